Source: an optimization exercise on an open RTL-to-GDS flow (aim: small area and a short achievable clock period). Production flows keep margins and buffers that such runs may drop. The RTL was checked by simulation tests, not by an equivalence proof against the original design. Order is by start time. A run may have started before the one above it ended, and the first run may already hold edits. Some runs may be left out. An edit can pass the tests and still lose a function that they never use.

<file path="design/flow/config.mk">
export PLATFORM = sky130hd
export DESIGN_NAME = mult_div_pipe
export DESIGN_NICKNAME = mult_div_pipe
export VERILOG_FILES = /design/flow/design.v
export SDC_FILE = /design/flow/constraint.sdc
export NUM_CORES = 4
export LEC_CHECK = 0
export CAP_MARGIN = 20
export CORE_MARGIN = 2
export CORE_UTILIZATION = 40
export SLEW_MARGIN = 20
</file>
<file path="design/flow/constraint.sdc">
create_clock -name core_clock -period 115.0 [get_ports {clk}]
set_input_delay 23.0000 -clock core_clock [delete_from_list [all_inputs] [get_ports {clk}]]
set_output_delay 23.0000 -clock core_clock [all_outputs]
set_load 0.01 [all_outputs]
</file>
<file path="design/flow/design.v">
package PARAMS_pkg;
    parameter INSTR_SIZE = 32;
    parameter ADDR_SIZE = 32;
    parameter WD_SIZE = 32;
    parameter INSTR_REG_SIZE = 5;
    parameter OPCODE_SIZE = 7;
    parameter FUNCT3_SIZE = 3;
    parameter FUNCT7_SIZE = 7;
    parameter IMM_I_SIZE = 12;
    parameter OPCODE_OP = 7'b0110011;  
    parameter OPCODE_IM = 7'b0010011;
    parameter OPCODE_LD = 7'b0000011;
    parameter OPCODE_ST = 7'b0100011;
    parameter OPCODE_BR = 7'b1100011;
    parameter OPCODE_JM = 7'b1101111;
    parameter F7_ADD = 7'b0;
    parameter F7_SUB = 7'b0100000;
    parameter F7_MULDIV = 7'b0000001;
    parameter F3_ADD = 3'b0;
    parameter F3_SUB = 3'b0;
    parameter F3_MUL = 3'b0;
    parameter F3_MULH = 3'b001;
    parameter F3_MULHSU = 3'b010;
    parameter F3_MULHU = 3'b011;
    parameter F3_DIV = 3'b100;
    parameter F3_DIVU = 3'b101;
    parameter F3_REM = 3'b110;
    parameter F3_REMU = 3'b111;
    parameter F3_LDB = 3'b0;
    parameter F3_LDW = 3'b010;
    parameter F3_STB = 3'b0;
    parameter F3_STW = 3'b010;
    parameter F3_BEQ = 3'b0;
    parameter F3_BNE = 3'b001;
    parameter F3_BLT = 3'b100;
    parameter F3_BGE = 3'b101;
    parameter F3_BLTU = 3'b110;
    parameter F3_BGEU = 3'b111;
    parameter MEM_ACCESS_BYTE = 3'b000;
    parameter MEM_ACCESS_HALF = 3'b001;
    parameter MEM_ACCESS_WORD = 3'b010;
    parameter RD = 1'b0;
    parameter WR = 1'b1;
    parameter BOOT_ADDR = 32'h00001000;
    parameter EXCEP_ADDR = 32'h00002000;
    parameter NOP_INSTR = { {{WD_SIZE-7}{1'b0}}, OPCODE_IM};  
    parameter CACHE_LINE_SIZE = 64;  
    parameter CACHE_NUM_LINES = 4;
endpackage
`timescale 1ns/1ps
import PARAMS_pkg::*;
module mult_div #(
    parameter bit FINAL_STAGE = 0
) (
    input clk,
    input reset_n,
    input logic op_i,
    output logic op_o,
    input logic [FUNCT7_SIZE-1:0] funct7_i,
    output logic [FUNCT7_SIZE-1:0] funct7_o,
    input logic [FUNCT3_SIZE-1:0] funct3_i,
    output logic [FUNCT3_SIZE-1:0] funct3_o,
    input logic [WD_SIZE-1:0] op1_data_i,
    output logic [WD_SIZE-1:0] op1_data_o,
    input logic [WD_SIZE-1:0] op2_data_i, 
    output logic [WD_SIZE-1:0] op2_data_o,
    input logic ctrl_reg_write_i,
    output logic ctrl_reg_write_o,
    input logic [INSTR_REG_SIZE-1:0] rd_i,
    output logic [INSTR_REG_SIZE-1:0] rd_o,
    output logic [WD_SIZE-1:0] bypass_ml_data_o,
    output logic bypass_ctrl_reg_write_ml_o,
    output logic valid_result_o,
    output logic [WD_SIZE-1:0] result_o
);
localparam integer DW_SIZE = 2*WD_SIZE;
logic ctrl_reg_write_q, op_q;
logic [FUNCT7_SIZE-1:0] funct7_q;
logic [FUNCT3_SIZE-1:0] funct3_q;
logic [WD_SIZE-1:0] op1_data_q, op2_data_q;
logic [INSTR_REG_SIZE-1:0] rd_q;
assign op_o = op_q;
assign ctrl_reg_write_o = ctrl_reg_write_q;
assign funct7_o = funct7_q;
assign funct3_o = funct3_q;
assign op1_data_o = op1_data_q;
assign op2_data_o = op2_data_q;
assign rd_o = rd_q;
always_ff@(posedge clk) begin
    if (!reset_n) begin
        ctrl_reg_write_q <= 1'b0;
        rd_q <= 5'b0;
    end
    else begin
        op_q <= op_i;
        funct7_q <= funct7_i;
        funct3_q <= funct3_i;
        op1_data_q <= op1_data_i;
        op2_data_q <= op2_data_i;
        rd_q <= ctrl_reg_write_i ? rd_i : 5'b0;
        ctrl_reg_write_q <= ctrl_reg_write_i;
    end
end
logic [DW_SIZE-1:0] mult_result_s, mult_result_su, mult_result_u;
logic signed [WD_SIZE-1:0] op1_s, op2_s;
logic unsigned [WD_SIZE-1:0] op1_u, op2_u;
generate 
logic valid_result_d;
logic [WD_SIZE-1:0] result_d;
    if (FINAL_STAGE == 1) begin
        assign op1_s = signed'(op1_data_i);
        assign op2_s = signed'(op2_data_i);
        assign op1_u = unsigned'(op1_data_i);
        assign op2_u = unsigned'(op2_data_i);
        assign mult_result_s = op1_s * op2_s;
        assign mult_result_u = op1_u * op2_u;
        assign mult_result_su = { {WD_SIZE{op1_data_i[WD_SIZE-1]}}, op1_data_i } * { {WD_SIZE{1'b0}}, op2_data_i };
        logic div_zero, div_ovf;
        assign div_zero = (op2_data_i == {WD_SIZE{1'b0}});
        assign div_ovf = (op1_data_i == {1'b1, {WD_SIZE-1{1'b0}}}) && (op2_data_i == {WD_SIZE{1'b1}});
        logic signed [WD_SIZE-1:0] div_s, rem_s;
        logic [WD_SIZE-1:0] div_u, rem_u;
        assign div_s = op1_s / op2_s;
        assign rem_s = op1_s % op2_s;
        assign div_u = op1_u / op2_u;
        assign rem_u = op1_u % op2_u;
        always_comb begin
            case (funct3_i) 
                F3_MUL: 
                    result_d = mult_result_s[WD_SIZE-1:0];
                F3_MULH: 
                    result_d = mult_result_s[DW_SIZE-1:WD_SIZE];
                F3_MULHSU:
                    result_d = mult_result_su[DW_SIZE-1:WD_SIZE];
                F3_MULHU:
                    result_d = mult_result_u[DW_SIZE-1:WD_SIZE];
                F3_DIV:
                    result_d = div_zero ? {WD_SIZE{1'b1}} : div_ovf ? op1_data_i : div_s;
                F3_DIVU:
                    result_d = div_zero ? {WD_SIZE{1'b1}} : div_u;
                F3_REM:
                    result_d = div_zero ? op1_data_i : div_ovf ? {WD_SIZE{1'b0}} : rem_s;
                default:  
                    result_d = div_zero ? op1_data_i : rem_u;
            endcase
        end
        assign valid_result_d = (op_i) && (funct7_i == F7_MULDIV) && (ctrl_reg_write_i);  
        assign bypass_ml_data_o = result_d;
        assign bypass_ctrl_reg_write_ml_o = ctrl_reg_write_i;
        always_ff@(posedge clk) begin
            if (!reset_n) begin
                valid_result_o <= 1'b0;
            end
            else begin
                valid_result_o <= valid_result_d;
                result_o <= result_d;
            end
        end
    end
endgenerate
endmodule
`timescale 1ns/1ps
import PARAMS_pkg::*;
module mult_div_pipe (
    input clk,
    input reset_n,
    input logic op_i,
    input logic [FUNCT7_SIZE-1:0] funct7_i,
    input logic [FUNCT3_SIZE-1:0] funct3_i,
    input logic [WD_SIZE-1:0] op1_data_i,
    input logic [WD_SIZE-1:0] op2_data_i,
    input logic [INSTR_REG_SIZE-1:0] rd_i,
    input logic ctrl_reg_write_i,
    output logic [INSTR_REG_SIZE-1:0] rd_m0_o,
    output logic [INSTR_REG_SIZE-1:0] rd_m1_o,
    output logic [INSTR_REG_SIZE-1:0] rd_m2_o,
    output logic [INSTR_REG_SIZE-1:0] rd_m3_o,
    output logic [WD_SIZE-1:0] bypass_ml_data_o,
    output logic bypass_ctrl_reg_write_ml_o,
    output logic [INSTR_REG_SIZE-1:0] rd_o,
    output logic ctrl_reg_write_o,
    output logic valid_result_o,
    output logic [WD_SIZE-1:0] result_o
);
wire op_m0_m1, op_m1_m2, op_m2_m3, op_m3_m4;
wire [FUNCT7_SIZE-1:0] funct7_m0_m1, funct7_m1_m2, funct7_m2_m3, funct7_m3_m4;
wire [FUNCT3_SIZE-1:0] funct3_m0_m1, funct3_m1_m2, funct3_m2_m3, funct3_m3_m4;
wire [WD_SIZE-1:0] op1_data_m0_m1, op1_data_m1_m2, op1_data_m2_m3, op1_data_m3_m4;
wire [WD_SIZE-1:0] op2_data_m0_m1, op2_data_m1_m2, op2_data_m2_m3, op2_data_m3_m4;
wire ctrl_reg_write_m0_m1, ctrl_reg_write_m1_m2, ctrl_reg_write_m2_m3, ctrl_reg_write_m3_m4;
wire [INSTR_REG_SIZE-1:0] rd_m0_m1, rd_m1_m2, rd_m2_m3, rd_m3_m4;
assign rd_m0_o = rd_m0_m1;
assign rd_m1_o = rd_m1_m2;
assign rd_m2_o = rd_m2_m3;
assign rd_m3_o = rd_m3_m4;
mult_div #() m0_inst (
    .clk (clk),
    .reset_n (reset_n),
    .op_i (op_i),
    .op_o (op_m0_m1),
    .funct7_i (funct7_i),
    .funct7_o (funct7_m0_m1),
    .funct3_i (funct3_i),
    .funct3_o (funct3_m0_m1),
    .op1_data_i (op1_data_i),
    .op1_data_o (op1_data_m0_m1),
    .op2_data_i (op2_data_i),
    .op2_data_o (op2_data_m0_m1),
    .rd_i (rd_i),
    .rd_o (rd_m0_m1),
    .ctrl_reg_write_i (ctrl_reg_write_i),
    .ctrl_reg_write_o (ctrl_reg_write_m0_m1),
    .bypass_ml_data_o (),
    .bypass_ctrl_reg_write_ml_o (),
    .valid_result_o (),
    .result_o ()
);
mult_div #() m1_inst (
    .clk (clk),
    .reset_n (reset_n),
    .op_i (op_m0_m1),
    .op_o (op_m1_m2),
    .funct7_i (funct7_m0_m1),
    .funct7_o (funct7_m1_m2),
    .funct3_i (funct3_m0_m1),
    .funct3_o (funct3_m1_m2),
    .op1_data_i (op1_data_m0_m1),
    .op1_data_o (op1_data_m1_m2),
    .op2_data_i (op2_data_m0_m1),
    .op2_data_o (op2_data_m1_m2),
    .rd_i (rd_m0_m1),
    .rd_o (rd_m1_m2),
    .ctrl_reg_write_i (ctrl_reg_write_m0_m1),
    .ctrl_reg_write_o (ctrl_reg_write_m1_m2),
    .bypass_ml_data_o (),
    .bypass_ctrl_reg_write_ml_o (),
    .valid_result_o (),
    .result_o ()
);
mult_div #() m2_inst (
    .clk (clk),
    .reset_n (reset_n),
    .op_i (op_m1_m2),
    .op_o (op_m2_m3),
    .funct7_i (funct7_m1_m2),
    .funct7_o (funct7_m2_m3),
    .funct3_i (funct3_m1_m2),
    .funct3_o (funct3_m2_m3),
    .op1_data_i (op1_data_m1_m2),
    .op1_data_o (op1_data_m2_m3),
    .op2_data_i (op2_data_m1_m2),
    .op2_data_o (op2_data_m2_m3),
    .rd_i (rd_m1_m2),
    .rd_o (rd_m2_m3),
    .ctrl_reg_write_i (ctrl_reg_write_m1_m2),
    .ctrl_reg_write_o (ctrl_reg_write_m2_m3),
    .bypass_ml_data_o (),
    .bypass_ctrl_reg_write_ml_o (),
    .valid_result_o (),
    .result_o ()
);
mult_div #() m3_inst (
    .clk (clk),
    .reset_n (reset_n),
    .op_i (op_m2_m3),
    .op_o (op_m3_m4),
    .funct7_i (funct7_m2_m3),
    .funct7_o (funct7_m3_m4),
    .funct3_i (funct3_m2_m3),
    .funct3_o (funct3_m3_m4),
    .op1_data_i (op1_data_m2_m3),
    .op1_data_o (op1_data_m3_m4),
    .op2_data_i (op2_data_m2_m3),
    .op2_data_o (op2_data_m3_m4),
    .rd_i (rd_m2_m3),
    .rd_o (rd_m3_m4),
    .ctrl_reg_write_i (ctrl_reg_write_m2_m3),
    .ctrl_reg_write_o (ctrl_reg_write_m3_m4),
    .bypass_ml_data_o (),
    .bypass_ctrl_reg_write_ml_o (),
    .valid_result_o (),
    .result_o ()
);
mult_div #(
    .FINAL_STAGE (1)
    ) m4_inst (
    .clk (clk),
    .reset_n (reset_n),
    .op_i (op_m3_m4),
    .op_o (),
    .funct7_i (funct7_m3_m4),
    .funct7_o (),
    .funct3_i (funct3_m3_m4),
    .funct3_o (),
    .op1_data_i (op1_data_m3_m4),
    .op1_data_o (),
    .op2_data_i (op2_data_m3_m4),
    .op2_data_o (),
    .rd_i (rd_m3_m4),
    .rd_o (rd_o),
    .ctrl_reg_write_i (ctrl_reg_write_m3_m4),
    .ctrl_reg_write_o (ctrl_reg_write_o),
    .bypass_ml_data_o (bypass_ml_data_o),
    .bypass_ctrl_reg_write_ml_o (bypass_ctrl_reg_write_ml_o),
    .valid_result_o (valid_result_o),
    .result_o (result_o)
);
endmodule
</file>
<file path="design/flow/run.sh">
#!/bin/bash
# synth_recipe.tcl (not shown) runs the flow's synth.tcl, then flattens the netlist and writes it again
# the make line also repeats each setting of config.mk as NAME=value (left out here)
make -C /OpenROAD-flow-scripts/flow DESIGN_CONFIG=/design/flow/config.mk WORK_HOME=/design/flow/orfs CLKGATE_MAP_FILE= SYNTH_SCRIPT=/design/flow/synth_recipe.tcl finish
</file>
==> summary.txt, run 1 <==
status timing/DRC/antenna clean; Hold Buf Count CTS 0; Core Box Area 369000 µm²; wire per inst 28.6 µm; post-DP HPWL 580 mm; crit path launch type flip-flop; vias in the first global route 140k; hold slack 350 ps; fraction of layout cells with a size suffix above 1 0.141; Slew Limit Fails 0; Num CTS Buffers 37; clock buffer depth 3; Worst EP required 92000 ps; Pre-antenna DRT Iters 9; Synth async-reset ratio 0; initial antenna violation count 76; Least-Margin Pin Slew 1350 ps; Data arrival, critical path 87710 ps; PortBufs 174; # DRC 0; most frequent cells in the layout inv_1, fa_1, buf_4; final net count 23.4k; most used cell, CP buf_4; synthesized area 148000 µm²; Die ar. 376000 µm²; final hold vios 0; # H-tree levels 2; global route hottest layer met2; Final Non-Filler Cells 24.4k; synth unique cells 121; routed vias/inst 5.83; final core utilization 0.468; grt met2 use 0.551; FP Rows 223; largest net degree at the start of global routing 115; clock skew 104 ps; worst min-delay path category flip-flop to flip-flop; Detailed Route Iter0 Violations 15.2k; synthesized flop and latch total 363; Cells after Synth 17.6k; Post-synth top flop edfxtp_1; CP endpoint kind output pin; grt ovf 0; final setup violation count 0; M3 GR Usage 0.0842; drt total wl 698 mm; multi-input logic area 126000 µm²; Max Fclk 9.03 MHz; register area 10600 µm²; I/O pin count 175; CP max-delay cell or4_1; CTS tree yes; Layout area overhead 16.5%; Post-synth EDFFs 332; Worst slew margin 0.0918; clock transition at the registers of the reported paths 60 ps; Starting Density 0.402; DR vias 142k; All-Layer GR Usage 0.367; Setup Crit Path Kind flip-flop to output pin; clock latency on the worst-skew pair 730 ps; placer congestion estimate 1.08; Die Wd 613 µm; first-pass GRT wire length 994 mm; Num Clock Sinks 363; commonest non-fill, non-tap cell in the layout inv_1; dpl cells 24.2k; CP max FO 20; met1 GRT Util 0.475; Root Driver clkbuf_16; yosys warns 2; Max Cap Viol 0; min cycle time layout 110710 ps; chip height 613 µm; sequential element share of the synthesized area 0.0714; Max stage delay on crit path 760 ps; crit share post-route 0.963; synthesized net count 21.6k; syn_area_per_cell 8.45 µm²; FILL cells 36.3k; antenna-violating nets left 0
[metrics by stage]
| stage | instance area (µm²) | setup WS, ps | setup TNS [ps] |
|---|---|---|---|
| after floorplan | 148000 | 8530 | 0 |
| after global placement | 171000 | 2280 | 0 |
| after global routing | 173000 | -78.8 | -78.8 |
| after detailed placement | 171000 | 2360 | 0 |
| after CTS | 172000 | 1180 | 0 |
| final | 173000 | 4290 | 0 |
[per-layer routing]
metal | share of wire | up-vias
li1 | - | 62900
met1 | 0.40 | 69900
met2 | 0.42 | 7549
met3 | 0.10 | 1648
met4 | 0.078 | 44
met5 | 0.00044 | -
[timing repair]
action	in CTS	in global routing
setup endpoints to repair	0	32
buffers inserted	0	15
endpoints found under the hold margin	0	0
gates resized for setup	0	78
[layout make-up]
cell class                 count  area share
multi-input combinational  13900       0.731
timing repair buffer        2375       0.107
sequential                   363      0.0613
inverter                    2629      0.0572
tap                         4950      0.0358
clock buffer                  47     0.00581
clock inverter                20     0.00102
antenna                       52    0.000753
[final timing paths]
kind	end	cells after the start	from	slack [ps]
worst max register to register	m4_inst.result_o[28]$_DFFE_PP_	353	m3_inst.op2_data_q[26]$_DFFE_PP_	27950
worst min-delay path	m1_inst.op2_data_q[20]$_DFFE_PP_	0	m0_inst.op2_data_q[20]$_DFFE_PP_	350
worst min register to register	m1_inst.op2_data_q[20]$_DFFE_PP_	0	m0_inst.op2_data_q[20]$_DFFE_PP_	350
worst max-delay path	bypass_ml_data_o[30]	354	m3_inst.op2_data_q[26]$_DFFE_PP_	4290
[registers in the layout (all words and copies together) (netlist names), 32 cells and up]
| register | cells |
|---|---|
| m2_inst.op1_data_q | 32 |
| m2_inst.op2_data_q | 32 |
| m3_inst.op2_data_q | 32 |
| m1_inst.op1_data_q | 32 |
| m4_inst.result_o | 32 |
| m3_inst.op1_data_q | 32 |
| m1_inst.op2_data_q | 32 |
| m0_inst.op1_data_q | 32 |
| m0_inst.op2_data_q | 32 |
[critical path: cells and delay by family, from the launching register on]
| kind | cells | cell delay [ps] |
|---|---|---|
| flip-flops | 1 | 710 |
| AND/OR/NAND/NOR | 114 | 26900 |
| multiplexers | 6 | 2280 |
| buffers and inverters | 51 | 9240 |
| adder cells (fa/ha/maj) | 32 | 9340 |
| AO/OA/AOI/OAI | 150 | 38140 |
| XOR/XNOR | 1 | 200 |
[cell families (layout without fill, tap and decap cells)]
logic type,after synthesis,in the layout,synth area share
simple gates,5154,5154,0.163
fa+ha+maj,3998,3998,0.453
compound gates,3665,3665,0.162
buf+inv,3256,5071,0.0831
xor+xnor,982,982,0.0580
flops,363,363,0.0714
mux,140,140,0.0101
other cells,0,52,0
[cell usage after synthesis, types with 118 or more instances]
cell      number  area [µm²]
a31oi_1      172        1080
a21oi_1     1030        5150
xnor2_1      633        5540
o21ai_0      662        3310
nor2_1      1550        5820
nand4_1      138         863
clkbuf_1     466        1750
buf_1        118         443
fa_1        2279       45600
inv_1       2612        9800
nand3_1      321        1610
nor2b_1      137         857
xor2_1       349        3060
a211oi_1     120         901
nor3_1       345        1730
or3_1        131         820
ha_1        1719       21500
nand2_1     1578        5920
and2_1       302        1890
o21a_1       248        1860
nand2b_1     137         857
edfxtp_1     332        9970
and3_1       127         795
a21o_1       353        2650
Power of run 1 is left out: the tool's default activity adds up to more than one toggle a clock period on the data nets, which glitch-free logic cannot reach.
==> run 2, diff against run 1 <==
==> design/flow/design.v (replaced) <==
package PARAMS_pkg;
    parameter INSTR_SIZE = 32;
    parameter ADDR_SIZE = 32;
    parameter WD_SIZE = 32;
    parameter INSTR_REG_SIZE = 5;
    parameter OPCODE_SIZE = 7;
    parameter FUNCT3_SIZE = 3;
    parameter FUNCT7_SIZE = 7;
    parameter IMM_I_SIZE = 12;
    parameter OPCODE_OP = 7'b0110011;  
    parameter OPCODE_IM = 7'b0010011;
    parameter OPCODE_LD = 7'b0000011;
    parameter OPCODE_ST = 7'b0100011;
    parameter OPCODE_BR = 7'b1100011;
    parameter OPCODE_JM = 7'b1101111;
    parameter F7_ADD = 7'b0;
    parameter F7_SUB = 7'b0100000;
    parameter F7_MULDIV = 7'b0000001;
    parameter F3_ADD = 3'b0;
    parameter F3_SUB = 3'b0;
    parameter F3_MUL = 3'b0;
    parameter F3_MULH = 3'b001;
    parameter F3_MULHSU = 3'b010;
    parameter F3_MULHU = 3'b011;
    parameter F3_DIV = 3'b100;
    parameter F3_DIVU = 3'b101;
    parameter F3_REM = 3'b110;
    parameter F3_REMU = 3'b111;
    parameter F3_LDB = 3'b0;
    parameter F3_LDW = 3'b010;
    parameter F3_STB = 3'b0;
    parameter F3_STW = 3'b010;
    parameter F3_BEQ = 3'b0;
    parameter F3_BNE = 3'b001;
    parameter F3_BLT = 3'b100;
    parameter F3_BGE = 3'b101;
    parameter F3_BLTU = 3'b110;
    parameter F3_BGEU = 3'b111;
    parameter MEM_ACCESS_BYTE = 3'b000;
    parameter MEM_ACCESS_HALF = 3'b001;
    parameter MEM_ACCESS_WORD = 3'b010;
    parameter RD = 1'b0;
    parameter WR = 1'b1;
    parameter BOOT_ADDR = 32'h00001000;
    parameter EXCEP_ADDR = 32'h00002000;
    parameter NOP_INSTR = { {{WD_SIZE-7}{1'b0}}, OPCODE_IM};  
    parameter CACHE_LINE_SIZE = 64;  
    parameter CACHE_NUM_LINES = 4;
endpackage
`timescale 1ns/1ps
module div_chain #(
    parameter integer K0 = 0,
    parameter integer K1 = 8
) (
    input  logic [(K0 > 0 ? K0 : 1)-1:0] r_i,
    input  logic [31:0] n_i,             
    input  logic [31:0] d_i,             
    output logic [K1-1:0] r_o,           
    output logic [K1-K0-1:0] q_o         
);
    logic [K1:K0][31:0] rr;
    if (K0 > 0) begin : g_rin
        assign rr[K0] = {{(32-K0){1'b0}}, r_i[K0-1:0]};
    end else begin : g_rzero
        assign rr[K0] = 32'b0;
    end
    for (genvar k = K0; k < K1; k++) begin : st
        localparam integer W = k + 1;
        logic [W-1:0] x;
        logic [W:0] diff;
        logic hnz, q;
        if (k == 0) begin : g_x0
            assign x = n_i[31];
        end else begin : g_xn
            assign x = {rr[k][k-1:0], n_i[31-k]};
        end
        assign diff = {1'b0, x} - {1'b0, d_i[W-1:0]};
        if (W < 32) begin : g_hi
            assign hnz = |d_i[31:W];
            assign rr[k+1][31:W] = '0;
        end else begin : g_nohi
            assign hnz = 1'b0;
        end
        assign q = ~diff[W] & ~hnz;
        assign rr[k+1][W-1:0] = q ? diff[W-1:0] : x;
        assign q_o[K1-1-k] = q;
    end
    assign r_o = rr[K1][K1-1:0];
endmodule
module booth_mul (
    input  logic [32:0] x,    
    input  logic [32:0] y,    
    output logic [63:0] p
);
    localparam integer NR = 17;
    logic [33:0] ys;
    assign ys = {y[32], y};
    logic [33:0] xs;             
    assign xs = {x[32], x};
    localparam logic [63:0] C = 64'h5555555600000000;
    logic [NR-1:0][63:0] row;
    for (genvar i = 0; i < NR; i++) begin : g_row
        logic y0, y1, y2, one, two, neg;
        assign y0 = (i == 0) ? 1'b0 : ys[2*i-1];
        assign y1 = ys[2*i];
        assign y2 = ys[2*i+1];
        assign one = y1 ^ y0;
        assign two = (y2 & ~y1 & ~y0) | (~y2 & y1 & y0);
        assign neg = y2;
        logic [33:0] sel;
        assign sel = ({34{one}} & xs) | ({34{two}} & {xs[32:0], 1'b0});
        logic [33:0] pv;
        assign pv = sel ^ {34{neg}};
        logic [63:0] r;
        assign r = ({30'b0, ~pv[33], pv[32:0]} << (2*i));
        assign row[i] = r;
    end
    logic [63:0] negs;
    for (genvar i = 0; i < 64; i++) begin : g_neg
        if (i % 2 == 0 && i / 2 < NR) begin : g_n
            assign negs[i] = g_row[i/2].neg;
        end else begin : g_z
            assign negs[i] = 1'b0;
        end
    end
    always_comb begin
        p = C + negs;
        for (int i = 0; i < NR; i++) p = p + row[i];
    end
endmodule
`timescale 1ns/1ps
import PARAMS_pkg::*;
module mult_div_pipe (
    input clk,
    input reset_n,
    input logic op_i,
    input logic [FUNCT7_SIZE-1:0] funct7_i,
    input logic [FUNCT3_SIZE-1:0] funct3_i,
    input logic [WD_SIZE-1:0] op1_data_i,
    input logic [WD_SIZE-1:0] op2_data_i,
    input logic [INSTR_REG_SIZE-1:0] rd_i,
    input logic ctrl_reg_write_i,
    output logic [INSTR_REG_SIZE-1:0] rd_m0_o,
    output logic [INSTR_REG_SIZE-1:0] rd_m1_o,
    output logic [INSTR_REG_SIZE-1:0] rd_m2_o,
    output logic [INSTR_REG_SIZE-1:0] rd_m3_o,
    output logic [WD_SIZE-1:0] bypass_ml_data_o,
    output logic bypass_ctrl_reg_write_ml_o,
    output logic [INSTR_REG_SIZE-1:0] rd_o,
    output logic ctrl_reg_write_o,
    output logic valid_result_o,
    output logic [WD_SIZE-1:0] result_o
);
localparam integer K1 = 13;    
localparam integer K2 = 22;    
logic v0, w0;
logic [4:0] rd0;
logic [2:0] f0;
logic [31:0] a0, b0;
always_ff @(posedge clk) begin
    a0 <= op1_data_i;
    b0 <= op2_data_i;
    f0 <= funct3_i;
    if (!reset_n) begin
        v0 <= 1'b0;
        w0 <= 1'b0;
        rd0 <= 5'b0;
    end else begin
        v0 <= op_i && (funct7_i == F7_MULDIV) && ctrl_reg_write_i;
        w0 <= ctrl_reg_write_i;
        rd0 <= ctrl_reg_write_i ? rd_i : 5'b0;
    end
end
logic as1, bs1;
assign as1 = a0[31] & (f0[1:0] != 2'b11);
assign bs1 = b0[31] & (f0[1:0] == 2'b01);
logic [63:0] prod;
booth_mul bm (.x ({as1, a0}), .y ({bs1, b0}), .p (prod));
logic [31:0] mulres;
assign mulres = (f0[1:0] == 2'b00) ? prod[31:0] : prod[63:32];
logic na, nb, bz;
assign na = ~f0[0] & a0[31];
assign nb = ~f0[0] & b0[31];
assign bz = (b0 == 32'b0);
logic [31:0] ua, ub;
assign ua = (a0 ^ {32{na}}) + {31'b0, na};
assign ub = (b0 ^ {32{nb}}) + {31'b0, nb};
logic [K1-1:0] r1_d, q1_d;
div_chain #(.K0(0), .K1(K1)) dc1 (
    .r_i (1'b0), .n_i (ua), .d_i (ub), .r_o (r1_d), .q_o (q1_d)
);
logic v1, w1, neg1, rem1, mul1;
logic [4:0] rd1;
logic [K1-1:0] r1, q1;
logic [31-K1:0] n1;
logic [31:0] d1;
always_ff @(posedge clk) begin
    r1 <= r1_d;
    q1 <= q1_d;
    n1 <= ua[31-K1:0];
    d1 <= f0[2] ? ub : mulres;
    neg1 <= f0[1] ? na : (na ^ nb) & ~bz;
    rem1 <= f0[1];
    mul1 <= ~f0[2];
    if (!reset_n) begin
        v1 <= 1'b0;
        w1 <= 1'b0;
        rd1 <= 5'b0;
    end else begin
        v1 <= v0;
        w1 <= w0;
        rd1 <= rd0;
    end
end
logic [K2-1:0] r2_d;
logic [K2-K1-1:0] q2_d;
div_chain #(.K0(K1), .K1(K2)) dc2 (
    .r_i (r1), .n_i ({q1, n1}), .d_i (d1), .r_o (r2_d), .q_o (q2_d)
);
logic v2, w2, neg2, rem2, mul2;
logic [4:0] rd2;
logic [K2-1:0] r2, q2;
logic [31-K2:0] n2;
logic [31:0] d2;
always_ff @(posedge clk) begin
    r2 <= r2_d;
    q2 <= {q1, q2_d};
    n2 <= n1[31-K2:0];
    d2 <= d1;
    neg2 <= neg1;
    rem2 <= rem1;
    mul2 <= mul1;
    if (!reset_n) begin
        v2 <= 1'b0;
        w2 <= 1'b0;
        rd2 <= 5'b0;
    end else begin
        v2 <= v1;
        w2 <= w1;
        rd2 <= rd1;
    end
end
logic [31:0] r3_d;
logic [31-K2:0] q3_d;
div_chain #(.K0(K2), .K1(32)) dc3 (
    .r_i (r2), .n_i ({q2, n2}), .d_i (d2), .r_o (r3_d), .q_o (q3_d)
);
logic [31:0] dres, sres, res3_d;
assign dres = rem2 ? r3_d : {q2, q3_d};
assign sres = (dres ^ {32{neg2}}) + {31'b0, neg2};
assign res3_d = mul2 ? d2 : sres;
logic v3, w3, v4, w4;
logic [4:0] rd3, rd4;
logic [31:0] res3, res4;
always_ff @(posedge clk) begin
    res3 <= res3_d;
    res4 <= res3;
    if (!reset_n) begin
        v3 <= 1'b0;
        w3 <= 1'b0;
        rd3 <= 5'b0;
        v4 <= 1'b0;
        w4 <= 1'b0;
        rd4 <= 5'b0;
    end else begin
        v3 <= v2;
        w3 <= w2;
        rd3 <= rd2;
        v4 <= v3;
        w4 <= w3;
        rd4 <= rd3;
    end
end
assign rd_m0_o = rd0;
assign rd_m1_o = rd1;
assign rd_m2_o = rd2;
assign rd_m3_o = rd3;
assign bypass_ml_data_o = res3;
assign bypass_ctrl_reg_write_ml_o = w3;
assign rd_o = rd4;
assign ctrl_reg_write_o = w4;
assign valid_result_o = v4;
assign result_o = res4;
endmodule
--- a/design/flow/config.mk
+++ b/design/flow/config.mk
@@ -5,6 +5,7 @@
 export SDC_FILE = /design/flow/constraint.sdc
 export NUM_CORES = 4
 export LEC_CHECK = 0
+export ABC_AREA = 1
 export CAP_MARGIN = 20
 export CORE_MARGIN = 2
 export CORE_UTILIZATION = 40
==> summary.txt, run 2 <==
Num Clock Sinks 335 (-7.7%); CP max FO 32 (+60%); synthesized flop and latch total 335 (-7.7%); post-synthesis adder-cell area fraction 0.275 (-0.178); fraction of layout cells with a size suffix above 1 0.0439 (-0.0967); post-DP HPWL 209 mm (-64%); Post-CTS Setup Bufs 0 (unchanged); register-to-register setup slack 85270 ps (+57320 ps); area leader, netlist fa_1; synthesized area 69100 µm² (-53%); Core Box Area 172000 µm² (-53%); synth top area cells fa_1, ha_1, nand2_1; Critical Path Start a0[31]$_DFF_P_; sequential element share of the synthesized area 0.0970 (+0.0256); CP endpoint kind flip-flop; Worst slew margin 0.256 (+0.164); Compound-Gate Fraction of Synth Area 0.163 (+0.000589); Detailed Route Iter0 Violations 5579 (-63%); Max Cap Viol 0 (unchanged); Data arrival, critical path 30210 ps (-57500 ps); Worst R2R Start a0[31]$_DFF_P_; Hold Buf Count CTS 0 (unchanged); first-pass GRT wire length 405 mm (-59%); min cycle time layout 29730 ps (-80980 ps); Post-Synth Simple-Gate Area 0.231 (+0.0689); clock latency on the worst-skew pair 630 ps (-100 ps); post-synth top area share 0.139 (-0.168); Post-synth top flop dfxtp_1; post_cts resized 0 (unchanged); vias in the first global route 68.3k (-51%); routed vias/inst 5.58 (-4.2%); Slew Limit Fails 0 (unchanged); I/O pin count 175 (unchanged); wire per inst 21.5 µm (-25%); antenna-violating nets left 0 (unchanged); synth cell count leaders nand2_1, inv_1, xor2_1, ha_1, a21oi_1; clock transition at the registers of the reported paths 70 ps (about the same); Post-synth EDFFs 0 (-100%); # H-tree levels 2 (unchanged); clock skew 38.3 ps (-65.2 ps); drt total wl 268 mm (-62%); crit share post-route 0.259 (-0.704); syn_area_per_cell 6.82 µm² (-19%); dpl cell area 73400 µm² (-57%); final setup violation count 0 (unchanged); most frequent cells in the layout nand2_1, inv_1, xor2_1; crit path launch type flip-flop; worst min-delay path category flip-flop to flip-flop; All-Layer GR Usage 0.297 (-0.0698); status timing/DRC/antenna clean; design area 74800 µm² (-57%); CP max-delay cell dfxtp_1; final setup TNS 0 ps (unchanged); Least-Margin Pin Slew 1120 ps (-235 ps); commonest non-fill, non-tap cell in the layout nand2_1; FF-to-FF End r1[8]$_DFF_P_; # DRC 0 (unchanged); Worst EP required 115480 ps (+23480 ps); largest family of logic cells by synthesized area adder cells; Root Driver clkbuf_16; FP Rows 152 (-32%); Cells after Synth 10.1k (-42%); Layout area overhead 8.23%; clock buffer depth 3 (unchanged); chip height 420 µm (-32%); Die ar. 176000 µm² (-53%); most used cell, CP nand2_1; grt ovf 0 (unchanged); DR vias 69.5k (-51%); RSZ-0062 raised after global routing no; xor/xnor share of the synthesized area 0.135 (+0.0770); largest net degree at the start of global routing 66 (-43%); Setup Crit Path Kind flip-flop to flip-flop; PortBufs 174 (unchanged); crit path capture r1[8]$_DFF_P_; final hold vios 0 (unchanged); Num CTS Buffers 41 (+11%); CTS tree yes; Max stage delay on crit path 580 ps (-180 ps); reg2reg path depth 170 (-52%); most numerous cell in the Yosys netlist nand2_1; synth unique cells 74 (-39%); final net count 11.4k (-51%); Die Wd 420 µm (-32%); yosys warns 2 (unchanged); Pre-antenna DRT Iters 8 (-1); initial antenna violation count 10 (-87%); Starting Density 0.403 (+0.000691); synthesized net count 11.5k (-47%); multiplexer area fraction after synthesis 0.000145 (-0.00993); Max Fclk 33.6 MHz (+270%); hold slack 326 ps (-24.3 ps); placer congestion estimate 1.00 (-6.9%); FILL cells 17.9k (-51%); Synth async-reset ratio 0 (unchanged)
[run 2: layout make-up]
type,count,area (µm²),area share
Tap cell,2310,2890,0.0386
Antenna cell,6,15.0,0.000201
Clock inverter,20,295,0.00395
Inverter,1398,5250,0.0702
Multi-Input combinational cell,8017,55700,0.745
Timing Repair Buffer,310,2770,0.0370
Clock buffer,54,1150,0.0153
Sequential cell,335,6720,0.0898
[run 2: how the worst min path moves through the flow]
stage | slack (ps) | depth (start not counted) | end | startpoint
3_5_place_dp | 310 | 0 | rem2$_DFF_P_ | rem1$_DFF_P_
6_report | 330 | 0 | q2[13]$_DFF_P_ | q1[4]$_DFF_P_
2_1_floorplan | 310 | 0 | mul2$_DFF_P_ | mul1$_DFF_P_
5_1_grt | 330 | 0 | n2[4]$_DFF_P_ | n1[4]$_DFF_P_
3_3_place_gp | 310 | 0 | n2[9]$_DFF_P_ | n1[9]$_DFF_P_
4_1_cts | 320 | 0 | neg2$_DFF_P_ | neg1$_DFF_P_
[run 2: metal layers]
| metal | global-route usage | vias up | share of wire |
|---|---|---|---|
| li1 | - | 33100 | - |
| met1 | 0.354 | 32500 | 0.39 |
| met2 | 0.499 | 3037 | 0.46 |
| met3 | 0.0449 | 835 | 0.073 |
| met4 | 0.189 | 2 | 0.074 |
| met5 | 0 | - | 0.000048 |
[run 2: kinds of logic after synthesis]
| family | Yosys count |
|---|---|
| AOI/OAI and AO/OA | 1946 |
| xor gates and xnor gates | 1052 |
| adders and majority gates | 1230 |
| buffers and inverters | 1788 |
| DFF | 335 |
| muxes | 1 |
| and+or+nand+nor | 3788 |
[run 2: worst max-delay path, delay by kind of cell (launching register included)]
family,cells,cell delay [ps]
xor+xnor,1,390
compound gates,50,8170
flops,1,580
fa+ha+maj,15,4990
simple gates,85,12480
buf+inv,19,2890
[run 2: metrics by stage]
step           cells   util  setup slack, ps
3_5_place_dp   12400  0.427            85570
4_1_cts        12400  0.436            85450
5_1_grt        12400  0.436            82350
6_report       12500  0.436            85270
3_3_place_gp   12400  0.427            85490
2_1_floorplan  10100      -            91300
Power of run 2 is left out for the same reason.
==> run 3, diff against run 2 <==
==> design/flow/flow/run.sh (new file) <==
#!/bin/bash
# The standard layout, with repair_timing asked to leave a setup margin so
# that it shortens the register-to-register paths below the clock period.
# The clock period, the I/O delays and every other constraint are unchanged.
set -euo pipefail
export SETUP_SLACK_MARGIN=90
bash standard.sh > standard_flow.log 2>&1
==> design/flow/standard.sh (new file) <==
#!/bin/bash
# synth_recipe.tcl (not shown) runs the flow's synth.tcl, then flattens the netlist and writes it again
# the make line also repeats each setting of config.mk as NAME=value (left out here)
make -C /OpenROAD-flow-scripts/flow DESIGN_CONFIG=/design/flow/config.mk WORK_HOME=/design/flow/orfs CLKGATE_MAP_FILE= SYNTH_SCRIPT=/design/flow/synth_recipe.tcl "${@:-finish}"
--- a/design/flow/config.mk
+++ b/design/flow/config.mk
@@ -8,5 +8,5 @@
 export ABC_AREA = 1
 export CAP_MARGIN = 20
 export CORE_MARGIN = 2
-export CORE_UTILIZATION = 40
+export CORE_UTILIZATION = 55
 export SLEW_MARGIN = 20
removed: design/flow/run.sh
==> summary.txt, run 3 <==
final setup TNS 0 ps (unchanged); Hold Path Depth 0 (unchanged); placer congestion estimate 1.00 (about the same); Crit path depth 1 (-99%); Root Driver clkbuf_16; synthesized net count 11.5k (unchanged); Starting Density 0.552 (+0.149); # H-tree levels 2 (unchanged); Num Clock Sinks 335 (unchanged); crit share post-route 0.215 (-0.0438); chip height 359 µm (-15%); register-to-register setup slack 91680 ps (+6410 ps); Max stage delay on crit path 590 ps (about the same); post-synth top area share 0.139 (unchanged); FP Rows 130 (-14%); RSZ-0062 raised after global routing no; most frequent cells in the layout nand2_1, inv_1, xor2_1; Post-synth EDFFs 0 (unchanged); fraction of layout cells with a size suffix above 1 0.0644 (+0.0205); sequential element share of the synthesized area 0.0970 (unchanged); Slew Limit Fails 0 (unchanged); most numerous cell in the Yosys netlist nand2_1; # DRC 0 (unchanged); worst min-delay path category flip-flop to flip-flop; grt ovf 0 (unchanged); syn_area_per_cell 6.82 µm² (unchanged); clock buffer depth 3 (unchanged); commonest non-fill, non-tap cell in the layout nand2_1; Die Wd 359 µm (-15%); multi-input logic area 56500 µm² (+1.3%); I/O pin count 175 (unchanged); PortBufs 174 (unchanged); register area 6740 µm² (+0.30%); Synth async-reset ratio 0 (unchanged); CTS tree yes; Worst slew margin 0.251 (-0.00495); Hold Buf Count CTS 0 (unchanged); CP max FO 2 (-94%); Setup Crit Path Kind flip-flop to output pin; final hold vios 0 (unchanged); reg2reg path depth 166 (-2.4%); final net count 11.5k (+0.65%); delay-heaviest family, CP buffers and inverters; Least-Margin Pin Slew 1120 ps (+7.42 ps); Post-synth top flop dfxtp_1; Num CTS Buffers 43 (+4.9%); drt total wl 270 mm (+0.81%); wire per inst 22.8 µm (+5.8%); yosys warns 2 (unchanged); area leader, netlist fa_1; first-pass GRT wire length 403 mm (-0.39%); largest net degree at the start of global routing 66 (unchanged); Core Box Area 125000 µm² (-27%); synthesized area 69100 µm² (unchanged); Die ar. 129000 µm² (-27%); post-DP HPWL 206 mm (-1.3%); Cells after Synth 10.1k (unchanged); vias in the first global route 68.8k (+0.67%); synth top area cells fa_1, ha_1, nand2_1; clock latency on the worst-skew pair 650 ps (+20 ps); critical path cell sequence clkdlybuf4s50_1; synthesized flop and latch total 335 (unchanged); crit path launch type flip-flop; Worst EP required 92000 ps (-23480 ps); final setup violation count 0 (unchanged); All-Layer GR Usage 0.408 (+0.111); worst path bufs/invs 1 (-18); synth cell count leaders nand2_1, inv_1, xor2_1, ha_1, a21oi_1; Max Fclk 40.5 MHz (+20%); CP endpoint kind output pin; clock transition at the registers of the reported paths 60 ps (about the same); synth unique cells 74 (unchanged); FILL cells 11.9k (-34%); Detailed Route Iter0 Violations 7242 (+30%); clock skew 37.1 ps (-1.22 ps); Max Cap Viol 0 (unchanged); Layout area overhead 9.45%; initial antenna violation count 9 (-1); min cycle time layout 24690 ps (-5040 ps); Pre-antenna DRT Iters 7 (-1); DR vias 71.2k (+2.4%); antenna-violating nets left 0 (unchanged); Data arrival, critical path 1690 ps (-28520 ps); CP max-delay cell clkdlybuf4s50_1; status timing/DRC/antenna clean; routed vias/inst 6.00 (+7.5%)
-- run 3: per-layer routing --
layer,global-route usage,vias to the layer above,wire [µm]
met2,0.645,3707,118000
met1,0.497,33100,105000
li1,-,33300,-
met4,0.282,2,22500
met5,0,-,9
met3,0.0866,1099,25200
-- run 3: what timing repair did --
action	CTS	global route
endpoints found under the setup margin	68	70
endpoints found under the hold margin	0	0
gates cloned	2	8
setup buffers	14	60
pin swaps	2	28
gates resized for setup	61	220
-- run 3: layout make-up --
type / count / share of cell area
clock buffers: 52 / 0.0149
flip-flops and latches: 335 / 0.0891
clock inverters: 28 / 0.00546
multi-input cells: 8024 / 0.746
repair buffers: 372 / 0.0453
well taps: 1650 / 0.0273
repair inverters: 3 / 0.000265
inverters: 1398 / 0.0711
diodes: 4 / 0.000132
-- run 3: logic make-up after synthesis --
logic type | count (synthesis) | share of synthesized area
AOI/OAI and AO/OA | 1946 | 0.163
muxes | 1 | 0.000145
xor gates and xnor gates | 1052 | 0.135
DFF | 335 | 0.0970
and+or+nand+nor | 3788 | 0.231
buffers and inverters | 1788 | 0.0986
adders and majority gates | 1230 | 0.275
-- run 3: path summary, 6_finish.rpt --
| kind | start | to |
|---|---|---|
| min | rem1$_DFF_P_ | rem2$_DFF_P_ |
| max | res3[0]$_DFF_P_ | bypass_ml_data_o[0] |
| min reg2reg | rem1$_DFF_P_ | rem2$_DFF_P_ |
| max reg2reg | b0[31]$_DFF_P_ | r1[11]$_DFF_P_ |
-- run 3: through the flow --
| step | util | instances | area (µm²) | hold slack, ps | setup WS [ps] |
|---|---|---|---|---|---|
| final | 0.604 | 11900 | 75700 | 319 | 90310 |
| after global routing | 0.604 | 11900 | 75700 | 325 | 89610 |
| after CTS | 0.593 | 11800 | 74300 | 314 | 90010 |
| after detailed placement | 0.578 | 11700 | 72400 | 312 | 87040 |
| after global placement | 0.578 | 11700 | 72400 | 310 | 87440 |
| after floorplan | - | 10100 | 69100 | 310 | 91300 |
Power of run 3 is left out for the same reason.
==> run 4, diff against run 3 <==
--- a/design/flow/design.v
+++ b/design/flow/design.v
@@ -87,46 +87,795 @@
     end
     assign r_o = rr[K1][K1-1:0];
 endmodule
+module cond_neg (
+    input  logic [31:0] x,
+    input  logic n,
+    input  logic c,
+    output logic [31:0] y
+);
+    logic [6*32-1:0] a;        
+    assign a[31:0] = {~x[30:0], 1'b1};
+    for (genvar l = 0; l < 5; l++) begin : lv
+        for (genvar j = 0; j < 32; j++) begin : b
+            if (j >= (1 << l)) begin : c2
+                assign a[(l+1)*32+j] = a[l*32+j] & a[l*32+j-(1<<l)];
+            end else begin : c1
+                assign a[(l+1)*32+j] = a[l*32+j];
+            end
+        end
+    end
+    assign y = n ? (~x ^ ({32{c}} & a[5*32 +: 32])) : x;
+endmodule
 module booth_mul (
-    input  logic [32:0] x,    
-    input  logic [32:0] y,    
+    input  logic [32:0] x,
+    input  logic [32:0] y,
     output logic [63:0] p
 );
-    localparam integer NR = 17;
     logic [33:0] ys;
     assign ys = {y[32], y};
-    logic [33:0] xs;             
+    logic [33:0] xs, x2;
     assign xs = {x[32], x};
-    localparam logic [63:0] C = 64'h5555555600000000;
-    logic [NR-1:0][63:0] row;
-    for (genvar i = 0; i < NR; i++) begin : g_row
-        logic y0, y1, y2, one, two, neg;
-        assign y0 = (i == 0) ? 1'b0 : ys[2*i-1];
-        assign y1 = ys[2*i];
-        assign y2 = ys[2*i+1];
-        assign one = y1 ^ y0;
-        assign two = (y2 & ~y1 & ~y0) | (~y2 & y1 & y0);
-        assign neg = y2;
-        logic [33:0] sel;
-        assign sel = ({34{one}} & xs) | ({34{two}} & {xs[32:0], 1'b0});
-        logic [33:0] pv;
-        assign pv = sel ^ {34{neg}};
-        logic [63:0] r;
-        assign r = ({30'b0, ~pv[33], pv[32:0]} << (2*i));
-        assign row[i] = r;
-    end
-    logic [63:0] negs;
-    for (genvar i = 0; i < 64; i++) begin : g_neg
-        if (i % 2 == 0 && i / 2 < NR) begin : g_n
-            assign negs[i] = g_row[i/2].neg;
-        end else begin : g_z
-            assign negs[i] = 1'b0;
-        end
-    end
-    always_comb begin
-        p = C + negs;
-        for (int i = 0; i < NR; i++) p = p + row[i];
-    end
+    assign x2 = {x, 1'b0};
+    logic one0, two0, neg0;
+    assign one0 = ys[0] ^ 1'b0;
+    assign two0 = (ys[1] & ~ys[0] & ~1'b0) | (~ys[1] & ys[0] & 1'b0);
+    assign neg0 = ys[1];
+    logic [33:0] pp0;
+    assign pp0 = (({34{one0}} & xs) | ({34{two0}} & x2)) ^ {34{neg0}};
+    logic one1, two1, neg1;
+    assign one1 = ys[2] ^ ys[1];
+    assign two1 = (ys[3] & ~ys[2] & ~ys[1]) | (~ys[3] & ys[2] & ys[1]);
+    assign neg1 = ys[3];
+    logic [33:0] pp1;
+    assign pp1 = (({34{one1}} & xs) | ({34{two1}} & x2)) ^ {34{neg1}};
+    logic one2, two2, neg2;
+    assign one2 = ys[4] ^ ys[3];
+    assign two2 = (ys[5] & ~ys[4] & ~ys[3]) | (~ys[5] & ys[4] & ys[3]);
+    assign neg2 = ys[5];
+    logic [33:0] pp2;
+    assign pp2 = (({34{one2}} & xs) | ({34{two2}} & x2)) ^ {34{neg2}};
+    logic one3, two3, neg3;
+    assign one3 = ys[6] ^ ys[5];
+    assign two3 = (ys[7] & ~ys[6] & ~ys[5]) | (~ys[7] & ys[6] & ys[5]);
+    assign neg3 = ys[7];
+    logic [33:0] pp3;
+    assign pp3 = (({34{one3}} & xs) | ({34{two3}} & x2)) ^ {34{neg3}};
+    logic one4, two4, neg4;
+    assign one4 = ys[8] ^ ys[7];
+    assign two4 = (ys[9] & ~ys[8] & ~ys[7]) | (~ys[9] & ys[8] & ys[7]);
+    assign neg4 = ys[9];
+    logic [33:0] pp4;
+    assign pp4 = (({34{one4}} & xs) | ({34{two4}} & x2)) ^ {34{neg4}};
+    logic one5, two5, neg5;
+    assign one5 = ys[10] ^ ys[9];
+    assign two5 = (ys[11] & ~ys[10] & ~ys[9]) | (~ys[11] & ys[10] & ys[9]);
+    assign neg5 = ys[11];
+    logic [33:0] pp5;
+    assign pp5 = (({34{one5}} & xs) | ({34{two5}} & x2)) ^ {34{neg5}};
+    logic one6, two6, neg6;
+    assign one6 = ys[12] ^ ys[11];
+    assign two6 = (ys[13] & ~ys[12] & ~ys[11]) | (~ys[13] & ys[12] & ys[11]);
+    assign neg6 = ys[13];
+    logic [33:0] pp6;
+    assign pp6 = (({34{one6}} & xs) | ({34{two6}} & x2)) ^ {34{neg6}};
+    logic one7, two7, neg7;
+    assign one7 = ys[14] ^ ys[13];
+    assign two7 = (ys[15] & ~ys[14] & ~ys[13]) | (~ys[15] & ys[14] & ys[13]);
+    assign neg7 = ys[15];
+    logic [33:0] pp7;
+    assign pp7 = (({34{one7}} & xs) | ({34{two7}} & x2)) ^ {34{neg7}};
+    logic one8, two8, neg8;
+    assign one8 = ys[16] ^ ys[15];
+    assign two8 = (ys[17] & ~ys[16] & ~ys[15]) | (~ys[17] & ys[16] & ys[15]);
+    assign neg8 = ys[17];
+    logic [33:0] pp8;
+    assign pp8 = (({34{one8}} & xs) | ({34{two8}} & x2)) ^ {34{neg8}};
+    logic one9, two9, neg9;
+    assign one9 = ys[18] ^ ys[17];
+    assign two9 = (ys[19] & ~ys[18] & ~ys[17]) | (~ys[19] & ys[18] & ys[17]);
+    assign neg9 = ys[19];
+    logic [33:0] pp9;
+    assign pp9 = (({34{one9}} & xs) | ({34{two9}} & x2)) ^ {34{neg9}};
+    logic one10, two10, neg10;
+    assign one10 = ys[20] ^ ys[19];
+    assign two10 = (ys[21] & ~ys[20] & ~ys[19]) | (~ys[21] & ys[20] & ys[19]);
+    assign neg10 = ys[21];
+    logic [33:0] pp10;
+    assign pp10 = (({34{one10}} & xs) | ({34{two10}} & x2)) ^ {34{neg10}};
+    logic one11, two11, neg11;
+    assign one11 = ys[22] ^ ys[21];
+    assign two11 = (ys[23] & ~ys[22] & ~ys[21]) | (~ys[23] & ys[22] & ys[21]);
+    assign neg11 = ys[23];
+    logic [33:0] pp11;
+    assign pp11 = (({34{one11}} & xs) | ({34{two11}} & x2)) ^ {34{neg11}};
+    logic one12, two12, neg12;
+    assign one12 = ys[24] ^ ys[23];
+    assign two12 = (ys[25] & ~ys[24] & ~ys[23]) | (~ys[25] & ys[24] & ys[23]);
+    assign neg12 = ys[25];
+    logic [33:0] pp12;
+    assign pp12 = (({34{one12}} & xs) | ({34{two12}} & x2)) ^ {34{neg12}};
+    logic one13, two13, neg13;
+    assign one13 = ys[26] ^ ys[25];
+    assign two13 = (ys[27] & ~ys[26] & ~ys[25]) | (~ys[27] & ys[26] & ys[25]);
+    assign neg13 = ys[27];
+    logic [33:0] pp13;
+    assign pp13 = (({34{one13}} & xs) | ({34{two13}} & x2)) ^ {34{neg13}};
+    logic one14, two14, neg14;
+    assign one14 = ys[28] ^ ys[27];
+    assign two14 = (ys[29] & ~ys[28] & ~ys[27]) | (~ys[29] & ys[28] & ys[27]);
+    assign neg14 = ys[29];
+    logic [33:0] pp14;
+    assign pp14 = (({34{one14}} & xs) | ({34{two14}} & x2)) ^ {34{neg14}};
+    logic one15, two15, neg15;
+    assign one15 = ys[30] ^ ys[29];
+    assign two15 = (ys[31] & ~ys[30] & ~ys[29]) | (~ys[31] & ys[30] & ys[29]);
+    assign neg15 = ys[31];
+    logic [33:0] pp15;
+    assign pp15 = (({34{one15}} & xs) | ({34{two15}} & x2)) ^ {34{neg15}};
+    logic one16, two16, neg16;
+    assign one16 = ys[32] ^ ys[31];
+    assign two16 = (ys[33] & ~ys[32] & ~ys[31]) | (~ys[33] & ys[32] & ys[31]);
+    assign neg16 = ys[33];
+    logic [33:0] pp16;
+    assign pp16 = (({34{one16}} & xs) | ({34{two16}} & x2)) ^ {34{neg16}};
+    logic t1, t2, t3, t4, t5, t6, t7, t8, t9, t10, t11, t12, t13, t14, t15, t16, t17, t18, t19, t20, t21, t22, t23, t24, t25, t26, t27, t28, t29, t30, t31, t32, t33, t34, t35, t36, t37, t38, t39, t40, t41, t42, t43, t44, t45, t46, t47, t48, t49, t50, t51, t52, t53, t54, t55, t56, t57, t58, t59, t60, t61, t62, t63, t64, t65, t66, t67, t68, t69, t70, t71, t72, t73, t74, t75, t76, t77, t78, t79, t80, t81, t82, t83, t84, t85, t86, t87, t88, t89, t90, t91, t92, t93, t94, t95, t96, t97, t98, t99, t100, t101, t102, t103, t104, t105, t106, t107, t108, t109, t110, t111, t112, t113, t114, t115, t116, t117, t118, t119, t120, t121, t122, t123, t124, t125, t126, t127, t128, t129, t130, t131, t132, t133, t134, t135, t136, t137, t138, t139, t140, t141, t142, t143, t144, t145, t146, t147, t148, t149, t150, t151, t152, t153, t154, t155, t156, t157, t158, t159, t160, t161, t162, t163, t164, t165, t166, t167, t168, t169, t170, t171, t172, t173, t174, t175, t176, t177, t178, t179, t180, t181, t182, t183, t184, t185, t186, t187, t188, t189, t190, t191, t192, t193, t194, t195, t196, t197, t198, t199, t200, t201, t202, t203, t204, t205, t206, t207, t208, t209, t210, t211, t212, t213, t214, t215, t216, t217, t218, t219, t220, t221, t222, t223, t224, t225, t226, t227, t228, t229, t230, t231, t232, t233, t234, t235, t236, t237, t238, t239, t240, t241, t242, t243, t244, t245, t246, t247, t248, t249, t250, t251, t252, t253, t254, t255, t256, t257, t258, t259, t260, t261, t262, t263, t264, t265, t266, t267, t268, t269, t270, t271, t272, t273, t274, t275, t276, t277, t278, t279, t280, t281, t282, t283, t284, t285, t286, t287, t288, t289, t290, t291, t292, t293, t294, t295, t296, t297, t298, t299, t300, t301, t302, t303, t304, t305, t306, t307, t308, t309, t310, t311, t312, t313, t314, t315, t316, t317, t318, t319, t320, t321, t322, t323, t324, t325, t326, t327, t328, t329, t330, t331, t332, t333, t334, t335, t336, t337, t338, t339, t340, t341, t342, t343, t344, t345, t346, t347, t348, t349, t350, t351, t352, t353, t354, t355, t356, t357, t358, t359, t360, t361, t362, t363, t364, t365, t366, t367, t368, t369, t370, t371, t372, t373, t374, t375, t376, t377, t378, t379, t380, t381, t382, t383, t384, t385, t386, t387, t388, t389, t390, t391, t392, t393, t394, t395, t396, t397, t398, t399, t400, t401, t402, t403, t404, t405, t406, t407, t408, t409, t410, t411, t412, t413, t414, t415, t416, t417, t418, t419, t420, t421, t422, t423, t424, t425, t426, t427, t428, t429, t430, t431, t432, t433, t434, t435, t436, t437, t438, t439, t440, t441, t442, t443, t444, t445, t446, t447, t448, t449, t450, t451, t452, t453, t454, t455, t456, t457, t458, t459, t460, t461, t462, t463, t464, t465, t466, t467, t468, t469, t470, t471, t472, t473, t474, t475, t476, t477, t478, t479, t480, t481, t482, t483, t484, t485, t486, t487, t488, t489, t490, t491, t492, t493, t494, t495, t496, t497, t498, t499, t500, t501, t502, t503, t504, t505, t506, t507, t508, t509, t510, t511, t512, t513, t514, t515, t516, t517, t518, t519, t520, t521, t522, t523, t524, t525, t526, t527, t528, t529, t530, t531, t532, t533, t534, t535, t536, t537, t538, t539, t540, t541, t542, t543, t544, t545, t546, t547, t548, t549, t550, t551, t552, t553, t554, t555, t556, t557, t558, t559, t560, t561, t562, t563, t564, t565, t566, t567, t568, t569, t570, t571, t572, t573, t574, t575, t576, t577, t578, t579, t580, t581, t582, t583, t584, t585, t586, t587, t588, t589, t590, t591, t592, t593, t594, t595, t596, t597, t598, t599, t600, t601, t602, t603, t604, t605, t606, t607, t608, t609, t610, t611, t612, t613, t614, t615, t616, t617, t618, t619, t620, t621, t622, t623, t624, t625, t626, t627, t628, t629, t630, t631, t632, t633, t634, t635, t636, t637, t638, t639, t640, t641, t642, t643, t644, t645, t646, t647, t648, t649, t650, t651, t652, t653, t654, t655, t656, t657, t658, t659, t660, t661, t662, t663, t664, t665, t666, t667, t668, t669, t670, t671, t672, t673, t674, t675, t676, t677, t678, t679, t680, t681, t682, t683, t684, t685, t686, t687, t688, t689, t690, t691, t692, t693, t694, t695, t696, t697, t698, t699, t700, t701, t702, t703, t704, t705, t706, t707, t708, t709, t710, t711, t712, t713, t714, t715, t716, t717, t718, t719, t720, t721, t722, t723, t724, t725, t726, t727, t728, t729, t730, t731, t732, t733, t734, t735, t736, t737, t738, t739, t740, t741, t742, t743, t744, t745, t746, t747, t748, t749, t750, t751, t752, t753, t754, t755, t756, t757, t758, t759, t760, t761, t762, t763, t764, t765, t766, t767, t768, t769, t770, t771, t772, t773, t774, t775, t776, t777, t778, t779, t780, t781, t782, t783, t784, t785, t786, t787, t788, t789, t790, t791, t792, t793, t794, t795, t796, t797, t798, t799, t800, t801, t802, t803, t804, t805, t806, t807, t808, t809, t810, t811, t812, t813, t814, t815, t816, t817, t818, t819, t820, t821, t822, t823, t824, t825, t826, t827, t828, t829, t830, t831, t832, t833, t834, t835, t836, t837, t838, t839, t840, t841, t842, t843, t844, t845, t846, t847, t848, t849, t850, t851, t852, t853, t854, t855, t856, t857, t858, t859, t860, t861, t862, t863, t864, t865, t866, t867, t868, t869, t870, t871, t872, t873, t874, t875, t876, t877, t878, t879, t880, t881, t882, t883, t884, t885, t886, t887, t888, t889, t890, t891, t892, t893, t894, t895, t896, t897, t898, t899, t900, t901, t902, t903, t904, t905, t906, t907, t908, t909, t910, t911, t912, t913, t914, t915, t916, t917, t918, t919, t920, t921, t922, t923, t924, t925, t926, t927, t928, t929, t930, t931, t932, t933, t934, t935, t936, t937, t938, t939, t940, t941, t942, t943, t944, t945, t946, t947, t948, t949, t950, t951, t952, t953, t954, t955, t956, t957, t958, t959, t960, t961, t962, t963, t964, t965, t966, t967, t968, t969, t970, t971, t972, t973, t974, t975, t976, t977, t978, t979, t980, t981, t982, t983, t984, t985, t986, t987, t988, t989, t990, t991, t992, t993, t994, t995, t996, t997, t998, t999, t1000, t1001, t1002, t1003, t1004, t1005, t1006, t1007, t1008, t1009, t1010, t1011, t1012, t1013, t1014, t1015, t1016, t1017, t1018, t1019, t1020, t1021, t1022, t1023, t1024, t1025, t1026, t1027, t1028, t1029, t1030, t1031, t1032, t1033, t1034, t1035, t1036, t1037, t1038, t1039, t1040, t1041, t1042, t1043, t1044, t1045, t1046, t1047, t1048, t1049, t1050, t1051, t1052, t1053, t1054;
+    assign {t2, t1} = {1'b0, pp0[24]} + {1'b0, pp1[22]};
+    assign {t4, t3} = {1'b0, pp0[25]} + {1'b0, pp1[23]};
+    assign {t6, t5} = {1'b0, pp0[26]} + {1'b0, pp1[24]} + {1'b0, pp2[22]};
+    assign {t8, t7} = {1'b0, pp3[20]} + {1'b0, pp4[18]};
+    assign {t10, t9} = {1'b0, pp0[27]} + {1'b0, pp1[25]} + {1'b0, pp2[23]};
+    assign {t12, t11} = {1'b0, pp3[21]} + {1'b0, pp4[19]};
+    assign {t14, t13} = {1'b0, pp0[28]} + {1'b0, pp1[26]} + {1'b0, pp2[24]};
+    assign {t16, t15} = {1'b0, pp3[22]} + {1'b0, pp4[20]} + {1'b0, pp5[18]};
+    assign {t18, t17} = {1'b0, pp6[16]} + {1'b0, pp7[14]};
+    assign {t20, t19} = {1'b0, pp0[29]} + {1'b0, pp1[27]} + {1'b0, pp2[25]};
+    assign {t22, t21} = {1'b0, pp3[23]} + {1'b0, pp4[21]} + {1'b0, pp5[19]};
+    assign {t24, t23} = {1'b0, pp6[17]} + {1'b0, pp7[15]};
+    assign {t26, t25} = {1'b0, pp0[30]} + {1'b0, pp1[28]} + {1'b0, pp2[26]};
+    assign {t28, t27} = {1'b0, pp3[24]} + {1'b0, pp4[22]} + {1'b0, pp5[20]};
+    assign {t30, t29} = {1'b0, pp6[18]} + {1'b0, pp7[16]} + {1'b0, pp8[14]};
+    assign {t32, t31} = {1'b0, pp9[12]} + {1'b0, pp10[10]};
+    assign {t34, t33} = {1'b0, pp0[31]} + {1'b0, pp1[29]} + {1'b0, pp2[27]};
+    assign {t36, t35} = {1'b0, pp3[25]} + {1'b0, pp4[23]} + {1'b0, pp5[21]};
+    assign {t38, t37} = {1'b0, pp6[19]} + {1'b0, pp7[17]} + {1'b0, pp8[15]};
+    assign {t40, t39} = {1'b0, pp9[13]} + {1'b0, pp10[11]};
+    assign {t42, t41} = {1'b0, pp0[32]} + {1'b0, pp1[30]} + {1'b0, pp2[28]};
+    assign {t44, t43} = {1'b0, pp3[26]} + {1'b0, pp4[24]} + {1'b0, pp5[22]};
+    assign {t46, t45} = {1'b0, pp6[20]} + {1'b0, pp7[18]} + {1'b0, pp8[16]};
+    assign {t48, t47} = {1'b0, pp9[14]} + {1'b0, pp10[12]} + {1'b0, pp11[10]};
+    assign {t50, t49} = {1'b0, pp12[8]} + {1'b0, pp13[6]};
+    assign {t52, t51} = {1'b0, ~pp0[33]} + {1'b0, pp1[31]} + {1'b0, pp2[29]};
+    assign {t54, t53} = {1'b0, pp3[27]} + {1'b0, pp4[25]} + {1'b0, pp5[23]};
+    assign {t56, t55} = {1'b0, pp6[21]} + {1'b0, pp7[19]} + {1'b0, pp8[17]};
+    assign {t58, t57} = {1'b0, pp9[15]} + {1'b0, pp10[13]} + {1'b0, pp11[11]};
+    assign {t60, t59} = {1'b0, pp12[9]} + {1'b0, pp13[7]} + {1'b0, pp14[5]};
+    assign {t62, t61} = {1'b0, pp1[32]} + {1'b0, pp2[30]} + {1'b0, pp3[28]};
+    assign {t64, t63} = {1'b0, pp4[26]} + {1'b0, pp5[24]} + {1'b0, pp6[22]};
+    assign {t66, t65} = {1'b0, pp7[20]} + {1'b0, pp8[18]} + {1'b0, pp9[16]};
+    assign {t68, t67} = {1'b0, pp10[14]} + {1'b0, pp11[12]} + {1'b0, pp12[10]};
+    assign {t70, t69} = {1'b0, pp13[8]} + {1'b0, pp14[6]};
+    assign {t72, t71} = {1'b0, ~pp1[33]} + {1'b0, pp2[31]} + {1'b0, pp3[29]};
+    assign {t74, t73} = {1'b0, pp4[27]} + {1'b0, pp5[25]} + {1'b0, pp6[23]};
+    assign {t76, t75} = {1'b0, pp7[21]} + {1'b0, pp8[19]} + {1'b0, pp9[17]};
+    assign {t78, t77} = {1'b0, pp10[15]} + {1'b0, pp11[13]} + {1'b0, pp12[11]};
+    assign {t80, t79} = {1'b0, pp2[32]} + {1'b0, pp3[30]} + {1'b0, pp4[28]};
+    assign {t82, t81} = {1'b0, pp5[26]} + {1'b0, pp6[24]} + {1'b0, pp7[22]};
+    assign {t84, t83} = {1'b0, pp8[20]} + {1'b0, pp9[18]} + {1'b0, pp10[16]};
+    assign {t86, t85} = {1'b0, pp11[14]} + {1'b0, pp12[12]};
+    assign {t88, t87} = {1'b0, ~pp2[33]} + {1'b0, pp3[31]} + {1'b0, pp4[29]};
+    assign {t90, t89} = {1'b0, pp5[27]} + {1'b0, pp6[25]} + {1'b0, pp7[23]};
+    assign {t92, t91} = {1'b0, pp8[21]} + {1'b0, pp9[19]} + {1'b0, pp10[17]};
+    assign {t94, t93} = {1'b0, pp3[32]} + {1'b0, pp4[30]} + {1'b0, pp5[28]};
+    assign {t96, t95} = {1'b0, pp6[26]} + {1'b0, pp7[24]} + {1'b0, pp8[22]};
+    assign {t98, t97} = {1'b0, pp9[20]} + {1'b0, pp10[18]};
+    assign {t100, t99} = {1'b0, ~pp3[33]} + {1'b0, pp4[31]} + {1'b0, pp5[29]};
+    assign {t102, t101} = {1'b0, pp6[27]} + {1'b0, pp7[25]} + {1'b0, pp8[23]};
+    assign {t104, t103} = {1'b0, pp4[32]} + {1'b0, pp5[30]} + {1'b0, pp6[28]};
+    assign {t106, t105} = {1'b0, pp7[26]} + {1'b0, pp8[24]};
+    assign {t108, t107} = {1'b0, ~pp4[33]} + {1'b0, pp5[31]} + {1'b0, pp6[29]};
+    assign {t110, t109} = {1'b0, pp5[32]} + {1'b0, pp6[30]};
+    assign {t112, t111} = {1'b0, pp0[16]} + {1'b0, pp1[14]};
+    assign {t114, t113} = {1'b0, pp0[17]} + {1'b0, pp1[15]};
+    assign {t116, t115} = {1'b0, pp0[18]} + {1'b0, pp1[16]} + {1'b0, pp2[14]};
+    assign {t118, t117} = {1'b0, pp3[12]} + {1'b0, pp4[10]};
+    assign {t120, t119} = {1'b0, pp0[19]} + {1'b0, pp1[17]} + {1'b0, pp2[15]};
+    assign {t122, t121} = {1'b0, pp3[13]} + {1'b0, pp4[11]};
+    assign {t124, t123} = {1'b0, pp0[20]} + {1'b0, pp1[18]} + {1'b0, pp2[16]};
+    assign {t126, t125} = {1'b0, pp3[14]} + {1'b0, pp4[12]} + {1'b0, pp5[10]};
+    assign {t128, t127} = {1'b0, pp6[8]} + {1'b0, pp7[6]};
+    assign {t130, t129} = {1'b0, pp0[21]} + {1'b0, pp1[19]} + {1'b0, pp2[17]};
+    assign {t132, t131} = {1'b0, pp3[15]} + {1'b0, pp4[13]} + {1'b0, pp5[11]};
+    assign {t134, t133} = {1'b0, pp6[9]} + {1'b0, pp7[7]};
+    assign {t136, t135} = {1'b0, pp0[22]} + {1'b0, pp1[20]} + {1'b0, pp2[18]};
+    assign {t138, t137} = {1'b0, pp3[16]} + {1'b0, pp4[14]} + {1'b0, pp5[12]};
+    assign {t140, t139} = {1'b0, pp6[10]} + {1'b0, pp7[8]} + {1'b0, pp8[6]};
+    assign {t142, t141} = {1'b0, pp9[4]} + {1'b0, pp10[2]};
+    assign {t144, t143} = {1'b0, pp0[23]} + {1'b0, pp1[21]} + {1'b0, pp2[19]};
+    assign {t146, t145} = {1'b0, pp3[17]} + {1'b0, pp4[15]} + {1'b0, pp5[13]};
+    assign {t148, t147} = {1'b0, pp6[11]} + {1'b0, pp7[9]} + {1'b0, pp8[7]};
+    assign {t150, t149} = {1'b0, pp9[5]} + {1'b0, pp10[3]};
+    assign {t152, t151} = {1'b0, t1} + {1'b0, pp2[20]} + {1'b0, pp3[18]};
+    assign {t154, t153} = {1'b0, pp4[16]} + {1'b0, pp5[14]} + {1'b0, pp6[12]};
+    assign {t156, t155} = {1'b0, pp7[10]} + {1'b0, pp8[8]} + {1'b0, pp9[6]};
+    assign {t158, t157} = {1'b0, pp10[4]} + {1'b0, pp11[2]} + {1'b0, pp12[0]};
+    assign {t160, t159} = {1'b0, t3} + {1'b0, pp2[21]} + {1'b0, pp3[19]};
+    assign {t162, t161} = {1'b0, pp4[17]} + {1'b0, pp5[15]} + {1'b0, pp6[13]};
+    assign {t164, t163} = {1'b0, pp7[11]} + {1'b0, pp8[9]} + {1'b0, pp9[7]};
+    assign {t166, t165} = {1'b0, pp10[5]} + {1'b0, pp11[3]} + {1'b0, pp12[1]};
+    assign {t168, t167} = {1'b0, t5} + {1'b0, t7} + {1'b0, pp5[16]};
+    assign {t170, t169} = {1'b0, pp6[14]} + {1'b0, pp7[12]} + {1'b0, pp8[10]};
+    assign {t172, t171} = {1'b0, pp9[8]} + {1'b0, pp10[6]} + {1'b0, pp11[4]};
+    assign {t174, t173} = {1'b0, pp12[2]} + {1'b0, pp13[0]} + {1'b0, neg13};
+    assign {t176, t175} = {1'b0, t9} + {1'b0, t11} + {1'b0, pp5[17]};
+    assign {t178, t177} = {1'b0, pp6[15]} + {1'b0, pp7[13]} + {1'b0, pp8[11]};
+    assign {t180, t179} = {1'b0, pp9[9]} + {1'b0, pp10[7]} + {1'b0, pp11[5]};
+    assign {t182, t181} = {1'b0, pp12[3]} + {1'b0, pp13[1]} + {1'b0, t6};
+    assign {t184, t183} = {1'b0, t13} + {1'b0, t15} + {1'b0, t17};
+    assign {t186, t185} = {1'b0, pp8[12]} + {1'b0, pp9[10]} + {1'b0, pp10[8]};
+    assign {t188, t187} = {1'b0, pp11[6]} + {1'b0, pp12[4]} + {1'b0, pp13[2]};
+    assign {t190, t189} = {1'b0, pp14[0]} + {1'b0, neg14} + {1'b0, t10};
+    assign {t192, t191} = {1'b0, t19} + {1'b0, t21} + {1'b0, t23};
+    assign {t194, t193} = {1'b0, pp8[13]} + {1'b0, pp9[11]} + {1'b0, pp10[9]};
+    assign {t196, t195} = {1'b0, pp11[7]} + {1'b0, pp12[5]} + {1'b0, pp13[3]};
+    assign {t198, t197} = {1'b0, pp14[1]} + {1'b0, t14} + {1'b0, t16};
+    assign {t200, t199} = {1'b0, t25} + {1'b0, t27} + {1'b0, t29};
+    assign {t202, t201} = {1'b0, t31} + {1'b0, pp11[8]} + {1'b0, pp12[6]};
+    assign {t204, t203} = {1'b0, pp13[4]} + {1'b0, pp14[2]} + {1'b0, pp15[0]};
+    assign {t206, t205} = {1'b0, neg15} + {1'b0, t20} + {1'b0, t22};
+    assign {t208, t207} = {1'b0, t33} + {1'b0, t35} + {1'b0, t37};
+    assign {t210, t209} = {1'b0, t39} + {1'b0, pp11[9]} + {1'b0, pp12[7]};
+    assign {t212, t211} = {1'b0, pp13[5]} + {1'b0, pp14[3]} + {1'b0, pp15[1]};
+    assign {t214, t213} = {1'b0, t26} + {1'b0, t28} + {1'b0, t30};
+    assign {t216, t215} = {1'b0, t41} + {1'b0, t43} + {1'b0, t45};
+    assign {t218, t217} = {1'b0, t47} + {1'b0, t49} + {1'b0, pp14[4]};
+    assign {t220, t219} = {1'b0, pp15[2]} + {1'b0, pp16[0]} + {1'b0, neg16};
+    assign {t222, t221} = {1'b0, t34} + {1'b0, t36} + {1'b0, t38};
+    assign {t224, t223} = {1'b0, t51} + {1'b0, t53} + {1'b0, t55};
+    assign {t226, t225} = {1'b0, t57} + {1'b0, t59} + {1'b0, pp15[3]};
+    assign {t228, t227} = {1'b0, pp16[1]} + {1'b0, 1'b1} + {1'b0, t42};
+    assign {t230, t229} = {1'b0, t44} + {1'b0, t46} + {1'b0, t48};
+    assign {t232, t231} = {1'b0, t61} + {1'b0, t63} + {1'b0, t65};
+    assign {t234, t233} = {1'b0, t67} + {1'b0, t69} + {1'b0, pp15[4]};
+    assign {t236, t235} = {1'b0, pp16[2]} + {1'b0, 1'b1} + {1'b0, t52};
+    assign {t238, t237} = {1'b0, t54} + {1'b0, t56} + {1'b0, t58};
+    assign {t240, t239} = {1'b0, t71} + {1'b0, t73} + {1'b0, t75};
+    assign {t242, t241} = {1'b0, t77} + {1'b0, pp13[9]} + {1'b0, pp14[7]};
+    assign {t244, t243} = {1'b0, pp15[5]} + {1'b0, pp16[3]} + {1'b0, t62};
+    assign {t246, t245} = {1'b0, t64} + {1'b0, t66} + {1'b0, t68};
+    assign {t248, t247} = {1'b0, t79} + {1'b0, t81} + {1'b0, t83};
+    assign {t250, t249} = {1'b0, t85} + {1'b0, pp13[10]} + {1'b0, pp14[8]};
+    assign {t252, t251} = {1'b0, pp15[6]} + {1'b0, pp16[4]} + {1'b0, 1'b1};
+    assign {t254, t253} = {1'b0, t72} + {1'b0, t74} + {1'b0, t76};
+    assign {t256, t255} = {1'b0, t87} + {1'b0, t89} + {1'b0, t91};
+    assign {t258, t257} = {1'b0, pp11[15]} + {1'b0, pp12[13]} + {1'b0, pp13[11]};
+    assign {t260, t259} = {1'b0, pp14[9]} + {1'b0, pp15[7]} + {1'b0, pp16[5]};
+    assign {t262, t261} = {1'b0, t80} + {1'b0, t82} + {1'b0, t84};
+    assign {t264, t263} = {1'b0, t93} + {1'b0, t95} + {1'b0, t97};
+    assign {t266, t265} = {1'b0, pp11[16]} + {1'b0, pp12[14]} + {1'b0, pp13[12]};
+    assign {t268, t267} = {1'b0, pp14[10]} + {1'b0, pp15[8]} + {1'b0, pp16[6]};
+    assign {t270, t269} = {1'b0, 1'b1} + {1'b0, t88} + {1'b0, t90};
+    assign {t272, t271} = {1'b0, t99} + {1'b0, t101} + {1'b0, pp9[21]};
+    assign {t274, t273} = {1'b0, pp10[19]} + {1'b0, pp11[17]} + {1'b0, pp12[15]};
+    assign {t276, t275} = {1'b0, pp13[13]} + {1'b0, pp14[11]} + {1'b0, pp15[9]};
+    assign {t278, t277} = {1'b0, pp16[7]} + {1'b0, t94} + {1'b0, t96};
+    assign {t280, t279} = {1'b0, t103} + {1'b0, t105} + {1'b0, pp9[22]};
+    assign {t282, t281} = {1'b0, pp10[20]} + {1'b0, pp11[18]} + {1'b0, pp12[16]};
+    assign {t284, t283} = {1'b0, pp13[14]} + {1'b0, pp14[12]} + {1'b0, pp15[10]};
+    assign {t286, t285} = {1'b0, pp16[8]} + {1'b0, 1'b1} + {1'b0, t100};
+    assign {t288, t287} = {1'b0, t107} + {1'b0, pp7[27]} + {1'b0, pp8[25]};
+    assign {t290, t289} = {1'b0, pp9[23]} + {1'b0, pp10[21]} + {1'b0, pp11[19]};
+    assign {t292, t291} = {1'b0, pp12[17]} + {1'b0, pp13[15]} + {1'b0, pp14[13]};
+    assign {t294, t293} = {1'b0, pp15[11]} + {1'b0, pp16[9]} + {1'b0, t104};
+    assign {t296, t295} = {1'b0, t109} + {1'b0, pp7[28]} + {1'b0, pp8[26]};
+    assign {t298, t297} = {1'b0, pp9[24]} + {1'b0, pp10[22]} + {1'b0, pp11[20]};
+    assign {t300, t299} = {1'b0, pp12[18]} + {1'b0, pp13[16]} + {1'b0, pp14[14]};
+    assign {t302, t301} = {1'b0, pp15[12]} + {1'b0, pp16[10]} + {1'b0, 1'b1};
+    assign {t304, t303} = {1'b0, ~pp5[33]} + {1'b0, pp6[31]} + {1'b0, pp7[29]};
+    assign {t306, t305} = {1'b0, pp8[27]} + {1'b0, pp9[25]} + {1'b0, pp10[23]};
+    assign {t308, t307} = {1'b0, pp11[21]} + {1'b0, pp12[19]} + {1'b0, pp13[17]};
+    assign {t310, t309} = {1'b0, pp14[15]} + {1'b0, pp15[13]} + {1'b0, pp16[11]};
+    assign {t312, t311} = {1'b0, pp6[32]} + {1'b0, pp7[30]} + {1'b0, pp8[28]};
+    assign {t314, t313} = {1'b0, pp9[26]} + {1'b0, pp10[24]} + {1'b0, pp11[22]};
+    assign {t316, t315} = {1'b0, pp12[20]} + {1'b0, pp13[18]} + {1'b0, pp14[16]};
+    assign {t318, t317} = {1'b0, pp15[14]} + {1'b0, pp16[12]};
+    assign {t320, t319} = {1'b0, ~pp6[33]} + {1'b0, pp7[31]} + {1'b0, pp8[29]};
+    assign {t322, t321} = {1'b0, pp9[27]} + {1'b0, pp10[25]} + {1'b0, pp11[23]};
+    assign {t324, t323} = {1'b0, pp12[21]} + {1'b0, pp13[19]} + {1'b0, pp14[17]};
+    assign {t326, t325} = {1'b0, pp7[32]} + {1'b0, pp8[30]} + {1'b0, pp9[28]};
+    assign {t328, t327} = {1'b0, pp10[26]} + {1'b0, pp11[24]} + {1'b0, pp12[22]};
+    assign {t330, t329} = {1'b0, pp13[20]} + {1'b0, pp14[18]};
+    assign {t332, t331} = {1'b0, ~pp7[33]} + {1'b0, pp8[31]} + {1'b0, pp9[29]};
+    assign {t334, t333} = {1'b0, pp10[27]} + {1'b0, pp11[25]} + {1'b0, pp12[23]};
+    assign {t336, t335} = {1'b0, pp8[32]} + {1'b0, pp9[30]} + {1'b0, pp10[28]};
+    assign {t338, t337} = {1'b0, pp11[26]} + {1'b0, pp12[24]};
+    assign {t340, t339} = {1'b0, ~pp8[33]} + {1'b0, pp9[31]} + {1'b0, pp10[29]};
+    assign {t342, t341} = {1'b0, pp9[32]} + {1'b0, pp10[30]};
+    assign {t344, t343} = {1'b0, pp0[10]} + {1'b0, pp1[8]};
+    assign {t346, t345} = {1'b0, pp0[11]} + {1'b0, pp1[9]};
+    assign {t348, t347} = {1'b0, pp0[12]} + {1'b0, pp1[10]} + {1'b0, pp2[8]};
+    assign {t350, t349} = {1'b0, pp3[6]} + {1'b0, pp4[4]};
+    assign {t352, t351} = {1'b0, pp0[13]} + {1'b0, pp1[11]} + {1'b0, pp2[9]};
+    assign {t354, t353} = {1'b0, pp3[7]} + {1'b0, pp4[5]};
+    assign {t356, t355} = {1'b0, pp0[14]} + {1'b0, pp1[12]} + {1'b0, pp2[10]};
+    assign {t358, t357} = {1'b0, pp3[8]} + {1'b0, pp4[6]} + {1'b0, pp5[4]};
+    assign {t360, t359} = {1'b0, pp6[2]} + {1'b0, pp7[0]};
+    assign {t362, t361} = {1'b0, pp0[15]} + {1'b0, pp1[13]} + {1'b0, pp2[11]};
+    assign {t364, t363} = {1'b0, pp3[9]} + {1'b0, pp4[7]} + {1'b0, pp5[5]};
+    assign {t366, t365} = {1'b0, pp6[3]} + {1'b0, pp7[1]};
+    assign {t368, t367} = {1'b0, t111} + {1'b0, pp2[12]} + {1'b0, pp3[10]};
+    assign {t370, t369} = {1'b0, pp4[8]} + {1'b0, pp5[6]} + {1'b0, pp6[4]};
+    assign {t372, t371} = {1'b0, pp7[2]} + {1'b0, pp8[0]} + {1'b0, neg8};
+    assign {t374, t373} = {1'b0, t113} + {1'b0, pp2[13]} + {1'b0, pp3[11]};
+    assign {t376, t375} = {1'b0, pp4[9]} + {1'b0, pp5[7]} + {1'b0, pp6[5]};
+    assign {t378, t377} = {1'b0, pp7[3]} + {1'b0, pp8[1]} + {1'b0, t112};
+    assign {t380, t379} = {1'b0, t115} + {1'b0, t117} + {1'b0, pp5[8]};
+    assign {t382, t381} = {1'b0, pp6[6]} + {1'b0, pp7[4]} + {1'b0, pp8[2]};
+    assign {t384, t383} = {1'b0, pp9[0]} + {1'b0, neg9} + {1'b0, t114};
+    assign {t386, t385} = {1'b0, t119} + {1'b0, t121} + {1'b0, pp5[9]};
+    assign {t388, t387} = {1'b0, pp6[7]} + {1'b0, pp7[5]} + {1'b0, pp8[3]};
+    assign {t390, t389} = {1'b0, pp9[1]} + {1'b0, t116} + {1'b0, t118};
+    assign {t392, t391} = {1'b0, t123} + {1'b0, t125} + {1'b0, t127};
+    assign {t394, t393} = {1'b0, pp8[4]} + {1'b0, pp9[2]} + {1'b0, pp10[0]};
+    assign {t396, t395} = {1'b0, neg10} + {1'b0, t120} + {1'b0, t122};
+    assign {t398, t397} = {1'b0, t129} + {1'b0, t131} + {1'b0, t133};
+    assign {t400, t399} = {1'b0, pp8[5]} + {1'b0, pp9[3]} + {1'b0, pp10[1]};
+    assign {t402, t401} = {1'b0, t124} + {1'b0, t126} + {1'b0, t128};
+    assign {t404, t403} = {1'b0, t135} + {1'b0, t137} + {1'b0, t139};
+    assign {t406, t405} = {1'b0, t141} + {1'b0, pp11[0]} + {1'b0, neg11};
+    assign {t408, t407} = {1'b0, t130} + {1'b0, t132} + {1'b0, t134};
+    assign {t410, t409} = {1'b0, t143} + {1'b0, t145} + {1'b0, t147};
+    assign {t412, t411} = {1'b0, t149} + {1'b0, pp11[1]} + {1'b0, t136};
+    assign {t414, t413} = {1'b0, t138} + {1'b0, t140} + {1'b0, t142};
+    assign {t416, t415} = {1'b0, t151} + {1'b0, t153} + {1'b0, t155};
+    assign {t418, t417} = {1'b0, t157} + {1'b0, neg12} + {1'b0, t144};
+    assign {t420, t419} = {1'b0, t146} + {1'b0, t148} + {1'b0, t150};
+    assign {t422, t421} = {1'b0, t159} + {1'b0, t161} + {1'b0, t163};
+    assign {t424, t423} = {1'b0, t165} + {1'b0, t2} + {1'b0, t152};
+    assign {t426, t425} = {1'b0, t154} + {1'b0, t156} + {1'b0, t158};
+    assign {t428, t427} = {1'b0, t167} + {1'b0, t169} + {1'b0, t171};
+    assign {t430, t429} = {1'b0, t173} + {1'b0, t4} + {1'b0, t160};
+    assign {t432, t431} = {1'b0, t162} + {1'b0, t164} + {1'b0, t166};
+    assign {t434, t433} = {1'b0, t175} + {1'b0, t177} + {1'b0, t179};
+    assign {t436, t435} = {1'b0, t181} + {1'b0, t8} + {1'b0, t168};
+    assign {t438, t437} = {1'b0, t170} + {1'b0, t172} + {1'b0, t174};
+    assign {t440, t439} = {1'b0, t183} + {1'b0, t185} + {1'b0, t187};
+    assign {t442, t441} = {1'b0, t189} + {1'b0, t12} + {1'b0, t176};
+    assign {t444, t443} = {1'b0, t178} + {1'b0, t180} + {1'b0, t182};
+    assign {t446, t445} = {1'b0, t191} + {1'b0, t193} + {1'b0, t195};
+    assign {t448, t447} = {1'b0, t197} + {1'b0, t18} + {1'b0, t184};
+    assign {t450, t449} = {1'b0, t186} + {1'b0, t188} + {1'b0, t190};
+    assign {t452, t451} = {1'b0, t199} + {1'b0, t201} + {1'b0, t203};
+    assign {t454, t453} = {1'b0, t205} + {1'b0, t24} + {1'b0, t192};
+    assign {t456, t455} = {1'b0, t194} + {1'b0, t196} + {1'b0, t198};
+    assign {t458, t457} = {1'b0, t207} + {1'b0, t209} + {1'b0, t211};
+    assign {t460, t459} = {1'b0, t213} + {1'b0, t32} + {1'b0, t200};
+    assign {t462, t461} = {1'b0, t202} + {1'b0, t204} + {1'b0, t206};
+    assign {t464, t463} = {1'b0, t215} + {1'b0, t217} + {1'b0, t219};
+    assign {t466, t465} = {1'b0, t221} + {1'b0, t40} + {1'b0, t208};
+    assign {t468, t467} = {1'b0, t210} + {1'b0, t212} + {1'b0, t214};
+    assign {t470, t469} = {1'b0, t223} + {1'b0, t225} + {1'b0, t227};
+    assign {t472, t471} = {1'b0, t229} + {1'b0, t50} + {1'b0, t216};
+    assign {t474, t473} = {1'b0, t218} + {1'b0, t220} + {1'b0, t222};
+    assign {t476, t475} = {1'b0, t231} + {1'b0, t233} + {1'b0, t235};
+    assign {t478, t477} = {1'b0, t237} + {1'b0, t60} + {1'b0, t224};
+    assign {t480, t479} = {1'b0, t226} + {1'b0, t228} + {1'b0, t230};
+    assign {t482, t481} = {1'b0, t239} + {1'b0, t241} + {1'b0, t243};
+    assign {t484, t483} = {1'b0, t245} + {1'b0, t70} + {1'b0, t232};
+    assign {t486, t485} = {1'b0, t234} + {1'b0, t236} + {1'b0, t238};
+    assign {t488, t487} = {1'b0, t247} + {1'b0, t249} + {1'b0, t251};
+    assign {t490, t489} = {1'b0, t253} + {1'b0, t78} + {1'b0, t240};
+    assign {t492, t491} = {1'b0, t242} + {1'b0, t244} + {1'b0, t246};
+    assign {t494, t493} = {1'b0, t255} + {1'b0, t257} + {1'b0, t259};
+    assign {t496, t495} = {1'b0, t261} + {1'b0, t86} + {1'b0, t248};
+    assign {t498, t497} = {1'b0, t250} + {1'b0, t252} + {1'b0, t254};
+    assign {t500, t499} = {1'b0, t263} + {1'b0, t265} + {1'b0, t267};
+    assign {t502, t501} = {1'b0, t269} + {1'b0, t92} + {1'b0, t256};
+    assign {t504, t503} = {1'b0, t258} + {1'b0, t260} + {1'b0, t262};
+    assign {t506, t505} = {1'b0, t271} + {1'b0, t273} + {1'b0, t275};
+    assign {t508, t507} = {1'b0, t277} + {1'b0, t98} + {1'b0, t264};
+    assign {t510, t509} = {1'b0, t266} + {1'b0, t268} + {1'b0, t270};
+    assign {t512, t511} = {1'b0, t279} + {1'b0, t281} + {1'b0, t283};
+    assign {t514, t513} = {1'b0, t285} + {1'b0, t102} + {1'b0, t272};
+    assign {t516, t515} = {1'b0, t274} + {1'b0, t276} + {1'b0, t278};
+    assign {t518, t517} = {1'b0, t287} + {1'b0, t289} + {1'b0, t291};
+    assign {t520, t519} = {1'b0, t293} + {1'b0, t106} + {1'b0, t280};
+    assign {t522, t521} = {1'b0, t282} + {1'b0, t284} + {1'b0, t286};
+    assign {t524, t523} = {1'b0, t295} + {1'b0, t297} + {1'b0, t299};
+    assign {t526, t525} = {1'b0, t301} + {1'b0, t108} + {1'b0, t288};
+    assign {t528, t527} = {1'b0, t290} + {1'b0, t292} + {1'b0, t294};
+    assign {t530, t529} = {1'b0, t303} + {1'b0, t305} + {1'b0, t307};
+    assign {t532, t531} = {1'b0, t309} + {1'b0, t110} + {1'b0, t296};
+    assign {t534, t533} = {1'b0, t298} + {1'b0, t300} + {1'b0, t302};
+    assign {t536, t535} = {1'b0, t311} + {1'b0, t313} + {1'b0, t315};
+    assign {t538, t537} = {1'b0, t317} + {1'b0, 1'b1} + {1'b0, t304};
+    assign {t540, t539} = {1'b0, t306} + {1'b0, t308} + {1'b0, t310};
+    assign {t542, t541} = {1'b0, t319} + {1'b0, t321} + {1'b0, t323};
+    assign {t544, t543} = {1'b0, pp15[15]} + {1'b0, pp16[13]} + {1'b0, t312};
+    assign {t546, t545} = {1'b0, t314} + {1'b0, t316} + {1'b0, t318};
+    assign {t548, t547} = {1'b0, t325} + {1'b0, t327} + {1'b0, t329};
+    assign {t550, t549} = {1'b0, pp15[16]} + {1'b0, pp16[14]} + {1'b0, 1'b1};
+    assign {t552, t551} = {1'b0, t320} + {1'b0, t322} + {1'b0, t324};
+    assign {t554, t553} = {1'b0, t331} + {1'b0, t333} + {1'b0, pp13[21]};
+    assign {t556, t555} = {1'b0, pp14[19]} + {1'b0, pp15[17]} + {1'b0, pp16[15]};
+    assign {t558, t557} = {1'b0, t326} + {1'b0, t328} + {1'b0, t330};
+    assign {t560, t559} = {1'b0, t335} + {1'b0, t337} + {1'b0, pp13[22]};
+    assign {t562, t561} = {1'b0, pp14[20]} + {1'b0, pp15[18]} + {1'b0, pp16[16]};
+    assign {t564, t563} = {1'b0, 1'b1} + {1'b0, t332} + {1'b0, t334};
+    assign {t566, t565} = {1'b0, t339} + {1'b0, pp11[27]} + {1'b0, pp12[25]};
+    assign {t568, t567} = {1'b0, pp13[23]} + {1'b0, pp14[21]} + {1'b0, pp15[19]};
+    assign {t570, t569} = {1'b0, pp16[17]} + {1'b0, t336} + {1'b0, t338};
+    assign {t572, t571} = {1'b0, t341} + {1'b0, pp11[28]} + {1'b0, pp12[26]};
+    assign {t574, t573} = {1'b0, pp13[24]} + {1'b0, pp14[22]} + {1'b0, pp15[20]};
+    assign {t576, t575} = {1'b0, pp16[18]} + {1'b0, 1'b1} + {1'b0, t340};
+    assign {t578, t577} = {1'b0, ~pp9[33]} + {1'b0, pp10[31]} + {1'b0, pp11[29]};
+    assign {t580, t579} = {1'b0, pp12[27]} + {1'b0, pp13[25]} + {1'b0, pp14[23]};
+    assign {t582, t581} = {1'b0, pp15[21]} + {1'b0, pp16[19]} + {1'b0, t342};
+    assign {t584, t583} = {1'b0, pp10[32]} + {1'b0, pp11[30]} + {1'b0, pp12[28]};
+    assign {t586, t585} = {1'b0, pp13[26]} + {1'b0, pp14[24]} + {1'b0, pp15[22]};
+    assign {t588, t587} = {1'b0, pp16[20]} + {1'b0, 1'b1};
+    assign {t590, t589} = {1'b0, ~pp10[33]} + {1'b0, pp11[31]} + {1'b0, pp12[29]};
+    assign {t592, t591} = {1'b0, pp13[27]} + {1'b0, pp14[25]} + {1'b0, pp15[23]};
+    assign {t594, t593} = {1'b0, pp11[32]} + {1'b0, pp12[30]} + {1'b0, pp13[28]};
+    assign {t596, t595} = {1'b0, pp14[26]} + {1'b0, pp15[24]};
+    assign {t598, t597} = {1'b0, ~pp11[33]} + {1'b0, pp12[31]} + {1'b0, pp13[29]};
+    assign {t600, t599} = {1'b0, pp12[32]} + {1'b0, pp13[30]};
+    assign {t602, t601} = {1'b0, pp0[6]} + {1'b0, pp1[4]};
+    assign {t604, t603} = {1'b0, pp0[7]} + {1'b0, pp1[5]};
+    assign {t606, t605} = {1'b0, pp0[8]} + {1'b0, pp1[6]} + {1'b0, pp2[4]};
+    assign {t608, t607} = {1'b0, pp3[2]} + {1'b0, pp4[0]};
+    assign {t610, t609} = {1'b0, pp0[9]} + {1'b0, pp1[7]} + {1'b0, pp2[5]};
+    assign {t612, t611} = {1'b0, pp3[3]} + {1'b0, pp4[1]};
+    assign {t614, t613} = {1'b0, t343} + {1'b0, pp2[6]} + {1'b0, pp3[4]};
+    assign {t616, t615} = {1'b0, pp4[2]} + {1'b0, pp5[0]} + {1'b0, neg5};
+    assign {t618, t617} = {1'b0, t345} + {1'b0, pp2[7]} + {1'b0, pp3[5]};
+    assign {t620, t619} = {1'b0, pp4[3]} + {1'b0, pp5[1]} + {1'b0, t344};
+    assign {t622, t621} = {1'b0, t347} + {1'b0, t349} + {1'b0, pp5[2]};
+    assign {t624, t623} = {1'b0, pp6[0]} + {1'b0, neg6} + {1'b0, t346};
+    assign {t626, t625} = {1'b0, t351} + {1'b0, t353} + {1'b0, pp5[3]};
+    assign {t628, t627} = {1'b0, pp6[1]} + {1'b0, t348} + {1'b0, t350};
+    assign {t630, t629} = {1'b0, t355} + {1'b0, t357} + {1'b0, t359};
+    assign {t632, t631} = {1'b0, neg7} + {1'b0, t352} + {1'b0, t354};
+    assign {t634, t633} = {1'b0, t361} + {1'b0, t363} + {1'b0, t365};
+    assign {t636, t635} = {1'b0, t356} + {1'b0, t358} + {1'b0, t360};
+    assign {t638, t637} = {1'b0, t367} + {1'b0, t369} + {1'b0, t371};
+    assign {t640, t639} = {1'b0, t362} + {1'b0, t364} + {1'b0, t366};
+    assign {t642, t641} = {1'b0, t373} + {1'b0, t375} + {1'b0, t377};
+    assign {t644, t643} = {1'b0, t368} + {1'b0, t370} + {1'b0, t372};
+    assign {t646, t645} = {1'b0, t379} + {1'b0, t381} + {1'b0, t383};
+    assign {t648, t647} = {1'b0, t374} + {1'b0, t376} + {1'b0, t378};
+    assign {t650, t649} = {1'b0, t385} + {1'b0, t387} + {1'b0, t389};
+    assign {t652, t651} = {1'b0, t380} + {1'b0, t382} + {1'b0, t384};
+    assign {t654, t653} = {1'b0, t391} + {1'b0, t393} + {1'b0, t395};
+    assign {t656, t655} = {1'b0, t386} + {1'b0, t388} + {1'b0, t390};
+    assign {t658, t657} = {1'b0, t397} + {1'b0, t399} + {1'b0, t401};
+    assign {t660, t659} = {1'b0, t392} + {1'b0, t394} + {1'b0, t396};
+    assign {t662, t661} = {1'b0, t403} + {1'b0, t405} + {1'b0, t407};
+    assign {t664, t663} = {1'b0, t398} + {1'b0, t400} + {1'b0, t402};
+    assign {t666, t665} = {1'b0, t409} + {1'b0, t411} + {1'b0, t413};
+    assign {t668, t667} = {1'b0, t404} + {1'b0, t406} + {1'b0, t408};
+    assign {t670, t669} = {1'b0, t415} + {1'b0, t417} + {1'b0, t419};
+    assign {t672, t671} = {1'b0, t410} + {1'b0, t412} + {1'b0, t414};
+    assign {t674, t673} = {1'b0, t421} + {1'b0, t423} + {1'b0, t425};
+    assign {t676, t675} = {1'b0, t416} + {1'b0, t418} + {1'b0, t420};
+    assign {t678, t677} = {1'b0, t427} + {1'b0, t429} + {1'b0, t431};
+    assign {t680, t679} = {1'b0, t422} + {1'b0, t424} + {1'b0, t426};
+    assign {t682, t681} = {1'b0, t433} + {1'b0, t435} + {1'b0, t437};
+    assign {t684, t683} = {1'b0, t428} + {1'b0, t430} + {1'b0, t432};
+    assign {t686, t685} = {1'b0, t439} + {1'b0, t441} + {1'b0, t443};
+    assign {t688, t687} = {1'b0, t434} + {1'b0, t436} + {1'b0, t438};
+    assign {t690, t689} = {1'b0, t445} + {1'b0, t447} + {1'b0, t449};
+    assign {t692, t691} = {1'b0, t440} + {1'b0, t442} + {1'b0, t444};
+    assign {t694, t693} = {1'b0, t451} + {1'b0, t453} + {1'b0, t455};
+    assign {t696, t695} = {1'b0, t446} + {1'b0, t448} + {1'b0, t450};
+    assign {t698, t697} = {1'b0, t457} + {1'b0, t459} + {1'b0, t461};
+    assign {t700, t699} = {1'b0, t452} + {1'b0, t454} + {1'b0, t456};
+    assign {t702, t701} = {1'b0, t463} + {1'b0, t465} + {1'b0, t467};
+    assign {t704, t703} = {1'b0, t458} + {1'b0, t460} + {1'b0, t462};
+    assign {t706, t705} = {1'b0, t469} + {1'b0, t471} + {1'b0, t473};
+    assign {t708, t707} = {1'b0, t464} + {1'b0, t466} + {1'b0, t468};
+    assign {t710, t709} = {1'b0, t475} + {1'b0, t477} + {1'b0, t479};
+    assign {t712, t711} = {1'b0, t470} + {1'b0, t472} + {1'b0, t474};
+    assign {t714, t713} = {1'b0, t481} + {1'b0, t483} + {1'b0, t485};
+    assign {t716, t715} = {1'b0, t476} + {1'b0, t478} + {1'b0, t480};
+    assign {t718, t717} = {1'b0, t487} + {1'b0, t489} + {1'b0, t491};
+    assign {t720, t719} = {1'b0, t482} + {1'b0, t484} + {1'b0, t486};
+    assign {t722, t721} = {1'b0, t493} + {1'b0, t495} + {1'b0, t497};
+    assign {t724, t723} = {1'b0, t488} + {1'b0, t490} + {1'b0, t492};
+    assign {t726, t725} = {1'b0, t499} + {1'b0, t501} + {1'b0, t503};
+    assign {t728, t727} = {1'b0, t494} + {1'b0, t496} + {1'b0, t498};
+    assign {t730, t729} = {1'b0, t505} + {1'b0, t507} + {1'b0, t509};
+    assign {t732, t731} = {1'b0, t500} + {1'b0, t502} + {1'b0, t504};
+    assign {t734, t733} = {1'b0, t511} + {1'b0, t513} + {1'b0, t515};
+    assign {t736, t735} = {1'b0, t506} + {1'b0, t508} + {1'b0, t510};
+    assign {t738, t737} = {1'b0, t517} + {1'b0, t519} + {1'b0, t521};
+    assign {t740, t739} = {1'b0, t512} + {1'b0, t514} + {1'b0, t516};
+    assign {t742, t741} = {1'b0, t523} + {1'b0, t525} + {1'b0, t527};
+    assign {t744, t743} = {1'b0, t518} + {1'b0, t520} + {1'b0, t522};
+    assign {t746, t745} = {1'b0, t529} + {1'b0, t531} + {1'b0, t533};
+    assign {t748, t747} = {1'b0, t524} + {1'b0, t526} + {1'b0, t528};
+    assign {t750, t749} = {1'b0, t535} + {1'b0, t537} + {1'b0, t539};
+    assign {t752, t751} = {1'b0, t530} + {1'b0, t532} + {1'b0, t534};
+    assign {t754, t753} = {1'b0, t541} + {1'b0, t543} + {1'b0, t545};
+    assign {t756, t755} = {1'b0, t536} + {1'b0, t538} + {1'b0, t540};
+    assign {t758, t757} = {1'b0, t547} + {1'b0, t549} + {1'b0, t551};
+    assign {t760, t759} = {1'b0, t542} + {1'b0, t544} + {1'b0, t546};
+    assign {t762, t761} = {1'b0, t553} + {1'b0, t555} + {1'b0, t557};
+    assign {t764, t763} = {1'b0, t548} + {1'b0, t550} + {1'b0, t552};
+    assign {t766, t765} = {1'b0, t559} + {1'b0, t561} + {1'b0, t563};
+    assign {t768, t767} = {1'b0, t554} + {1'b0, t556} + {1'b0, t558};
+    assign {t770, t769} = {1'b0, t565} + {1'b0, t567} + {1'b0, t569};
+    assign {t772, t771} = {1'b0, t560} + {1'b0, t562} + {1'b0, t564};
+    assign {t774, t773} = {1'b0, t571} + {1'b0, t573} + {1'b0, t575};
+    assign {t776, t775} = {1'b0, t566} + {1'b0, t568} + {1'b0, t570};
+    assign {t778, t777} = {1'b0, t577} + {1'b0, t579} + {1'b0, t581};
+    assign {t780, t779} = {1'b0, t572} + {1'b0, t574} + {1'b0, t576};
+    assign {t782, t781} = {1'b0, t583} + {1'b0, t585} + {1'b0, t587};
+    assign {t784, t783} = {1'b0, t578} + {1'b0, t580} + {1'b0, t582};
+    assign {t786, t785} = {1'b0, t589} + {1'b0, t591} + {1'b0, pp16[21]};
+    assign {t788, t787} = {1'b0, t584} + {1'b0, t586} + {1'b0, t588};
+    assign {t790, t789} = {1'b0, t593} + {1'b0, t595} + {1'b0, pp16[22]};
+    assign {t792, t791} = {1'b0, 1'b1} + {1'b0, t590} + {1'b0, t592};
+    assign {t794, t793} = {1'b0, t597} + {1'b0, pp14[27]} + {1'b0, pp15[25]};
+    assign {t796, t795} = {1'b0, pp16[23]} + {1'b0, t594} + {1'b0, t596};
+    assign {t798, t797} = {1'b0, t599} + {1'b0, pp14[28]} + {1'b0, pp15[26]};
+    assign {t800, t799} = {1'b0, pp16[24]} + {1'b0, 1'b1} + {1'b0, t598};
+    assign {t802, t801} = {1'b0, ~pp12[33]} + {1'b0, pp13[31]} + {1'b0, pp14[29]};
+    assign {t804, t803} = {1'b0, pp15[27]} + {1'b0, pp16[25]} + {1'b0, t600};
+    assign {t806, t805} = {1'b0, pp13[32]} + {1'b0, pp14[30]} + {1'b0, pp15[28]};
+    assign {t808, t807} = {1'b0, pp16[26]} + {1'b0, 1'b1};
+    assign {t810, t809} = {1'b0, ~pp13[33]} + {1'b0, pp14[31]} + {1'b0, pp15[29]};
+    assign {t812, t811} = {1'b0, pp14[32]} + {1'b0, pp15[30]};
+    assign {t814, t813} = {1'b0, pp0[4]} + {1'b0, pp1[2]};
+    assign {t816, t815} = {1'b0, pp0[5]} + {1'b0, pp1[3]};
+    assign {t818, t817} = {1'b0, t601} + {1'b0, pp2[2]} + {1'b0, pp3[0]};
+    assign {t820, t819} = {1'b0, t603} + {1'b0, pp2[3]} + {1'b0, pp3[1]};
+    assign {t822, t821} = {1'b0, t605} + {1'b0, t607} + {1'b0, neg4};
+    assign {t824, t823} = {1'b0, t609} + {1'b0, t611} + {1'b0, t606};
+    assign {t826, t825} = {1'b0, t613} + {1'b0, t615} + {1'b0, t610};
+    assign {t828, t827} = {1'b0, t617} + {1'b0, t619} + {1'b0, t614};
+    assign {t830, t829} = {1'b0, t621} + {1'b0, t623} + {1'b0, t618};
+    assign {t832, t831} = {1'b0, t625} + {1'b0, t627} + {1'b0, t622};
+    assign {t834, t833} = {1'b0, t629} + {1'b0, t631} + {1'b0, t626};
+    assign {t836, t835} = {1'b0, t633} + {1'b0, t635} + {1'b0, t630};
+    assign {t838, t837} = {1'b0, t637} + {1'b0, t639} + {1'b0, t634};
+    assign {t840, t839} = {1'b0, t641} + {1'b0, t643} + {1'b0, t638};
+    assign {t842, t841} = {1'b0, t645} + {1'b0, t647} + {1'b0, t642};
+    assign {t844, t843} = {1'b0, t649} + {1'b0, t651} + {1'b0, t646};
+    assign {t846, t845} = {1'b0, t653} + {1'b0, t655} + {1'b0, t650};
+    assign {t848, t847} = {1'b0, t657} + {1'b0, t659} + {1'b0, t654};
+    assign {t850, t849} = {1'b0, t661} + {1'b0, t663} + {1'b0, t658};
+    assign {t852, t851} = {1'b0, t665} + {1'b0, t667} + {1'b0, t662};
+    assign {t854, t853} = {1'b0, t669} + {1'b0, t671} + {1'b0, t666};
+    assign {t856, t855} = {1'b0, t673} + {1'b0, t675} + {1'b0, t670};
+    assign {t858, t857} = {1'b0, t677} + {1'b0, t679} + {1'b0, t674};
+    assign {t860, t859} = {1'b0, t681} + {1'b0, t683} + {1'b0, t678};
+    assign {t862, t861} = {1'b0, t685} + {1'b0, t687} + {1'b0, t682};
+    assign {t864, t863} = {1'b0, t689} + {1'b0, t691} + {1'b0, t686};
+    assign {t866, t865} = {1'b0, t693} + {1'b0, t695} + {1'b0, t690};
+    assign {t868, t867} = {1'b0, t697} + {1'b0, t699} + {1'b0, t694};
+    assign {t870, t869} = {1'b0, t701} + {1'b0, t703} + {1'b0, t698};
+    assign {t872, t871} = {1'b0, t705} + {1'b0, t707} + {1'b0, t702};
+    assign {t874, t873} = {1'b0, t709} + {1'b0, t711} + {1'b0, t706};
+    assign {t876, t875} = {1'b0, t713} + {1'b0, t715} + {1'b0, t710};
+    assign {t878, t877} = {1'b0, t717} + {1'b0, t719} + {1'b0, t714};
+    assign {t880, t879} = {1'b0, t721} + {1'b0, t723} + {1'b0, t718};
+    assign {t882, t881} = {1'b0, t725} + {1'b0, t727} + {1'b0, t722};
+    assign {t884, t883} = {1'b0, t729} + {1'b0, t731} + {1'b0, t726};
+    assign {t886, t885} = {1'b0, t733} + {1'b0, t735} + {1'b0, t730};
+    assign {t888, t887} = {1'b0, t737} + {1'b0, t739} + {1'b0, t734};
+    assign {t890, t889} = {1'b0, t741} + {1'b0, t743} + {1'b0, t738};
+    assign {t892, t891} = {1'b0, t745} + {1'b0, t747} + {1'b0, t742};
+    assign {t894, t893} = {1'b0, t749} + {1'b0, t751} + {1'b0, t746};
+    assign {t896, t895} = {1'b0, t753} + {1'b0, t755} + {1'b0, t750};
+    assign {t898, t897} = {1'b0, t757} + {1'b0, t759} + {1'b0, t754};
+    assign {t900, t899} = {1'b0, t761} + {1'b0, t763} + {1'b0, t758};
+    assign {t902, t901} = {1'b0, t765} + {1'b0, t767} + {1'b0, t762};
+    assign {t904, t903} = {1'b0, t769} + {1'b0, t771} + {1'b0, t766};
+    assign {t906, t905} = {1'b0, t773} + {1'b0, t775} + {1'b0, t770};
+    assign {t908, t907} = {1'b0, t777} + {1'b0, t779} + {1'b0, t774};
+    assign {t910, t909} = {1'b0, t781} + {1'b0, t783} + {1'b0, t778};
+    assign {t912, t911} = {1'b0, t785} + {1'b0, t787} + {1'b0, t782};
+    assign {t914, t913} = {1'b0, t789} + {1'b0, t791} + {1'b0, t786};
+    assign {t916, t915} = {1'b0, t793} + {1'b0, t795} + {1'b0, t790};
+    assign {t918, t917} = {1'b0, t797} + {1'b0, t799} + {1'b0, t794};
+    assign {t920, t919} = {1'b0, t801} + {1'b0, t803} + {1'b0, t798};
+    assign {t922, t921} = {1'b0, t805} + {1'b0, t807} + {1'b0, t802};
+    assign {t924, t923} = {1'b0, t809} + {1'b0, pp16[27]} + {1'b0, t806};
+    assign {t926, t925} = {1'b0, t811} + {1'b0, pp16[28]} + {1'b0, 1'b1};
+    assign {t928, t927} = {1'b0, ~pp14[33]} + {1'b0, pp15[31]} + {1'b0, pp16[29]};
+    assign {t930, t929} = {1'b0, pp15[32]} + {1'b0, pp16[30]};
+    assign {t932, t931} = {1'b0, pp0[2]} + {1'b0, pp1[0]};
+    assign {t934, t933} = {1'b0, pp0[3]} + {1'b0, pp1[1]};
+    assign {t936, t935} = {1'b0, t813} + {1'b0, pp2[0]} + {1'b0, neg2};
+    assign {t938, t937} = {1'b0, t815} + {1'b0, pp2[1]} + {1'b0, t814};
+    assign {t940, t939} = {1'b0, t817} + {1'b0, neg3} + {1'b0, t816};
+    assign {t942, t941} = {1'b0, t819} + {1'b0, t602} + {1'b0, t818};
+    assign {t944, t943} = {1'b0, t821} + {1'b0, t604} + {1'b0, t820};
+    assign {t946, t945} = {1'b0, t823} + {1'b0, t608} + {1'b0, t822};
+    assign {t948, t947} = {1'b0, t825} + {1'b0, t612} + {1'b0, t824};
+    assign {t950, t949} = {1'b0, t827} + {1'b0, t616} + {1'b0, t826};
+    assign {t952, t951} = {1'b0, t829} + {1'b0, t620} + {1'b0, t828};
+    assign {t954, t953} = {1'b0, t831} + {1'b0, t624} + {1'b0, t830};
+    assign {t956, t955} = {1'b0, t833} + {1'b0, t628} + {1'b0, t832};
+    assign {t958, t957} = {1'b0, t835} + {1'b0, t632} + {1'b0, t834};
+    assign {t960, t959} = {1'b0, t837} + {1'b0, t636} + {1'b0, t836};
+    assign {t962, t961} = {1'b0, t839} + {1'b0, t640} + {1'b0, t838};
+    assign {t964, t963} = {1'b0, t841} + {1'b0, t644} + {1'b0, t840};
+    assign {t966, t965} = {1'b0, t843} + {1'b0, t648} + {1'b0, t842};
+    assign {t968, t967} = {1'b0, t845} + {1'b0, t652} + {1'b0, t844};
+    assign {t970, t969} = {1'b0, t847} + {1'b0, t656} + {1'b0, t846};
+    assign {t972, t971} = {1'b0, t849} + {1'b0, t660} + {1'b0, t848};
+    assign {t974, t973} = {1'b0, t851} + {1'b0, t664} + {1'b0, t850};
+    assign {t976, t975} = {1'b0, t853} + {1'b0, t668} + {1'b0, t852};
+    assign {t978, t977} = {1'b0, t855} + {1'b0, t672} + {1'b0, t854};
+    assign {t980, t979} = {1'b0, t857} + {1'b0, t676} + {1'b0, t856};
+    assign {t982, t981} = {1'b0, t859} + {1'b0, t680} + {1'b0, t858};
+    assign {t984, t983} = {1'b0, t861} + {1'b0, t684} + {1'b0, t860};
+    assign {t986, t985} = {1'b0, t863} + {1'b0, t688} + {1'b0, t862};
+    assign {t988, t987} = {1'b0, t865} + {1'b0, t692} + {1'b0, t864};
+    assign {t990, t989} = {1'b0, t867} + {1'b0, t696} + {1'b0, t866};
+    assign {t992, t991} = {1'b0, t869} + {1'b0, t700} + {1'b0, t868};
+    assign {t994, t993} = {1'b0, t871} + {1'b0, t704} + {1'b0, t870};
+    assign {t996, t995} = {1'b0, t873} + {1'b0, t708} + {1'b0, t872};
+    assign {t998, t997} = {1'b0, t875} + {1'b0, t712} + {1'b0, t874};
+    assign {t1000, t999} = {1'b0, t877} + {1'b0, t716} + {1'b0, t876};
+    assign {t1002, t1001} = {1'b0, t879} + {1'b0, t720} + {1'b0, t878};
+    assign {t1004, t1003} = {1'b0, t881} + {1'b0, t724} + {1'b0, t880};
+    assign {t1006, t1005} = {1'b0, t883} + {1'b0, t728} + {1'b0, t882};
+    assign {t1008, t1007} = {1'b0, t885} + {1'b0, t732} + {1'b0, t884};
+    assign {t1010, t1009} = {1'b0, t887} + {1'b0, t736} + {1'b0, t886};
+    assign {t1012, t1011} = {1'b0, t889} + {1'b0, t740} + {1'b0, t888};
+    assign {t1014, t1013} = {1'b0, t891} + {1'b0, t744} + {1'b0, t890};
+    assign {t1016, t1015} = {1'b0, t893} + {1'b0, t748} + {1'b0, t892};
+    assign {t1018, t1017} = {1'b0, t895} + {1'b0, t752} + {1'b0, t894};
+    assign {t1020, t1019} = {1'b0, t897} + {1'b0, t756} + {1'b0, t896};
+    assign {t1022, t1021} = {1'b0, t899} + {1'b0, t760} + {1'b0, t898};
+    assign {t1024, t1023} = {1'b0, t901} + {1'b0, t764} + {1'b0, t900};
+    assign {t1026, t1025} = {1'b0, t903} + {1'b0, t768} + {1'b0, t902};
+    assign {t1028, t1027} = {1'b0, t905} + {1'b0, t772} + {1'b0, t904};
+    assign {t1030, t1029} = {1'b0, t907} + {1'b0, t776} + {1'b0, t906};
+    assign {t1032, t1031} = {1'b0, t909} + {1'b0, t780} + {1'b0, t908};
+    assign {t1034, t1033} = {1'b0, t911} + {1'b0, t784} + {1'b0, t910};
+    assign {t1036, t1035} = {1'b0, t913} + {1'b0, t788} + {1'b0, t912};
+    assign {t1038, t1037} = {1'b0, t915} + {1'b0, t792} + {1'b0, t914};
+    assign {t1040, t1039} = {1'b0, t917} + {1'b0, t796} + {1'b0, t916};
+    assign {t1042, t1041} = {1'b0, t919} + {1'b0, t800} + {1'b0, t918};
+    assign {t1044, t1043} = {1'b0, t921} + {1'b0, t804} + {1'b0, t920};
+    assign {t1046, t1045} = {1'b0, t923} + {1'b0, t808} + {1'b0, t922};
+    assign {t1048, t1047} = {1'b0, t925} + {1'b0, t810} + {1'b0, t924};
+    assign {t1050, t1049} = {1'b0, t927} + {1'b0, t812} + {1'b0, t926};
+    assign {t1052, t1051} = {1'b0, t929} + {1'b0, 1'b1} + {1'b0, t928};
+    assign {t1054, t1053} = {1'b0, ~pp15[33]} + {1'b0, pp16[31]} + {1'b0, t930};
+    logic [63:0] sa, sb;
+    assign sa[0] = pp0[0];
+    assign sb[0] = neg0;
+    assign sa[1] = pp0[1];
+    assign sb[1] = 1'b0;
+    assign sa[2] = t931;
+    assign sb[2] = neg1;
+    assign sa[3] = t933;
+    assign sb[3] = t932;
+    assign sa[4] = t935;
+    assign sb[4] = t934;
+    assign sa[5] = t937;
+    assign sb[5] = t936;
+    assign sa[6] = t939;
+    assign sb[6] = t938;
+    assign sa[7] = t941;
+    assign sb[7] = t940;
+    assign sa[8] = t943;
+    assign sb[8] = t942;
+    assign sa[9] = t945;
+    assign sb[9] = t944;
+    assign sa[10] = t947;
+    assign sb[10] = t946;
+    assign sa[11] = t949;
+    assign sb[11] = t948;
+    assign sa[12] = t951;
+    assign sb[12] = t950;
+    assign sa[13] = t953;
+    assign sb[13] = t952;
+    assign sa[14] = t955;
+    assign sb[14] = t954;
+    assign sa[15] = t957;
+    assign sb[15] = t956;
+    assign sa[16] = t959;
+    assign sb[16] = t958;
+    assign sa[17] = t961;
+    assign sb[17] = t960;
+    assign sa[18] = t963;
+    assign sb[18] = t962;
+    assign sa[19] = t965;
+    assign sb[19] = t964;
+    assign sa[20] = t967;
+    assign sb[20] = t966;
+    assign sa[21] = t969;
+    assign sb[21] = t968;
+    assign sa[22] = t971;
+    assign sb[22] = t970;
+    assign sa[23] = t973;
+    assign sb[23] = t972;
+    assign sa[24] = t975;
+    assign sb[24] = t974;
+    assign sa[25] = t977;
+    assign sb[25] = t976;
+    assign sa[26] = t979;
+    assign sb[26] = t978;
+    assign sa[27] = t981;
+    assign sb[27] = t980;
+    assign sa[28] = t983;
+    assign sb[28] = t982;
+    assign sa[29] = t985;
+    assign sb[29] = t984;
+    assign sa[30] = t987;
+    assign sb[30] = t986;
+    assign sa[31] = t989;
+    assign sb[31] = t988;
+    assign sa[32] = t991;
+    assign sb[32] = t990;
+    assign sa[33] = t993;
+    assign sb[33] = t992;
+    assign sa[34] = t995;
+    assign sb[34] = t994;
+    assign sa[35] = t997;
+    assign sb[35] = t996;
+    assign sa[36] = t999;
+    assign sb[36] = t998;
+    assign sa[37] = t1001;
+    assign sb[37] = t1000;
+    assign sa[38] = t1003;
+    assign sb[38] = t1002;
+    assign sa[39] = t1005;
+    assign sb[39] = t1004;
+    assign sa[40] = t1007;
+    assign sb[40] = t1006;
+    assign sa[41] = t1009;
+    assign sb[41] = t1008;
+    assign sa[42] = t1011;
+    assign sb[42] = t1010;
+    assign sa[43] = t1013;
+    assign sb[43] = t1012;
+    assign sa[44] = t1015;
+    assign sb[44] = t1014;
+    assign sa[45] = t1017;
+    assign sb[45] = t1016;
+    assign sa[46] = t1019;
+    assign sb[46] = t1018;
+    assign sa[47] = t1021;
+    assign sb[47] = t1020;
+    assign sa[48] = t1023;
+    assign sb[48] = t1022;
+    assign sa[49] = t1025;
+    assign sb[49] = t1024;
+    assign sa[50] = t1027;
+    assign sb[50] = t1026;
+    assign sa[51] = t1029;
+    assign sb[51] = t1028;
+    assign sa[52] = t1031;
+    assign sb[52] = t1030;
+    assign sa[53] = t1033;
+    assign sb[53] = t1032;
+    assign sa[54] = t1035;
+    assign sb[54] = t1034;
+    assign sa[55] = t1037;
+    assign sb[55] = t1036;
+    assign sa[56] = t1039;
+    assign sb[56] = t1038;
+    assign sa[57] = t1041;
+    assign sb[57] = t1040;
+    assign sa[58] = t1043;
+    assign sb[58] = t1042;
+    assign sa[59] = t1045;
+    assign sb[59] = t1044;
+    assign sa[60] = t1047;
+    assign sb[60] = t1046;
+    assign sa[61] = t1049;
+    assign sb[61] = t1048;
+    assign sa[62] = t1051;
+    assign sb[62] = t1050;
+    assign sa[63] = t1053;
+    assign sb[63] = t1052;
+    assign p = sa + sb;
 endmodule
 `timescale 1ns/1ps
 import PARAMS_pkg::*;
@@ -151,7 +900,7 @@
     output logic valid_result_o,
     output logic [WD_SIZE-1:0] result_o
 );
-localparam integer K1 = 13;    
+localparam integer K1 = 12;    
 localparam integer K2 = 22;    
 logic v0, w0;
 logic [4:0] rd0;
@@ -171,25 +920,27 @@
         rd0 <= ctrl_reg_write_i ? rd_i : 5'b0;
     end
 end
-logic as1, bs1;
-assign as1 = a0[31] & (f0[1:0] != 2'b11);
-assign bs1 = b0[31] & (f0[1:0] == 2'b01);
+logic sa0, sb0, na0, nb0;
+assign sa0 = f0[2] ? ~f0[0] : (f0[1] ^ f0[0]);
+assign sb0 = f0[2] ? ~f0[0] : (f0[1:0] == 2'b01);
+assign na0 = sa0 & a0[31];
+assign nb0 = sb0 & b0[31];
+logic [31:0] ua0, ub0;
+cond_neg nga (.x (a0), .n (na0), .c (1'b1), .y (ua0));
+cond_neg ngb (.x (b0), .n (nb0), .c (1'b1), .y (ub0));
 logic [63:0] prod;
-booth_mul bm (.x ({as1, a0}), .y ({bs1, b0}), .p (prod));
+booth_mul bm (.x ({1'b0, ua0}), .y ({1'b0, ub0}), .p (prod));
 logic [31:0] mulres;
 assign mulres = (f0[1:0] == 2'b00) ? prod[31:0] : prod[63:32];
-logic na, nb, bz;
-assign na = ~f0[0] & a0[31];
-assign nb = ~f0[0] & b0[31];
-assign bz = (b0 == 32'b0);
-logic [31:0] ua, ub;
-assign ua = (a0 ^ {32{na}}) + {31'b0, na};
-assign ub = (b0 ^ {32{nb}}) + {31'b0, nb};
+logic bz, neg, cin;
+assign bz = (ub0 == 32'b0);
+assign neg = ~f0[2] ? (na0 ^ nb0) : f0[1] ? na0 : (na0 ^ nb0) & ~bz;
+assign cin = neg & (f0[2] | (f0[1:0] == 2'b00) | (prod[31:0] == 32'b0));
 logic [K1-1:0] r1_d, q1_d;
 div_chain #(.K0(0), .K1(K1)) dc1 (
-    .r_i (1'b0), .n_i (ua), .d_i (ub), .r_o (r1_d), .q_o (q1_d)
+    .r_i (1'b0), .n_i (ua0), .d_i (ub0), .r_o (r1_d), .q_o (q1_d)
 );
-logic v1, w1, neg1, rem1, mul1;
+logic v1, w1, neg1, cin1, rem1, mul1;
 logic [4:0] rd1;
 logic [K1-1:0] r1, q1;
 logic [31-K1:0] n1;
@@ -197,9 +948,10 @@
 always_ff @(posedge clk) begin
     r1 <= r1_d;
     q1 <= q1_d;
-    n1 <= ua[31-K1:0];
-    d1 <= f0[2] ? ub : mulres;
-    neg1 <= f0[1] ? na : (na ^ nb) & ~bz;
+    n1 <= ua0[31-K1:0];
+    d1 <= f0[2] ? ub0 : mulres;
+    neg1 <= neg;
+    cin1 <= cin;
     rem1 <= f0[1];
     mul1 <= ~f0[2];
     if (!reset_n) begin
@@ -217,7 +969,7 @@
 div_chain #(.K0(K1), .K1(K2)) dc2 (
     .r_i (r1), .n_i ({q1, n1}), .d_i (d1), .r_o (r2_d), .q_o (q2_d)
 );
-logic v2, w2, neg2, rem2, mul2;
+logic v2, w2, neg2, cin2, rem2, mul2;
 logic [4:0] rd2;
 logic [K2-1:0] r2, q2;
 logic [31-K2:0] n2;
@@ -228,6 +980,7 @@
     n2 <= n1[31-K2:0];
     d2 <= d1;
     neg2 <= neg1;
+    cin2 <= cin1;
     rem2 <= rem1;
     mul2 <= mul1;
     if (!reset_n) begin
@@ -245,10 +998,9 @@
 div_chain #(.K0(K2), .K1(32)) dc3 (
     .r_i (r2), .n_i ({q2, n2}), .d_i (d2), .r_o (r3_d), .q_o (q3_d)
 );
-logic [31:0] dres, sres, res3_d;
-assign dres = rem2 ? r3_d : {q2, q3_d};
-assign sres = (dres ^ {32{neg2}}) + {31'b0, neg2};
-assign res3_d = mul2 ? d2 : sres;
+logic [31:0] ures, res3_d;
+assign ures = mul2 ? d2 : rem2 ? r3_d : {q2, q3_d};
+cond_neg ngr (.x (ures), .n (neg2), .c (cin2), .y (res3_d));
 logic v3, w3, v4, w4;
 logic [4:0] rd3, rd4;
 logic [31:0] res3, res4;
==> summary.txt, run 4 <==
RSZ-0062 raised after global routing no; final hold vios 0 (unchanged); Cells after Synth 9898 (-2.4%); worst path bufs/invs 1 (unchanged); Setup Crit Path Kind flip-flop to output pin; post-DP HPWL 196 mm (-5.1%); clock latency on the worst-skew pair 610 ps (-40 ps); first-pass GRT wire length 400 mm (-0.75%); Post-synth EDFFs 0 (unchanged); CP endpoint kind output pin; Hold Path Depth 0 (unchanged); most numerous cell in the Yosys netlist nand2_1; Starting Density 0.553 (+0.00143); min cycle time layout 24530 ps (-165 ps); clock buffer depth 3 (unchanged); placer congestion estimate 1.02 (+1.2%); CP max FO 2 (unchanged); yosys warns 1 (-1); drt total wl 268 mm (-0.95%); Least-Margin Pin Slew 1240 ps (+117 ps); Worst EP required 92000 ps (about the same); vias in the first global route 68.3k (-0.61%); Num Clock Sinks 336 (+0.30%); Core Box Area 122000 µm² (-2.9%); reg2reg path depth 169 (+1.8%); routed vias/inst 6.03 (+0.50%); most frequent cells in the layout nand2_1, inv_1, xor2_1; clock transition at the registers of the reported paths 60 ps (about the same); clock skew 35.0 ps (-2.12 ps); Pre-antenna DRT Iters 9 (+2); commonest non-fill, non-tap cell in the layout nand2_1; antenna-violating nets left 0 (unchanged); Max Cap Viol 0 (unchanged); Num CTS Buffers 39 (-9.3%); PortBufs 174 (unchanged); register-to-register setup slack 91400 ps (-280 ps); synth unique cells 64 (-14%); Slew Limit Fails 0 (unchanged); sequential element share of the synthesized area 0.100 (+0.00298); worst min-delay path category flip-flop to flip-flop; synth cell count leaders nand2_1, inv_1, xor2_1, ha_1, a21oi_1; area leader, netlist fa_1; DR vias 70.4k (-1.1%); Worst slew margin 0.171 (-0.0801); crit path launch type flip-flop; CTS tree yes; # DRC 0 (unchanged); Post-synth top flop dfxtp_1; I/O pin count 175 (unchanged); Crit path depth 1 (unchanged); # H-tree levels 2 (unchanged); syn_area_per_cell 6.80 µm² (-0.31%); chip height 354 µm (-1.3%); post-synth top area share 0.145 (+0.00594); delay-heaviest family, CP buffers and inverters; initial antenna violation count 11 (+2); synthesized net count 11.2k (-2.6%); final setup violation count 0 (unchanged); Hold Buf Count CTS 0 (unchanged); Max Fclk 40.8 MHz (+0.67%); final core utilization 0.613 (+0.00837); synthesized area 67300 µm² (-2.7%); critical path cell sequence clkdlybuf4s50_1; CP max-delay cell clkdlybuf4s50_1; largest net degree at the start of global routing 48 (-27%); status timing/DRC/antenna clean; Synth async-reset ratio 0 (unchanged); Die ar. 125000 µm² (-2.7%); crit share post-route 0.213 (-0.00143); Data arrival, critical path 1530 ps (-160 ps); Max stage delay on crit path 570 ps (-20 ps); fraction of layout cells with a size suffix above 1 0.0714 (+0.00695); synthesized flop and latch total 336 (+0.30%); Root Driver clkbuf_16; grt ovf 0 (unchanged); FP Rows 128 (-1.5%); Die Wd 354 µm (-1.3%); wire per inst 22.9 µm (+0.68%); final setup TNS 0 ps (unchanged); final net count 11.3k (-1.9%); synth top area cells fa_1, ha_1, nand2_1; Layout area overhead 10.7%; All-Layer GR Usage 0.412 (+0.00417); FILL cells 11.7k (-2.1%); Detailed Route Iter0 Violations 6902 (-4.7%)
run 4: cell families after synthesis:
| family | after synthesis | share of synthesized area |
|---|---|---|
| fa+ha+maj | 1169 | 0.272 |
| buf+inv | 1766 | 0.0995 |
| compound gates | 1889 | 0.161 |
| flops | 336 | 0.100 |
| simple gates | 3713 | 0.233 |
| xor+xnor | 1022 | 0.134 |
| mux | 3 | 0.000502 |
run 4: routing by layer:
| metal | up-vias | share of wire | global-route usage |
|---|---|---|---|
| li1 | 32600 | - | - |
| met1 | 32700 | 0.38 | 0.496 |
| met2 | 3856 | 0.43 | 0.642 |
| met3 | 1207 | 0.11 | 0.108 |
| met4 | 12 | 0.085 | 0.286 |
| met5 | - | 0.00027 | 0 |
run 4: path summary, 6_finish.rpt:
| check | startpoint | endpoint |
|---|---|---|
| worst max-delay path | res3[11]$_DFF_P_ | bypass_ml_data_o[11] |
| worst max register to register | d1[3]$_DFF_P_ | r2[20]$_DFF_P_ |
| worst min-delay path | q1[4]$_DFF_P_ | q2[14]$_DFF_P_ |
| worst min register to register | q1[4]$_DFF_P_ | q2[14]$_DFF_P_ |
run 4: what timing repair did:
item                       in CTS  in global routing
resized for setup             117                219
gates cloned                    9                 16
pin swaps                      16                 54
setup endpoints to repair      68                 68
setup buffers                  44                 69
run 4: area by class of cell:
cell class | instances | area (µm²) | share of cell area
repair inverters | 5 | 32.5 | 0.000437
clock inverters | 24 | 309 | 0.00415
clock buffers | 46 | 1030 | 0.0139
well taps | 1625 | 2030 | 0.0273
repair buffers | 423 | 3870 | 0.0520
flip-flops and latches | 336 | 6730 | 0.0904
diodes | 4 | 10.0 | 0.000134
multi-input cells | 7810 | 55000 | 0.739
inverters | 1400 | 5420 | 0.0728
run 4: through the flow:
stage	area (µm²)	hold slack, ps	worst slack (ps)	cells
floorplan	67300	310	91300	9898
CTS	72800	318	90000	11600
detailed placement	70700	312	83710	11500
global placement	70700	310	84500	11500
global route	74500	327	89790	11700
finish	74500	311	90470	11700
Power of run 4 is left out for the same reason.
==> run 5, diff against run 4 <==
--- a/design/flow/design.v
+++ b/design/flow/design.v
@@ -902,13 +902,23 @@
 );
 localparam integer K1 = 12;    
 localparam integer K2 = 22;    
-logic v0, w0;
+logic sa_i, sb_i, na_i, nb_i;
+assign sa_i = funct3_i[2] ? ~funct3_i[0] : (funct3_i[1] ^ funct3_i[0]);
+assign sb_i = funct3_i[2] ? ~funct3_i[0] : (funct3_i[1:0] == 2'b01);
+assign na_i = sa_i & op1_data_i[31];
+assign nb_i = sb_i & op2_data_i[31];
+logic v0, w0, na0, nb0;
 logic [4:0] rd0;
 logic [2:0] f0;
-logic [31:0] a0, b0;
+logic [31:0] ua0, ub0;
+logic [31:0] ua_i, ub_i;
+cond_neg nga (.x (op1_data_i), .n (na_i), .c (1'b1), .y (ua_i));
+cond_neg ngb (.x (op2_data_i), .n (nb_i), .c (1'b1), .y (ub_i));
 always_ff @(posedge clk) begin
-    a0 <= op1_data_i;
-    b0 <= op2_data_i;
+    ua0 <= ua_i;
+    ub0 <= ub_i;
+    na0 <= na_i;
+    nb0 <= nb_i;
     f0 <= funct3_i;
     if (!reset_n) begin
         v0 <= 1'b0;
@@ -920,14 +930,6 @@
         rd0 <= ctrl_reg_write_i ? rd_i : 5'b0;
     end
 end
-logic sa0, sb0, na0, nb0;
-assign sa0 = f0[2] ? ~f0[0] : (f0[1] ^ f0[0]);
-assign sb0 = f0[2] ? ~f0[0] : (f0[1:0] == 2'b01);
-assign na0 = sa0 & a0[31];
-assign nb0 = sb0 & b0[31];
-logic [31:0] ua0, ub0;
-cond_neg nga (.x (a0), .n (na0), .c (1'b1), .y (ua0));
-cond_neg ngb (.x (b0), .n (nb0), .c (1'b1), .y (ub0));
 logic [63:0] prod;
 booth_mul bm (.x ({1'b0, ua0}), .y ({1'b0, ub0}), .p (prod));
 logic [31:0] mulres;
@@ -998,15 +1000,17 @@
 div_chain #(.K0(K2), .K1(32)) dc3 (
     .r_i (r2), .n_i ({q2, n2}), .d_i (d2), .r_o (r3_d), .q_o (q3_d)
 );
-logic [31:0] ures, res3_d;
-assign ures = mul2 ? d2 : rem2 ? r3_d : {q2, q3_d};
-cond_neg ngr (.x (ures), .n (neg2), .c (cin2), .y (res3_d));
-logic v3, w3, v4, w4;
+logic [31:0] res3_d;
+assign res3_d = mul2 ? d2 : rem2 ? r3_d : {q2, q3_d};
+logic v3, w3, v4, w4, neg3, cin3;
 logic [4:0] rd3, rd4;
-logic [31:0] res3, res4;
+logic [31:0] res3, res4, sres;
+cond_neg ngr (.x (res3), .n (neg3), .c (cin3), .y (sres));
 always_ff @(posedge clk) begin
     res3 <= res3_d;
-    res4 <= res3;
+    neg3 <= neg2;
+    cin3 <= cin2;
+    res4 <= sres;
     if (!reset_n) begin
         v3 <= 1'b0;
         w3 <= 1'b0;
@@ -1027,7 +1031,7 @@
 assign rd_m1_o = rd1;
 assign rd_m2_o = rd2;
 assign rd_m3_o = rd3;
-assign bypass_ml_data_o = res3;
+assign bypass_ml_data_o = sres;
 assign bypass_ctrl_reg_write_ml_o = w3;
 assign rd_o = rd4;
 assign ctrl_reg_write_o = w4;
==> summary.txt, run 5 <==
status timing/DRC/antenna clean; commonest non-fill, non-tap cell in the layout nand2_1; vias in the first global route 69.7k (+2.0%); Worst R2R Start d2[26]$_DFF_P_; first-pass GRT wire length 416 mm (+4.1%); drt total wl 283 mm (+5.6%); Die Wd 358 µm (+1.1%); chip height 358 µm (+1.1%); worst slack, placed 88280 ps (+4570 ps); Max Cap Viol 0 (unchanged); clock buffer depth 3 (unchanged); Critical Path Start res3[0]$_DFF_P_; worst hold path startpoint n1[1]$_DFF_P_; delay-heaviest family, CP buffers and inverters; synthesized flop and latch total 340 (+1.2%); post-DP HPWL 214 mm (+9.1%); wire per inst 24.1 µm (+4.8%); initial antenna violation count 10 (-1); # DRC 0 (unchanged); CP endpoint kind output pin; critical path cell sequence nor2_4, buf_4, buf_6, buf_6, buf_6, buf_6, buf_6, nand4_1, nor2_2, inv_2, nor2_4, nand3_4, buf_4, o21ai_4, xor2_1, buf_4, clkdlybuf4s15_2; final net count 11.3k (+0.61%); grt ovf 0 (unchanged); # H-tree levels 2 (unchanged); Pre-antenna DRT Iters 8 (-1); largest net degree at the start of global routing 53 (+10%); antenna-violating nets left 0 (unchanged); Num Clock Sinks 340 (+1.2%); Hold Buf Count CTS 0 (unchanged); RSZ-0062 raised after global routing yes; clock skew 32.7 ps (-2.26 ps); yosys warns 1 (unchanged); most frequent cells in the layout nand2_1, inv_1, xor2_1; clock latency on the worst-skew pair 610 ps (about the same); Worst EP required 92000 ps (about the same); routed vias/inst 6.12 (+1.6%); Slew Limit Fails 0 (unchanged); post-synth top area share 0.142 (-0.00331); worst path bufs/invs 10 (+9); Setup Crit Path Kind flip-flop to output pin; Root Driver clkbuf_16; Max Fclk 38.5 MHz (-5.6%); Core Box Area 124000 µm² (+2.0%); Max stage delay on crit path 330 ps (-240 ps); CTS tree yes; syn_area_per_cell 6.88 µm² (+1.3%); Num CTS Buffers 38 (-2.6%); DR vias 72.0k (+2.3%); Cells after Synth 10.0k (+1.0%); clock transition at the registers of the reported paths 60 ps (about the same); fraction of layout cells with a size suffix above 1 0.0808 (+0.00943); Data arrival, critical path 2990 ps (+1460 ps); Worst slew margin 0.262 (+0.0909); synth top area cells fa_1, ha_1, nand2_1; worst min-delay path category flip-flop to flip-flop; CP max-delay cell dfxtp_2; area leader, netlist fa_1; synth unique cells 76 (+19%); Least-Margin Pin Slew 1110 ps (-132 ps); final setup violation count 0 (unchanged); synth cell count leaders nand2_1, inv_1, xor2_1, a21oi_1, ha_1; Post-synth EDFFs 0 (unchanged); FP Rows 129 (+0.78%); crit path launch type flip-flop; CP max FO 3 (+1); All-Layer GR Usage 0.429 (+0.0168); Synth async-reset ratio 0 (unchanged); Detailed Route Iter0 Violations 7648 (+11%); crit share post-route 0.226 (+0.0127); worst setup margin 89010 ps (-1460 ps); dpl cell area 72200 µm² (+2.1%); hold slack 326 ps (+15.3 ps); Die ar. 128000 µm² (+2.3%); most used cell, CP buf_6; synthesized area 68800 µm² (+2.3%); design area 75100 µm² (+0.89%); min cycle time layout 25990 ps (+1460 ps); sequential element share of the synthesized area 0.0989 (-0.00111); Layout area overhead 9.12%; synthesized net count 11.3k (+0.91%); placer congestion estimate 1.06 (+4.5%); Post-synth top flop dfxtp_1; PortBufs 174 (unchanged); most numerous cell in the Yosys netlist nand2_1; final setup TNS 0 ps (unchanged); final hold vios 0 (unchanged); Starting Density 0.555 (+0.00192); I/O pin count 175 (unchanged)
==> run 5: changes by cell type after synthesis, sizes merged, moves of 28 or more <==
cell / delta
nand3: -60
o21ai: +51
inv: +38
clkbuf: -38
nor2: +63
buf: +44
a21oi: +57
a31oi: +28
nand2: -149
==> run 5: logic make-up after synthesis <==
kind of cell | count (synthesis) | share of synthesized area
buf+inv | 1808 | 0.102
simple gates | 3598 | 0.226
mux | 2 | 0.000327
flops | 340 | 0.0989
xor+xnor | 1026 | 0.131
fa+ha+maj | 1167 | 0.265
compound gates | 2060 | 0.176
==> run 5: per-layer routing <==
metal,up-vias,track usage,routed length (µm)
li1,33000,-,-
met1,33500,0.523,106000
met2,4244,0.658,119000
met3,1231,0.121,34200
met4,0,0.291,23000
met5,-,0,0
==> run 5: stage by stage <==
step / std cells / util
5_1_grt: 11700 / 0.606
3_3_place_gp: 11600 / 0.582
3_5_place_dp: 11600 / 0.582
4_1_cts: 11700 / 0.599
6_report: 11800 / 0.606
2_1_floorplan: 10000 / -
==> run 5: worst reg2reg max path, delay by kind of cell, from the launching register on <==
family | cells | cell delay, ps
AND/OR/NAND/NOR | 58 | 8140
AO/OA/AOI/OAI | 36 | 7060
buffers and inverters | 20 | 4260
adder cells (fa/ha/maj) | 9 | 3300
flip-flops | 1 | 470
==> run 5: area by class of cell <==
type                    count  area [µm²]
multi-input cells        7853       56000
fillers                 11900       48800
flip-flops and latches    340        6820
inverters                1436        5490
repair buffers            413        3600
well taps                1637        2050
clock buffers              47        1040
clock inverters            17         133
repair inverters            4        22.5
diodes                      7        17.5
==> run 5: timing repair <==
item,4_1_cts,5_1_grt
setup endpoints to repair,102,105
resized for setup,257,152
pin swaps,43,38
endpoints found under the hold margin,0,0
buffers inserted,45,40
cloned,2,2
==> run 5: path summary, 6_finish.rpt <==
check / endpoint / slack, ps / cells after the start
max reg2reg: res3[14]$_DFF_P_ / 91680 / 123
min: n2[1]$_DFF_P_ / 330 / 0
max: bypass_ml_data_o[21] / 89010 / 17
min reg2reg: n2[1]$_DFF_P_ / 330 / 0
Power of run 5 is left out for the same reason.
==> run 6, diff against run 5 <==
==> design/flow/design.v (replaced) <==
package PARAMS_pkg;
    parameter INSTR_SIZE = 32;
    parameter ADDR_SIZE = 32;
    parameter WD_SIZE = 32;
    parameter INSTR_REG_SIZE = 5;
    parameter OPCODE_SIZE = 7;
    parameter FUNCT3_SIZE = 3;
    parameter FUNCT7_SIZE = 7;
    parameter IMM_I_SIZE = 12;
    parameter OPCODE_OP = 7'b0110011;  
    parameter OPCODE_IM = 7'b0010011;
    parameter OPCODE_LD = 7'b0000011;
    parameter OPCODE_ST = 7'b0100011;
    parameter OPCODE_BR = 7'b1100011;
    parameter OPCODE_JM = 7'b1101111;
    parameter F7_ADD = 7'b0;
    parameter F7_SUB = 7'b0100000;
    parameter F7_MULDIV = 7'b0000001;
    parameter F3_ADD = 3'b0;
    parameter F3_SUB = 3'b0;
    parameter F3_MUL = 3'b0;
    parameter F3_MULH = 3'b001;
    parameter F3_MULHSU = 3'b010;
    parameter F3_MULHU = 3'b011;
    parameter F3_DIV = 3'b100;
    parameter F3_DIVU = 3'b101;
    parameter F3_REM = 3'b110;
    parameter F3_REMU = 3'b111;
    parameter F3_LDB = 3'b0;
    parameter F3_LDW = 3'b010;
    parameter F3_STB = 3'b0;
    parameter F3_STW = 3'b010;
    parameter F3_BEQ = 3'b0;
    parameter F3_BNE = 3'b001;
    parameter F3_BLT = 3'b100;
    parameter F3_BGE = 3'b101;
    parameter F3_BLTU = 3'b110;
    parameter F3_BGEU = 3'b111;
    parameter MEM_ACCESS_BYTE = 3'b000;
    parameter MEM_ACCESS_HALF = 3'b001;
    parameter MEM_ACCESS_WORD = 3'b010;
    parameter RD = 1'b0;
    parameter WR = 1'b1;
    parameter BOOT_ADDR = 32'h00001000;
    parameter EXCEP_ADDR = 32'h00002000;
    parameter NOP_INSTR = { {{WD_SIZE-7}{1'b0}}, OPCODE_IM};  
    parameter CACHE_LINE_SIZE = 64;  
    parameter CACHE_NUM_LINES = 4;
endpackage
`timescale 1ns/1ps
module div_chain #(
    parameter integer K0 = 0,
    parameter integer K1 = 8
) (
    input  logic [(K0 > 0 ? K0 : 1)-1:0] r_i,
    input  logic [31:0] n_i,             
    input  logic [31:0] d_i,             
    output logic [K1-1:0] r_o,           
    output logic [K1-K0-1:0] q_o         
);
    logic [K1:K0][31:0] rr;
    if (K0 > 0) begin : g_rin
        assign rr[K0] = {{(32-K0){1'b0}}, r_i[K0-1:0]};
    end else begin : g_rzero
        assign rr[K0] = 32'b0;
    end
    for (genvar k = K0; k < K1; k++) begin : st
        localparam integer W = k + 1;
        logic [W-1:0] x;
        logic [W:0] diff;
        logic hnz, q;
        if (k == 0) begin : g_x0
            assign x = n_i[31];
        end else begin : g_xn
            assign x = {rr[k][k-1:0], n_i[31-k]};
        end
        assign diff = {1'b0, x} - {1'b0, d_i[W-1:0]};
        if (W < 32) begin : g_hi
            assign hnz = |d_i[31:W];
            assign rr[k+1][31:W] = '0;
        end else begin : g_nohi
            assign hnz = 1'b0;
        end
        assign q = ~diff[W] & ~hnz;
        assign rr[k+1][W-1:0] = q ? diff[W-1:0] : x;
        assign q_o[K1-1-k] = q;
    end
    assign r_o = rr[K1][K1-1:0];
endmodule
module md_rows #(
    parameter integer K0 = 12,
    parameter integer K1 = 22
) (
    input  logic div,                    
    input  logic [31:0] f_i,             
    input  logic [31:0] b_i,             
    input  logic [31:0] d_i,             
    input  logic [31:0] e_i,             
    input  logic k_i,                    
    output logic [31:0] f_o,             
    output logic [K1-K0-1:0] qs_o,       
    output logic [K1-K0-1:0] uc_o,       
    output logic [31:0] e_o,             
    output logic k_o
);
    logic [K1:K0][31:0] ff, ee;
    logic [K1:K0] kk;
    assign ff[K0] = f_i;
    assign ee[K0] = e_i;
    assign kk[K0] = k_i;
    for (genvar k = K0; k < K1; k++) begin : st
        localparam integer W = k + 1;
        logic [W-1:0] x, s, o;
        logic c, nhz, y, sel;
        assign y = b_i[31-k];
        if (k == 0) begin : g_x0
            assign x = y & div;
        end else begin : g_xn
            assign x = {ff[k][k-1:0], y & div};
        end
        assign o = ~d_i[W-1:0];
        logic [W+1:0] sum;
        assign sum = {1'b0, x, div} + {1'b0, o, div};
        assign s = sum[W:1];
        assign c = sum[W+1];
        if (W < 32) begin : g_hi
            assign nhz = div & ~|d_i[31:W];
        end else begin : g_nohi
            assign nhz = div;
        end
        assign sel = (c & nhz) | (~div & y);
        assign ff[k+1][W-1:0] = sel ? s : x;
        if (W < 32) begin : g_ff
            assign ff[k+1][31:W] = '0;
        end
        assign qs_o[K1-1-k] = div ? sel : ee[k][31];
        logic [32:W] kc;
        assign kc[W] = kk[k];
        for (genvar i = W; i < 32; i++) begin : ext
            assign {kc[i+1], ee[k+1][i]} = {1'b0, ee[k][i-1]} + {1'b0, ~d_i[i] & y} + {1'b0, kc[i]};
        end
        assign ee[k+1][W-1:0] = '0;
        assign uc_o[K1-1-k] = kc[32];
        assign kk[k+1] = c & y;
    end
    assign f_o = ff[K1];
    assign e_o = ee[K1];
    assign k_o = kk[K1];
endmodule
module cond_neg (
    input  logic [31:0] x,
    input  logic n,
    input  logic c,
    output logic [31:0] y
);
    logic [6*32-1:0] a;        
    assign a[31:0] = {~x[30:0], 1'b1};
    for (genvar l = 0; l < 5; l++) begin : lv
        for (genvar j = 0; j < 32; j++) begin : b
            if (j >= (1 << l)) begin : c2
                assign a[(l+1)*32+j] = a[l*32+j] & a[l*32+j-(1<<l)];
            end else begin : c1
                assign a[(l+1)*32+j] = a[l*32+j];
            end
        end
    end
    assign y = n ? (~x ^ ({32{c}} & a[5*32 +: 32])) : x;
endmodule
module booth_small (
    input  logic [32:0] x,
    input  logic [13:0] y,
    output logic [44:0] p
);
    logic [14:0] ys;
    assign ys = {{1{y[13]}}, y};
    logic [33:0] xs, x2;
    assign xs = {x[32], x};
    assign x2 = {x, 1'b0};
    logic one0, two0, neg0;
    assign one0 = ys[0] ^ 1'b0;
    assign two0 = (ys[1] & ~ys[0] & ~1'b0) | (~ys[1] & ys[0] & 1'b0);
    assign neg0 = ys[1];
    logic [33:0] pp0;
    assign pp0 = (({34{one0}} & xs) | ({34{two0}} & x2)) ^ {34{neg0}};
    logic one1, two1, neg1;
    assign one1 = ys[2] ^ ys[1];
    assign two1 = (ys[3] & ~ys[2] & ~ys[1]) | (~ys[3] & ys[2] & ys[1]);
    assign neg1 = ys[3];
    logic [33:0] pp1;
    assign pp1 = (({34{one1}} & xs) | ({34{two1}} & x2)) ^ {34{neg1}};
    logic one2, two2, neg2;
    assign one2 = ys[4] ^ ys[3];
    assign two2 = (ys[5] & ~ys[4] & ~ys[3]) | (~ys[5] & ys[4] & ys[3]);
    assign neg2 = ys[5];
    logic [33:0] pp2;
    assign pp2 = (({34{one2}} & xs) | ({34{two2}} & x2)) ^ {34{neg2}};
    logic one3, two3, neg3;
    assign one3 = ys[6] ^ ys[5];
    assign two3 = (ys[7] & ~ys[6] & ~ys[5]) | (~ys[7] & ys[6] & ys[5]);
    assign neg3 = ys[7];
    logic [33:0] pp3;
    assign pp3 = (({34{one3}} & xs) | ({34{two3}} & x2)) ^ {34{neg3}};
    logic one4, two4, neg4;
    assign one4 = ys[8] ^ ys[7];
    assign two4 = (ys[9] & ~ys[8] & ~ys[7]) | (~ys[9] & ys[8] & ys[7]);
    assign neg4 = ys[9];
    logic [33:0] pp4;
    assign pp4 = (({34{one4}} & xs) | ({34{two4}} & x2)) ^ {34{neg4}};
    logic one5, two5, neg5;
    assign one5 = ys[10] ^ ys[9];
    assign two5 = (ys[11] & ~ys[10] & ~ys[9]) | (~ys[11] & ys[10] & ys[9]);
    assign neg5 = ys[11];
    logic [33:0] pp5;
    assign pp5 = (({34{one5}} & xs) | ({34{two5}} & x2)) ^ {34{neg5}};
    logic one6, two6, neg6;
    assign one6 = ys[12] ^ ys[11];
    assign two6 = (ys[13] & ~ys[12] & ~ys[11]) | (~ys[13] & ys[12] & ys[11]);
    assign neg6 = ys[13];
    logic [33:0] pp6;
    assign pp6 = (({34{one6}} & xs) | ({34{two6}} & x2)) ^ {34{neg6}};
    logic t1, t2, t3, t4, t5, t6, t7, t8, t9, t10, t11, t12, t13, t14, t15, t16;
    logic t17, t18, t19, t20, t21, t22, t23, t24, t25, t26, t27, t28, t29, t30, t31, t32;
    logic t33, t34, t35, t36, t37, t38, t39, t40, t41, t42, t43, t44, t45, t46, t47, t48;
    logic t49, t50, t51, t52, t53, t54, t55, t56, t57, t58, t59, t60, t61, t62, t63, t64;
    logic t65, t66, t67, t68, t69, t70, t71, t72, t73, t74, t75, t76, t77, t78, t79, t80;
    logic t81, t82, t83, t84, t85, t86, t87, t88, t89, t90, t91, t92, t93, t94, t95, t96;
    logic t97, t98, t99, t100, t101, t102, t103, t104, t105, t106, t107, t108, t109, t110, t111, t112;
    logic t113, t114, t115, t116, t117, t118, t119, t120, t121, t122, t123, t124, t125, t126, t127, t128;
    logic t129, t130, t131, t132, t133, t134, t135, t136, t137, t138, t139, t140, t141, t142, t143, t144;
    logic t145, t146, t147, t148, t149, t150, t151, t152, t153, t154, t155, t156, t157, t158, t159, t160;
    logic t161, t162, t163, t164, t165, t166, t167, t168, t169, t170, t171, t172, t173, t174, t175, t176;
    logic t177, t178, t179, t180, t181, t182, t183, t184, t185, t186, t187, t188, t189, t190, t191, t192;
    logic t193, t194, t195, t196, t197, t198, t199, t200, t201, t202, t203, t204, t205, t206, t207, t208;
    logic t209, t210, t211, t212, t213, t214, t215, t216, t217, t218, t219, t220, t221, t222, t223, t224;
    logic t225, t226, t227, t228, t229, t230, t231, t232, t233, t234, t235, t236, t237, t238, t239, t240;
    logic t241, t242, t243, t244, t245, t246, t247, t248, t249, t250, t251, t252, t253, t254, t255, t256;
    logic t257, t258, t259, t260, t261, t262, t263, t264, t265, t266, t267, t268, t269, t270, t271, t272;
    logic t273, t274, t275, t276, t277, t278, t279, t280, t281, t282, t283, t284, t285, t286, t287, t288;
    logic t289, t290, t291, t292, t293, t294, t295, t296, t297, t298, t299, t300, t301, t302, t303, t304;
    logic t305, t306, t307, t308, t309, t310, t311, t312, t313, t314, t315, t316, t317, t318, t319, t320;
    logic t321, t322, t323, t324, t325, t326, t327, t328, t329, t330, t331, t332, t333, t334, t335, t336;
    logic t337, t338, t339, t340, t341, t342, t343, t344, t345, t346, t347, t348, t349, t350, t351, t352;
    logic t353, t354, t355, t356, t357, t358, t359, t360, t361, t362, t363, t364, t365, t366, t367, t368;
    logic t369, t370, t371, t372, t373, t374, t375, t376, t377, t378, t379, t380, t381, t382, t383, t384;
    logic t385, t386, t387, t388, t389, t390, t391, t392, t393, t394, t395, t396;
    assign {t2, t1} = {1'b0, pp0[10]} + {1'b0, pp1[8]};
    assign {t4, t3} = {1'b0, pp0[11]} + {1'b0, pp1[9]};
    assign {t6, t5} = {1'b0, pp0[12]} + {1'b0, pp1[10]} + {1'b0, pp2[8]};
    assign {t8, t7} = {1'b0, pp3[6]} + {1'b0, pp4[4]};
    assign {t10, t9} = {1'b0, pp0[13]} + {1'b0, pp1[11]} + {1'b0, pp2[9]};
    assign {t12, t11} = {1'b0, pp3[7]} + {1'b0, pp4[5]};
    assign {t14, t13} = {1'b0, pp0[14]} + {1'b0, pp1[12]} + {1'b0, pp2[10]};
    assign {t16, t15} = {1'b0, pp3[8]} + {1'b0, pp4[6]};
    assign {t18, t17} = {1'b0, pp0[15]} + {1'b0, pp1[13]} + {1'b0, pp2[11]};
    assign {t20, t19} = {1'b0, pp3[9]} + {1'b0, pp4[7]};
    assign {t22, t21} = {1'b0, pp0[16]} + {1'b0, pp1[14]} + {1'b0, pp2[12]};
    assign {t24, t23} = {1'b0, pp3[10]} + {1'b0, pp4[8]};
    assign {t26, t25} = {1'b0, pp0[17]} + {1'b0, pp1[15]} + {1'b0, pp2[13]};
    assign {t28, t27} = {1'b0, pp3[11]} + {1'b0, pp4[9]};
    assign {t30, t29} = {1'b0, pp0[18]} + {1'b0, pp1[16]} + {1'b0, pp2[14]};
    assign {t32, t31} = {1'b0, pp3[12]} + {1'b0, pp4[10]};
    assign {t34, t33} = {1'b0, pp0[19]} + {1'b0, pp1[17]} + {1'b0, pp2[15]};
    assign {t36, t35} = {1'b0, pp3[13]} + {1'b0, pp4[11]};
    assign {t38, t37} = {1'b0, pp0[20]} + {1'b0, pp1[18]} + {1'b0, pp2[16]};
    assign {t40, t39} = {1'b0, pp3[14]} + {1'b0, pp4[12]};
    assign {t42, t41} = {1'b0, pp0[21]} + {1'b0, pp1[19]} + {1'b0, pp2[17]};
    assign {t44, t43} = {1'b0, pp3[15]} + {1'b0, pp4[13]};
    assign {t46, t45} = {1'b0, pp0[22]} + {1'b0, pp1[20]} + {1'b0, pp2[18]};
    assign {t48, t47} = {1'b0, pp3[16]} + {1'b0, pp4[14]};
    assign {t50, t49} = {1'b0, pp0[23]} + {1'b0, pp1[21]} + {1'b0, pp2[19]};
    assign {t52, t51} = {1'b0, pp3[17]} + {1'b0, pp4[15]};
    assign {t54, t53} = {1'b0, pp0[24]} + {1'b0, pp1[22]} + {1'b0, pp2[20]};
    assign {t56, t55} = {1'b0, pp3[18]} + {1'b0, pp4[16]};
    assign {t58, t57} = {1'b0, pp0[25]} + {1'b0, pp1[23]} + {1'b0, pp2[21]};
    assign {t60, t59} = {1'b0, pp3[19]} + {1'b0, pp4[17]};
    assign {t62, t61} = {1'b0, pp0[26]} + {1'b0, pp1[24]} + {1'b0, pp2[22]};
    assign {t64, t63} = {1'b0, pp3[20]} + {1'b0, pp4[18]};
    assign {t66, t65} = {1'b0, pp0[27]} + {1'b0, pp1[25]} + {1'b0, pp2[23]};
    assign {t68, t67} = {1'b0, pp3[21]} + {1'b0, pp4[19]};
    assign {t70, t69} = {1'b0, pp0[28]} + {1'b0, pp1[26]} + {1'b0, pp2[24]};
    assign {t72, t71} = {1'b0, pp3[22]} + {1'b0, pp4[20]};
    assign {t74, t73} = {1'b0, pp0[29]} + {1'b0, pp1[27]} + {1'b0, pp2[25]};
    assign {t76, t75} = {1'b0, pp3[23]} + {1'b0, pp4[21]};
    assign {t78, t77} = {1'b0, pp0[30]} + {1'b0, pp1[28]} + {1'b0, pp2[26]};
    assign {t80, t79} = {1'b0, pp3[24]} + {1'b0, pp4[22]};
    assign {t82, t81} = {1'b0, pp0[31]} + {1'b0, pp1[29]} + {1'b0, pp2[27]};
    assign {t84, t83} = {1'b0, pp3[25]} + {1'b0, pp4[23]};
    assign {t86, t85} = {1'b0, pp0[32]} + {1'b0, pp1[30]} + {1'b0, pp2[28]};
    assign {t88, t87} = {1'b0, pp3[26]} + {1'b0, pp4[24]};
    assign {t90, t89} = {1'b0, ~pp0[33]} + {1'b0, pp1[31]} + {1'b0, pp2[29]};
    assign {t92, t91} = {1'b0, pp3[27]} + {1'b0, pp4[25]} + {1'b0, pp5[23]};
    assign {t94, t93} = {1'b0, pp1[32]} + {1'b0, pp2[30]} + {1'b0, pp3[28]};
    assign {t96, t95} = {1'b0, pp4[26]} + {1'b0, pp5[24]};
    assign {t98, t97} = {1'b0, ~pp1[33]} + {1'b0, pp2[31]} + {1'b0, pp3[29]};
    assign {t100, t99} = {1'b0, pp2[32]} + {1'b0, pp3[30]};
    assign {t102, t101} = {1'b0, pp0[6]} + {1'b0, pp1[4]};
    assign {t104, t103} = {1'b0, pp0[7]} + {1'b0, pp1[5]};
    assign {t106, t105} = {1'b0, pp0[8]} + {1'b0, pp1[6]} + {1'b0, pp2[4]};
    assign {t108, t107} = {1'b0, pp3[2]} + {1'b0, pp4[0]};
    assign {t110, t109} = {1'b0, pp0[9]} + {1'b0, pp1[7]} + {1'b0, pp2[5]};
    assign {t112, t111} = {1'b0, pp3[3]} + {1'b0, pp4[1]};
    assign {t114, t113} = {1'b0, t1} + {1'b0, pp2[6]} + {1'b0, pp3[4]};
    assign {t116, t115} = {1'b0, pp4[2]} + {1'b0, pp5[0]} + {1'b0, neg5};
    assign {t118, t117} = {1'b0, t3} + {1'b0, pp2[7]} + {1'b0, pp3[5]};
    assign {t120, t119} = {1'b0, pp4[3]} + {1'b0, pp5[1]} + {1'b0, t2};
    assign {t122, t121} = {1'b0, t5} + {1'b0, t7} + {1'b0, pp5[2]};
    assign {t124, t123} = {1'b0, pp6[0]} + {1'b0, neg6} + {1'b0, t4};
    assign {t126, t125} = {1'b0, t9} + {1'b0, t11} + {1'b0, pp5[3]};
    assign {t128, t127} = {1'b0, pp6[1]} + {1'b0, t6} + {1'b0, t8};
    assign {t130, t129} = {1'b0, t13} + {1'b0, t15} + {1'b0, pp5[4]};
    assign {t132, t131} = {1'b0, pp6[2]} + {1'b0, t10} + {1'b0, t12};
    assign {t134, t133} = {1'b0, t17} + {1'b0, t19} + {1'b0, pp5[5]};
    assign {t136, t135} = {1'b0, pp6[3]} + {1'b0, t14} + {1'b0, t16};
    assign {t138, t137} = {1'b0, t21} + {1'b0, t23} + {1'b0, pp5[6]};
    assign {t140, t139} = {1'b0, pp6[4]} + {1'b0, t18} + {1'b0, t20};
    assign {t142, t141} = {1'b0, t25} + {1'b0, t27} + {1'b0, pp5[7]};
    assign {t144, t143} = {1'b0, pp6[5]} + {1'b0, t22} + {1'b0, t24};
    assign {t146, t145} = {1'b0, t29} + {1'b0, t31} + {1'b0, pp5[8]};
    assign {t148, t147} = {1'b0, pp6[6]} + {1'b0, t26} + {1'b0, t28};
    assign {t150, t149} = {1'b0, t33} + {1'b0, t35} + {1'b0, pp5[9]};
    assign {t152, t151} = {1'b0, pp6[7]} + {1'b0, t30} + {1'b0, t32};
    assign {t154, t153} = {1'b0, t37} + {1'b0, t39} + {1'b0, pp5[10]};
    assign {t156, t155} = {1'b0, pp6[8]} + {1'b0, t34} + {1'b0, t36};
    assign {t158, t157} = {1'b0, t41} + {1'b0, t43} + {1'b0, pp5[11]};
    assign {t160, t159} = {1'b0, pp6[9]} + {1'b0, t38} + {1'b0, t40};
    assign {t162, t161} = {1'b0, t45} + {1'b0, t47} + {1'b0, pp5[12]};
    assign {t164, t163} = {1'b0, pp6[10]} + {1'b0, t42} + {1'b0, t44};
    assign {t166, t165} = {1'b0, t49} + {1'b0, t51} + {1'b0, pp5[13]};
    assign {t168, t167} = {1'b0, pp6[11]} + {1'b0, t46} + {1'b0, t48};
    assign {t170, t169} = {1'b0, t53} + {1'b0, t55} + {1'b0, pp5[14]};
    assign {t172, t171} = {1'b0, pp6[12]} + {1'b0, t50} + {1'b0, t52};
    assign {t174, t173} = {1'b0, t57} + {1'b0, t59} + {1'b0, pp5[15]};
    assign {t176, t175} = {1'b0, pp6[13]} + {1'b0, t54} + {1'b0, t56};
    assign {t178, t177} = {1'b0, t61} + {1'b0, t63} + {1'b0, pp5[16]};
    assign {t180, t179} = {1'b0, pp6[14]} + {1'b0, t58} + {1'b0, t60};
    assign {t182, t181} = {1'b0, t65} + {1'b0, t67} + {1'b0, pp5[17]};
    assign {t184, t183} = {1'b0, pp6[15]} + {1'b0, t62} + {1'b0, t64};
    assign {t186, t185} = {1'b0, t69} + {1'b0, t71} + {1'b0, pp5[18]};
    assign {t188, t187} = {1'b0, pp6[16]} + {1'b0, t66} + {1'b0, t68};
    assign {t190, t189} = {1'b0, t73} + {1'b0, t75} + {1'b0, pp5[19]};
    assign {t192, t191} = {1'b0, pp6[17]} + {1'b0, t70} + {1'b0, t72};
    assign {t194, t193} = {1'b0, t77} + {1'b0, t79} + {1'b0, pp5[20]};
    assign {t196, t195} = {1'b0, pp6[18]} + {1'b0, t74} + {1'b0, t76};
    assign {t198, t197} = {1'b0, t81} + {1'b0, t83} + {1'b0, pp5[21]};
    assign {t200, t199} = {1'b0, pp6[19]} + {1'b0, t78} + {1'b0, t80};
    assign {t202, t201} = {1'b0, t85} + {1'b0, t87} + {1'b0, pp5[22]};
    assign {t204, t203} = {1'b0, pp6[20]} + {1'b0, t82} + {1'b0, t84};
    assign {t206, t205} = {1'b0, t89} + {1'b0, t91} + {1'b0, pp6[21]};
    assign {t208, t207} = {1'b0, 1'b1} + {1'b0, t86} + {1'b0, t88};
    assign {t210, t209} = {1'b0, t93} + {1'b0, t95} + {1'b0, pp6[22]};
    assign {t212, t211} = {1'b0, 1'b1} + {1'b0, t90} + {1'b0, t92};
    assign {t214, t213} = {1'b0, t97} + {1'b0, pp4[27]} + {1'b0, pp5[25]};
    assign {t216, t215} = {1'b0, pp6[23]} + {1'b0, t94} + {1'b0, t96};
    assign {t218, t217} = {1'b0, t99} + {1'b0, pp4[28]} + {1'b0, pp5[26]};
    assign {t220, t219} = {1'b0, pp6[24]} + {1'b0, 1'b1} + {1'b0, t98};
    assign {t222, t221} = {1'b0, ~pp2[33]} + {1'b0, pp3[31]} + {1'b0, pp4[29]};
    assign {t224, t223} = {1'b0, pp5[27]} + {1'b0, pp6[25]} + {1'b0, t100};
    assign {t226, t225} = {1'b0, pp3[32]} + {1'b0, pp4[30]} + {1'b0, pp5[28]};
    assign {t228, t227} = {1'b0, pp6[26]} + {1'b0, 1'b1};
    assign {t230, t229} = {1'b0, ~pp3[33]} + {1'b0, pp4[31]} + {1'b0, pp5[29]};
    assign {t232, t231} = {1'b0, pp4[32]} + {1'b0, pp5[30]};
    assign {t234, t233} = {1'b0, pp0[4]} + {1'b0, pp1[2]};
    assign {t236, t235} = {1'b0, pp0[5]} + {1'b0, pp1[3]};
    assign {t238, t237} = {1'b0, t101} + {1'b0, pp2[2]} + {1'b0, pp3[0]};
    assign {t240, t239} = {1'b0, t103} + {1'b0, pp2[3]} + {1'b0, pp3[1]};
    assign {t242, t241} = {1'b0, t105} + {1'b0, t107} + {1'b0, neg4};
    assign {t244, t243} = {1'b0, t109} + {1'b0, t111} + {1'b0, t106};
    assign {t246, t245} = {1'b0, t113} + {1'b0, t115} + {1'b0, t110};
    assign {t248, t247} = {1'b0, t117} + {1'b0, t119} + {1'b0, t114};
    assign {t250, t249} = {1'b0, t121} + {1'b0, t123} + {1'b0, t118};
    assign {t252, t251} = {1'b0, t125} + {1'b0, t127} + {1'b0, t122};
    assign {t254, t253} = {1'b0, t129} + {1'b0, t131} + {1'b0, t126};
    assign {t256, t255} = {1'b0, t133} + {1'b0, t135} + {1'b0, t130};
    assign {t258, t257} = {1'b0, t137} + {1'b0, t139} + {1'b0, t134};
    assign {t260, t259} = {1'b0, t141} + {1'b0, t143} + {1'b0, t138};
    assign {t262, t261} = {1'b0, t145} + {1'b0, t147} + {1'b0, t142};
    assign {t264, t263} = {1'b0, t149} + {1'b0, t151} + {1'b0, t146};
    assign {t266, t265} = {1'b0, t153} + {1'b0, t155} + {1'b0, t150};
    assign {t268, t267} = {1'b0, t157} + {1'b0, t159} + {1'b0, t154};
    assign {t270, t269} = {1'b0, t161} + {1'b0, t163} + {1'b0, t158};
    assign {t272, t271} = {1'b0, t165} + {1'b0, t167} + {1'b0, t162};
    assign {t274, t273} = {1'b0, t169} + {1'b0, t171} + {1'b0, t166};
    assign {t276, t275} = {1'b0, t173} + {1'b0, t175} + {1'b0, t170};
    assign {t278, t277} = {1'b0, t177} + {1'b0, t179} + {1'b0, t174};
    assign {t280, t279} = {1'b0, t181} + {1'b0, t183} + {1'b0, t178};
    assign {t282, t281} = {1'b0, t185} + {1'b0, t187} + {1'b0, t182};
    assign {t284, t283} = {1'b0, t189} + {1'b0, t191} + {1'b0, t186};
    assign {t286, t285} = {1'b0, t193} + {1'b0, t195} + {1'b0, t190};
    assign {t288, t287} = {1'b0, t197} + {1'b0, t199} + {1'b0, t194};
    assign {t290, t289} = {1'b0, t201} + {1'b0, t203} + {1'b0, t198};
    assign {t292, t291} = {1'b0, t205} + {1'b0, t207} + {1'b0, t202};
    assign {t294, t293} = {1'b0, t209} + {1'b0, t211} + {1'b0, t206};
    assign {t296, t295} = {1'b0, t213} + {1'b0, t215} + {1'b0, t210};
    assign {t298, t297} = {1'b0, t217} + {1'b0, t219} + {1'b0, t214};
    assign {t300, t299} = {1'b0, t221} + {1'b0, t223} + {1'b0, t218};
    assign {t302, t301} = {1'b0, t225} + {1'b0, t227} + {1'b0, t222};
    assign {t304, t303} = {1'b0, t229} + {1'b0, pp6[27]} + {1'b0, t226};
    assign {t306, t305} = {1'b0, t231} + {1'b0, pp6[28]} + {1'b0, 1'b1};
    assign {t308, t307} = {1'b0, ~pp4[33]} + {1'b0, pp5[31]} + {1'b0, pp6[29]};
    assign {t310, t309} = {1'b0, pp5[32]} + {1'b0, pp6[30]};
    assign {t312, t311} = {1'b0, pp0[2]} + {1'b0, pp1[0]};
    assign {t314, t313} = {1'b0, pp0[3]} + {1'b0, pp1[1]};
    assign {t316, t315} = {1'b0, t233} + {1'b0, pp2[0]} + {1'b0, neg2};
    assign {t318, t317} = {1'b0, t235} + {1'b0, pp2[1]} + {1'b0, t234};
    assign {t320, t319} = {1'b0, t237} + {1'b0, neg3} + {1'b0, t236};
    assign {t322, t321} = {1'b0, t239} + {1'b0, t102} + {1'b0, t238};
    assign {t324, t323} = {1'b0, t241} + {1'b0, t104} + {1'b0, t240};
    assign {t326, t325} = {1'b0, t243} + {1'b0, t108} + {1'b0, t242};
    assign {t328, t327} = {1'b0, t245} + {1'b0, t112} + {1'b0, t244};
    assign {t330, t329} = {1'b0, t247} + {1'b0, t116} + {1'b0, t246};
    assign {t332, t331} = {1'b0, t249} + {1'b0, t120} + {1'b0, t248};
    assign {t334, t333} = {1'b0, t251} + {1'b0, t124} + {1'b0, t250};
    assign {t336, t335} = {1'b0, t253} + {1'b0, t128} + {1'b0, t252};
    assign {t338, t337} = {1'b0, t255} + {1'b0, t132} + {1'b0, t254};
    assign {t340, t339} = {1'b0, t257} + {1'b0, t136} + {1'b0, t256};
    assign {t342, t341} = {1'b0, t259} + {1'b0, t140} + {1'b0, t258};
    assign {t344, t343} = {1'b0, t261} + {1'b0, t144} + {1'b0, t260};
    assign {t346, t345} = {1'b0, t263} + {1'b0, t148} + {1'b0, t262};
    assign {t348, t347} = {1'b0, t265} + {1'b0, t152} + {1'b0, t264};
    assign {t350, t349} = {1'b0, t267} + {1'b0, t156} + {1'b0, t266};
    assign {t352, t351} = {1'b0, t269} + {1'b0, t160} + {1'b0, t268};
    assign {t354, t353} = {1'b0, t271} + {1'b0, t164} + {1'b0, t270};
    assign {t356, t355} = {1'b0, t273} + {1'b0, t168} + {1'b0, t272};
    assign {t358, t357} = {1'b0, t275} + {1'b0, t172} + {1'b0, t274};
    assign {t360, t359} = {1'b0, t277} + {1'b0, t176} + {1'b0, t276};
    assign {t362, t361} = {1'b0, t279} + {1'b0, t180} + {1'b0, t278};
    assign {t364, t363} = {1'b0, t281} + {1'b0, t184} + {1'b0, t280};
    assign {t366, t365} = {1'b0, t283} + {1'b0, t188} + {1'b0, t282};
    assign {t368, t367} = {1'b0, t285} + {1'b0, t192} + {1'b0, t284};
    assign {t370, t369} = {1'b0, t287} + {1'b0, t196} + {1'b0, t286};
    assign {t372, t371} = {1'b0, t289} + {1'b0, t200} + {1'b0, t288};
    assign {t374, t373} = {1'b0, t291} + {1'b0, t204} + {1'b0, t290};
    assign {t376, t375} = {1'b0, t293} + {1'b0, t208} + {1'b0, t292};
    assign {t378, t377} = {1'b0, t295} + {1'b0, t212} + {1'b0, t294};
    assign {t380, t379} = {1'b0, t297} + {1'b0, t216} + {1'b0, t296};
    assign {t382, t381} = {1'b0, t299} + {1'b0, t220} + {1'b0, t298};
    assign {t384, t383} = {1'b0, t301} + {1'b0, t224} + {1'b0, t300};
    assign {t386, t385} = {1'b0, t303} + {1'b0, t228} + {1'b0, t302};
    assign {t388, t387} = {1'b0, t305} + {1'b0, t230} + {1'b0, t304};
    assign {t390, t389} = {1'b0, t307} + {1'b0, t232} + {1'b0, t306};
    assign {t392, t391} = {1'b0, t309} + {1'b0, 1'b1} + {1'b0, t308};
    assign {t394, t393} = {1'b0, ~pp5[33]} + {1'b0, pp6[31]} + {1'b0, t310};
    assign {t396, t395} = {1'b0, pp6[32]} + {1'b0, 1'b1};
    logic [44:0] sa, sb;
    assign sa[0] = pp0[0];
    assign sb[0] = neg0;
    assign sa[1] = pp0[1];
    assign sb[1] = 1'b0;
    assign sa[2] = t311;
    assign sb[2] = neg1;
    assign sa[3] = t313;
    assign sb[3] = t312;
    assign sa[4] = t315;
    assign sb[4] = t314;
    assign sa[5] = t317;
    assign sb[5] = t316;
    assign sa[6] = t319;
    assign sb[6] = t318;
    assign sa[7] = t321;
    assign sb[7] = t320;
    assign sa[8] = t323;
    assign sb[8] = t322;
    assign sa[9] = t325;
    assign sb[9] = t324;
    assign sa[10] = t327;
    assign sb[10] = t326;
    assign sa[11] = t329;
    assign sb[11] = t328;
    assign sa[12] = t331;
    assign sb[12] = t330;
    assign sa[13] = t333;
    assign sb[13] = t332;
    assign sa[14] = t335;
    assign sb[14] = t334;
    assign sa[15] = t337;
    assign sb[15] = t336;
    assign sa[16] = t339;
    assign sb[16] = t338;
    assign sa[17] = t341;
    assign sb[17] = t340;
    assign sa[18] = t343;
    assign sb[18] = t342;
    assign sa[19] = t345;
    assign sb[19] = t344;
    assign sa[20] = t347;
    assign sb[20] = t346;
    assign sa[21] = t349;
    assign sb[21] = t348;
    assign sa[22] = t351;
    assign sb[22] = t350;
    assign sa[23] = t353;
    assign sb[23] = t352;
    assign sa[24] = t355;
    assign sb[24] = t354;
    assign sa[25] = t357;
    assign sb[25] = t356;
    assign sa[26] = t359;
    assign sb[26] = t358;
    assign sa[27] = t361;
    assign sb[27] = t360;
    assign sa[28] = t363;
    assign sb[28] = t362;
    assign sa[29] = t365;
    assign sb[29] = t364;
    assign sa[30] = t367;
    assign sb[30] = t366;
    assign sa[31] = t369;
    assign sb[31] = t368;
    assign sa[32] = t371;
    assign sb[32] = t370;
    assign sa[33] = t373;
    assign sb[33] = t372;
    assign sa[34] = t375;
    assign sb[34] = t374;
    assign sa[35] = t377;
    assign sb[35] = t376;
    assign sa[36] = t379;
    assign sb[36] = t378;
    assign sa[37] = t381;
    assign sb[37] = t380;
    assign sa[38] = t383;
    assign sb[38] = t382;
    assign sa[39] = t385;
    assign sb[39] = t384;
    assign sa[40] = t387;
    assign sb[40] = t386;
    assign sa[41] = t389;
    assign sb[41] = t388;
    assign sa[42] = t391;
    assign sb[42] = t390;
    assign sa[43] = t393;
    assign sb[43] = t392;
    assign sa[44] = t395;
    assign sb[44] = t394;
    assign p = sa + sb;
endmodule
`timescale 1ns/1ps
import PARAMS_pkg::*;
module mult_div_pipe (
    input clk,
    input reset_n,
    input logic op_i,
    input logic [FUNCT7_SIZE-1:0] funct7_i,
    input logic [FUNCT3_SIZE-1:0] funct3_i,
    input logic [WD_SIZE-1:0] op1_data_i,
    input logic [WD_SIZE-1:0] op2_data_i,
    input logic [INSTR_REG_SIZE-1:0] rd_i,
    input logic ctrl_reg_write_i,
    output logic [INSTR_REG_SIZE-1:0] rd_m0_o,
    output logic [INSTR_REG_SIZE-1:0] rd_m1_o,
    output logic [INSTR_REG_SIZE-1:0] rd_m2_o,
    output logic [INSTR_REG_SIZE-1:0] rd_m3_o,
    output logic [WD_SIZE-1:0] bypass_ml_data_o,
    output logic bypass_ctrl_reg_write_ml_o,
    output logic [INSTR_REG_SIZE-1:0] rd_o,
    output logic ctrl_reg_write_o,
    output logic valid_result_o,
    output logic [WD_SIZE-1:0] result_o
);
localparam integer K1 = 13;    
localparam integer K2 = 22;    
logic v0, w0;
logic [4:0] rd0;
logic [2:0] f0;
logic [31:0] a0, b0;
always_ff @(posedge clk) begin
    a0 <= op1_data_i;
    b0 <= op2_data_i;
    f0 <= funct3_i;
    if (!reset_n) begin
        v0 <= 1'b0;
        w0 <= 1'b0;
        rd0 <= 5'b0;
    end else begin
        v0 <= op_i && (funct7_i == F7_MULDIV) && ctrl_reg_write_i;
        w0 <= ctrl_reg_write_i;
        rd0 <= ctrl_reg_write_i ? rd_i : 5'b0;
    end
end
logic sa0, sb0, na0, nb0;
assign sa0 = f0[2] ? ~f0[0] : (f0[1] ^ f0[0]);
assign sb0 = f0[2] ? ~f0[0] : (f0[1:0] == 2'b01);
assign na0 = sa0 & a0[31];
assign nb0 = sb0 & b0[31];
logic [31:0] ua0, ub0;
cond_neg nga (.x (a0), .n (na0), .c (1'b1), .y (ua0));
cond_neg ngb (.x (b0), .n (nb0), .c (1'b1), .y (ub0));
logic [31+K1:0] ph;
booth_small bm (.x ({1'b0, ua0}), .y ({1'b0, ub0[31:32-K1]}), .p (ph));
logic [K1-1:0] r1_d, q1_d;
div_chain #(.K0(0), .K1(K1)) dc1 (
    .r_i (1'b0), .n_i (ua0), .d_i (ub0), .r_o (r1_d), .q_o (q1_d)
);
logic bz, neg;
assign bz = (ub0 == 32'b0);
assign neg = ~f0[2] ? (na0 ^ nb0) : f0[1] ? na0 : (na0 ^ nb0) & ~bz;
logic v1, w1, div1, neg1, low1;
logic [4:0] rd1;
logic [K1-1:0] r1, q1;
logic [31:K1] e1;
logic [31-K1:0] n1;
logic [31:0] d1;
always_ff @(posedge clk) begin
    r1 <= f0[2] ? r1_d : ph[K1-1:0];
    q1 <= f0[2] ? q1_d : ph[31+K1:32];
    e1 <= ph[31:K1];
    n1 <= f0[2] ? ua0[31-K1:0] : ub0[31-K1:0];
    d1 <= f0[2] ? ub0 : ~ua0;
    div1 <= f0[2];
    neg1 <= neg;
    low1 <= f0[2] ? f0[1] : (f0[1:0] == 2'b00);
    if (!reset_n) begin
        v1 <= 1'b0;
        w1 <= 1'b0;
        rd1 <= 5'b0;
    end else begin
        v1 <= v0;
        w1 <= w0;
        rd1 <= rd0;
    end
end
logic [31:0] f2_d, e2_d;
logic [K2-K1-1:0] qs2_d, uc2_d;
logic k2_d;
md_rows #(.K0(K1), .K1(K2)) mr2 (
    .div (div1), .f_i ({{(32-K1){1'b0}}, r1}), .b_i ({{K1{1'b0}}, n1}), .d_i (d1),
    .e_i ({e1, {K1{1'b0}}}), .k_i (1'b0),
    .f_o (f2_d), .qs_o (qs2_d), .uc_o (uc2_d), .e_o (e2_d), .k_o (k2_d)
);
logic v2, w2, div2, neg2, low2, k2;
logic [4:0] rd2;
logic [K2-1:0] f2, qs2;
logic [K2-K1-1:0] uc2;
logic [31:K2] e2;
logic [31-K2:0] n2;
logic [31:0] d2;
always_ff @(posedge clk) begin
    f2 <= f2_d[K2-1:0];
    qs2 <= {q1, qs2_d};
    uc2 <= uc2_d;
    e2 <= e2_d[31:K2];
    k2 <= k2_d;
    n2 <= n1[31-K2:0];
    d2 <= d1;
    div2 <= div1;
    neg2 <= neg1;
    low2 <= low1;
    if (!reset_n) begin
        v2 <= 1'b0;
        w2 <= 1'b0;
        rd2 <= 5'b0;
    end else begin
        v2 <= v1;
        w2 <= w1;
        rd2 <= rd1;
    end
end
logic [31:0] f3_d, e3_d;
logic [31-K2:0] qs3_d, uc3_d;
logic k3_d;
md_rows #(.K0(K2), .K1(32)) mr3 (
    .div (div2), .f_i ({{(32-K2){1'b0}}, f2}), .b_i ({{K2{1'b0}}, n2}), .d_i (d2),
    .e_i ({e2, {K2{1'b0}}}), .k_i (k2),
    .f_o (f3_d), .qs_o (qs3_d), .uc_o (uc3_d), .e_o (e3_d), .k_o (k3_d)
);
logic [31:0] qs3, hi3, ures, res3_d;
assign qs3 = {qs2, qs3_d};
assign hi3 = qs3 + {{K1{1'b0}}, uc2, uc3_d} + {31'b0, k3_d};
assign ures = low2 ? f3_d : div2 ? qs3 : hi3;
logic cin;
assign cin = neg2 & (div2 | (f3_d == 32'b0));
cond_neg ngr (.x (ures), .n (neg2), .c (cin), .y (res3_d));
logic v3, w3, v4, w4;
logic [4:0] rd3, rd4;
logic [31:0] res3, res4;
always_ff @(posedge clk) begin
    res3 <= res3_d;
    res4 <= res3;
    if (!reset_n) begin
        v3 <= 1'b0;
        w3 <= 1'b0;
        rd3 <= 5'b0;
        v4 <= 1'b0;
        w4 <= 1'b0;
        rd4 <= 5'b0;
    end else begin
        v3 <= v2;
        w3 <= w2;
        rd3 <= rd2;
        v4 <= v3;
        w4 <= w3;
        rd4 <= rd3;
    end
end
assign rd_m0_o = rd0;
assign rd_m1_o = rd1;
assign rd_m2_o = rd2;
assign rd_m3_o = rd3;
assign bypass_ml_data_o = res3;
assign bypass_ctrl_reg_write_ml_o = w3;
assign rd_o = rd4;
assign ctrl_reg_write_o = w4;
assign valid_result_o = v4;
assign result_o = res4;
endmodule
==> summary.txt, run 6 <==
status timing/DRC/antenna clean; most frequent cells in the layout nand2_1, inv_1, nand3_1; I/O pin count 175 (unchanged); clock latency on the worst-skew pair 600 ps (about the same); Post-synth top flop dfxtp_1; critical path cell sequence clkdlybuf4s50_1; worst min-delay path category flip-flop to flip-flop; grt ovf 0 (unchanged); Root Driver clkbuf_16; synth top area cells nand2_1, ha_1, dfxtp_1; area leader, netlist nand2_1; Die Wd 338 µm (-5.5%); final setup TNS 0 ps (unchanged); Setup Crit Path Kind flip-flop to output pin; post-DP HPWL 175 mm (-18%); Data arrival, critical path 1510 ps (-1480 ps); Worst slew margin 0.232 (-0.0296); Worst EP required 92000 ps (about the same); synthesized area 61400 µm² (-11%); Pre-antenna DRT Iters 9 (+1); chip height 338 µm (-5.5%); Detailed Route Iter0 Violations 5145 (-33%); CTS tree yes; Num Clock Sinks 374 (+10%); synthesized flop and latch total 374 (+10%); PortBufs 174 (unchanged); # DRC 0 (unchanged); synth cell count leaders nand2_1, inv_1, ha_1, nand3_1, nor2_1; RSZ-0062 raised after global routing no; synthesized net count 10.5k (-7.1%); crit share post-route 0.213 (-0.0129); drt total wl 228 mm (-19%); vias in the first global route 62.6k (-10%); crit path launch type flip-flop; initial antenna violation count 2 (-8); largest net degree at the start of global routing 78 (+47%); Cells after Synth 9368 (-6.3%); FILL cells 10.3k (-13%); Max Cap Viol 0 (unchanged); Max stage delay on crit path 560 ps (+230 ps); placer congestion estimate 1.01 (-5.2%); yosys warns 1 (unchanged); final hold vios 0 (unchanged); Starting Density 0.555 (about the same); clock skew 23.2 ps (-9.52 ps); CP max FO 2 (-1); DR vias 65.2k (-9.5%); delay-heaviest family, CP buffers and inverters; clock transition at the registers of the reported paths 60 ps (about the same); Num CTS Buffers 40 (+5.3%); antenna-violating nets left 0 (unchanged); routed vias/inst 5.81 (-5.2%); synth unique cells 77 (+1.3%); Slew Limit Fails 0 (unchanged); Synth async-reset ratio 0 (unchanged); CP max-delay cell clkdlybuf4s50_1; first-pass GRT wire length 342 mm (-18%); Core Box Area 111000 µm² (-11%); final net count 10.8k (-4.8%); min cycle time layout 24510 ps (-1480 ps); Least-Margin Pin Slew 1140 ps (+32.4 ps); clock buffer depth 3 (unchanged); Post-synth EDFFs 0 (unchanged); commonest non-fill, non-tap cell in the layout nand2_1; All-Layer GR Usage 0.375 (-0.0536); CP endpoint kind output pin; # H-tree levels 2 (unchanged); most numerous cell in the Yosys netlist nand2_1; fraction of layout cells with a size suffix above 1 0.117 (+0.0361); Die ar. 114000 µm² (-11%); syn_area_per_cell 6.56 µm² (-4.8%); Max Fclk 40.8 MHz (+6.0%); Layout area overhead 16.8%; FP Rows 122 (-5.4%); final setup violation count 0 (unchanged); worst path bufs/invs 1 (-9); Hold Buf Count CTS 0 (unchanged); sequential element share of the synthesized area 0.122 (+0.0230); Diodes inserted 0 (-7); post-synth top area share 0.147 (+0.00509); wire per inst 20.3 µm (-16%)
run 6: final cells by class:
type | instances | area (µm²) | area share
clock buffers | 46 | 1050 | 0.0147
clock inverters | 28 | 310 | 0.00433
inverters | 1360 | 5370 | 0.0748
multi-input cells | 7389 | 50600 | 0.705
flip-flops and latches | 374 | 7510 | 0.105
well taps | 1488 | 1860 | 0.0260
repair buffers | 531 | 4960 | 0.0692
repair inverters | 10 | 70.1 | 0.000977
run 6: cells by family (layout without fill, tap and decap cells):
logic type	after synthesis	in the layout	share of synthesized area
adder cells (fa/ha/maj)	1000	1000	0.247
flip-flops	374	374	0.122
AND/OR/NAND/NOR	4095	4099	0.282
XOR/XNOR	687	687	0.0983
multiplexers	2	2	0.000346
buffers and inverters	1610	1975	0.101
AO/OA/AOI/OAI	1600	1601	0.149
run 6: layer usage:
metal | routed length (µm) | track usage | vias to the layer above | share of wire
li1 | - | - | 31200 | -
met1 | 86100 | 0.431 | 30300 | 0.38
met2 | 106000 | 0.647 | 2874 | 0.47
met3 | 16600 | 0.0546 | 858 | 0.073
met4 | 18900 | 0.253 | 2 | 0.083
met5 | 9 | 0 | - | 0.000039
run 6: repair_timing:
action | in CTS | in global routing
cloned | 13 | 17
gates resized for setup | 274 | 498
pin swaps | 63 | 183
setup endpoints to repair | 84 | 77
setup buffers | 88 | 163
endpoints found under the hold margin | 0 | 0
run 6: through the flow:
stage	cell area [µm²]	setup WS, ps	utilization	hold WS, ps	cells
floorplan	61400	91300	-	310	9368
global placement	64700	82710	0.584	312	10900
detailed placement	64700	83060	0.584	312	10900
CTS	68000	90010	0.614	327	11000
global route	71700	89580	0.648	330	11200
finish	71700	90490	0.648	327	11200
run 6: final timing paths:
path,start,to,slack [ps],cells past startpoint
max,res3[13]$_DFF_P_,bypass_ml_data_o[13],90490,1
min,q1[5]$_DFF_P_,qs2[14]$_DFF_P_,330,0
max reg2reg,d2[0]$_DFF_P_,res3[28]$_DFF_P_,90870,154
min reg2reg,q1[5]$_DFF_P_,qs2[14]$_DFF_P_,330,0
Power of run 6 is left out for the same reason.
==> run 7, diff against run 6 <==
==> design/flow/flow/run.sh (replaced) <==
#!/bin/bash
# The standard layout, with repair_timing asked to leave a setup margin so
# that it shortens the register-to-register paths below the clock period.
# The clock period, the I/O delays and every other constraint are unchanged.
set -euo pipefail
export SETUP_SLACK_MARGIN=91
bash standard.sh > standard_flow.log 2>&1
==> summary.txt, run 7 <==
Detailed Route Iter0 Violations 5622 (+9.3%); sequential element share of the synthesized area 0.122 (unchanged); Starting Density 0.555 (unchanged); worst slack, placed 83060 ps (unchanged); Data arrival, critical path 1060 ps (-450 ps); clock transition at the registers of the reported paths 70 ps (about the same); clock skew 25.7 ps (+2.46 ps); first-pass GRT wire length 346 mm (+1.2%); Synth async-reset ratio 0 (unchanged); Setup Crit Path Kind flip-flop to output pin; final setup violation count 0 (unchanged); Least-Margin Pin Slew 1270 ps (+133 ps); All-Layer GR Usage 0.380 (+0.00489); Core Box Area 111000 µm² (unchanged); yosys warns 1 (unchanged); Post-synth top flop dfxtp_1; worst min-delay path category flip-flop to flip-flop; clock latency on the worst-skew pair 610 ps (about the same); CP endpoint kind output pin; clock buffer depth 3 (unchanged); routed vias/inst 5.84 (+0.67%); # H-tree levels 2 (unchanged); syn_area_per_cell 6.56 µm² (unchanged); worst path bufs/invs 1 (unchanged); Max stage delay on crit path 330 ps (-230 ps); most frequent cells in the layout nand2_1, inv_1, nand3_1; PortBufs 174 (unchanged); Num Clock Sinks 374 (unchanged); Slew Limit Fails 0 (unchanged); crit path launch type flip-flop; antenna-violating nets left 0 (unchanged); synth top area cells nand2_1, ha_1, dfxtp_1; Worst slew margin 0.149 (-0.0832); Pre-antenna DRT Iters 6 (-3); most numerous cell in the Yosys netlist nand2_1; multi-input logic area 52800 µm² (+4.4%); FP Rows 122 (unchanged); delay-heaviest family, CP flip-flops; Max Fclk 41.6 MHz (+1.9%); I/O pin count 175 (unchanged); vias in the first global route 63.3k (+1.2%); crit share post-route 0.209 (-0.00394); largest net degree at the start of global routing 78 (unchanged); Worst EP required 92000 ps (about the same); chip height 338 µm (unchanged); min cycle time layout 24060 ps (-453 ps); post-DP HPWL 175 mm (unchanged); register area 7610 µm² (+1.4%); final setup TNS 0 ps (unchanged); Max Cap Viol 0 (unchanged); commonest non-fill, non-tap cell in the layout nand2_1; synthesized area 61400 µm² (unchanged); placer congestion estimate 1.01 (unchanged); RSZ-0062 raised after global routing yes; initial antenna violation count 3 (+1); Cells after Synth 9368 (unchanged); grt ovf 0 (unchanged); CTS tree yes; CP max-delay cell dfxtp_2; CP max FO 2 (unchanged); Root Driver clkbuf_16; post-synth top area share 0.147 (unchanged); area leader, netlist nand2_1; synth unique cells 77 (unchanged); wire per inst 20.6 µm (+1.4%); worst setup margin 90940 ps (+453 ps); Layout area overhead 22.7%; fraction of layout cells with a size suffix above 1 0.180 (+0.0629); Die Wd 338 µm (unchanged); Num CTS Buffers 40 (unchanged); final net count 10.9k (+1.3%); Die ar. 114000 µm² (unchanged); FILL cells 9783 (-5.2%); synth cell count leaders nand2_1, inv_1, ha_1, nand3_1, nor2_1; DR vias 66.4k (+1.9%); final hold vios 0 (unchanged); Post-synth EDFFs 0 (unchanged); synthesized net count 10.5k (unchanged); synthesized flop and latch total 374 (unchanged); status timing/DRC/antenna clean; drt total wl 234 mm (+2.6%); # DRC 0 (unchanged); critical path cell sequence buf_6
-- run 7: final timing paths --
| kind | startpoint | to | slack [ps] | cells after the start |
|---|---|---|---|---|
| hold / removal | q1[5]$_DFF_P_ | qs2[14]$_DFF_P_ | 330 | 0 |
| setup / recovery | rd1[3]$_SDFF_PN0_ | rd_m1_o[3] | 90940 | 1 |
| setup reg to reg | d2[0]$_DFF_P_ | res3[30]$_DFF_P_ | 91600 | 154 |
| hold reg to reg | q1[5]$_DFF_P_ | qs2[14]$_DFF_P_ | 330 | 0 |
-- run 7: cells by family after synthesis --
kind of cell,share of synthesized area
xor gates and xnor gates,0.0983
adders and majority gates,0.247
muxes,0.000346
buffers and inverters,0.101
and+or+nand+nor,0.282
AOI/OAI and AO/OA,0.149
DFF,0.122
-- run 7: timing repair --
action                                  in CTS  in global routing
endpoints found under the setup margin     184                169
setup buffers                              148                239
hold buffers                                 0                  0
cloned                                      22                 12
gates resized for setup                    914                838
pin swaps                                   99                363
-- run 7: layout make-up --
class / instances / area share
Timing Repair Buffer: 666 / 0.0819
Antenna cell: 1 / 0.0000332
Multi-Input combinational cell: 7391 / 0.701
Tap cell: 1488 / 0.0247
Sequential cell: 374 / 0.101
Clock inverter: 28 / 0.00412
Clock buffer: 46 / 0.0140
Inverter: 1360 / 0.0717
Timing Repair inverter: 12 / 0.00130
-- run 7: per-stage QoR --
step	hold slack (ps)	utilization	std cells	instance area, µm²
after floorplan	310	-	9368	61400
after detailed placement	312	0.584	10900	64700
after global placement	312	0.584	10900	64700
after global routing	330	0.681	11400	75300
final	327	0.681	11400	75300
after CTS	327	0.626	11100	69300
-- run 7: per-layer routing --
layer,GRT usage,wire (µm)
met5,0,12
met1,0.435,87200
met2,0.650,109000
met4,0.269,20700
met3,0.0559,16900
Power of run 7 is left out for the same reason.
==> run 8, diff against run 7 <==
--- a/design/flow/design.v
+++ b/design/flow/design.v
@@ -67,22 +67,22 @@
     for (genvar k = K0; k < K1; k++) begin : st
         localparam integer W = k + 1;
         logic [W-1:0] x;
-        logic [W:0] diff;
-        logic hnz, q;
+        logic [W-1:0] diff;
+        logic nb, hnz, q;
         if (k == 0) begin : g_x0
             assign x = n_i[31];
         end else begin : g_xn
             assign x = {rr[k][k-1:0], n_i[31-k]};
         end
-        assign diff = {1'b0, x} - {1'b0, d_i[W-1:0]};
+        sk_add #(.W(W)) sub (.x (x), .y (~d_i[W-1:0]), .ci (1'b1), .s (diff), .co (nb));
         if (W < 32) begin : g_hi
             assign hnz = |d_i[31:W];
             assign rr[k+1][31:W] = '0;
         end else begin : g_nohi
             assign hnz = 1'b0;
         end
-        assign q = ~diff[W] & ~hnz;
-        assign rr[k+1][W-1:0] = q ? diff[W-1:0] : x;
+        assign q = nb & ~hnz;
+        assign rr[k+1][W-1:0] = q ? diff : x;
         assign q_o[K1-1-k] = q;
     end
     assign r_o = rr[K1][K1-1:0];
@@ -119,10 +119,7 @@
             assign x = {ff[k][k-1:0], y & div};
         end
         assign o = ~d_i[W-1:0];
-        logic [W+1:0] sum;
-        assign sum = {1'b0, x, div} + {1'b0, o, div};
-        assign s = sum[W:1];
-        assign c = sum[W+1];
+        sk_add #(.W(W)) add (.x (x), .y (o), .ci (div), .s (s), .co (c));
         if (W < 32) begin : g_hi
             assign nhz = div & ~|d_i[31:W];
         end else begin : g_nohi
@@ -147,6 +144,36 @@
     assign e_o = ee[K1];
     assign k_o = kk[K1];
 endmodule
+module sk_add #(
+    parameter integer W = 8
+) (
+    input  logic [W-1:0] x,
+    input  logic [W-1:0] y,
+    input  logic ci,
+    output logic [W-1:0] s,
+    output logic co
+);
+    localparam integer N = W + 1;            
+    localparam integer L = (N <= 2) ? 1 : (N <= 4) ? 2 : (N <= 8) ? 3 : (N <= 16) ? 4 :
+                           (N <= 32) ? 5 : (N <= 64) ? 6 : 7;
+    logic [(L+1)*N-1:0] g, p;                
+    assign g[N-1:0] = {x & y, ci};
+    assign p[N-1:0] = {x ^ y, 1'b0};
+    for (genvar l = 0; l < L; l++) begin : lv
+        for (genvar j = 0; j < N; j++) begin : b
+            if (((j >> l) & 1) == 1) begin : c
+                localparam integer K = ((j >> l) << l) - 1;
+                assign g[(l+1)*N+j] = g[l*N+j] | (p[l*N+j] & g[l*N+K]);
+                assign p[(l+1)*N+j] = p[l*N+j] & p[l*N+K];
+            end else begin : n
+                assign g[(l+1)*N+j] = g[l*N+j];
+                assign p[(l+1)*N+j] = p[l*N+j];
+            end
+        end
+    end
+    assign s = p[W:1] ^ g[L*N +: W];
+    assign co = g[L*N+W];
+endmodule
 module cond_neg (
     input  logic [31:0] x,
     input  logic n,
@@ -157,8 +184,8 @@
     assign a[31:0] = {~x[30:0], 1'b1};
     for (genvar l = 0; l < 5; l++) begin : lv
         for (genvar j = 0; j < 32; j++) begin : b
-            if (j >= (1 << l)) begin : c2
-                assign a[(l+1)*32+j] = a[l*32+j] & a[l*32+j-(1<<l)];
+            if (((j >> l) & 1) == 1) begin : c2
+                assign a[(l+1)*32+j] = a[l*32+j] & a[l*32+((j >> l) << l)-1];
             end else begin : c1
                 assign a[(l+1)*32+j] = a[l*32+j];
             end
@@ -532,7 +559,8 @@
     assign sb[43] = t392;
     assign sa[44] = t395;
     assign sb[44] = t394;
-    assign p = sa + sb;
+    logic co;
+    sk_add #(.W(45)) fin (.x (sa), .y (sb), .ci (1'b0), .s (p), .co (co));
 endmodule
 `timescale 1ns/1ps
 import PARAMS_pkg::*;
@@ -558,7 +586,7 @@
     output logic [WD_SIZE-1:0] result_o
 );
 localparam integer K1 = 13;    
-localparam integer K2 = 22;    
+localparam integer K2 = 21;    
 logic v0, w0;
 logic [4:0] rd0;
 logic [2:0] f0;
@@ -665,7 +693,8 @@
 );
 logic [31:0] qs3, hi3, ures, res3_d;
 assign qs3 = {qs2, qs3_d};
-assign hi3 = qs3 + {{K1{1'b0}}, uc2, uc3_d} + {31'b0, k3_d};
+logic hco;
+sk_add #(.W(32)) hadd (.x (qs3), .y ({{K1{1'b0}}, uc2, uc3_d}), .ci (k3_d), .s (hi3), .co (hco));
 assign ures = low2 ? f3_d : div2 ? qs3 : hi3;
 logic cin;
 assign cin = neg2 & (div2 | (f3_d == 32'b0));
==> design/flow/flow/run.sh (replaced) <==
#!/bin/bash
# The standard layout, with repair_timing asked to leave a setup margin so
# that it shortens the register-to-register paths below the clock period.
# The clock period, the I/O delays and every other constraint are unchanged.
set -euo pipefail
export SETUP_SLACK_MARGIN=90
bash standard.sh > standard_flow.log 2>&1
==> summary.txt, run 8 <==
crit path launch type flip-flop; # DRC 0 (unchanged); worst min-delay path category flip-flop to flip-flop; fraction of layout cells with a size suffix above 1 0.230 (+0.0501); # H-tree levels 2 (unchanged); Worst slew margin 0.275 (+0.126); Crit path depth 1 (unchanged); FF-to-FF End res3[29]$_DFF_P_; grt ovf 0 (unchanged); RSZ-0062 raised after global routing no; Final Non-Filler Cells 10.1k (-11%); clock transition at the registers of the reported paths 70 ps (about the same); post-synthesis adder-cell area fraction 0.299 (+0.0515); Num CTS Buffers 40 (unchanged); drt total wl 211 mm (-10%); largest net degree at the start of global routing 72 (-7.7%); synth cell count leaders nand2_1, inv_1, nand3_1, ha_1, fa_1; CP max-delay cell clkdlybuf4s50_1; PortBufs 174 (unchanged); Least-Margin Pin Slew 1080 ps (-196 ps); CTS tree yes; min cycle time layout 24550 ps (+491 ps); Starting Density 0.556 (+0.000953); largest family of logic cells by synthesized area adder cells; Critical Path Start res3[3]$_DFF_P_; Die Wd 325 µm (-3.9%); I/O pin count 175 (unchanged); area leader, netlist fa_1; final core utilization 0.708 (+0.0269); chip height 325 µm (-3.9%); Slew Limit Fails 0 (unchanged); crit share post-route 0.213 (+0.00427); Max stage delay on crit path 560 ps (+230 ps); Worst EP required 92000 ps (about the same); wire per inst 20.9 µm (+1.6%); routed vias/inst 5.77 (-1.3%); commonest non-fill, non-tap cell in the layout nand2_1; initial antenna violation count 7 (+4); synthesized flop and latch total 373 (-0.27%); placer congestion estimate 0.954 (-5.1%); design area 72100 µm² (-4.3%); first-pass GRT wire length 307 mm (-11%); clock skew 53.4 ps (+27.8 ps); Root Driver clkbuf_16; Die ar. 106000 µm² (-7.7%); sequential element share of the synthesized area 0.132 (+0.00993); DR vias 58.1k (-13%); synthesized net count 9259 (-11%); synthesized area 56600 µm² (-7.8%); Synth async-reset ratio 0 (unchanged); CP max FO 2 (unchanged); dpl cells 9468 (-13%); Max Cap Viol 0 (unchanged); status timing/DRC/antenna clean; most frequent cells in the layout nand2_1, inv_1, nand3_1; register-to-register setup slack 90530 ps (-1070 ps); xor/xnor share of the synthesized area 0.0789 (-0.0194); crit path capture bypass_ml_data_o[3]; Hold Buf Count CTS 0 (unchanged); FP Rows 117 (-4.1%); final hold vios 0 (unchanged); syn_area_per_cell 7.00 µm² (+6.7%); FILL cells 8491 (-13%); final setup TNS 0 ps (unchanged); Num Clock Sinks 373 (-0.27%); Worst R2R Start div2$_DFF_P_; Pre-antenna DRT Iters 8 (+2); post-synth top area share 0.160 (+0.0135); All-Layer GR Usage 0.369 (-0.0111); antenna-violating nets left 0 (unchanged); Cells after Synth 8096 (-14%); Max Fclk 40.7 MHz (-2.0%); final setup violation count 0 (unchanged); worst path bufs/invs 1 (unchanged); post-DP HPWL 150 mm (-14%); Detailed Route Iter0 Violations 4631 (-18%); reg2reg path depth 181 (+18%); Setup Crit Path Kind flip-flop to output pin; Core Box Area 102000 µm² (-7.9%); Post-Synth Simple-Gate Area 0.277 (-0.00470); yosys warns 1 (unchanged); delay-heaviest family, CP buffers and inverters; vias in the first global route 55.0k (-13%); most numerous cell in the Yosys netlist nand2_1; final net count 9835 (-10%); clock latency on the worst-skew pair 620 ps (about the same); Compound-Gate Fraction of Synth Area 0.110 (-0.0399); clock buffer depth 3 (unchanged); multiplexer area fraction after synthesis 0.000376 (+0.0000292); synth top area cells fa_1, ha_1, dfxtp_1; Layout area overhead 27.3%; critical path cell sequence clkdlybuf4s50_1; Data arrival, critical path 1550 ps (+490 ps); synth unique cells 77 (unchanged); Post-synth top flop dfxtp_1; Post-synth EDFFs 0 (unchanged); CP endpoint kind output pin; dpl cell area 59600 µm² (-7.8%)
==> run 8: logic make-up (layout without fill, tap and decap cells) <==
kind of cell	Yosys count	after routing
buf+inv	1513	2091
xor+xnor	507	507
other cells	0	4
mux	2	2
flops	373	373
compound gates	1057	1072
simple gates	3564	3577
fa+ha+maj	1080	1080
==> run 8: what timing repair did <==
item / CTS / global route
resized for setup: 481 / 994
setup buffers: 180 / 296
endpoints found under the setup margin: 84 / 77
pin swaps: 142 / 466
gates cloned: 37 / 17
==> run 8: cell type report <==
type                            instances  area (µm²)  share of cell area
Multi-Input combinational cell       6238       49500               0.686
Sequential cell                       373        7500               0.104
Timing Repair Buffer                  749        6910              0.0959
Inverter                             1261        4960              0.0688
Tap cell                             1368        1710              0.0237
Clock buffer                           55        1150              0.0159
Clock inverter                         17         275             0.00382
Timing Repair inverter                  9        91.3             0.00127
Antenna cell                            4        10.0            0.000139
==> run 8: stage by stage <==
stage	hold WS, ps	worst slack, ps
final	325	90450
after global routing	331	89270
after CTS	325	90010
after detailed placement	313	82310
after global placement	310	83050
after floorplan	310	90680
==> run 8: worst min path at each step <==
stage	cells past startpoint	to	start	slack, ps
after global placement	0	n2[8]$_DFF_P_	n1[8]$_DFF_P_	310
final	0	neg2$_DFF_P_	neg1$_DFF_P_	330
after floorplan	0	low2$_DFF_P_	low1$_DFF_P_	310
after detailed placement	0	n2[5]$_DFF_P_	n1[5]$_DFF_P_	310
after CTS	0	qs2[12]$_DFF_P_	q1[4]$_DFF_P_	320
after global routing	0	n2[8]$_DFF_P_	n1[8]$_DFF_P_	330
==> run 8: metal layers <==
metal  track usage  up-vias  part of all wire
li1              -    27200                 -
met1         0.451    27400              0.39
met2         0.625     2609              0.47
met3        0.0481      898             0.073
met4         0.214        2             0.074
met5             0        -          0.000081
Power of run 8 is left out for the same reason.
==> run 9, diff against run 8 <==
==> design/flow/design.v: back to that of run 6 <==
==> design/flow/flow/run.sh (replaced) <==
#!/bin/bash
# The standard layout, with two changes to how it is made:
# - repair_timing is asked to leave a setup margin, so that it shortens the
#   register-to-register paths well below the clock period;
# - the port buffers are buf_4 cells instead of the delay buffers that
#   buffer_ports picks by default.
# The clock period, the I/O delays and every other constraint are unchanged;
# every port still gets its own buffer.
set -euo pipefail
export SETUP_SLACK_MARGIN=90
export BUFFER_PORTS_ARGS="-buffer_cell sky130_fd_sc_hd__buf_4"
bash standard.sh > standard_flow.log 2>&1
==> summary.txt, run 9 <==
Setup Crit Path Kind flip-flop to flip-flop; Synth async-reset ratio 0 (unchanged); worst slack, placed 82580 ps (+266 ps); clock skew 28.9 ps (-24.5 ps); Post-Synth Simple-Gate Area 0.282 (+0.00470); area leader, netlist nand2_1; most frequent cells in the layout nand2_1, inv_1, nand3_1; routed vias/inst 5.84 (+1.4%); placer congestion estimate 1.03 (+7.7%); final setup violation count 0 (unchanged); post-synthesis adder-cell area fraction 0.247 (-0.0515); clock buffer depth 3 (unchanged); reg2reg path depth 167 (-7.7%); dpl cells 10.9k (+15%); crit share post-route 0.210 (-0.00304); Root Driver clkbuf_16; vias in the first global route 63.0k (+15%); synth unique cells 77 (unchanged); # H-tree levels 2 (unchanged); Starting Density 0.555 (-0.000953); delay-heaviest family, CP simple AND/OR/NAND/NOR gates; final setup TNS 0 ps (unchanged); Detailed Route Iter0 Violations 5611 (+21%); xor/xnor share of the synthesized area 0.0983 (+0.0194); grt ovf 0 (unchanged); worst min-delay path category flip-flop to flip-flop; status timing/DRC/antenna clean; multiplexer area fraction after synthesis 0.000346 (-0.0000292); chip height 338 µm (+4.1%); most numerous cell in the Yosys netlist nand2_1; synth top area cells nand2_1, ha_1, dfxtp_1; yosys warns 1 (unchanged); final hold vios 0 (unchanged); crit path launch type flip-flop; CP max FO 16 (+14); Final Non-Filler Cells 11.3k (+12%); CP endpoint kind flip-flop; PortBufs 174 (unchanged); min cycle time layout 24200 ps (-350 ps); RSZ-0062 raised after global routing no; synth cell count leaders nand2_1, inv_1, ha_1, nand3_1, nor2_1; synthesized flop and latch total 374 (+0.27%); worst setup margin 90800 ps (+350 ps); Post-synth EDFFs 0 (unchanged); CTS tree yes; All-Layer GR Usage 0.382 (+0.0131); Slew Limit Fails 0 (unchanged); antenna-violating nets left 0 (unchanged); # DRC 0 (unchanged); post-DP HPWL 178 mm (+19%); CP max-delay cell or3b_2; final net count 10.8k (+9.9%); Worst EP required 115460 ps (+23460 ps); most used cell, CP nand2_1; syn_area_per_cell 6.56 µm² (-6.3%); clock latency on the worst-skew pair 600 ps (-20 ps); Num CTS Buffers 38 (-5.0%); Hold Buf Count CTS 0 (unchanged); synthesized area 61400 µm² (+8.4%); Max Cap Viol 0 (unchanged); sequential element share of the synthesized area 0.122 (-0.00993); FILL cells 10.3k (+21%); DR vias 65.7k (+13%); Least-Margin Pin Slew 1190 ps (+111 ps); initial antenna violation count 7 (unchanged); synthesized net count 10.5k (+13%); Data arrival, critical path 24660 ps (+23110 ps); Worst slew margin 0.200 (-0.0748); Hold Path Depth 0 (unchanged); Num Clock Sinks 374 (+0.27%); FP Rows 122 (+4.3%); Layout area overhead 17.0%; worst path bufs/invs 23 (+22); Cells after Synth 9368 (+16%); Die ar. 114000 µm² (+8.3%); Max Fclk 41.3 MHz (+1.4%); Die Wd 338 µm (+4.1%); I/O pin count 175 (unchanged); clock transition at the registers of the reported paths 70 ps (about the same); Core Box Area 111000 µm² (+8.6%); post-synth top area share 0.147 (-0.0135); Compound-Gate Fraction of Synth Area 0.149 (+0.0399); Max stage delay on crit path 450 ps (-110 ps); largest net degree at the start of global routing 79 (+9.7%); first-pass GRT wire length 348 mm (+14%); wire per inst 20.7 µm (-1.1%); commonest non-fill, non-tap cell in the layout nand2_1; Pre-antenna DRT Iters 6 (-2); Post-synth top flop dfxtp_1; Crit path depth 167 (+166); drt total wl 233 mm (+10%); fraction of layout cells with a size suffix above 1 0.142 (-0.0879); largest family of logic cells by synthesized area simple AND/OR/NAND/NOR gates
## run 9: cell types whose count changed after synthesis, sizes merged, moves of 35 or more
cell	delta
nand3	-116
nand2	+412
o21bai	+39
inv	+101
nor2	+195
fa	-98
or2	-41
nor3	+38
xor2	+128
a21oi	+255
o21ai	+153
a31oi	+35
xnor2	+52
## run 9: what timing repair did
item | CTS | global route
resized for setup | 331 | 495
buffers inserted | 103 | 174
endpoints found under the setup margin | 83 | 77
cloned | 14 | 16
pin swaps | 65 | 188
## run 9: worst paths after layout
| check | start | endpoint | slack [ps] |
|---|---|---|---|
| worst max-delay path | b0[0]$_DFF_P_ | r1[10]$_DFF_P_ | 90800 |
| worst max register to register | b0[0]$_DFF_P_ | r1[10]$_DFF_P_ | 90800 |
| worst min-delay path | n1[5]$_DFF_P_ | n2[5]$_DFF_P_ | 330 |
| worst min register to register | n1[5]$_DFF_P_ | n2[5]$_DFF_P_ | 330 |
## run 9: layout make-up
cell class | count | area, µm² | share of cell area
multi-input cells | 7389 | 50900 | 0.708
flip-flops and latches | 374 | 7510 | 0.105
inverters | 1360 | 5380 | 0.0749
repair buffers | 558 | 4850 | 0.0675
well taps | 1488 | 1860 | 0.0259
clock buffers | 45 | 1030 | 0.0143
clock inverters | 25 | 265 | 0.00369
repair inverters | 7 | 52.6 | 0.000732
diodes | 4 | 10.0 | 0.000139
## run 9: layer usage
layer	share of wire	vias to the layer above	GRT usage	routed length (µm)
li1	-	31200	-	-
met1	0.38	30500	0.447	88000
met2	0.47	3152	0.659	108000
met3	0.080	922	0.0580	18600
met4	0.077	6	0.231	17800
met5	0.00015	-	0	36
## run 9: cell families after synthesis
group | count (synthesis)
simple gates | 4095
buf+inv | 1610
compound gates | 1600
fa+ha+maj | 1000
xor+xnor | 687
flops | 374
mux | 2
## run 9: through the flow
step	area, µm²	hold WS (ps)	util
detailed placement	64200	313	0.580
global route	71800	339	0.649
finish	71800	331	0.649
global placement	64200	314	0.580
floorplan	61400	310	-
CTS	67900	332	0.614
## run 9: worst register-to-register path: cells and delay by family (launching register included)
family,cells,cell delay (ps)
AND/OR/NAND/NOR,78,9330
adder cells (fa/ha/maj),13,3700
buffers and inverters,23,2850
XOR/XNOR,1,190
flip-flops,1,290
AO/OA/AOI/OAI,52,7760
Power of run 9 is left out for the same reason.
==> run 10, diff against run 9 <==
--- a/design/flow/design.v
+++ b/design/flow/design.v
@@ -559,7 +559,10 @@
 );
 localparam integer K1 = 13;    
 localparam integer K2 = 22;    
-logic v0, w0;
+logic sa_i, sb_i;
+assign sa_i = funct3_i[2] ? ~funct3_i[0] : (funct3_i[1] ^ funct3_i[0]);
+assign sb_i = funct3_i[2] ? ~funct3_i[0] : (funct3_i[1:0] == 2'b01);
+logic v0, w0, na0, nb0;
 logic [4:0] rd0;
 logic [2:0] f0;
 logic [31:0] a0, b0;
@@ -567,6 +570,8 @@
     a0 <= op1_data_i;
     b0 <= op2_data_i;
     f0 <= funct3_i;
+    na0 <= sa_i & op1_data_i[31];
+    nb0 <= sb_i & op2_data_i[31];
     if (!reset_n) begin
         v0 <= 1'b0;
         w0 <= 1'b0;
@@ -577,11 +582,6 @@
         rd0 <= ctrl_reg_write_i ? rd_i : 5'b0;
     end
 end
-logic sa0, sb0, na0, nb0;
-assign sa0 = f0[2] ? ~f0[0] : (f0[1] ^ f0[0]);
-assign sb0 = f0[2] ? ~f0[0] : (f0[1:0] == 2'b01);
-assign na0 = sa0 & a0[31];
-assign nb0 = sb0 & b0[31];
 logic [31:0] ua0, ub0;
 cond_neg nga (.x (a0), .n (na0), .c (1'b1), .y (ua0));
 cond_neg ngb (.x (b0), .n (nb0), .c (1'b1), .y (ub0));
==> summary.txt, run 10 <==
yosys warns 1 (unchanged); CTS tree yes; Die Wd 343 µm (+1.4%); # H-tree levels 2 (unchanged); synthesized area 63100 µm² (+2.8%); largest net degree at the start of global routing 82 (+3.8%); Max stage delay on crit path 420 ps (-30 ps); most numerous cell in the Yosys netlist nand2_1; antenna-violating nets left 0 (unchanged); Starting Density 0.553 (-0.00151); final setup violation count 0 (unchanged); most frequent cells in the layout nand2_1, inv_1, nor2_1; final hold vios 0 (unchanged); commonest non-fill, non-tap cell in the layout nand2_1; CP max-delay cell dfxtp_1; grt ovf 0 (unchanged); Synth async-reset ratio 0 (unchanged); syn_area_per_cell 6.65 µm² (+1.5%); Setup Crit Path Kind flip-flop to output pin; post-DP HPWL 183 mm (+2.7%); initial antenna violation count 5 (-2); chip height 343 µm (+1.4%); Core Box Area 114000 µm² (+3.0%); final net count 10.8k (+0.19%); Hold Path Depth 0 (unchanged); final setup TNS 0 ps (unchanged); Worst EP required 92000 ps (-23460 ps); Root Driver clkbuf_16; Post-synth top flop dfxtp_1; dpl cell area 65600 µm² (+2.2%); PortBufs 174 (unchanged); Max Fclk 41.4 MHz (+0.14%); Layout area overhead 13.0%; synth top area cells nand2_1, ha_1, dfxtp_1; clock skew 35.3 ps (+6.37 ps); drt total wl 236 mm (+1.5%); crit share post-route 0.210 (-0.000294); clock latency on the worst-skew pair 620 ps (+20 ps); min cycle time layout 24160 ps (-33.8 ps); Num Clock Sinks 376 (+0.53%); reg2reg path depth 164 (-1.8%); post-synth top area share 0.140 (-0.00746); delay-heaviest family, CP flip-flops; RSZ-0062 raised after global routing no; Crit path depth 1 (-99%); area leader, netlist nand2_1; Pre-antenna DRT Iters 8 (+2); Post-synth EDFFs 0 (unchanged); vias in the first global route 61.9k (-1.8%); placer congestion estimate 1.02 (-0.70%); Data arrival, critical path 1160 ps (-23500 ps); FILL cells 10.9k (+6.5%); Cells after Synth 9489 (+1.3%); sequential element share of the synthesized area 0.119 (-0.00264); synth cell count leaders nand2_1, inv_1, nor2_1, ha_1, a21oi_1; critical path cell sequence buf_4; Slew Limit Fails 0 (unchanged); worst path bufs/invs 1 (-96%); fraction of layout cells with a size suffix above 1 0.135 (-0.00667); Worst slew margin 0.244 (+0.0445); All-Layer GR Usage 0.384 (+0.00135); CP max FO 2 (-14); first-pass GRT wire length 353 mm (+1.2%); clock transition at the registers of the reported paths 70 ps (about the same); synth unique cells 78 (+1.3%); Num CTS Buffers 41 (+7.9%); Die ar. 117000 µm² (+2.7%); routed vias/inst 5.82 (-0.40%); design area 71300 µm² (-0.72%); Max Cap Viol 0 (unchanged); final core utilization 0.625 (-0.0237); Detailed Route Iter0 Violations 6074 (+8.3%); synthesized net count 10.6k (+1.1%); synthesized flop and latch total 376 (+0.53%); Hold Buf Count CTS 0 (unchanged); clock buffer depth 3 (unchanged); DR vias 65.8k (+0.012%); crit path launch type flip-flop; wire per inst 20.9 µm (+1.1%); CP endpoint kind output pin; I/O pin count 175 (unchanged); FP Rows 124 (+1.6%); # DRC 0 (unchanged); Least-Margin Pin Slew 1130 ps (-58.4 ps); worst min-delay path category flip-flop to flip-flop; status timing/DRC/antenna clean
run 10: repair_timing:
action,in CTS,in global routing
gates cloned,10,16
resized for setup,194,376
buffers inserted,77,129
endpoints found under the setup margin,84,77
pin swaps,24,126
run 10: worst paths after layout:
path                          to  slack, ps            start
max          bypass_ml_data_o[3]      90840  res3[3]$_DFF_P_
min               qs2[9]$_DFF_P_        320    q1[0]$_DFF_P_
min reg2reg       qs2[9]$_DFF_P_        320    q1[0]$_DFF_P_
max reg2reg        r1[5]$_DFF_P_      91230    b0[0]$_DFF_P_
run 10: kinds of logic after synthesis:
logic type               Yosys count  share of synthesized area
XOR/XNOR                         695                     0.0969
AND/OR/NAND/NOR                 4191                      0.295
multiplexers                       1                   0.000178
flip-flops                       376                      0.119
adder cells (fa/ha/maj)          998                      0.240
buffers and inverters           1610                      0.100
AO/OA/AOI/OAI                   1618                      0.149
run 10: per-stage QoR:
stage               setup WS (ps)  hold WS [ps]  instances
finish                      90840           323      11300
global route                89730           330      11300
CTS                         90000           320      11100
detailed placement          82930           313      11000
global placement            83350           311      11000
floorplan                   91300           310       9489
run 10: layout make-up:
class	instances	area [µm²]	area share
Inverter	1363	5420	0.0759
Multi-Input combinational cell	7514	51300	0.720
Timing Repair Buffer	446	3650	0.0512
Timing Repair inverter	9	66.3	0.000930
Clock inverter	24	282	0.00395
Clock buffer	49	1120	0.0156
Sequential cell	376	7560	0.106
Tap cell	1512	1890	0.0265
Antenna cell	4	10.0	0.000140
run 10: per-layer routing:
layer	part of all wire	GRT usage	up-vias
li1	-	-	31400
met1	0.41	0.487	30700
met5	0.00058	0.00761	-
met4	0.065	0.207	4
met3	0.087	0.0709	698
met2	0.44	0.616	2975
Power of run 10 is left out for the same reason.
==> run 11, diff against run 10 <==
--- a/design/flow/design.v
+++ b/design/flow/design.v
@@ -559,10 +559,7 @@
 );
 localparam integer K1 = 13;    
 localparam integer K2 = 22;    
-logic sa_i, sb_i;
-assign sa_i = funct3_i[2] ? ~funct3_i[0] : (funct3_i[1] ^ funct3_i[0]);
-assign sb_i = funct3_i[2] ? ~funct3_i[0] : (funct3_i[1:0] == 2'b01);
-logic v0, w0, na0, nb0;
+logic v0, w0;
 logic [4:0] rd0;
 logic [2:0] f0;
 logic [31:0] a0, b0;
@@ -570,8 +567,6 @@
     a0 <= op1_data_i;
     b0 <= op2_data_i;
     f0 <= funct3_i;
-    na0 <= sa_i & op1_data_i[31];
-    nb0 <= sb_i & op2_data_i[31];
     if (!reset_n) begin
         v0 <= 1'b0;
         w0 <= 1'b0;
@@ -582,6 +577,11 @@
         rd0 <= ctrl_reg_write_i ? rd_i : 5'b0;
     end
 end
+logic sa0, sb0, na0, nb0;
+assign sa0 = f0[2] ? ~f0[0] : (f0[1] ^ f0[0]);
+assign sb0 = f0[2] ? ~f0[0] : (f0[1:0] == 2'b01);
+assign na0 = sa0 & a0[31];
+assign nb0 = sb0 & b0[31];
 logic [31:0] ua0, ub0;
 cond_neg nga (.x (a0), .n (na0), .c (1'b1), .y (ua0));
 cond_neg ngb (.x (b0), .n (nb0), .c (1'b1), .y (ub0));
==> design/flow/flow/run.sh (replaced) <==
#!/bin/bash
# The standard layout, with repair_timing asked to leave a setup margin so
# that it shortens the register-to-register paths below the clock period.
# The clock period, the I/O delays and every other constraint are unchanged.
set -euo pipefail
export SETUP_SLACK_MARGIN=89
bash standard.sh > standard_flow.log 2>&1
==> summary.txt, run 11 <==
status timing/DRC/antenna clean; grt ovf 0 (unchanged); Worst R2R Start d2[0]$_DFF_P_; post-synth top area share 0.147 (+0.00746); Setup Crit Path Kind flip-flop to flip-flop; Least-Margin Pin Slew 1220 ps (+93.7 ps); Post-synth EDFFs 0 (unchanged); final net count 10.7k (-1.4%); register area 7500 µm² (-0.71%); final hold vios 0 (unchanged); Core Box Area 111000 µm² (-3.0%); CP max-delay cell fa_1; Critical Path Start d2[0]$_DFF_P_; Worst slew margin 0.176 (-0.0682); worst hold path startpoint q1[5]$_DFF_P_; Die ar. 114000 µm² (-2.7%); worst path bufs/invs 29 (+28); clock skew 25.8 ps (-9.45 ps); grt met2 use 0.641 (+0.0252); Max stage delay on crit path 450 ps (+30 ps); synth top area cells nand2_1, ha_1, dfxtp_1; Max Cap Viol 0 (unchanged); I/O pin count 175 (unchanged); # H-tree levels 2 (unchanged); synth unique cells 77 (-1.3%); All-Layer GR Usage 0.371 (-0.0123); M3 GR Usage 0.0529 (-0.0180); FF-to-FF End res3[29]$_DFF_P_; final setup violation count 0 (unchanged); Layout area overhead 13.2%; Hold Path Depth 0 (unchanged); synthesized net count 10.5k (-1.1%); yosys warns 1 (unchanged); wire per inst 20.1 µm (-4.1%); DR vias 64.3k (-2.1%); Num Clock Sinks 374 (-0.53%); worst min-delay path category flip-flop to flip-flop; FP Rows 122 (-1.6%); Die Wd 338 µm (-1.3%); global route hottest layer met2; delay-heaviest family, CP simple AND/OR/NAND/NOR gates; synthesized area 61400 µm² (-2.7%); final setup TNS 0 ps (unchanged); Post-synth top flop dfxtp_1; reg2reg path depth 157 (-4.3%); Cells after Synth 9368 (-1.3%); post-DP HPWL 175 mm (-4.4%); sequential element share of the synthesized area 0.122 (+0.00264); chip height 338 µm (-1.3%); most used cell, CP nand2_1; clock buffer depth 3 (unchanged); first-pass GRT wire length 339 mm (-3.9%); CP endpoint kind flip-flop; Max Fclk 40.5 MHz (-2.1%); fraction of layout cells with a size suffix above 1 0.0881 (-0.0473); Pre-antenna DRT Iters 9 (+1); routed vias/inst 5.79 (-0.59%); Detailed Route Iter0 Violations 4927 (-19%); min cycle time layout 24680 ps (+514 ps); vias in the first global route 62.1k (+0.31%); clock transition at the registers of the reported paths 70 ps (about the same); Hold Path End qs2[14]$_DFF_P_; Num CTS Buffers 40 (-2.4%); drt total wl 223 mm (-5.6%); synthesized flop and latch total 374 (-0.53%); antenna-violating nets left 0 (unchanged); area leader, netlist nand2_1; initial antenna violation count 3 (-2); met1 GRT Util 0.429 (-0.0585); CP max FO 31 (+29); Synth async-reset ratio 0 (unchanged); RSZ-0062 raised after global routing no; Data arrival, critical path 25170 ps (+24010 ps); crit path launch type flip-flop; hold slack 327 ps (+3.71 ps); clock latency on the worst-skew pair 610 ps (about the same); Root Driver clkbuf_16; # DRC 0 (unchanged); Slew Limit Fails 0 (unchanged); commonest non-fill, non-tap cell in the layout nand2_1; synth cell count leaders nand2_1, inv_1, ha_1, nand3_1, nor2_1; crit share post-route 0.215 (+0.00447); register-to-register setup slack 90320 ps (-910 ps); multi-input logic area 49500 µm² (-3.6%); CTS tree yes; syn_area_per_cell 6.56 µm² (-1.4%); placer congestion estimate 1.01 (-1.4%); most frequent cells in the layout nand2_1, inv_1, nand3_1; FILL cells 10.6k (-2.7%); Worst EP required 115500 ps (+23500 ps); most numerous cell in the Yosys netlist nand2_1; PortBufs 174 (unchanged); largest net degree at the start of global routing 78 (-4.9%); Starting Density 0.555 (+0.00151)
[run 11: changes by cell type in the layout (fill, tap and decap cells not counted), moves of 22 or more]
cell             change
o21ai_0             +35
nand2_1             +76
nand3_1             +87
nand3_2            -131
nand2_2             -64
buf_4              -202
clkdlybuf4s50_1    +174
o21ai_1             -22
nor2_1              -36
[run 11: timing repair]
| action | 4_1_cts | 5_1_grt |
|---|---|---|
| pin swaps | 27 | 89 |
| gates cloned | 8 | 12 |
| resized for setup | 173 | 311 |
| buffers inserted | 57 | 97 |
| setup endpoints to repair | 80 | 77 |
| hold endpoints to repair | 0 | 0 |
| hold buffers | 0 | 0 |
[run 11: final cells by class]
cell class                 count  share of cell area
sequential                   374               0.108
clock buffer                  46              0.0152
antenna                        3            0.000108
inverter                    1360              0.0767
timing repair inverter         7            0.000648
clock inverter                28             0.00446
tap                         1488              0.0268
multi-input combinational   7388               0.712
timing repair buffer         427              0.0567
[run 11: worst max path at each step]
| stage | to | slack (ps) | depth (start not counted) |
|---|---|---|---|
| floorplan | rd2[2]$_SDFF_PN0_ | 91300 | 4 |
| global placement | res3[29]$_DFF_P_ | 82710 | 152 |
| detailed placement | res3[29]$_DFF_P_ | 83060 | 152 |
| CTS | res3[27]$_DFF_P_ | 89010 | 157 |
| global route | f2[2]$_DFF_P_ | 88650 | 172 |
| finish | res3[29]$_DFF_P_ | 90320 | 157 |
[run 11: kinds of logic after synthesis]
group           share of synthesized area
simple gates                        0.282
fa+ha+maj                           0.247
flops                               0.122
xor+xnor                           0.0983
compound gates                      0.149
mux                              0.000346
buf+inv                             0.101
[run 11: per-stage QoR]
stage | cells | area, µm² | util | worst slack (ps)
after floorplan | 9368 | 61400 | - | 91300
after global placement | 10900 | 64700 | 0.584 | 82710
after detailed placement | 10900 | 64700 | 0.584 | 83060
after CTS | 11000 | 67200 | 0.608 | 89010
after global routing | 11100 | 69500 | 0.628 | 88650
final | 11100 | 69500 | 0.628 | 90320
[run 11: routing by layer]
metal | routed length, µm | part of all wire | vias up
met1 | 84500 | 0.38 | 29900
met4 | 17600 | 0.079 | 4
met3 | 16100 | 0.072 | 825
met5 | 23 | 0.00010 | -
li1 | - | - | 30900
met2 | 105000 | 0.47 | 2681
Power of run 11 is left out for the same reason.
==> run 12, diff against run 11 <==
--- a/design/flow/design.v
+++ b/design/flow/design.v
@@ -559,7 +559,10 @@
 );
 localparam integer K1 = 13;    
 localparam integer K2 = 22;    
-logic v0, w0;
+logic sa_i, sb_i;
+assign sa_i = funct3_i[2] ? ~funct3_i[0] : (funct3_i[1] ^ funct3_i[0]);
+assign sb_i = funct3_i[2] ? ~funct3_i[0] : (funct3_i[1:0] == 2'b01);
+logic v0, w0, na0, nb0;
 logic [4:0] rd0;
 logic [2:0] f0;
 logic [31:0] a0, b0;
@@ -567,6 +570,8 @@
     a0 <= op1_data_i;
     b0 <= op2_data_i;
     f0 <= funct3_i;
+    na0 <= sa_i & op1_data_i[31];
+    nb0 <= sb_i & op2_data_i[31];
     if (!reset_n) begin
         v0 <= 1'b0;
         w0 <= 1'b0;
@@ -577,11 +582,6 @@
         rd0 <= ctrl_reg_write_i ? rd_i : 5'b0;
     end
 end
-logic sa0, sb0, na0, nb0;
-assign sa0 = f0[2] ? ~f0[0] : (f0[1] ^ f0[0]);
-assign sb0 = f0[2] ? ~f0[0] : (f0[1:0] == 2'b01);
-assign na0 = sa0 & a0[31];
-assign nb0 = sb0 & b0[31];
 logic [31:0] ua0, ub0;
 cond_neg nga (.x (a0), .n (na0), .c (1'b1), .y (ua0));
 cond_neg ngb (.x (b0), .n (nb0), .c (1'b1), .y (ub0));
==> design/flow/flow/run.sh (replaced) <==
#!/bin/bash
# The standard layout, with two changes to how it is made:
# - repair_timing is asked to leave a setup margin, so that it shortens the
#   register-to-register paths well below the clock period;
# - the port buffers are buf_4 cells instead of the delay buffers that
#   buffer_ports picks by default.
# The clock period, the I/O delays and every other constraint are unchanged;
# every port still gets its own buffer.
set -euo pipefail
export SETUP_SLACK_MARGIN=89
export BUFFER_PORTS_ARGS="-buffer_cell sky130_fd_sc_hd__buf_4"
bash standard.sh > standard_flow.log 2>&1
==> summary.txt, run 12 <==
status timing/DRC/antenna clean; Detailed Route Iter0 Violations 5962 (+21%); most used cell, CP nand2_1; clock latency on the worst-skew pair 610 ps (about the same); syn_area_per_cell 6.65 µm² (+1.5%); Max Cap Viol 0 (unchanged); post-DP HPWL 183 mm (+4.7%); worst min-delay path category flip-flop to flip-flop; synthesized flop and latch total 376 (+0.53%); most frequent cells in the layout nand2_1, inv_1, nor2_1; wire length on met2 104 mm (-1.1%); antenna-violating nets left 0 (unchanged); routed vias/inst 5.80 (+0.27%); clock skew 35.5 ps (+9.73 ps); Core Box Area 114000 µm² (+3.0%); All-Layer GR Usage 0.381 (+0.0100); synthesized net count 10.6k (+1.1%); clock buffer depth 3 (unchanged); FP Rows 124 (+1.6%); DR vias 65.2k (+1.4%); final hold vios 0 (unchanged); Least-Margin Pin Slew 1120 ps (-102 ps); crit path launch type flip-flop; Max Fclk 40.6 MHz (+0.18%); fraction of layout cells with a size suffix above 1 0.119 (+0.0308); final core utilization 0.615 (-0.0137); Data arrival, critical path 25090 ps (-80 ps); CTS tree yes; Starting Density 0.553 (-0.00151); yosys warns 1 (unchanged); post-synth top area share 0.140 (-0.00746); initial antenna violation count 6 (+3); Cells after Synth 9489 (+1.3%); Worst EP required 115460 ps (-40 ps); Die Wd 343 µm (+1.4%); area leader, netlist nand2_1; commonest non-fill, non-tap cell in the layout nand2_1; Post-synth top flop dfxtp_1; Die ar. 117000 µm² (+2.7%); Pre-antenna DRT Iters 6 (-3); RSZ-0062 raised after global routing no; Top Metal Used met5; Setup Crit Path Kind flip-flop to flip-flop; placer congestion estimate 1.02 (+1.5%); Post-synth EDFFs 0 (unchanged); Post-Route M1 WL 95.4 mm (+13%); PortBufs 174 (unchanged); grt ovf 0 (unchanged); FILL cells 11.1k (+4.3%); # DRC 0 (unchanged); I/O pin count 175 (unchanged); vias in the first global route 61.6k (-0.82%); drt total wl 233 mm (+4.5%); most numerous cell in the Yosys netlist nand2_1; synthesized area 63100 µm² (+2.8%); wire per inst 20.7 µm (+3.4%); Hold Buf Count CTS 0 (unchanged); synth cell count leaders nand2_1, inv_1, nor2_1, ha_1, a21oi_1; final setup violation count 0 (unchanged); clock transition at the registers of the reported paths 70 ps (about the same); CP max-delay cell fa_1; Slew Limit Fails 0 (unchanged); min cycle time layout 24630 ps (-45.5 ps); first-pass GRT wire length 351 mm (+3.5%); Worst slew margin 0.250 (+0.0739); met3 wire len 19.4 mm (+20%); Layout area overhead 11.0%; Synth async-reset ratio 0 (unchanged); final setup TNS 0 ps (unchanged); CP max FO 15 (-52%); Max stage delay on crit path 470 ps (+20 ps); largest net degree at the start of global routing 82 (+5.1%); crit share post-route 0.214 (-0.000396); Root Driver clkbuf_16; CP endpoint kind flip-flop; Num Clock Sinks 376 (+0.53%); synth top area cells nand2_1, ha_1, dfxtp_1; sequential element share of the synthesized area 0.119 (-0.00264); Num CTS Buffers 41 (+2.5%); # H-tree levels 2 (unchanged); final net count 10.8k (+0.92%); chip height 343 µm (+1.4%); synth unique cells 78 (+1.3%)
run 12: changes by cell type in the layout (fill, tap and decap cells not counted), sizes merged, moves of 7 or more:
| cell | change |
|---|---|
| clkdlybuf4s50 | -174 |
| buf | +153 |
| nor2 | +49 |
| nand3 | +40 |
| a21oi | +27 |
| nand4 | +17 |
| xor2 | +17 |
| a31oi | -16 |
| o21a | +9 |
| xnor2 | -9 |
| nand2 | -8 |
| o211ai | +7 |
run 12: worst paths after layout:
kind	start	endpoint	slack, ps	depth (start not counted)
worst min-delay path	q1[0]$_DFF_P_	qs2[9]$_DFF_P_	320	0
worst min register to register	q1[0]$_DFF_P_	qs2[9]$_DFF_P_	320	0
worst max-delay path	d1[2]$_DFF_P_	e2[31]$_DFF_P_	90370	160
worst max register to register	d1[2]$_DFF_P_	e2[31]$_DFF_P_	90370	160
run 12: worst max-delay path: cells and delay by family, from the launching register on:
family | cells | cell delay (ps)
compound gates | 60 | 8790
fa+ha+maj | 18 | 6810
buf+inv | 19 | 2530
flops | 1 | 370
simple gates | 63 | 5930
run 12: metrics by stage:
| step | instance area, µm² | cells | setup slack [ps] | hold slack [ps] |
|---|---|---|---|---|
| finish | 70100 | 11200 | 90370 | 322 |
| floorplan | 63100 | 9489 | 91300 | 310 |
| global placement | 65600 | 11000 | 83350 | 311 |
| detailed placement | 65600 | 11000 | 82930 | 313 |
| CTS | 68000 | 11100 | 88980 | 320 |
| global route | 70100 | 11200 | 88740 | 330 |
run 12: cell type report:
type                       instances  area [µm²]  share of cell area
tap                             1512        1890              0.0270
clock buffer                      49        1120              0.0159
antenna                            2        5.00           0.0000714
clock inverter                    24         282             0.00402
timing repair inverter             6        37.5            0.000536
timing repair buffer             401        3230              0.0461
multi-input combinational       7509       50600               0.722
inverter                        1363        5390              0.0769
sequential                       376        7550               0.108
run 12: per-layer routing:
layer / GRT usage / vias up
li1: - / 31300
met1: 0.487 / 30400
met2: 0.614 / 2844
met3: 0.0664 / 676
met4: 0.204 / 2
met5: 0 / -
run 12: logic make-up (layout without fill, tap and decap cells):
group	after synthesis	count (layout)	share of synthesized area
buffers and inverters	1610	1843	0.100
flip-flops	376	376	0.119
AND/OR/NAND/NOR	4191	4193	0.295
other	0	2	0
adder cells (fa/ha/maj)	998	998	0.240
XOR/XNOR	695	695	0.0969
multiplexers	1	1	0.000178
AO/OA/AOI/OAI	1618	1622	0.149
run 12: what timing repair did:
item / CTS / global route
resized for setup: 117 / 275
setup buffers: 63 / 100
setup endpoints to repair: 83 / 77
pin swaps: 10 / 68
endpoints found under the hold margin: 0 / 0
gates cloned: 7 / 9
Power of run 12 is left out for the same reason.
==> run 13, diff against run 12 <==
--- a/design/flow/design.v
+++ b/design/flow/design.v
@@ -166,6 +166,36 @@
     end
     assign y = n ? (~x ^ ({32{c}} & a[5*32 +: 32])) : x;
 endmodule
+module sk_add #(
+    parameter integer W = 8
+) (
+    input  logic [W-1:0] x,
+    input  logic [W-1:0] y,
+    input  logic ci,
+    output logic [W-1:0] s,
+    output logic co
+);
+    localparam integer N = W + 1;            
+    localparam integer L = (N <= 2) ? 1 : (N <= 4) ? 2 : (N <= 8) ? 3 : (N <= 16) ? 4 :
+                           (N <= 32) ? 5 : (N <= 64) ? 6 : 7;
+    logic [(L+1)*N-1:0] g, p;                
+    assign g[N-1:0] = {x & y, ci};
+    assign p[N-1:0] = {x ^ y, 1'b0};
+    for (genvar l = 0; l < L; l++) begin : lv
+        for (genvar j = 0; j < N; j++) begin : b
+            if (((j >> l) & 1) == 1) begin : c
+                localparam integer K = ((j >> l) << l) - 1;
+                assign g[(l+1)*N+j] = g[l*N+j] | (p[l*N+j] & g[l*N+K]);
+                assign p[(l+1)*N+j] = p[l*N+j] & p[l*N+K];
+            end else begin : n
+                assign g[(l+1)*N+j] = g[l*N+j];
+                assign p[(l+1)*N+j] = p[l*N+j];
+            end
+        end
+    end
+    assign s = p[W:1] ^ g[L*N +: W];
+    assign co = g[L*N+W];
+endmodule
 module booth_small (
     input  logic [32:0] x,
     input  logic [13:0] y,
@@ -532,7 +562,8 @@
     assign sb[43] = t392;
     assign sa[44] = t395;
     assign sb[44] = t394;
-    assign p = sa + sb;
+    logic co;
+    sk_add #(.W(45)) fin (.x (sa), .y (sb), .ci (1'b0), .s (p), .co (co));
 endmodule
 `timescale 1ns/1ps
 import PARAMS_pkg::*;
--- a/design/flow/flow/run.sh
+++ b/design/flow/flow/run.sh
@@ -7,6 +7,6 @@
 # The clock period, the I/O delays and every other constraint are unchanged;
 # every port still gets its own buffer.
 set -euo pipefail
-export SETUP_SLACK_MARGIN=89
+export SETUP_SLACK_MARGIN=90
 export BUFFER_PORTS_ARGS="-buffer_cell sky130_fd_sc_hd__buf_4"
 bash standard.sh > standard_flow.log 2>&1
==> summary.txt, run 13 <==
status timing/DRC/antenna clean; chip height 337 µm (-1.6%); area leader, netlist nand2_1; synthesized flop and latch total 376 (unchanged); synth unique cells 73 (-6.4%); min cycle time layout 24250 ps (-385 ps); critical path cell sequence buf_4; PortBufs 174 (unchanged); clock buffer depth 3 (unchanged); Worst slew margin 0.177 (-0.0726); Max Cap Viol 0 (unchanged); grt ovf 0 (unchanged); Crit path depth 1 (-99%); first-pass GRT wire length 333 mm (-5.1%); Starting Density 0.553 (about the same); sequential element share of the synthesized area 0.123 (+0.00386); vias in the first global route 60.2k (-2.3%); synthesized net count 10.4k (-1.7%); clock transition at the registers of the reported paths 70 ps (about the same); worst path bufs/invs 1 (-18); post-synth top area share 0.144 (+0.00477); Final Non-Filler Cells 11.1k (-1.3%); delay-heaviest family, CP flip-flops; CP endpoint kind output pin; Num Clock Sinks 376 (unchanged); syn_area_per_cell 6.57 µm² (-1.2%); wire per inst 20.0 µm (-3.6%); synth cell count leaders nand2_1, inv_1, ha_1, nor2_1, nand3_1; # DRC 0 (unchanged); clock latency on the worst-skew pair 610 ps (about the same); Pre-antenna DRT Iters 8 (+2); Data arrival, critical path 1250 ps (-23840 ps); Die ar. 114000 µm² (-3.1%); final setup violation count 0 (unchanged); post-DP HPWL 172 mm (-6.2%); crit share post-route 0.211 (-0.00335); crit path launch type flip-flop; Hold Path Depth 0 (unchanged); final hold vios 0 (unchanged); final setup TNS 0 ps (unchanged); largest net degree at the start of global routing 90 (+9.8%); RSZ-0062 raised after global routing yes; clock skew 41.8 ps (+6.26 ps); routed vias/inst 5.74 (-1.1%); Post-synth EDFFs 0 (unchanged); antenna-violating nets left 0 (unchanged); FP Rows 122 (-1.6%); Root Driver clkbuf_16; yosys warns 1 (unchanged); most frequent cells in the layout nand2_1, inv_1, nor2_1; drt total wl 222 mm (-4.8%); most numerous cell in the Yosys netlist nand2_1; Core Box Area 111000 µm² (-3.1%); Setup Crit Path Kind flip-flop to output pin; Layout area overhead 14.6%; reg2reg path depth 164 (+2.5%); worst min-delay path category flip-flop to flip-flop; dpl cells 10.8k (-1.9%); Detailed Route Iter0 Violations 5570 (-6.6%); All-Layer GR Usage 0.373 (-0.00861); Die Wd 337 µm (-1.6%); initial antenna violation count 3 (-3); Post-synth top flop dfxtp_1; Hold Buf Count CTS 0 (unchanged); Slew Limit Fails 0 (unchanged); Cells after Synth 9305 (-1.9%); CP max-delay cell dfxtp_1; I/O pin count 175 (unchanged); CTS tree yes; commonest non-fill, non-tap cell in the layout nand2_1; final net count 10.7k (-1.1%); # H-tree levels 2 (unchanged); CP max FO 2 (-13); Num CTS Buffers 39 (-4.9%); Synth async-reset ratio 0 (unchanged); synth top area cells nand2_1, ha_1, dfxtp_1; Least-Margin Pin Slew 1230 ps (+112 ps); Worst EP required 92000 ps (-23460 ps); placer congestion estimate 1.04 (+1.7%); final core utilization 0.634 (+0.0195); DR vias 63.7k (-2.4%); Max Fclk 41.2 MHz (+1.6%); fraction of layout cells with a size suffix above 1 0.123 (+0.00395); synthesized area 61100 µm² (-3.1%); Max stage delay on crit path 460 ps (about the same)
==> run 13: worst paths after layout <==
check	start	end	slack [ps]
setup / recovery	res3[4]$_DFF_P_	bypass_ml_data_o[4]	90750
hold / removal	q1[3]$_DFF_P_	qs2[12]$_DFF_P_	320
setup reg to reg	b0[0]$_DFF_P_	r1[5]$_DFF_P_	91190
hold reg to reg	q1[3]$_DFF_P_	qs2[12]$_DFF_P_	320
==> run 13: cell families (layout without fill, tap and decap cells) <==
logic type                 after synthesis  after routing  synth area share
AOI/OAI and AO/OA                     1590           1593             0.149
xor gates and xnor gates               696            696             0.100
adders and majority gates             1003           1003             0.250
buffers and inverters                 1636           1924             0.103
DFF                                    376            376             0.123
muxes                                    2              2          0.000348
other                                    0              2                 0
and+or+nand+nor                       4002           4008             0.276
==> run 13: through the flow <==
stage	instance area [µm²]	hold slack [ps]	worst slack, ps
after floorplan	61100	310	90910
after global placement	63800	312	80520
after detailed placement	63800	312	80370
after CTS	66900	323	90020
after global routing	70100	326	89700
final	70100	321	90750
==> run 13: what timing repair did <==
action,4_1_cts,5_1_grt
cloned,13,22
resized for setup,234,465
setup buffers,87,115
endpoints found under the setup margin,86,77
pin swaps,38,131
==> run 13: final cells by class <==
| cell class | count | area (µm²) |
|---|---|---|
| flip-flops and latches | 376 | 7550 |
| well taps | 1488 | 1860 |
| diodes | 2 | 5.00 |
| inverters | 1377 | 5380 |
| multi-input cells | 7302 | 49800 |
| repair inverters | 10 | 62.6 |
| clock buffers | 46 | 1040 |
| repair buffers | 467 | 4000 |
| clock inverters | 24 | 333 |
| fillers | 10500 | 40400 |
==> run 13: worst register-to-register path: cells and delay by family (launching register included) <==
family | cells | cell delay, ps
AND/OR/NAND/NOR | 81 | 9810
AO/OA/AOI/OAI | 52 | 7200
adder cells (fa/ha/maj) | 13 | 3660
buffers and inverters | 17 | 2270
XOR/XNOR | 1 | 450
flip-flops | 1 | 290
==> run 13: routing by layer <==
layer / share of wire / vias to the layer above / GRT usage
met1: 0.39 / 29500 / 0.445
li1: - / 30700 / -
met5: 0.000045 / - / 0
met2: 0.46 / 2708 / 0.623
met4: 0.075 / 2 / 0.240
met3: 0.077 / 712 / 0.0598
Power of run 13 is left out for the same reason.
==> run 14, diff against run 13 <==
--- a/design/flow/design.v
+++ b/design/flow/design.v
@@ -166,36 +166,6 @@
     end
     assign y = n ? (~x ^ ({32{c}} & a[5*32 +: 32])) : x;
 endmodule
-module sk_add #(
-    parameter integer W = 8
-) (
-    input  logic [W-1:0] x,
-    input  logic [W-1:0] y,
-    input  logic ci,
-    output logic [W-1:0] s,
-    output logic co
-);
-    localparam integer N = W + 1;            
-    localparam integer L = (N <= 2) ? 1 : (N <= 4) ? 2 : (N <= 8) ? 3 : (N <= 16) ? 4 :
-                           (N <= 32) ? 5 : (N <= 64) ? 6 : 7;
-    logic [(L+1)*N-1:0] g, p;                
-    assign g[N-1:0] = {x & y, ci};
-    assign p[N-1:0] = {x ^ y, 1'b0};
-    for (genvar l = 0; l < L; l++) begin : lv
-        for (genvar j = 0; j < N; j++) begin : b
-            if (((j >> l) & 1) == 1) begin : c
-                localparam integer K = ((j >> l) << l) - 1;
-                assign g[(l+1)*N+j] = g[l*N+j] | (p[l*N+j] & g[l*N+K]);
-                assign p[(l+1)*N+j] = p[l*N+j] & p[l*N+K];
-            end else begin : n
-                assign g[(l+1)*N+j] = g[l*N+j];
-                assign p[(l+1)*N+j] = p[l*N+j];
-            end
-        end
-    end
-    assign s = p[W:1] ^ g[L*N +: W];
-    assign co = g[L*N+W];
-endmodule
 module booth_small (
     input  logic [32:0] x,
     input  logic [13:0] y,
@@ -562,8 +532,7 @@
     assign sb[43] = t392;
     assign sa[44] = t395;
     assign sb[44] = t394;
-    logic co;
-    sk_add #(.W(45)) fin (.x (sa), .y (sb), .ci (1'b0), .s (p), .co (co));
+    assign p = sa + sb;
 endmodule
 `timescale 1ns/1ps
 import PARAMS_pkg::*;
--- a/design/flow/config.mk
+++ b/design/flow/config.mk
@@ -9,4 +9,5 @@
 export CAP_MARGIN = 20
 export CORE_MARGIN = 2
 export CORE_UTILIZATION = 55
+export GPL_ROUTABILITY_DRIVEN = 0
 export SLEW_MARGIN = 20
==> summary.txt, run 14 <==
# DRC 0 (unchanged); Cells after Synth 9489 (+2.0%); min cycle time layout 24220 ps (-23.9 ps); crit path launch type flip-flop; Critical Path Start res3[28]$_DFF_P_; Root Driver clkbuf_16; worst min-delay path category flip-flop to flip-flop; largest family of logic cells by synthesized area simple AND/OR/NAND/NOR gates; CP max FO 2 (unchanged); sequential element share of the synthesized area 0.119 (-0.00386); Core Box Area 114000 µm² (+3.2%); commonest non-fill, non-tap cell in the layout nand2_1; Layout area overhead 11.9%; synthesized net count 10.6k (+1.7%); xor/xnor share of the synthesized area 0.0969 (-0.00322); drt total wl 232 mm (+4.6%); Setup Crit Path Kind flip-flop to output pin; Worst slew margin 0.261 (+0.0833); reg2reg path depth 159 (-3.0%); Max stage delay on crit path 440 ps (-20 ps); Worst R2R Start d1[3]$_DFF_P_; Data arrival, critical path 1220 ps (-30 ps); final core utilization 0.619 (-0.0147); DR vias 65.2k (+2.4%); FILL cells 11.0k (+5.1%); hold slack 325 ps (+3.60 ps); Compound-Gate Fraction of Synth Area 0.149 (about the same); # H-tree levels 2 (unchanged); yosys warns 1 (unchanged); met3 wire len 19.9 mm (+17%); largest net degree at the start of global routing 62 (-31%); final net count 10.8k (+1.2%); syn_area_per_cell 6.65 µm² (+1.2%); vias in the first global route 61.5k (+2.1%); clock latency on the worst-skew pair 630 ps (+20 ps); first-pass GRT wire length 349 mm (+4.9%); register-to-register setup slack 91210 ps (+20 ps); Starting Density 0.553 (about the same); Hold Path Depth 0 (unchanged); Die Wd 343 µm (+1.6%); Post-Route M1 WL 94.6 mm (+9.9%); clock skew 33.7 ps (-8.14 ps); antenna-violating nets left 0 (unchanged); synth unique cells 78 (+6.8%); Post-Synth Simple-Gate Area 0.295 (+0.0191); post-DP HPWL 182 mm (+5.6%); Num CTS Buffers 42 (+7.7%); RSZ-0062 raised after global routing yes; synthesized area 63100 µm² (+3.2%); Synth async-reset ratio 0 (unchanged); fraction of layout cells with a size suffix above 1 0.127 (+0.00382); Detailed Route Iter0 Violations 5485 (-1.5%); post-synthesis adder-cell area fraction 0.240 (-0.00930); final setup violation count 0 (unchanged); wire per inst 20.6 µm (+3.1%); wire length on met2 102 mm (-0.32%); post-synth top area share 0.140 (-0.00477); most frequent cells in the layout nand2_1, inv_1, nor2_1; critical path cell sequence buf_4; FF-to-FF End e2[31]$_DFF_P_; synth cell count leaders nand2_1, inv_1, nor2_1, ha_1, a21oi_1; final setup TNS 0 ps (unchanged); Max Fclk 41.3 MHz (about the same); crit share post-route 0.211 (about the same); final hold vios 0 (unchanged); initial antenna violation count 3 (unchanged); clock buffer depth 3 (unchanged); Top Metal Used met5; Max Cap Viol 0 (unchanged); PortBufs 174 (unchanged); chip height 343 µm (+1.6%); Crit path depth 1 (unchanged); Post-synth EDFFs 0 (unchanged); worst path bufs/invs 1 (unchanged); CP endpoint kind output pin; Final Non-Filler Cells 11.3k (+1.5%); All-Layer GR Usage 0.380 (+0.00729); routed vias/inst 5.79 (+0.88%); area leader, netlist nand2_1; synthesized flop and latch total 376 (unchanged); Slew Limit Fails 0 (unchanged); delay-heaviest family, CP flip-flops; most numerous cell in the Yosys netlist nand2_1; Pre-antenna DRT Iters 6 (-2); Die ar. 117000 µm² (+3.2%); multiplexer area fraction after synthesis 0.000178 (-0.000170); I/O pin count 175 (unchanged); clock transition at the registers of the reported paths 60 ps (about the same); synth top area cells nand2_1, ha_1, dfxtp_1; CP max-delay cell dfxtp_1; Num Clock Sinks 376 (unchanged); status timing/DRC/antenna clean; grt ovf 0 (unchanged); crit path capture bypass_ml_data_o[28]; Post-synth top flop dfxtp_1; Least-Margin Pin Slew 1110 ps (-125 ps); FP Rows 124 (+1.6%); Worst EP required 92000 ps (about the same); CTS tree yes; dpl cells 11.0k (+2.0%)
-- run 14: cell types whose count changed in the layout (fill, tap and decap cells not counted), sizes merged, moves of 14 or more --
cell	previous run	this run
o21a	19	33
nor2	634	691
buf	453	401
nand2	2372	2422
nand3	620	679
a21oi	610	634
-- run 14: worst min path at each step --
| stage | slack (ps) | endpoint | startpoint |
|---|---|---|---|
| 2_1_floorplan | 310 | low2$_DFF_P_ | low1$_DFF_P_ |
| 3_3_place_gp | 310 | qs2[15]$_DFF_P_ | q1[6]$_DFF_P_ |
| 3_5_place_dp | 310 | n2[5]$_DFF_P_ | n1[5]$_DFF_P_ |
| 4_1_cts | 320 | n2[5]$_DFF_P_ | n1[5]$_DFF_P_ |
| 5_1_grt | 330 | n2[5]$_DFF_P_ | n1[5]$_DFF_P_ |
| 6_report | 320 | n2[9]$_DFF_P_ | n1[9]$_DFF_P_ |
-- run 14: cell families after synthesis --
kind of cell               Yosys count
AOI/OAI and AO/OA                 1618
xor gates and xnor gates           695
buffers and inverters             1610
adders and majority gates          998
and+or+nand+nor                   4191
DFF                                376
muxes                                1
-- run 14: repair_timing --
action | CTS | global route
buffers inserted | 65 | 90
hold buffers | 0 | 0
cloned | 6 | 14
pin swaps | 17 | 109
resized for setup | 171 | 327
setup endpoints to repair | 84 | 76
-- run 14: layout make-up --
class	instances	area, µm²	share of cell area
tap	1512	1890	0.0268
clock buffer	52	1130	0.0160
antenna	3	7.51	0.000106
timing repair inverter	6	42.5	0.000602
inverter	1363	5410	0.0766
timing repair buffer	405	3270	0.0464
clock inverter	24	279	0.00395
sequential	376	7560	0.107
multi-input combinational	7513	51000	0.723
-- run 14: metrics by stage --
step | instance area, µm² | setup WS, ps
2_1_floorplan | 63100 | 91300
3_3_place_gp | 65700 | 83190
3_5_place_dp | 65700 | 83090
4_1_cts | 68300 | 89980
5_1_grt | 70600 | 89690
6_report | 70600 | 90780
-- run 14: metal layers --
| layer | global-route usage | vias up |
|---|---|---|
| met1 | 0.484 | 30300 |
| met2 | 0.604 | 2769 |
| li1 | - | 31400 |
| met4 | 0.219 | 4 |
| met5 | 0 | - |
| met3 | 0.0682 | 747 |
Power of run 14 is left out for the same reason.
==> run 15, diff against run 14 <==
--- a/design/flow/design.v
+++ b/design/flow/design.v
@@ -166,6 +166,36 @@
     end
     assign y = n ? (~x ^ ({32{c}} & a[5*32 +: 32])) : x;
 endmodule
+module sk_add #(
+    parameter integer W = 8
+) (
+    input  logic [W-1:0] x,
+    input  logic [W-1:0] y,
+    input  logic ci,
+    output logic [W-1:0] s,
+    output logic co
+);
+    localparam integer N = W + 1;            
+    localparam integer L = (N <= 2) ? 1 : (N <= 4) ? 2 : (N <= 8) ? 3 : (N <= 16) ? 4 :
+                           (N <= 32) ? 5 : (N <= 64) ? 6 : 7;
+    logic [(L+1)*N-1:0] g, p;                
+    assign g[N-1:0] = {x & y, ci};
+    assign p[N-1:0] = {x ^ y, 1'b0};
+    for (genvar l = 0; l < L; l++) begin : lv
+        for (genvar j = 0; j < N; j++) begin : b
+            if (((j >> l) & 1) == 1) begin : c
+                localparam integer K = ((j >> l) << l) - 1;
+                assign g[(l+1)*N+j] = g[l*N+j] | (p[l*N+j] & g[l*N+K]);
+                assign p[(l+1)*N+j] = p[l*N+j] & p[l*N+K];
+            end else begin : n
+                assign g[(l+1)*N+j] = g[l*N+j];
+                assign p[(l+1)*N+j] = p[l*N+j];
+            end
+        end
+    end
+    assign s = p[W:1] ^ g[L*N +: W];
+    assign co = g[L*N+W];
+endmodule
 module booth_small (
     input  logic [32:0] x,
     input  logic [13:0] y,
@@ -532,7 +562,8 @@
     assign sb[43] = t392;
     assign sa[44] = t395;
     assign sb[44] = t394;
-    assign p = sa + sb;
+    logic co;
+    sk_add #(.W(45)) fin (.x (sa), .y (sb), .ci (1'b0), .s (p), .co (co));
 endmodule
 `timescale 1ns/1ps
 import PARAMS_pkg::*;
--- a/design/flow/config.mk
+++ b/design/flow/config.mk
@@ -10,4 +10,5 @@
 export CORE_MARGIN = 2
 export CORE_UTILIZATION = 55
 export GPL_ROUTABILITY_DRIVEN = 0
+export PLACE_DENSITY = 0.7
 export SLEW_MARGIN = 20
==> summary.txt, run 15 <==
status timing/DRC/antenna clean; Post-synth EDFFs 0 (unchanged); Num CTS Buffers 41 (-2.4%); crit share post-route 0.210 (-0.000681); post-DP HPWL 163 mm (-10%); syn_area_per_cell 6.57 µm² (-1.2%); drt total wl 214 mm (-7.7%); Detailed Route Iter0 Violations 6027 (+9.9%); grt ovf 0 (unchanged); Root Driver clkbuf_16; Starting Density 0.553 (about the same); final setup violation count 0 (unchanged); vias in the first global route 60.9k (-0.87%); dpl cell area 63800 µm² (-3.0%); I/O pin count 175 (unchanged); Max Fclk 41.4 MHz (+0.32%); final hold vios 0 (unchanged); final setup TNS 0 ps (unchanged); post-synth top area share 0.144 (+0.00477); Layout area overhead 14.1%; fraction of layout cells with a size suffix above 1 0.119 (-0.00769); Core Box Area 111000 µm² (-3.1%); Worst slew margin 0.203 (-0.0574); Pre-antenna DRT Iters 7 (+1); synthesized flop and latch total 376 (unchanged); RSZ-0062 raised after global routing no; Least-Margin Pin Slew 1190 ps (+86.3 ps); most frequent cells in the layout nand2_1, inv_1, nor2_1; CP max-delay cell fa_1; Synth async-reset ratio 0 (unchanged); # H-tree levels 2 (unchanged); Die Wd 337 µm (-1.6%); wire per inst 19.3 µm (-6.3%); Max stage delay on crit path 440 ps (about the same); chip height 337 µm (-1.6%); Diodes inserted 0 (-3); CTS tree yes; yosys warns 1 (unchanged); synthesized net count 10.4k (-1.7%); synth cell count leaders nand2_1, inv_1, ha_1, nor2_1, nand3_1; PortBufs 174 (unchanged); CP max FO 7 (+5); first-pass GRT wire length 325 mm (-7.0%); sequential element share of the synthesized area 0.123 (+0.00386); clock skew 23.0 ps (-10.7 ps); routed vias/inst 5.83 (+0.74%); clock transition at the registers of the reported paths 60 ps (about the same); clock latency on the worst-skew pair 580 ps (-50 ps); design area 69800 µm² (-1.2%); Max Cap Viol 0 (unchanged); Slew Limit Fails 0 (unchanged); Hold Buf Count CTS 0 (unchanged); final core utilization 0.631 (+0.0120); most numerous cell in the Yosys netlist nand2_1; synth unique cells 73 (-6.4%); area leader, netlist nand2_1; worst min-delay path category flip-flop to flip-flop; commonest non-fill, non-tap cell in the layout nand2_1; Data arrival, critical path 24590 ps (+23370 ps); min cycle time layout 24140 ps (-78.3 ps); initial antenna violation count 4 (+1); FP Rows 122 (-1.6%); All-Layer GR Usage 0.359 (-0.0213); crit path launch type flip-flop; Num Clock Sinks 376 (unchanged); CP endpoint kind flip-flop; most used cell, CP nand2_1; Worst EP required 115450 ps (+23450 ps); Setup Crit Path Kind flip-flop to flip-flop; Post-synth top flop dfxtp_1; synthesized area 61100 µm² (-3.1%); DR vias 64.6k (-0.79%); final net count 10.7k (-1.3%); antenna-violating nets left 0 (unchanged); Cells after Synth 9305 (-1.9%); largest net degree at the start of global routing 103 (+66%); # DRC 0 (unchanged); Die ar. 114000 µm² (-3.1%); synth top area cells nand2_1, ha_1, dfxtp_1; clock buffer depth 3 (unchanged)
## run 15: cell types whose count changed after synthesis, moves of 21 or more
| cell | delta |
|---|---|
| o21ai_0 | +33 |
| nand2_2 | -52 |
| nand3_2 | -121 |
| inv_2 | -21 |
| nor2_1 | -45 |
| inv_1 | +34 |
| nand3_1 | +65 |
## run 15: what timing repair did
action                                  in CTS  in global routing
buffers inserted                           111                 98
endpoints found under the setup margin      86                 77
gates resized for setup                    242                421
gates cloned                                16                 15
pin swaps                                   47                137
## run 15: worst paths after layout
| kind | slack [ps] | depth (start not counted) | endpoint | from |
|---|---|---|---|---|
| max | 90860 | 160 | e2[31]$_DFF_P_ | d1[1]$_DFF_P_ |
| min | 330 | 0 | qs2[12]$_DFF_P_ | q1[3]$_DFF_P_ |
| max reg2reg | 90860 | 160 | e2[31]$_DFF_P_ | d1[1]$_DFF_P_ |
| min reg2reg | 330 | 0 | qs2[12]$_DFF_P_ | q1[3]$_DFF_P_ |
## run 15: cell families after synthesis
kind of cell / count (synthesis) / synth area share
buffers and inverters: 1636 / 0.103
flip-flops: 376 / 0.123
XOR/XNOR: 696 / 0.100
AND/OR/NAND/NOR: 4002 / 0.276
AO/OA/AOI/OAI: 1590 / 0.149
multiplexers: 2 / 0.000348
adder cells (fa/ha/maj): 1003 / 0.250
## run 15: final cells by class
cell class	count	area, µm²
Sequential cell	376	7560
Timing Repair Buffer	457	3920
Tap cell	1488	1860
Clock inverter	24	245
Fill cell	10200	40700
Clock buffer	50	1120
Inverter	1377	5400
Timing Repair inverter	10	60.1
Multi-Input combinational cell	7301	49600
## run 15: layer usage
layer | GRT usage | part of all wire
met1 | 0.439 | 0.39
met5 | 0 | 0.00019
met3 | 0.0556 | 0.085
met2 | 0.585 | 0.44
met4 | 0.238 | 0.081
## run 15: metrics by stage
step	setup WS (ps)	cells	hold slack [ps]
after floorplan	90910	9305	310
after global placement	81550	10800	311
after detailed placement	81340	10800	312
after CTS	90020	11000	327
after global routing	89550	11100	330
final	90860	11100	328
## run 15: critical path, delay by kind of cell, from the launching register on
kind            cells  cell delay [ps]
flops               1              380
buf+inv            17             2300
simple gates       63             6120
compound gates     62             8710
fa+ha+maj          18             6400
Power of run 15 is left out for the same reason.
==> run 16, diff against run 15 <==
--- a/design/flow/config.mk
+++ b/design/flow/config.mk
@@ -10,5 +10,4 @@
 export CORE_MARGIN = 2
 export CORE_UTILIZATION = 55
 export GPL_ROUTABILITY_DRIVEN = 0
-export PLACE_DENSITY = 0.7
 export SLEW_MARGIN = 20
==> summary.txt, run 16 <==
status timing/DRC/antenna clean; Hold Path Depth 0 (unchanged); Post-synth top flop dfxtp_1; crit share post-route 0.210 (+0.000267); largest family of logic cells by synthesized area simple AND/OR/NAND/NOR gates; most frequent cells in the layout nand2_1, inv_1, ha_1; All-Layer GR Usage 0.367 (+0.00787); first-pass GRT wire length 328 mm (+1.0%); clock buffer depth 3 (unchanged); vias in the first global route 60.2k (-1.3%); FP Rows 122 (unchanged); Post-Synth Simple-Gate Area 0.276 (unchanged); Setup Crit Path Kind flip-flop to output pin; Detailed Route Iter0 Violations 5242 (-13%); chip height 337 µm (unchanged); critical path cell sequence buf_4; post-DP HPWL 170 mm (+3.8%); clock skew 49.2 ps (+26.2 ps); antenna-violating nets left 0 (unchanged); final net count 10.7k (+0.25%); clock transition at the registers of the reported paths 70 ps (about the same); final setup violation count 0 (unchanged); post-synthesis adder-cell area fraction 0.250 (unchanged); Compound-Gate Fraction of Synth Area 0.149 (unchanged); worst hold path startpoint q1[0]$_DFF_P_; yosys warns 1 (unchanged); Cells after Synth 9305 (unchanged); FILL cells 10.5k (+2.6%); routed vias/inst 5.72 (-1.9%); multiplexer area fraction after synthesis 0.000348 (unchanged); Slew Limit Fails 0 (unchanged); crit path launch type flip-flop; CP endpoint kind output pin; Least-Margin Pin Slew 1110 ps (-86.5 ps); final hold vios 0 (unchanged); synthesized flop and latch total 376 (unchanged); CP max FO 2 (-5); Starting Density 0.553 (unchanged); Synth async-reset ratio 0 (unchanged); RSZ-0062 raised after global routing no; final setup TNS 0 ps (unchanged); Num CTS Buffers 40 (-2.4%); Post-synth EDFFs 0 (unchanged); commonest non-fill, non-tap cell in the layout nand2_1; delay-heaviest family, CP flip-flops; synthesized net count 10.4k (unchanged); sequential element share of the synthesized area 0.123 (unchanged); Final Non-Filler Cells 11.1k (+0.25%); # H-tree levels 2 (unchanged); Max stage delay on crit path 410 ps (-30 ps); worst path bufs/invs 1 (-16); clock latency on the worst-skew pair 610 ps (+30 ps); worst slack, placed 81510 ps (+170 ps); Die Wd 337 µm (unchanged); Max Fclk 41.4 MHz (-0.13%); fraction of layout cells with a size suffix above 1 0.122 (+0.00269); dpl cells 10.8k (+0.093%); synth top area cells nand2_1, ha_1, dfxtp_1; initial antenna violation count 3 (-1); Core Box Area 111000 µm² (unchanged); Root Driver clkbuf_16; Hold Buf Count CTS 0 (unchanged); Pre-antenna DRT Iters 9 (+2); wire per inst 19.7 µm (+1.9%); syn_area_per_cell 6.57 µm² (unchanged); synth cell count leaders nand2_1, inv_1, ha_1, nor2_1, nand3_1; Worst R2R Start n1[18]$_DFF_P_; Hold Path End qs2[9]$_DFF_P_; FF-to-FF End e2[31]$_DFF_P_; reg2reg path depth 161 (+0.63%); final core utilization 0.634 (+0.00241); Worst slew margin 0.261 (+0.0575); # DRC 0 (unchanged); most numerous cell in the Yosys netlist nand2_1; worst setup margin 90830 ps (-30.7 ps); area leader, netlist nand2_1; PortBufs 174 (unchanged); grt ovf 0 (unchanged); register-to-register setup slack 91240 ps (+380 ps); CP max-delay cell dfxtp_1; drt total wl 219 mm (+2.1%); min cycle time layout 24170 ps (+30.7 ps); post-synth top area share 0.144 (unchanged); synth unique cells 73 (unchanged); Num Clock Sinks 376 (unchanged); Die ar. 114000 µm² (unchanged); worst min-delay path category flip-flop to flip-flop; Layout area overhead 14.6%; Max Cap Viol 0 (unchanged); DR vias 63.6k (-1.6%); largest net degree at the start of global routing 86 (-17%); CTS tree yes; Data arrival, critical path 1170 ps (-23420 ps); I/O pin count 175 (unchanged); xor/xnor share of the synthesized area 0.100 (unchanged); Worst EP required 92000 ps (-23450 ps); synthesized area 61100 µm² (unchanged)
## run 16: cell types whose count changed in the layout (fill, tap and decap cells not counted), moves of 4 or more
| cell | before | now |
|---|---|---|
| clkinvlp_4 | 45 | 50 |
| nor2_2 | 27 | 32 |
| dfxtp_2 | 3 | 7 |
| ha_2 | 11 | 6 |
| nand2_1 | 2293 | 2288 |
| buf_4 | 409 | 427 |
| nand2_2 | 58 | 62 |
| a21oi_2 | 59 | 54 |
| ha_1 | 594 | 602 |
## run 16: worst max path at each step
stage / depth (start not counted) / slack (ps) / start / to
2_1_floorplan: 161 / 90910 / div1$_DFF_P_ / e2[31]$_DFF_P_
3_3_place_gp: 164 / 81620 / d1[0]$_DFF_P_ / f2[2]$_DFF_P_
3_5_place_dp: 164 / 81510 / d1[0]$_DFF_P_ / f2[3]$_DFF_P_
4_1_cts: 155 / 90000 / d2[0]$_DFF_P_ / res3[30]$_DFF_P_
5_1_grt: 161 / 89700 / n1[18]$_DFF_P_ / e2[31]$_DFF_P_
6_report: 1 / 90830 / res3[5]$_DFF_P_ / bypass_ml_data_o[5]
## run 16: what timing repair did
action                                  in CTS  in global routing
buffers inserted                            91                127
endpoints found under the setup margin      85                 77
gates resized for setup                    252                415
pin swaps                                   39                141
cloned                                      16                 24
## run 16: logic make-up (layout without fill, tap and decap cells)
family | Yosys count | after routing
buffers and inverters | 1636 | 1944
multiplexers | 2 | 2
other | 0 | 2
flip-flops | 376 | 376
adder cells (fa/ha/maj) | 1003 | 1003
AO/OA/AOI/OAI | 1590 | 1593
AND/OR/NAND/NOR | 4002 | 4007
XOR/XNOR | 696 | 696
## run 16: routing by layer
metal | vias to the layer above | wire length [µm] | global-route usage
met5 | - | 0 | 0
met4 | 0 | 17500 | 0.246
met3 | 775 | 15600 | 0.0531
met2 | 2693 | 99800 | 0.608
met1 | 29400 | 85700 | 0.441
li1 | 30800 | - | -
## run 16: area by class of cell
cell class              count  area, µm²  share of cell area
clock buffers              50       1090              0.0155
multi-input cells        7301      49600               0.708
repair buffers            480       4120              0.0589
repair inverters           15       93.8             0.00134
inverters                1377       5400              0.0770
diodes                      2       5.00           0.0000715
well taps                1488       1860              0.0266
clock inverters            22        302             0.00431
flip-flops and latches    376       7550               0.108
## run 16: stage by stage
stage,instance area (µm²),hold slack (ps)
floorplan,61100,310
global route,70000,328
CTS,67000,326
finish,70000,325
global placement,63800,312
detailed placement,63800,312
Power of run 16 is left out for the same reason.
==> run 17, diff against run 16 <==
--- a/design/flow/config.mk
+++ b/design/flow/config.mk
@@ -8,6 +8,6 @@
 export ABC_AREA = 1
 export CAP_MARGIN = 20
 export CORE_MARGIN = 2
-export CORE_UTILIZATION = 55
+export CORE_UTILIZATION = 60
 export GPL_ROUTABILITY_DRIVEN = 0
 export SLEW_MARGIN = 20
==> summary.txt, run 17 <==
status timing/DRC/antenna clean; Die Wd 323 µm (-4.2%); post-DP HPWL 165 mm (-2.7%); All-Layer GR Usage 0.394 (+0.0273); Layout area overhead 12.7%; area leader, netlist nand2_1; Pre-antenna DRT Iters 7 (-2); Starting Density 0.603 (+0.0494); final setup violation count 0 (unchanged); clock transition at the registers of the reported paths 60 ps (about the same); Cells after Synth 9305 (unchanged); Root Driver clkbuf_16; Slew Limit Fails 0 (unchanged); Hold Buf Count CTS 0 (unchanged); Max stage delay on crit path 400 ps (about the same); first-pass GRT wire length 324 mm (-1.1%); most numerous cell in the Yosys netlist nand2_1; synthesized flop and latch total 376 (unchanged); DR vias 63.8k (+0.32%); Synth async-reset ratio 0 (unchanged); CTS tree yes; most frequent cells in the layout nand2_1, inv_1, ha_1; post-synth top area share 0.144 (unchanged); Post-synth top flop dfxtp_1; crit path launch type flip-flop; Data arrival, critical path 1130 ps (-40 ps); clock buffer depth 3 (unchanged); synthesized area 61100 µm² (unchanged); clock latency on the worst-skew pair 610 ps (about the same); Least-Margin Pin Slew 1240 ps (+130 ps); Worst EP required 92000 ps (about the same); Detailed Route Iter0 Violations 5434 (+3.7%); commonest non-fill, non-tap cell in the layout nand2_1; syn_area_per_cell 6.57 µm² (unchanged); Crit path depth 1 (unchanged); clock skew 45.8 ps (-3.43 ps); largest net degree at the start of global routing 74 (-14%); min cycle time layout 24130 ps (-45.8 ps); # H-tree levels 2 (unchanged); FILL cells 9218 (-12%); final hold vios 0 (unchanged); Hold Path Depth 0 (unchanged); synth cell count leaders nand2_1, inv_1, ha_1, nor2_1, nand3_1; final net count 10.6k (-0.54%); antenna-violating nets left 0 (unchanged); Post-synth EDFFs 0 (unchanged); PortBufs 174 (unchanged); critical path cell sequence buf_4; synth unique cells 73 (unchanged); RSZ-0062 raised after global routing yes; fraction of layout cells with a size suffix above 1 0.113 (-0.00853); reg2reg path depth 163 (+1.2%); initial antenna violation count 4 (+1); CP max-delay cell dfxtp_1; Max Cap Viol 0 (unchanged); vias in the first global route 60.1k (-0.093%); worst min-delay path category flip-flop to flip-flop; final setup TNS 0 ps (unchanged); delay-heaviest family, CP flip-flops; Setup Crit Path Kind flip-flop to output pin; wire per inst 19.6 µm (-0.32%); CP endpoint kind output pin; chip height 323 µm (-4.2%); Num Clock Sinks 376 (unchanged); # DRC 0 (unchanged); multi-input logic area 49300 µm² (-0.66%); routed vias/inst 5.84 (+2.0%); Core Box Area 101000 µm² (-8.2%); Die ar. 104000 µm² (-8.2%); sequential element share of the synthesized area 0.123 (unchanged); drt total wl 214 mm (-1.9%); Worst slew margin 0.174 (-0.0867); yosys warns 1 (unchanged); Num CTS Buffers 39 (-2.5%); FP Rows 117 (-4.1%); worst path bufs/invs 1 (unchanged); CP max FO 2 (unchanged); synth top area cells nand2_1, ha_1, dfxtp_1; grt ovf 0 (unchanged); crit share post-route 0.210 (-0.000398); I/O pin count 175 (unchanged); register area 7560 µm² (about the same); synthesized net count 10.4k (unchanged); Max Fclk 41.4 MHz (+0.19%)
run 17: stage by stage:
stage	hold slack, ps	utilization	instances	cell area [µm²]	setup WS (ps)
2_1_floorplan	310	-	9305	61100	90910
3_3_place_gp	311	0.627	10700	63600	82480
3_5_place_dp	313	0.627	10700	63600	82050
4_1_cts	328	0.655	10800	66400	90000
5_1_grt	330	0.679	10900	68900	89600
6_report	326	0.679	10900	68900	90870
run 17: final cells by class:
| cell class | count | share of cell area |
|---|---|---|
| tap | 1368 | 0.0248 |
| timing repair buffer | 426 | 0.0517 |
| multi-input combinational | 7300 | 0.715 |
| timing repair inverter | 13 | 0.00123 |
| antenna | 2 | 0.0000726 |
| inverter | 1377 | 0.0784 |
| clock inverter | 23 | 0.00358 |
| clock buffer | 45 | 0.0154 |
| sequential | 376 | 0.110 |
run 17: cells by family (layout without fill, tap and decap cells):
| group | after synthesis | after routing | synth area share |
|---|---|---|---|
| buffers and inverters | 1636 | 1884 | 0.103 |
| adders and majority gates | 1003 | 1003 | 0.250 |
| and+or+nand+nor | 4002 | 4006 | 0.276 |
| other | 0 | 2 | 0 |
| AOI/OAI and AO/OA | 1590 | 1593 | 0.149 |
| muxes | 2 | 2 | 0.000348 |
| DFF | 376 | 376 | 0.123 |
| xor gates and xnor gates | 696 | 696 | 0.100 |
run 17: metal layers:
layer | up-vias | share of wire | GRT usage
li1 | 30600 | - | -
met1 | 29400 | 0.38 | 0.465
met2 | 2908 | 0.45 | 0.645
met3 | 849 | 0.085 | 0.0757
met4 | 4 | 0.085 | 0.277
met5 | - | 0.00014 | 0
run 17: timing repair:
action | CTS | global route
gates resized for setup | 221 | 394
gates cloned | 13 | 16
buffers inserted | 79 | 100
pin swaps | 32 | 120
endpoints found under the setup margin | 85 | 77
run 17: final timing paths:
kind | slack [ps] | startpoint | to
hold / removal | 330 | q1[5]$_DFF_P_ | qs2[14]$_DFF_P_
hold reg to reg | 330 | q1[5]$_DFF_P_ | qs2[14]$_DFF_P_
setup / recovery | 90870 | res3[3]$_DFF_P_ | bypass_ml_data_o[3]
setup reg to reg | 91160 | b0[0]$_DFF_P_ | r1[7]$_DFF_P_
Power of run 17 is left out for the same reason.
==> run 18, diff against run 17 <==
--- a/design/flow/config.mk
+++ b/design/flow/config.mk
@@ -8,6 +8,6 @@
 export ABC_AREA = 1
 export CAP_MARGIN = 20
 export CORE_MARGIN = 2
-export CORE_UTILIZATION = 60
+export CORE_UTILIZATION = 63
 export GPL_ROUTABILITY_DRIVEN = 0
 export SLEW_MARGIN = 20
==> summary.txt, run 18 <==
status timing/DRC/antenna clean; syn_area_per_cell 6.57 µm² (unchanged); final hold vios 0 (unchanged); most used cell, CP nand2_1; Num CTS Buffers 38 (-2.6%); Setup Crit Path Kind flip-flop to flip-flop; Die ar. 99500 µm² (-4.7%); Pre-antenna DRT Iters 10 (+3); synth cell count leaders nand2_1, inv_1, ha_1, nor2_1, nand3_1; Max Cap Viol 0 (unchanged); Post-synth EDFFs 0 (unchanged); first-pass GRT wire length 322 mm (-0.73%); synth unique cells 73 (unchanged); sequential element share of the synthesized area 0.123 (unchanged); register-to-register setup slack 90830 ps (-330 ps); All-Layer GR Usage 0.408 (+0.0141); Max stage delay on crit path 430 ps (+30 ps); area leader, netlist nand2_1; Die Wd 316 µm (-2.4%); fraction of layout cells with a size suffix above 1 0.118 (+0.00487); Post-synth top flop dfxtp_1; final setup TNS 0 ps (unchanged); Layout area overhead 13.4%; min cycle time layout 24170 ps (+46.1 ps); post-synth top area share 0.144 (unchanged); initial antenna violation count 2 (-2); final setup violation count 0 (unchanged); Root Driver clkbuf_16; Data arrival, critical path 24660 ps (+23530 ps); wire per inst 19.7 µm (+0.61%); Worst slew margin 0.229 (+0.0546); post-DP HPWL 163 mm (-1.4%); CTS tree yes; DR vias 64.7k (+1.4%); clock skew 29.2 ps (-16.5 ps); commonest non-fill, non-tap cell in the layout nand2_1; Hold Buf Count CTS 0 (unchanged); clock latency on the worst-skew pair 600 ps (about the same); chip height 316 µm (-2.4%); crit share post-route 0.210 (+0.000401); largest net degree at the start of global routing 61 (-18%); routed vias/inst 5.96 (+2.1%); I/O pin count 175 (unchanged); synth top area cells nand2_1, ha_1, dfxtp_1; # H-tree levels 2 (unchanged); most numerous cell in the Yosys netlist nand2_1; synthesized net count 10.4k (unchanged); yosys warns 1 (unchanged); clock transition at the registers of the reported paths 80 ps (+20 ps); Starting Density 0.634 (+0.0314); final net count 10.6k (+0.17%); # DRC 0 (unchanged); synthesized flop and latch total 376 (unchanged); drt total wl 214 mm (about the same); worst min-delay path category flip-flop to flip-flop; CP endpoint kind flip-flop; CP max FO 10 (+8); Worst EP required 115490 ps (+23490 ps); CP max-delay cell fa_1; vias in the first global route 60.8k (+1.2%); crit path launch type flip-flop; antenna-violating nets left 0 (unchanged); most frequent cells in the layout nand2_1, inv_1, ha_1; Core Box Area 96400 µm² (-5.0%); Detailed Route Iter0 Violations 6053 (+11%); FP Rows 114 (-2.6%); synthesized area 61100 µm² (unchanged); Least-Margin Pin Slew 1160 ps (-81.9 ps); PortBufs 174 (unchanged); RSZ-0062 raised after global routing no; Cells after Synth 9305 (unchanged); FILL cells 8380 (-9.1%); Num Clock Sinks 376 (unchanged); Slew Limit Fails 0 (unchanged); Max Fclk 41.4 MHz (-0.19%); grt ovf 0 (unchanged); clock buffer depth 3 (unchanged); Synth async-reset ratio 0 (unchanged)
run 18: cell counts after synthesis:
Identical to the previous run, type by type.
run 18: worst max-delay path, delay by kind of cell, from the launching register on:
kind	cells	cell delay (ps)
simple gates	63	6150
buf+inv	18	2270
compound gates	64	8980
flops	1	370
fa+ha+maj	18	6240
run 18: repair_timing:
| item | in CTS | in global routing |
|---|---|---|
| gates resized for setup | 228 | 417 |
| pin swaps | 43 | 130 |
| cloned | 19 | 16 |
| endpoints found under the hold margin | 0 | 0 |
| buffers inserted | 99 | 99 |
| endpoints found under the setup margin | 85 | 76 |
run 18: logic make-up after synthesis:
logic type                 Yosys count  synth area share
buffers and inverters             1636             0.103
and+or+nand+nor                   4002             0.276
AOI/OAI and AO/OA                 1590             0.149
DFF                                376             0.123
adders and majority gates         1003             0.250
xor gates and xnor gates           696             0.100
muxes                                2          0.000348
run 18: worst paths after layout:
kind	start	end	cells past startpoint
max	div1$_DFF_P_	e2[31]$_DFF_P_	163
min	n1[0]$_DFF_P_	n2[0]$_DFF_P_	0
max reg2reg	div1$_DFF_P_	e2[31]$_DFF_P_	163
min reg2reg	n1[0]$_DFF_P_	n2[0]$_DFF_P_	0
run 18: area by class of cell:
| class | instances | area, µm² | area share |
|---|---|---|---|
| Multi-Input combinational cell | 7298 | 49500 | 0.715 |
| Inverter | 1377 | 5400 | 0.0780 |
| Tap cell | 1276 | 1600 | 0.0230 |
| Clock buffer | 49 | 1020 | 0.0147 |
| Antenna cell | 2 | 5.00 | 0.0000722 |
| Timing Repair Buffer | 447 | 3830 | 0.0552 |
| Clock inverter | 21 | 272 | 0.00392 |
| Sequential cell | 376 | 7560 | 0.109 |
| Timing Repair inverter | 13 | 82.6 | 0.00119 |
run 18: layer usage:
metal | share of wire | routed length, µm | track usage | vias to the layer above
met5 | 0 | 0 | 0 | -
met4 | 0.092 | 19600 | 0.295 | 0
met3 | 0.089 | 19000 | 0.0756 | 1037
met2 | 0.45 | 96900 | 0.680 | 3197
met1 | 0.37 | 78800 | 0.471 | 29800
li1 | - | - | - | 30700
run 18: metrics by stage:
step           utilization  hold slack (ps)  setup WS [ps]  instance area, µm²  instances
6_report             0.719              321          90830               69300      10900
3_3_place_gp         0.658              311          81500               63500      10600
2_1_floorplan            -              310          90910               61100       9305
3_5_place_dp         0.658              312          81750               63500      10600
5_1_grt              0.719              322          89480               69300      10900
4_1_cts              0.690              320          90010               66600      10700
Power of run 18 is left out for the same reason.
==> run 19, diff against run 18 <==
--- a/design/flow/design.v
+++ b/design/flow/design.v
@@ -617,7 +617,7 @@
 cond_neg nga (.x (a0), .n (na0), .c (1'b1), .y (ua0));
 cond_neg ngb (.x (b0), .n (nb0), .c (1'b1), .y (ub0));
 logic [31+K1:0] ph;
-booth_small bm (.x ({1'b0, ua0}), .y ({1'b0, ub0[31:32-K1]}), .p (ph));
+booth_small bm (.x ({1'b0, ub0}), .y ({1'b0, ua0[31:32-K1]}), .p (ph));
 logic [K1-1:0] r1_d, q1_d;
 div_chain #(.K0(0), .K1(K1)) dc1 (
     .r_i (1'b0), .n_i (ua0), .d_i (ub0), .r_o (r1_d), .q_o (q1_d)
@@ -635,8 +635,8 @@
     r1 <= f0[2] ? r1_d : ph[K1-1:0];
     q1 <= f0[2] ? q1_d : ph[31+K1:32];
     e1 <= ph[31:K1];
-    n1 <= f0[2] ? ua0[31-K1:0] : ub0[31-K1:0];
-    d1 <= f0[2] ? ub0 : ~ua0;
+    n1 <= ua0[31-K1:0];
+    d1 <= ub0 ^ {32{~f0[2]}};
     div1 <= f0[2];
     neg1 <= neg;
     low1 <= f0[2] ? f0[1] : (f0[1:0] == 2'b00);
--- a/design/flow/config.mk
+++ b/design/flow/config.mk
@@ -8,6 +8,6 @@
 export ABC_AREA = 1
 export CAP_MARGIN = 20
 export CORE_MARGIN = 2
-export CORE_UTILIZATION = 63
+export CORE_UTILIZATION = 60
 export GPL_ROUTABILITY_DRIVEN = 0
 export SLEW_MARGIN = 20
==> summary.txt, run 19 <==
Hold Path Depth 0 (unchanged); Num CTS Buffers 44 (+16%); final setup TNS 0 ps (unchanged); Hold Buf Count CTS 0 (unchanged); Data arrival, critical path 1230 ps (-23430 ps); Slew Limit Fails 0 (unchanged); Post-synth top flop dfxtp_1; clock transition at the registers of the reported paths 60 ps (-20 ps); Cells after Synth 9211 (-1.0%); synth cell count leaders nand2_1, inv_1, nor2_1, ha_1, a21oi_1; vias in the first global route 60.4k (-0.71%); CP endpoint kind output pin; synth top area cells nand2_1, ha_1, dfxtp_1; # DRC 0 (unchanged); synth unique cells 73 (unchanged); most frequent cells in the layout nand2_1, inv_1, nor2_1; worst hold path startpoint n1[9]$_DFF_P_; # H-tree levels 2 (unchanged); first-pass GRT wire length 328 mm (+1.7%); Max Fclk 41.3 MHz (-0.24%); routed vias/inst 5.88 (-1.4%); multi-input logic area 50100 µm² (+1.1%); Post-synth EDFFs 0 (unchanged); Worst EP required 92000 ps (-23490 ps); Setup Crit Path Kind flip-flop to output pin; Core Box Area 101000 µm² (+5.2%); area leader, netlist nand2_1; chip height 323 µm (+2.5%); final setup violation count 0 (unchanged); Starting Density 0.603 (-0.0312); Least-Margin Pin Slew 1070 ps (-83.7 ps); synthesized net count 10.3k (-0.95%); CTS tree yes; Pre-antenna DRT Iters 6 (-4); commonest non-fill, non-tap cell in the layout nand2_1; fraction of layout cells with a size suffix above 1 0.134 (+0.0158); post-DP HPWL 167 mm (+2.4%); register area 7550 µm² (-0.12%); I/O pin count 175 (unchanged); final hold vios 0 (unchanged); post-synth top area share 0.141 (-0.00348); register-to-register setup slack 91000 ps (+170 ps); FP Rows 117 (+2.6%); Worst R2R Start nb0$_DFF_P_; FF-to-FF End q1[0]$_DFF_P_; Synth async-reset ratio 0 (unchanged); Num Clock Sinks 376 (unchanged); synthesized flop and latch total 376 (unchanged); CP max-delay cell dfxtp_1; antenna-violating nets left 0 (unchanged); yosys warns 1 (unchanged); Die ar. 104000 µm² (+5.0%); initial antenna violation count 2 (unchanged); final net count 10.6k (-0.57%); worst min-delay path category flip-flop to flip-flop; RSZ-0062 raised after global routing yes; All-Layer GR Usage 0.400 (-0.00797); Max Cap Viol 0 (unchanged); syn_area_per_cell 6.64 µm² (+1.0%); clock buffer depth 3 (unchanged); Detailed Route Iter0 Violations 5629 (-7.0%); Hold Path End n2[9]$_DFF_P_; Max stage delay on crit path 460 ps (+30 ps); crit path launch type flip-flop; Die Wd 323 µm (+2.5%); min cycle time layout 24230 ps (+58.5 ps); Layout area overhead 14.4%; most numerous cell in the Yosys netlist nand2_1; clock latency on the worst-skew pair 630 ps (+30 ps); FILL cells 9098 (+8.6%); crit share post-route 0.211 (+0.000509); delay-heaviest family, CP flip-flops; status timing/DRC/antenna clean; drt total wl 220 mm (+2.7%); critical path cell sequence buf_4; worst path bufs/invs 1 (-17); DR vias 64.0k (-1.1%); PortBufs 174 (unchanged); largest net degree at the start of global routing 49 (-20%); synthesized area 61100 µm² (about the same); grt ovf 0 (unchanged); Worst slew margin 0.278 (+0.0489); wire per inst 20.2 µm (+2.3%); clock skew 45.4 ps (+16.2 ps); CP max FO 2 (-8); Root Driver clkbuf_16; reg2reg path depth 167 (+2.5%); sequential element share of the synthesized area 0.123 (about the same)
run 19: changes by cell type after synthesis, moves of 12 or more:
cell      before   now
o21ai_2       19    35
or2_2         84    98
nor2_1       623   683
a21boi_0      36    22
inv_1       1345  1278
xor2_1       517   533
o21ai_1       86    74
o21ai_0      380   360
nand3_2        4    46
clkbuf_1     157   130
nand3_1      616   518
nand2_2       14    30
nand2_1     2350  2294
run 19: layout make-up:
type / instances / area share
diodes: 4 / 0.000143
clock buffers: 60 / 0.0177
clock inverters: 14 / 0.00325
inverters: 1326 / 0.0741
multi-input cells: 7277 / 0.715
flip-flops and latches: 376 / 0.108
well taps: 1368 / 0.0245
repair buffers: 464 / 0.0563
repair inverters: 6 / 0.000679
run 19: worst max path at each step:
stage / start / depth (start not counted) / endpoint / slack [ps]
floorplan: reset_n / 4 / rd2[4]$_SDFF_PN0_ / 91300
global placement: d1[0]$_DFF_P_ / 169 / f2[14]$_DFF_P_ / 83450
detailed placement: d1[0]$_DFF_P_ / 170 / f2[19]$_DFF_P_ / 83000
CTS: div1$_DFF_P_ / 159 / e2[31]$_DFF_P_ / 89910
global route: d2[22]$_DFF_P_ / 164 / res3[29]$_DFF_P_ / 89590
finish: res3[17]$_DFF_P_ / 1 / bypass_ml_data_o[17] / 90770
run 19: kinds of logic after synthesis:
| family | after synthesis | share of synthesized area |
|---|---|---|
| xor gates and xnor gates | 713 | 0.103 |
| muxes | 1 | 0.000164 |
| and+or+nand+nor | 3981 | 0.278 |
| adders and majority gates | 998 | 0.248 |
| DFF | 376 | 0.123 |
| AOI/OAI and AO/OA | 1573 | 0.147 |
| buffers and inverters | 1569 | 0.0997 |
run 19: metal layers:
| metal | up-vias | global-route usage | routed length (µm) | part of all wire |
|---|---|---|---|---|
| met3 | 929 | 0.0733 | 18600 | 0.085 |
| met2 | 3111 | 0.651 | 98700 | 0.45 |
| li1 | 30400 | - | - | - |
| met5 | - | 0.00370 | 63 | 0.00029 |
| met1 | 29500 | 0.471 | 83000 | 0.38 |
| met4 | 4 | 0.299 | 19600 | 0.089 |
run 19: per-stage QoR:
step	hold WS (ps)	instances	area, µm²	util	setup slack (ps)
after global routing	324	10900	70000	0.690	89590
after floorplan	310	9211	61100	-	91300
after global placement	310	10600	63800	0.629	83450
final	319	10900	70000	0.690	90770
after detailed placement	312	10600	63800	0.629	83000
after CTS	312	10800	66600	0.657	89910
run 19: repair_timing:
item,CTS,global route
gates resized for setup,210,489
setup endpoints to repair,84,76
pin swaps,39,152
buffers inserted,65,114
gates cloned,10,21
Power of run 19 is left out for the same reason.

static timing again, ports no longer ideal:
The flow's constraints put no driver on any port. The routed layouts listed below were extracted and timed again, unchanged, in two steps. Step 1, drivers: a clkbuf_16 drives clk and a buf_2 each remaining input, both assumed. Step 2 times the ports against the registers' clock, not the clock port: input delays grow and output delays shrink by t, the midpoint of the rising clock arrivals with the driver on. Slacks: ideal / step 1 / step 2; pairs: ideal / step 1.
run	shift t [ns]	setup WS [ns]	clock arrival spread, ns
run 1	0.735	4.289 / 4.227 / 4.962	0.108 / 0.108
run 2	0.685	85.268 / 85.268 / 85.268	0.039 / 0.039
run 3	0.712	90.307 / 90.223 / 89.898	0.040 / 0.041
run 4	0.667	90.472 / 90.396 / 90.078	0.036 / 0.036
run 5	0.672	89.009 / 88.929 / 89.514	0.034 / 0.034
run 6	0.657	90.491 / 90.428 / 90.078	0.025 / 0.025
run 7	0.669	90.945 / 90.873 / 90.726	0.027 / 0.027
run 8	0.667	90.454 / 90.383 / 90.040	0.053 / 0.054
run 9	0.657	90.804 / 90.804 / 90.804	0.029 / 0.029
run 10	0.667	90.838 / 90.769 / 90.987	0.039 / 0.039
run 11	0.669	90.324 / 90.324 / 90.088	0.027 / 0.027
run 12	0.674	90.370 / 90.370 / 90.370	0.039 / 0.039
run 13	0.656	90.754 / 90.686 / 90.910	0.043 / 0.042
run 14	0.683	90.778 / 90.703 / 91.007	0.037 / 0.037
run 15	0.637	90.857 / 90.801 / 90.857	0.028 / 0.029
run 16	0.655	90.826 / 90.754 / 90.857	0.049 / 0.049
run 17	0.652	90.872 / 90.803 / 90.859	0.046 / 0.046
run 18	0.659	90.826 / 90.762 / 90.826	0.030 / 0.030
run 19	0.685	90.767 / 90.693 / 90.357	0.045 / 0.045
After both steps setup and hold are still met in every run listed. For run 8, which loses most, drivers alone change the setup slack by -0.071 ns; drivers and shift together by -0.414 ns.
